Source: an optimization exercise on an open RTL-to-GDS flow (aim: small area). Production flows keep margins and buffers that such runs may drop.
Only simulation tests tie the RTL to the original design; equivalence was not proved.
Order is by start time. A run may have started before the one above it ended, and the first run may already hold edits.
Not every run is shown, and edits may drop behaviour that the tests do not exercise.
Power figures rest on the tool's default switching activity, not on a simulated workload.

===== flow/config.mk =====
export PLATFORM = sky130hd
export DESIGN_NAME = angle_display
export DESIGN_NICKNAME = angle_display
export VERILOG_FILES = /design/flow/design.v
export SDC_FILE = /design/flow/constraint.sdc
export NUM_CORES = 4
export LEC_CHECK = 0
export CAP_MARGIN = 20
export CORE_MARGIN = 2
export CORE_UTILIZATION = 40
export SLEW_MARGIN = 20

===== flow/constraint.sdc =====
create_clock -name core_clock -period 40.0 [get_ports {clk}]
set_input_delay 8.0000 -clock core_clock [delete_from_list [all_inputs] [get_ports {clk}]]
set_output_delay 8.0000 -clock core_clock [all_outputs]
set_load 0.01 [all_outputs]

===== flow/design.v =====
module hex_to_angle (
	input [15:0] hex_value,      
	input wire is_negative,      
	output reg [11:0] angle_dec  
);
	wire [7:0] value_8bit = hex_value[7:0];
	always @(*) begin
		if (is_negative) begin
			angle_dec = 900-(value_8bit * 899) / 255;
		end else begin
			angle_dec = 900 + ((value_8bit * 900) / 255);
		end
	end
endmodule
module hvsync_generator(
	input clk, 
	input rst,
	output vga_h_sync,
	output frame_end,
	output vga_v_sync,
	output reg inDisplayArea,
	output reg [9:0] CounterX,
	output reg [9:0] CounterY
);
reg vga_HS, vga_VS;
wire CounterXmaxed = (CounterX == 800);  
wire CounterYmaxed = (CounterY == 525);  
assign frame_end = CounterXmaxed && CounterYmaxed;
always @(posedge clk)
begin
	if (rst || CounterXmaxed)
		CounterX <= 0;
	else
		CounterX <= CounterX + 1;
end
always @(posedge clk)
begin
	if (rst)
		CounterY <= 0;
	else if (CounterXmaxed)
	begin
		if(CounterYmaxed)
			CounterY <= 0;
		else
			CounterY <= CounterY + 1;
	end
end
always @(posedge clk)
begin
	if (rst)
	begin
		vga_HS <= 0;
		vga_VS <= 0;
	end
	else
	begin
	vga_HS <= (CounterX > (640 + 16) && (CounterX < (640 + 16 + 96)));
	vga_VS <= (CounterY > (480 + 10) && (CounterY < (480 + 10 + 2)));
	end
end
always @(posedge clk)
begin
	if (rst)
		inDisplayArea <= 0;
	else
	inDisplayArea <= (CounterX < 640) && (CounterY < 480);
end
assign vga_h_sync = ~vga_HS;
assign vga_v_sync = ~vga_VS;
endmodule	
module  VGADemo (
   input clk, 
	input rst,
	input [7:0] X_VALUE, Y_VALUE, Z_VALUE,
   output reg[2:0] pixel,
   output hsync_out,
   output vsync_out,
   output frame_end
);
	wire inDisplayArea;
	wire [9:0] CounterX, CounterY;
	wire clk_25 = clk;
	hvsync_generator HVSYNC(
		.clk(clk_25),
		.rst(rst),
		.frame_end(frame_end),
		.vga_h_sync(hsync_out),
		.vga_v_sync(vsync_out),
		.CounterX(CounterX),
		.CounterY(CounterY),
		.inDisplayArea(inDisplayArea)
	);
function [7:0] get_font_data;
	input [7:0] ascii;
	input [2:0] row;
	begin
		case (ascii)
			"X": 
				case (row)
					0: get_font_data = 8'b1000_0001;
					1: get_font_data = 8'b0100_0010;
					2: get_font_data = 8'b0010_0100;
					3: get_font_data = 8'b0001_1000;
					4: get_font_data = 8'b0010_0100;
					5: get_font_data = 8'b0100_0010;
					6: get_font_data = 8'b1000_0001;
					7: get_font_data = 8'b0000_0000;
				endcase
			"Y": 
				case (row)
					0: get_font_data = 8'b1000_0001;
					1: get_font_data = 8'b0100_0010;
					2: get_font_data = 8'b0010_0100;
					3: get_font_data = 8'b0001_1000;
					4: get_font_data = 8'b0001_1000;
					5: get_font_data = 8'b0001_1000;
					6: get_font_data = 8'b0001_1000;
					7: get_font_data = 8'b0000_0000;
				endcase
			"Z": 
				case (row)
					0: get_font_data = 8'b1111_1111;
					1: get_font_data = 8'b0000_0010;
					2: get_font_data = 8'b0000_0100;
					3: get_font_data = 8'b0000_1000;
					4: get_font_data = 8'b0001_0000;
					5: get_font_data = 8'b0010_0000;
					6: get_font_data = 8'b1111_1111;
					7: get_font_data = 8'b0000_0000;
				endcase
			":": 
				case (row)
					0: get_font_data = 8'b0000_0000;
					1: get_font_data = 8'b0001_1000;
					2: get_font_data = 8'b0001_1000;
					3: get_font_data = 8'b0000_0000;
					4: get_font_data = 8'b0001_1000;
					5: get_font_data = 8'b0001_1000;
					6: get_font_data = 8'b0000_0000;
					7: get_font_data = 8'b0000_0000;
				endcase
			"0": 
				case (row)
					0: get_font_data = 8'b0011_1100;
					1: get_font_data = 8'b0100_0110;
					2: get_font_data = 8'b0100_1010;
					3: get_font_data = 8'b0101_0010;
					4: get_font_data = 8'b0110_0010;
					5: get_font_data = 8'b0100_0010;
					6: get_font_data = 8'b0011_1100;
					7: get_font_data = 8'b0000_0000;
				endcase
			"1": 
				case (row)
					0: get_font_data = 8'b0001_1000;
					1: get_font_data = 8'b0010_1000;
					2: get_font_data = 8'b0100_1000;
					3: get_font_data = 8'b0000_1000;
					4: get_font_data = 8'b0000_1000;
					5: get_font_data = 8'b0000_1000;
					6: get_font_data = 8'b0111_1110;
					7: get_font_data = 8'b0000_0000;
				endcase
			"2": 
				case (row)
					0: get_font_data = 8'b0011_1100;
					1: get_font_data = 8'b0100_0010;
					2: get_font_data = 8'b0000_0010;
					3: get_font_data = 8'b0000_1100;
					4: get_font_data = 8'b0011_0000;
					5: get_font_data = 8'b0100_0000;
					6: get_font_data = 8'b0111_1110;
					7: get_font_data = 8'b0000_0000;
				endcase
			"3": 
				case (row)
					0: get_font_data = 8'b0011_1100;
					1: get_font_data = 8'b0100_0010;
					2: get_font_data = 8'b0000_0010;
					3: get_font_data = 8'b0001_1100;
					4: get_font_data = 8'b0000_0010;
					5: get_font_data = 8'b0100_0010;
					6: get_font_data = 8'b0011_1100;
					7: get_font_data = 8'b0000_0000;
				endcase
			"4": 
				case (row)
					0: get_font_data = 8'b0000_0100;
					1: get_font_data = 8'b0000_1100;
					2: get_font_data = 8'b0001_0100;
					3: get_font_data = 8'b0010_0100;
					4: get_font_data = 8'b0111_1110;
					5: get_font_data = 8'b0000_0100;
					6: get_font_data = 8'b0000_0100;
					7: get_font_data = 8'b0000_0000;
				endcase
			"5": 
				case (row)
					0: get_font_data = 8'b0111_1110;
					1: get_font_data = 8'b0100_0000;
					2: get_font_data = 8'b0111_1100;
					3: get_font_data = 8'b0000_0010;
					4: get_font_data = 8'b0000_0010;
					5: get_font_data = 8'b0100_0010;
					6: get_font_data = 8'b0011_1100;
					7: get_font_data = 8'b0000_0000;
				endcase
			"6": 
				case (row)
					0: get_font_data = 8'b0011_1100;
					1: get_font_data = 8'b0100_0000;
					2: get_font_data = 8'b0111_1100;
					3: get_font_data = 8'b0100_0010;
					4: get_font_data = 8'b0100_0010;
					5: get_font_data = 8'b0100_0010;
					6: get_font_data = 8'b0011_1100;
					7: get_font_data = 8'b0000_0000;
				endcase
			"7": 
				case (row)
					0: get_font_data = 8'b0111_1110;
					1: get_font_data = 8'b0000_0010;
					2: get_font_data = 8'b0000_0100;
					3: get_font_data = 8'b0000_1000;
					4: get_font_data = 8'b0001_0000;
					5: get_font_data = 8'b0010_0000;
					6: get_font_data = 8'b0010_0000;
					7: get_font_data = 8'b0000_0000;
				endcase
			"8": 
				case (row)
					0: get_font_data = 8'b0011_1100;
					1: get_font_data = 8'b0100_0010;
					2: get_font_data = 8'b0100_0010;
					3: get_font_data = 8'b0011_1100;
					4: get_font_data = 8'b0100_0010;
					5: get_font_data = 8'b0100_0010;
					6: get_font_data = 8'b0011_1100;
					7: get_font_data = 8'b0000_0000;
				endcase
			"9": 
				case (row)
					0: get_font_data = 8'b0011_1100;
					1: get_font_data = 8'b0100_0010;
					2: get_font_data = 8'b0100_0010;
					3: get_font_data = 8'b0011_1110;
					4: get_font_data = 8'b0000_0010;
					5: get_font_data = 8'b0000_0010;
					6: get_font_data = 8'b0011_1100;
					7: get_font_data = 8'b0000_0000;
				endcase
			default: 
				get_font_data = 8'b0000_0000;
		endcase
	end
endfunction
function is_in_character;
	input [9:0] chx, chy;        
	input [7:0] character;       
	input [9:0] cx, cy;          
	begin
		if (cx >= chx && cx < chx + 8 && cy >= chy && cy < chy + 8) 
			begin
				reg [2:0] row;
				reg [2:0] col;
				reg [7:0] font_row;
				row = cy - chy;   
				col = cx - chx;   
				font_row = get_font_data(character, row);
				is_in_character = font_row[7-col];
			end 
		else
			is_in_character = 0;
	end
endfunction
function [7:0] get_digit;
	input [7:0] value;
	input [1:0] position;  
	begin
		case(position)
         0: get_digit = 8'd48 + (value % 10);                   
         1: get_digit = 8'd48 + ((value / 10) % 10);            
			2: get_digit = 8'd48 + ((value / 100) % 10);           
			default: get_digit = 8'd32;  
		endcase
	end
endfunction
function show_digit;
	input [7:0] value;
	input [1:0] position;  
	begin
		if (position == 0) 
			show_digit = 1;  
		else if (position == 1 && value >= 10)
			show_digit = 1;  
		else if (position == 2 && value >= 100)
			show_digit = 1;  
		else
			show_digit = 0;  
	end
endfunction
reg [7:0] x_d2, x_d1, x_d0, y_d2, y_d1, y_d0, z_d2, z_d1, z_d0;
reg x_s2, x_s1, y_s2, y_s1, z_s2, z_s1;
always @(posedge clk_25)
begin
	x_d2 <= get_digit(X_VALUE, 2); x_d1 <= get_digit(X_VALUE, 1); x_d0 <= get_digit(X_VALUE, 0);
	y_d2 <= get_digit(Y_VALUE, 2); y_d1 <= get_digit(Y_VALUE, 1); y_d0 <= get_digit(Y_VALUE, 0);
	z_d2 <= get_digit(Z_VALUE, 2); z_d1 <= get_digit(Z_VALUE, 1); z_d0 <= get_digit(Z_VALUE, 0);
	x_s2 <= show_digit(X_VALUE, 2); x_s1 <= show_digit(X_VALUE, 1);
	y_s2 <= show_digit(Y_VALUE, 2); y_s1 <= show_digit(Y_VALUE, 1);
	z_s2 <= show_digit(Z_VALUE, 2); z_s1 <= show_digit(Z_VALUE, 1);
end
localparam X_POS_X = 100;
localparam X_POS_Y = 100;
localparam Y_POS_X = 100;
localparam Y_POS_Y = 120;
localparam Z_POS_X = 100;
localparam Z_POS_Y = 140;
localparam CHAR_SPACING = 8;
wire is_text_pixel = 
	is_in_character(X_POS_X, X_POS_Y, "X", CounterX, CounterY) || 
	is_in_character(X_POS_X + 10, X_POS_Y, ":", CounterX, CounterY) ||
	(x_s2 && is_in_character(X_POS_X + 20, X_POS_Y, x_d2, CounterX, CounterY)) ||
	(x_s1 && is_in_character(X_POS_X + 28, X_POS_Y, x_d1, CounterX, CounterY)) ||
	(is_in_character(X_POS_X + 36, X_POS_Y, x_d0, CounterX, CounterY)) ||
	is_in_character(Y_POS_X, Y_POS_Y, "Y", CounterX, CounterY) ||
	is_in_character(Y_POS_X + 10, Y_POS_Y, ":", CounterX, CounterY) ||
	(y_s2 && is_in_character(Y_POS_X + 20, Y_POS_Y, y_d2, CounterX, CounterY)) ||
	(y_s1 && is_in_character(Y_POS_X + 28, Y_POS_Y, y_d1, CounterX, CounterY)) ||
	(is_in_character(Y_POS_X + 36, Y_POS_Y, y_d0, CounterX, CounterY)) ||
	is_in_character(Z_POS_X, Z_POS_Y, "Z", CounterX, CounterY) ||
	is_in_character(Z_POS_X + 10, Z_POS_Y, ":", CounterX, CounterY) ||
	(z_s2 && is_in_character(Z_POS_X + 20, Z_POS_Y, z_d2, CounterX, CounterY)) ||
	(z_s1 && is_in_character(Z_POS_X + 28, Z_POS_Y, z_d1, CounterX, CounterY)) ||
	(is_in_character(Z_POS_X + 36, Z_POS_Y, z_d0, CounterX, CounterY));
always @(posedge clk_25)
begin
	if (rst)
		pixel <= 3'b000;
	else if (inDisplayArea) 
		begin
			if (is_text_pixel)
				pixel <= 3'b111;
			else
				pixel <= 3'b000;
		end
	else
		pixel <= 3'b000;
end
endmodule
module angle_display (
	input clk,
	input rst,
	input [7:0] x_hex,
	input x_neg,
	input [7:0] y_hex,
	input y_neg,
	input [7:0] z_hex,
	input z_neg,
	output [2:0] pixel,
	output hsync,
	output vsync
);
	wire frame_end;
	reg [7:0] abs_x, abs_y, abs_z;
	reg neg_x, neg_y, neg_z;
	always @(posedge clk)
	begin
		if (rst)
		begin
			abs_x <= 8'd0;
			abs_y <= 8'd0;
			abs_z <= 8'd0;
			neg_x <= 1'b0;
			neg_y <= 1'b0;
			neg_z <= 1'b0;
		end
		else if (frame_end)
		begin
			abs_x <= x_hex;
			abs_y <= y_hex;
			abs_z <= z_hex;
			neg_x <= x_neg;
			neg_y <= y_neg;
			neg_z <= z_neg;
		end
	end
	wire [11:0] miliangle_wireX, miliangle_wireY, miliangle_wireZ;
	hex_to_angle hex_to_angleX(
		.hex_value({8'b0, abs_x}),
		.is_negative(neg_x),
		.angle_dec(miliangle_wireX)
	);
	hex_to_angle hex_to_angleY(
		.hex_value({8'b0, abs_y}),
		.is_negative(neg_y),
		.angle_dec(miliangle_wireY)
	);
	hex_to_angle hex_to_angleZ(
		.hex_value({8'b0, abs_z}),
		.is_negative(neg_z),
		.angle_dec(miliangle_wireZ)
	);
	reg [11:0] ang_x_q, ang_y_q, ang_z_q;
	reg [7:0] deg_x_q, deg_y_q, deg_z_q;
	always @(posedge clk)
	begin
		ang_x_q <= miliangle_wireX;
		ang_y_q <= miliangle_wireY;
		ang_z_q <= miliangle_wireZ;
		deg_x_q <= ang_x_q / 10;
		deg_y_q <= ang_y_q / 10;
		deg_z_q <= ang_z_q / 10;
	end
	VGADemo vga_inst (
		.clk(clk),
		.rst(rst),
		.X_VALUE(deg_x_q),
		.Y_VALUE(deg_y_q),
		.Z_VALUE(deg_z_q),
		.pixel(pixel),
		.hsync_out(hsync),
		.vsync_out(vsync),
		.frame_end(frame_end)
	);
endmodule

===== flow/run.sh =====
#!/bin/bash
# synth_recipe.tcl (not shown) runs the flow's synth.tcl, then flattens the netlist and writes it again
# the make line also repeats each setting of config.mk as NAME=value (left out here)
make -C /OpenROAD-flow-scripts/flow DESIGN_CONFIG=/design/flow/config.mk WORK_HOME=/design/flow/orfs CLKGATE_MAP_FILE= SYNTH_SCRIPT=/design/flow/synth_recipe.tcl finish

==> results of run 1 <==
==> cell type report <==
type	instances	area, sq um	share of cell area [%]
inverter	251	942.2	2.063
clock buffer	37	794.5	1.740
tap	1403	1755	3.845
multi-input combinational	5439	37370	81.85
clock inverter	15	197.7	0.4330
timing repair buffer	66	570.5	1.250
sequential	201	4025	8.815
==> kinds of logic after synthesis <==
kind of cell,Yosys count,share of synthesized area [%]
compound gates,2063,33.45
xor+xnor,370,7.639
fa+ha+maj,403,12.21
buf+inv,535,4.840
flops,201,9.260
mux,164,4.310
simple gates,2439,28.29
==> worst paths after layout <==
| path | from | to | slack (ns) | cells after the start |
|---|---|---|---|---|
| min | deg_x_q[0] | vga_inst.x_d0[0] | 0.32 | 0 |
| max reg2reg | abs_x[1] | ang_x_q[10] | 26.22 | 39 |
| max | abs_x[1] | ang_x_q[10] | 26.22 | 39 |
| min reg2reg | deg_x_q[0] | vga_inst.x_d0[0] | 0.32 | 0 |
==> metal layers <==
metal  vias to the layer above  wire (um)
met5                         -          0
met4                         0       2737
met3                       197       7114
met2                      1594      60890
met1                     21840      63180
li1                      23070          -
==> layout by cell type (no fill, tap or decap), types with 98 or more instances in the layout <==
cell	count
a21oi_1	416
a31oi_1	123
dfxtp_1	200
ha_1	340
inv_1	244
mux2i_1	100
nand2_1	626
nand3_1	210
nor2_1	585
nor3_1	211
o211ai_1	98
o21ai_0	358
xnor2_1	252
xor2_1	109
==> through the flow <==
step                      utilization (%)  cell area [sq um]  hold WS (ns)  std cells  setup WS [ns]
after floorplan                         -              43460        0.3096       6175          28.50
after global placement              41.57              44630        0.3149       7359          26.43
after detailed placement            41.57              44630        0.3144       7359          26.33
after CTS                           42.50              45620        0.3225       7411          26.30
after global routing                42.53              45660        0.3231       7412          24.92
final                               42.53              45660        0.3220       7412          26.22
==> critical path, delay by kind of cell, from the launching register on <==
kind | cells | cell delay, ns
AOI/OAI and AO/OA | 17 | 6.01
xor gates and xnor gates | 1 | 0.79
adders and majority gates | 5 | 2.06
buffers and inverters | 4 | 0.63
DFF | 1 | 0.66
muxes | 2 | 0.82
and+or+nand+nor | 10 | 2.71
==> reports/metrics.sh, run 1 <==
FMAXACHIEVABLE_MHz=72.59
POST-ROUTE-DRC-COUNT=0
YS_SEQ_ELEMENTS=201
CORE-AREA_SQ_UM=107400
FINALSETUPVIOLATIONS=0
TRITONCTS_CLOCK_TREE='yes'
GLOBAL_ROUTE.PEAK_USAGE_LAYER='met2'
YS_TYPES=144
WORST-PATH-MAX-FANOUT=13
SYNTH_AREA_SQ_UM=43460
UNREPAIRED_SETUP_ENDPOINTS_AFTER_GLOBAL_ROUTING='no'
YOSYSSEQAREASHARE_PCT=9.260
CTS_SINKS=201
POSTROUTEANTENNANETS=0
POST_CTS_SETUP_BUFFERS=0
USE_MET2_PCT=38.01
FP.DIEAREA_SQ_UM=111300
GRT_MAX_DEGREE=60
CTS.REPORTEDPATHS.CLKPINSLEW_NS=0.06
WORST_CLOCK_SKEW_NS=0.02155
FILLERS=10990
WORST_SKEW_PAIR.LATE_LATENCY_NS=0.59
CTS_HOLD_REPAIR.BUFFERS=0
CTSRESIZECOUNT=0
BOUNDARYPINS=34
TIMING_HOLD_VIOLATIONS_FINAL=0
DELAY_OF_THE_SLOWEST_CELL_ON_THE_WORST_PATH_NS=0.80
AREA_DELTA_SYNTH_FINAL_PCT=5.073
GRT_OVERFLOW_TOTAL=0
GLOBAL_ROUTE_WIRE_LENGTH_BEFORE_REPAIR_UM=220200
SYNTH.NET_COUNT=6586
FIRST_GLOBAL_VIAS=42580
DR.FIRST_ITER.DRC_COUNT=4313
FINAL_NET_COUNT=6398
WORST_HOLD_PATH_TYPE='register to register'
PLACE_CONGESTION=0.9354
TIMING.MAX_CAP.VIOLATIONS=0
FINALSETUPTNS_NS=0
CTS_INSERTED_BUFFERS=28
TYPE_OF_THE_WORST_SETUP_PATH='register to register'
DIE_W_UM=333.6
DETAILEDROUTE.FIRSTPASSITERATIONCOUNT=9
NUMBER_OF_INSTANCES_IN_THE_SYNTHESIZED_NETLIST=6175
SYNTH_LARGEST_AREA_CELL='ha_1'
WORST-ENDPOINT-REQUIRED_NS=40.50
GLOBAL_ROUTE.USAGE.MET3_PCT=1.919
TIGHTEST_SLEW_NS=1.045
SYNTH_TOP_AREA_SHARE_PCT=9.790
ROUTED_VIA_COUNT_DIVIDED_BY_CELL_COUNT=6.300
RUN_STATUS='finished clean'
TOTALWIRELENGTH_UM=133900
PLACE.PORT_BUFFERS=33
WORST_EP_ARRIVAL_TIME_NS=14.28
GLOBALROUTEMET1UTIL_PCT=31.91
SYNTH-EDFF-COUNT=0
TIMING.FINAL.CRIT_SHARE_PCT=34.44
SETUP.WORST_PATH.START_CLASS='register'
N_ANTENNA_CELL=0
SETUP.WORST_PATH.END_CLASS='register'
HTREE_LEVELS=1
GLOBAL_ROUTE_USAGE_OVER_ALL_LAYERS_PCT=22.86
TOTAL_VIA_COUNT_IN_THE_ROUTED_DESIGN=46700
SYNTH_TOP_FLOP_CELL='dfxtp_1'
PLACEMENT_ROWS=120
CLOCK_TREE.ROOT_CELL='clkbuf_16'
CRITICAL_PATH.SLOWEST_CELL='o21bai_1'
SYNTH.MOST_COMMON_CELL='nand2_1'
SYN-MEAN-INSTANCE-AREA_SQ_UM=7.037
SYNTH_TOP_CELLS_BY_AREA='ha_1, dfxtp_1, nand2_1'
DPL.HPWL_UM=102800
CLK_PATH_BUF_DEPTH=3
INITIAL_ANTENNA_VIOLATION_COUNT=0
YS.WARNINGS.COUNT=4
WORST_SLEW_MARGIN_REL_PCT=30.32
START_UTIL_PCT=40.48
DRIVE_ABOVE_1_SHARE_PCT=6.124
SYNTH.CELLS.MOST_FREQUENT='nand2_1, nor2_1, a21oi_1, o21ai_0, ha_1'
PERIOD_NEEDED_NS=13.78
DIE_Y_UM=333.6
YS_ASYNC_SR_FRACTION_PCT=0
AVGROUTEDWIREPERCELL_UM=18.07
SLEW_VIOL_FINAL=0
Power of run 1 is not shown: the default activity estimate is doubtful for this run.
==> run 2, diff against run 1 <==
==> flow/design.v (replaced) <==
module hex_to_angle (
	input clk,
	input init,                  
	input sweep,                 
	input [7:0] i,
	input [7:0] m,               
	input s,                     
	input zero,                  
	output reg hun,              
	output reg [3:0] ten,
	output reg [3:0] uni
);
	function [255:0] step_table;
		input neg;
		integer k;
		begin
			for (k = 0; k < 256; k = k + 1)
				if (neg)
					step_table[k] = (k < 255) &&
						(((899*(k+1) + 2295) / 2550) != ((899*k + 2295) / 2550));
				else
					step_table[k] = ((6*(k+1)) / 17) != ((6*k) / 17);
		end
	endfunction
	localparam [255:0] STEP_POS = step_table(1'b0);
	localparam [255:0] STEP_NEG = step_table(1'b1);
	wire below = (i < m);
	wire inc = sweep && !zero && (s ? (!below && STEP_NEG[i]) : (below && STEP_POS[i]));
	always @(posedge clk)
	begin
		if (init)
		begin
			hun <= 1'b0;
			ten <= (s && !zero) ? 4'd0 : 4'd9;
			uni <= 4'd0;
		end
		else if (inc)
		begin
			if (uni == 4'd9)
			begin
				uni <= 4'd0;
				if (ten == 4'd9)
				begin
					ten <= 4'd0;
					hun <= 1'b1;
				end
				else
					ten <= ten + 4'd1;
			end
			else
				uni <= uni + 4'd1;
		end
	end
endmodule
module hvsync_generator(
	input clk,
	input rst,
	output reg [9:0] hd,
	output reg [9:0] vd,
	output frame_end,
	output hsync,
	output vsync
);
	wire hd_end = (hd == 10'd800);
	always @(posedge clk)
	begin
		if (rst)
		begin
			hd <= 10'd800;
			vd <= 10'd525;
		end
		else
		begin
			hd <= hd_end ? 10'd0 : hd + 10'd1;
			if (hd_end)
				vd <= (vd == 10'd525) ? 10'd0 : vd + 10'd1;
		end
	end
	assign frame_end = (hd == 10'd799) && (vd == 10'd525);
	assign hsync = ~((hd > 10'd656) && (hd < 10'd752));
	assign vsync = ~(vd == 10'd491);
endmodule
module VGADemo (
	input [9:0] cx,
	input [9:0] cy,
	input hun,
	input [3:0] ten,
	input [3:0] uni,
	output text
);
	function [7:0] font;
		input [3:0] code;    
		input [2:0] row;
		begin
			font = 8'h00;
			case (code)
				4'd0: case (row) 0: font = 8'b0011_1100; 1: font = 8'b0100_0110; 2: font = 8'b0100_1010; 3: font = 8'b0101_0010; 4: font = 8'b0110_0010; 5: font = 8'b0100_0010; 6: font = 8'b0011_1100; default: font = 8'h00; endcase
				4'd1: case (row) 0: font = 8'b0001_1000; 1: font = 8'b0010_1000; 2: font = 8'b0100_1000; 3: font = 8'b0000_1000; 4: font = 8'b0000_1000; 5: font = 8'b0000_1000; 6: font = 8'b0111_1110; default: font = 8'h00; endcase
				4'd2: case (row) 0: font = 8'b0011_1100; 1: font = 8'b0100_0010; 2: font = 8'b0000_0010; 3: font = 8'b0000_1100; 4: font = 8'b0011_0000; 5: font = 8'b0100_0000; 6: font = 8'b0111_1110; default: font = 8'h00; endcase
				4'd3: case (row) 0: font = 8'b0011_1100; 1: font = 8'b0100_0010; 2: font = 8'b0000_0010; 3: font = 8'b0001_1100; 4: font = 8'b0000_0010; 5: font = 8'b0100_0010; 6: font = 8'b0011_1100; default: font = 8'h00; endcase
				4'd4: case (row) 0: font = 8'b0000_0100; 1: font = 8'b0000_1100; 2: font = 8'b0001_0100; 3: font = 8'b0010_0100; 4: font = 8'b0111_1110; 5: font = 8'b0000_0100; 6: font = 8'b0000_0100; default: font = 8'h00; endcase
				4'd5: case (row) 0: font = 8'b0111_1110; 1: font = 8'b0100_0000; 2: font = 8'b0111_1100; 3: font = 8'b0000_0010; 4: font = 8'b0000_0010; 5: font = 8'b0100_0010; 6: font = 8'b0011_1100; default: font = 8'h00; endcase
				4'd6: case (row) 0: font = 8'b0011_1100; 1: font = 8'b0100_0000; 2: font = 8'b0111_1100; 3: font = 8'b0100_0010; 4: font = 8'b0100_0010; 5: font = 8'b0100_0010; 6: font = 8'b0011_1100; default: font = 8'h00; endcase
				4'd7: case (row) 0: font = 8'b0111_1110; 1: font = 8'b0000_0010; 2: font = 8'b0000_0100; 3: font = 8'b0000_1000; 4: font = 8'b0001_0000; 5: font = 8'b0010_0000; 6: font = 8'b0010_0000; default: font = 8'h00; endcase
				4'd8: case (row) 0: font = 8'b0011_1100; 1: font = 8'b0100_0010; 2: font = 8'b0100_0010; 3: font = 8'b0011_1100; 4: font = 8'b0100_0010; 5: font = 8'b0100_0010; 6: font = 8'b0011_1100; default: font = 8'h00; endcase
				4'd9: case (row) 0: font = 8'b0011_1100; 1: font = 8'b0100_0010; 2: font = 8'b0100_0010; 3: font = 8'b0011_1110; 4: font = 8'b0000_0010; 5: font = 8'b0000_0010; 6: font = 8'b0011_1100; default: font = 8'h00; endcase
				4'd10: case (row) 0: font = 8'b1000_0001; 1: font = 8'b0100_0010; 2: font = 8'b0010_0100; 3: font = 8'b0001_1000; 4: font = 8'b0010_0100; 5: font = 8'b0100_0010; 6: font = 8'b1000_0001; default: font = 8'h00; endcase
				4'd11: case (row) 0: font = 8'b1000_0001; 1: font = 8'b0100_0010; 2: font = 8'b0010_0100; 3: font = 8'b0001_1000; 4: font = 8'b0001_1000; 5: font = 8'b0001_1000; 6: font = 8'b0001_1000; default: font = 8'h00; endcase
				4'd12: case (row) 0: font = 8'b1111_1111; 1: font = 8'b0000_0010; 2: font = 8'b0000_0100; 3: font = 8'b0000_1000; 4: font = 8'b0001_0000; 5: font = 8'b0010_0000; 6: font = 8'b1111_1111; default: font = 8'h00; endcase
				4'd13: case (row) 1: font = 8'b0001_1000; 2: font = 8'b0001_1000; 4: font = 8'b0001_1000; 5: font = 8'b0001_1000; default: font = 8'h00; endcase
				default: font = 8'h00;
			endcase
		end
	endfunction
	wire line_x = (cy >= 10'd100) && (cy < 10'd108);
	wire line_y = (cy >= 10'd120) && (cy < 10'd128);
	wire line_z = (cy >= 10'd140) && (cy < 10'd148);
	wire [2:0] row = line_y ? cy[2:0] : (cy[2:0] ^ 3'd4);
	wire c_letter = (cx >= 10'd100) && (cx < 10'd108);
	wire c_colon  = (cx >= 10'd110) && (cx < 10'd118);
	wire c_hun    = (cx[9:3] == 7'd15);    
	wire c_ten    = (cx[9:3] == 7'd16);    
	wire c_uni    = (cx[9:3] == 7'd17);    
	reg [3:0] code;
	reg [2:0] col;
	reg show;
	always @(*)
	begin
		code = 4'd0;
		col = cx[2:0];
		show = 1'b0;
		if (c_letter)
		begin
			code = line_x ? 4'd10 : (line_y ? 4'd11 : 4'd12);
			col = cx[2:0] ^ 3'd4;
			show = 1'b1;
		end
		else if (c_colon)
		begin
			code = 4'd13;
			col = cx[2:0] - 3'd6;
			show = 1'b1;
		end
		else if (c_hun)
		begin
			code = 4'd1;
			show = hun;
		end
		else if (c_ten)
		begin
			code = ten;
			show = hun || (ten != 4'd0);
		end
		else if (c_uni)
		begin
			code = uni;
			show = 1'b1;
		end
	end
	wire [7:0] bits = font(code, row);
	assign text = (line_x || line_y || line_z) && show && bits[3'd7 - col];
endmodule
module angle_display (
	input clk,
	input rst,
	input [7:0] x_hex,
	input x_neg,
	input [7:0] y_hex,
	input y_neg,
	input [7:0] z_hex,
	input z_neg,
	output [2:0] pixel,
	output hsync,
	output vsync
);
	wire [9:0] hd, vd;
	wire frame_end;
	hvsync_generator HVSYNC (
		.clk(clk),
		.rst(rst),
		.hd(hd),
		.vd(vd),
		.frame_end(frame_end),
		.hsync(hsync),
		.vsync(vsync)
	);
	reg [7:0] abs_x, abs_y, abs_z;
	reg neg_x, neg_y, neg_z;
	reg zero;
	always @(posedge clk)
	begin
		if (rst)
			zero <= 1'b1;
		else if (frame_end)
			zero <= 1'b0;
		if (frame_end)
		begin
			abs_x <= x_hex;
			abs_y <= y_hex;
			abs_z <= z_hex;
			neg_x <= x_neg;
			neg_y <= y_neg;
			neg_z <= z_neg;
		end
	end
	wire [7:0] m = vd[5] ? (vd[4] ? abs_y : abs_x) : abs_z;
	wire s = vd[5] ? (vd[4] ? neg_y : neg_x) : neg_z;
	wire hun;
	wire [3:0] ten, uni;
	hex_to_angle CONV (
		.clk(clk),
		.init(hd[9:8] == 2'b01),
		.sweep(hd[9:8] == 2'b10),
		.i(hd[7:0]),
		.m(m),
		.s(s),
		.zero(zero),
		.hun(hun),
		.ten(ten),
		.uni(uni)
	);
	wire text;
	VGADemo TEXT (
		.cx(hd),
		.cy(vd),
		.hun(hun),
		.ten(ten),
		.uni(uni),
		.text(text)
	);
	assign pixel = {3{text}};
endmodule
==> reports/metrics.sh, run 2 <==
FINAL_COMMON_CELL='nor2_1'
DIE_Y_UM=113.1
SYNTH.MOST_COMMON_CELL='nor2_1'
PERIOD_NEEDED_NS=12.87
TRITONCTS_CLOCK_TREE='yes'
WORST_SLEW_MARGIN_REL_PCT=43.03
VDD.IR_DROP.WORST_uV=23.69
WORST_CLOCK_SKEW_NS=0.007773
YOSYSSEQAREASHARE_PCT=30.47
GRT_OVERFLOW_TOTAL=0
FIRST_GLOBAL_VIAS=4305
SYNTH-COMPOUND-AREA-SHARE_PCT=25.11
TIGHTEST_SLEW_NS=0.8495
TOTAL_VIA_COUNT_IN_THE_ROUTED_DESIGN=4631
NUMBER_OF_INSTANCES_IN_THE_SYNTHESIZED_NETLIST=588
TYPE_OF_THE_WORST_SETUP_PATH='register to output pin'
WORST_SLACK_NS=27.13
LARGEST_FAMILY_OF_LOGIC_CELLS_BY_SYNTHESIZED_AREA='simple AND/OR/NAND/NOR gates'
DR.FIRST_ITER.DRC_COUNT=314
CRIT-REG2REG-LAUNCH='HVSYNC.hd[0]'
YS.WARNINGS.COUNT=4
SYN-MEAN-INSTANCE-AREA_SQ_UM=8.101
LEAK_uW=0.001862
CRIT_START='HVSYNC.hd[0]'
START_UTIL_PCT=41.36
GLOBAL_ROUTE_WIRE_LENGTH_BEFORE_REPAIR_UM=21670
DIE_W_UM=113.1
PLACEMENT.SETUP.WORST_SLACK_NS=27.59
DPL.HPWL_UM=9912
FMAXACHIEVABLE_MHz=77.70
ROUTED_VIA_COUNT_DIVIDED_BY_CELL_COUNT=6.250
TIMING.MAX_CAP.VIOLATIONS=0
SYNTH_AREA_SQ_UM=4763
POST_SYNTH_FA_HA_MAJ_AREA_FRACTION_PCT=5.253
AVGROUTEDWIREPERCELL_UM=18.16
POWER.DENSITY_CELL_AREA_nW_PER_UM2=51.17
TOP_REGS='HVSYNC.hd: 10 flops, HVSYNC.vd: 10 flops'
WORST-ENDPOINT-REQUIRED_NS=32.00
POSTROUTEANTENNANETS=0
SYNTH_SIMPLE_GATE_AREA_SHARE_PCT=26.66
INITIAL_ANTENNA_VIOLATION_COUNT=0
CTS.REPORTEDPATHS.CLKPINSLEW_NS=0.06
WHS_NS=0.5347
CTS_HOLD_REPAIR.BUFFERS=0
TIMING_HOLD_VIOLATIONS_FINAL=0
CORE-AREA_SQ_UM=11520
SYNTH_LARGEST_AREA_CELL='edfxtp_1'
FILLERS=1123
SETUP.WORST_PATH.END_CLASS='output pin'
CLOCK_TREE.ROOT_CELL='clkbuf_16'
YS_SEQ_ELEMENTS=57
SYNTHXORXNORAREAFRAC_PCT=3.677
POST_CTS_SETUP_BUFFERS=0
AREA_DELTA_SYNTH_FINAL_PCT=14.03
CTS_SINKS=57
WORST_SKEW_PAIR.LATE_LATENCY_NS=0.33
CLK_PATH_BUF_DEPTH=2
FINISH.UTILIZATION_PCT=47.16
PLACE_CONGESTION=0.9270
PLACEMENT_ROWS=39
SYNTH.CELLS.MOST_FREQUENT='nor2_1, nand2_1, a21oi_1, o21ai_0, edfxtp_1'
SYNTH_TOP_AREA_SHARE_PCT=19.54
WORST_EP_ARRIVAL_TIME_NS=4.87
YS_TYPES=73
CTSRESIZECOUNT=0
N_ANTENNA_CELL=0
POST-ROUTE-DRC-COUNT=0
SYNTH_TOP_CELLS_BY_AREA='edfxtp_1, dfxtp_1, ha_1'
WORST_HOLD_PATH_TYPE='register to register'
GLOBAL_ROUTE_USAGE_OVER_ALL_LAYERS_PCT=21.16
HTREE_LEVELS=3
FP.DIEAREA_SQ_UM=12800
SLEW_VIOL_FINAL=0
SYNTH-EDFF-COUNT=31
FINALSETUPTNS_NS=0
DETAILEDROUTE.FIRSTPASSITERATIONCOUNT=18
FINAL_NET_COUNT=642
DRIVE_ABOVE_1_SHARE_PCT=7.191
SYNTH_MUX_AREA_SHARE_PCT=3.152
CTS_INSERTED_BUFFERS=9
YS_ASYNC_SR_FRACTION_PCT=0
SYNTH.NET_COUNT=637
GRT_MAX_DEGREE=49
FINALSETUPVIOLATIONS=0
TIMING.FINAL.CRIT_SHARE_PCT=32.18
BOUNDARYPINS=34
SETUP.WORST_PATH.START_CLASS='register'
LAYOUT_COMMON_CELLS='nor2_1, nand2_1, o21ai_0, a21oi_1, clkdlybuf4s50_1'
RUN_STATUS='finished clean'
TOTALWIRELENGTH_UM=13460
WORST-PATH-MAX-FANOUT=15
PLACE.PORT_BUFFERS=33
HOLD_PATH.STARTPOINT='CONV.hun'
UNREPAIRED_SETUP_ENDPOINTS_AFTER_GLOBAL_ROUTING='no'
SYNTH_TOP_FLOP_CELL='edfxtp_1'
-- run 2: cell count changes after synthesis, moves of 199 or more --
| cell | before | now |
|---|---|---|
| nor2_1 | 587 | 59 |
| xnor2_1 | 254 | 13 |
| a21oi_1 | 416 | 33 |
| clkbuf_1 | 219 | 20 |
| ha_1 | 340 | 20 |
| inv_1 | 244 | 16 |
| nand2_1 | 626 | 53 |
| o21ai_0 | 358 | 33 |
-- run 2: area by class of cell --
| type | instances | area (sq um) | share of cell area [%] |
|---|---|---|---|
| Clock buffer | 9 | 225.2 | 4.147 |
| Tap cell | 143 | 178.9 | 3.294 |
| Multi-Input combinational cell | 469 | 3048 | 56.12 |
| Inverter | 16 | 60.06 | 1.106 |
| Clock inverter | 7 | 85.08 | 1.566 |
| Timing Repair Buffer | 40 | 382.9 | 7.049 |
| Sequential cell | 57 | 1451 | 26.72 |
-- run 2: kinds of logic after synthesis --
| group | count (synthesis) |
|---|---|
| muxes | 15 |
| AOI/OAI and AO/OA | 171 |
| DFF | 57 |
| buffers and inverters | 62 |
| adders and majority gates | 20 |
| and+or+nand+nor | 243 |
| xor gates and xnor gates | 20 |
-- run 2: where the power goes --
| part | internal [uW] | switching [uW] |
|---|---|---|
| logic | 44.2 | 71.0 |
| registers | 68.8 | 14.6 |
| clock network | 49.4 | 29.9 |
-- run 2: path summary, 6_finish.rpt --
path | end | slack, ns | depth (start not counted)
worst max-delay path | pixel[1] | 27.13 | 10
worst min-delay path | CONV.hun | 0.53 | 1
worst max register to register | CONV.ten[3] | 35.72 | 10
worst min register to register | CONV.hun | 0.53 | 1
-- run 2: per-stage QoR --
stage          instance area [sq um]  power [uW]  std cells
2_1_floorplan                   4763       166.0        588
3_3_place_gp                    5121       197.3        725
3_5_place_dp                    5121       196.5        725
4_1_cts                         5431       276.1        741
5_1_grt                         5431       295.2        741
6_report                        5431       277.9        741
-- run 2: per-layer routing --
layer	vias up	part of all wire, %	global-route usage (%)
met2	206	48	35.61
met3	45	5.7	3.053
met5	-	0	0
met1	2145	42	26.32
met4	0	4.0	11.06
li1	2235	-	-
-- run 2: critical path, cell delays in order (launching register included) --
cell and delay (ns):
dfxtp_1 0.77, nor2b_1 0.20, o22ai_1 0.26, a21oi_1 0.20, nor2_1 0.64, nand2_1 0.20, o311ai_0 0.57, a211o_1 0.19
a32oi_1 0.09, a2111oi_0 0.74, clkdlybuf4s50_1 0.67
==> run 3, diff against run 2 <==
==> flow/design.v (replaced) <==
module hex_to_angle (
	input clk,
	input init,                  
	input sweep,                 
	input [7:0] i,
	input [7:0] m,               
	input s,                     
	input zero,                  
	output reg hun,              
	output reg [3:0] ten,
	output reg [3:0] uni
);
	function [255:0] step_table;
		input neg;
		integer k;
		begin
			for (k = 0; k < 256; k = k + 1)
				if (neg)
					step_table[k] = (k < 255) &&
						(((899*(k+1) + 2295) / 2550) != ((899*k + 2295) / 2550));
				else
					step_table[k] = ((6*(k+1)) / 17) != ((6*k) / 17);
		end
	endfunction
	localparam [255:0] STEP_POS = step_table(1'b0);
	localparam [255:0] STEP_NEG = step_table(1'b1);
	wire below = (i < m);
	wire inc = sweep && !zero && (s ? (!below && STEP_NEG[i]) : (below && STEP_POS[i]));
	always @(posedge clk)
	begin
		if (init)
		begin
			hun <= 1'b0;
			ten <= (s && !zero) ? 4'd0 : 4'd9;
			uni <= 4'd0;
		end
		else if (inc)
		begin
			if (uni == 4'd9)
			begin
				uni <= 4'd0;
				if (ten == 4'd9)
				begin
					ten <= 4'd0;
					hun <= 1'b1;
				end
				else
					ten <= ten + 4'd1;
			end
			else
				uni <= uni + 4'd1;
		end
	end
endmodule
module hvsync_generator(
	input clk,
	input rst,
	output reg [9:0] hd,
	output reg [9:0] vd,
	output frame_end,
	output hsync,
	output vsync
);
	wire hd_end = hd[9] & hd[8] & hd[5];                   
	wire vd_end = vd[9] & vd[3] & vd[2] & vd[0];           
	always @(posedge clk)
	begin
		if (rst)
		begin
			hd <= 10'd800;
			vd <= 10'd525;
		end
		else
		begin
			hd <= hd_end ? 10'd0 : hd + 10'd1;
			if (hd_end)
				vd <= vd_end ? 10'd0 : vd + 10'd1;
		end
	end
	assign frame_end = hd[9] & hd[8] & (&hd[4:0]) & vd_end;
	assign hsync = ~(hd[9] & ~hd[8] & hd[7] & (hd[6:0] >= 7'd17) & (hd[6:0] <= 7'd111));
	assign vsync = ~(vd[8:0] == 9'd491);
endmodule
module VGADemo (
	input [9:0] cx,
	input [9:0] cy,
	input hun,
	input [3:0] ten,
	input [3:0] uni,
	output text
);
	function [7:0] digit_font;
		input [3:0] code;
		input [2:0] row;
		begin
			digit_font = 8'h00;
			case (code)
				4'd0: case (row) 0: digit_font = 8'b0011_1100; 1: digit_font = 8'b0100_0110; 2: digit_font = 8'b0100_1010; 3: digit_font = 8'b0101_0010; 4: digit_font = 8'b0110_0010; 5: digit_font = 8'b0100_0010; 6: digit_font = 8'b0011_1100; default: digit_font = 8'h00; endcase
				4'd1: case (row) 0: digit_font = 8'b0001_1000; 1: digit_font = 8'b0010_1000; 2: digit_font = 8'b0100_1000; 3: digit_font = 8'b0000_1000; 4: digit_font = 8'b0000_1000; 5: digit_font = 8'b0000_1000; 6: digit_font = 8'b0111_1110; default: digit_font = 8'h00; endcase
				4'd2: case (row) 0: digit_font = 8'b0011_1100; 1: digit_font = 8'b0100_0010; 2: digit_font = 8'b0000_0010; 3: digit_font = 8'b0000_1100; 4: digit_font = 8'b0011_0000; 5: digit_font = 8'b0100_0000; 6: digit_font = 8'b0111_1110; default: digit_font = 8'h00; endcase
				4'd3: case (row) 0: digit_font = 8'b0011_1100; 1: digit_font = 8'b0100_0010; 2: digit_font = 8'b0000_0010; 3: digit_font = 8'b0001_1100; 4: digit_font = 8'b0000_0010; 5: digit_font = 8'b0100_0010; 6: digit_font = 8'b0011_1100; default: digit_font = 8'h00; endcase
				4'd4: case (row) 0: digit_font = 8'b0000_0100; 1: digit_font = 8'b0000_1100; 2: digit_font = 8'b0001_0100; 3: digit_font = 8'b0010_0100; 4: digit_font = 8'b0111_1110; 5: digit_font = 8'b0000_0100; 6: digit_font = 8'b0000_0100; default: digit_font = 8'h00; endcase
				4'd5: case (row) 0: digit_font = 8'b0111_1110; 1: digit_font = 8'b0100_0000; 2: digit_font = 8'b0111_1100; 3: digit_font = 8'b0000_0010; 4: digit_font = 8'b0000_0010; 5: digit_font = 8'b0100_0010; 6: digit_font = 8'b0011_1100; default: digit_font = 8'h00; endcase
				4'd6: case (row) 0: digit_font = 8'b0011_1100; 1: digit_font = 8'b0100_0000; 2: digit_font = 8'b0111_1100; 3: digit_font = 8'b0100_0010; 4: digit_font = 8'b0100_0010; 5: digit_font = 8'b0100_0010; 6: digit_font = 8'b0011_1100; default: digit_font = 8'h00; endcase
				4'd7: case (row) 0: digit_font = 8'b0111_1110; 1: digit_font = 8'b0000_0010; 2: digit_font = 8'b0000_0100; 3: digit_font = 8'b0000_1000; 4: digit_font = 8'b0001_0000; 5: digit_font = 8'b0010_0000; 6: digit_font = 8'b0010_0000; default: digit_font = 8'h00; endcase
				4'd8: case (row) 0: digit_font = 8'b0011_1100; 1: digit_font = 8'b0100_0010; 2: digit_font = 8'b0100_0010; 3: digit_font = 8'b0011_1100; 4: digit_font = 8'b0100_0010; 5: digit_font = 8'b0100_0010; 6: digit_font = 8'b0011_1100; default: digit_font = 8'h00; endcase
				4'd9: case (row) 0: digit_font = 8'b0011_1100; 1: digit_font = 8'b0100_0010; 2: digit_font = 8'b0100_0010; 3: digit_font = 8'b0011_1110; 4: digit_font = 8'b0000_0010; 5: digit_font = 8'b0000_0010; 6: digit_font = 8'b0011_1100; default: digit_font = 8'h00; endcase
				default: digit_font = 8'h00;
			endcase
		end
	endfunction
	function [7:0] letter_font;
		input [1:0] which;       
		input [2:0] row;
		begin
			letter_font = 8'h00;
			case (which)
				2'd0: case (row) 0: letter_font = 8'b1000_0001; 1: letter_font = 8'b0100_0010; 2: letter_font = 8'b0010_0100; 3: letter_font = 8'b0001_1000; 4: letter_font = 8'b0010_0100; 5: letter_font = 8'b0100_0010; 6: letter_font = 8'b1000_0001; default: letter_font = 8'h00; endcase
				2'd1: case (row) 0: letter_font = 8'b1000_0001; 1: letter_font = 8'b0100_0010; 2: letter_font = 8'b0010_0100; 3: letter_font = 8'b0001_1000; 4: letter_font = 8'b0001_1000; 5: letter_font = 8'b0001_1000; 6: letter_font = 8'b0001_1000; default: letter_font = 8'h00; endcase
				default: case (row) 0: letter_font = 8'b1111_1111; 1: letter_font = 8'b0000_0010; 2: letter_font = 8'b0000_0100; 3: letter_font = 8'b0000_1000; 4: letter_font = 8'b0001_0000; 5: letter_font = 8'b0010_0000; 6: letter_font = 8'b1111_1111; default: letter_font = 8'h00; endcase
			endcase
		end
	endfunction
	wire line_x = (cy[8:3] == 6'd12 & cy[2]) | (cy[8:3] == 6'd13 & ~cy[2]);
	wire line_y = (cy[8:3] == 6'd15);
	wire line_z = (cy[8:3] == 6'd17 & cy[2]) | (cy[8:3] == 6'd18 & ~cy[2]);
	wire [2:0] row = {cy[2] ^ ~line_y, cy[1:0]};
	wire c_letter = (cx[9:3] == 7'd12 & cx[2]) | (cx[9:3] == 7'd13 & ~cx[2]);
	wire c_colon  = (cx == 10'd113) | (cx == 10'd114);
	wire c_hun    = (cx[9:3] == 7'd15);
	wire c_ten    = (cx[9:3] == 7'd16);
	wire c_uni    = (cx[9:3] == 7'd17);
	wire [3:0] code = c_hun ? 4'd1 : (c_ten ? ten : uni);
	wire show = c_hun ? hun : (c_ten ? (hun | (ten != 4'd0)) : c_uni);
	wire [7:0] dbits = digit_font(code, row);
	wire [7:0] lbits = letter_font(line_x ? 2'd0 : (line_y ? 2'd1 : 2'd2), row);
	wire colon_row = (row == 3'd1) | (row == 3'd2) | (row == 3'd4) | (row == 3'd5);
	wire on_letter = c_letter & lbits[3'd7 - {~cx[2], cx[1:0]}];
	wire on_colon  = c_colon & colon_row;
	wire on_digit  = show & dbits[3'd7 - cx[2:0]];
	assign text = (line_x | line_y | line_z) & (on_letter | on_colon | on_digit);
endmodule
module angle_display (
	input clk,
	input rst,
	input [7:0] x_hex,
	input x_neg,
	input [7:0] y_hex,
	input y_neg,
	input [7:0] z_hex,
	input z_neg,
	output [2:0] pixel,
	output hsync,
	output vsync
);
	wire [9:0] hd, vd;
	wire frame_end;
	hvsync_generator HVSYNC (
		.clk(clk),
		.rst(rst),
		.hd(hd),
		.vd(vd),
		.frame_end(frame_end),
		.hsync(hsync),
		.vsync(vsync)
	);
	reg [7:0] abs_x, abs_y, abs_z;
	reg neg_x, neg_y, neg_z;
	reg zero;
	always @(posedge clk)
	begin
		if (rst)
			zero <= 1'b1;
		else if (frame_end)
			zero <= 1'b0;
		if (frame_end)
		begin
			abs_x <= x_hex;
			abs_y <= y_hex;
			abs_z <= z_hex;
			neg_x <= x_neg;
			neg_y <= y_neg;
			neg_z <= z_neg;
		end
	end
	wire [7:0] m = vd[5] ? (vd[4] ? abs_y : abs_x) : abs_z;
	wire s = vd[5] ? (vd[4] ? neg_y : neg_x) : neg_z;
	wire hun;
	wire [3:0] ten, uni;
	hex_to_angle CONV (
		.clk(clk),
		.init(~hd[9] & hd[8]),
		.sweep(hd[9] & ~hd[8]),
		.i(hd[7:0]),
		.m(m),
		.s(s),
		.zero(zero),
		.hun(hun),
		.ten(ten),
		.uni(uni)
	);
	wire text;
	VGADemo TEXT (
		.cx(hd),
		.cy(vd),
		.hun(hun),
		.ten(ten),
		.uni(uni),
		.text(text)
	);
	assign pixel = {3{text}};
endmodule
==> flow/flow/run.sh (new file) <==
#!/bin/bash
# Layout flow: the standard flow (standard.sh) unchanged, except that the
# synthesis maps the logic with a stronger ABC script (deep.abc: deepsyn, then
# area mapping) in place of ORFS's abc call. The synthesis script is otherwise
# synth_recipe.tcl and ORFS's synth.tcl as they are, so the registers, their
# names and their cells are the standard synthesis's.
set -euo pipefail
WORK=$(pwd)
F=$WORK/flow

# ORFS's synth.tcl with its abc call replaced
sed "s#log_cmd abc {\*}\$abc_args#log_cmd abc -script $F/deep.abc {*}\$lib_args {*}\$lib_dont_use_args#" \
	"$FLOW_HOME/scripts/synth.tcl" > "$WORK/synth_body.tcl"
grep -q "deep.abc" "$WORK/synth_body.tcl"
# synth_recipe.tcl sourcing it
sed "s#source \$::env(SCRIPTS_DIR)/synth.tcl#source $WORK/synth_body.tcl#" \
	"$WORK/synth_recipe.tcl" > "$WORK/own_synth.tcl"
grep -q "synth_body" "$WORK/own_synth.tcl"
# standard.sh with that synthesis script
sed "s#SYNTH_SCRIPT=[^ ]*#SYNTH_SCRIPT=$WORK/own_synth.tcl#" "$WORK/standard.sh" > "$WORK/own_standard.sh"
grep -q "own_synth" "$WORK/own_standard.sh"

bash "$WORK/own_standard.sh" synth > "$WORK/synth.log" 2>&1
bash "$WORK/standard.sh" > "$WORK/layout.log" 2>&1
==> flow/flow/deep.abc (new file) <==
strash
&get -n
&deepsyn -T 60
&put
dch -f
amap
==> flow/standard.sh (new file) <==
#!/bin/bash
# synth_recipe.tcl (not shown) runs the flow's synth.tcl, then flattens the netlist and writes it again
# the make line also repeats each setting of config.mk as NAME=value (left out here)
make -C /OpenROAD-flow-scripts/flow DESIGN_CONFIG=/design/flow/config.mk WORK_HOME=/design/flow/orfs CLKGATE_MAP_FILE= SYNTH_SCRIPT=/design/flow/synth_recipe.tcl "${@:-finish}"
removed: flow/run.sh
==> reports/metrics.sh, run 3 <==
HOLD_PATH.STARTPOINT='zero'
PLACE.PORT_BUFFERS=33
TIMING.MAX_CAP.VIOLATIONS=0
SYNTHXORXNORAREAFRAC_PCT=0
CRIT_START='HVSYNC.vd[2]'
SEQUENTIALPOWERSHARE_PCT=35.5
CLOCK_TREE.ROOT_CELL='clkbuf_8'
CELL_INT_POWER_uW=119.0
POST_CTS_SETUP_BUFFERS=0
CRITICAL_PATH.SLOWEST_CELL='o22ai_1'
PATH_CELLS='clkinv_1 > nor2_1 > clkinv_1 > o22ai_1 > clkinv_1 > nor2_1 > clkinv_1 > o21ai_0 > nand2_1 > o21ai_0 > o21a_1 > o32a_1 > o21ai_0 > o41ai_1 > nand3_1 > nand3_1 > nor3b_1 > clkdlybuf4s50_1'
VDD.IR_DROP.WORST_uV=20.56
YS_SEQ_ELEMENTS=57
SYNTH.NET_COUNT=535
CLOCKPOWERSHARE_PCT=26.8
PLACEMENT_ROWS=35
SYNTH_MUX_AREA_SHARE_PCT=0
CTSRESIZECOUNT=0
CTS.REPORTEDPATHS.CLKPINSLEW_NS=0.09
TOP_REGS='HVSYNC.hd: 10 flops, HVSYNC.vd: 10 flops'
YS_TYPES=44
TOTAL_VIA_COUNT_IN_THE_ROUTED_DESIGN=3761
FINALSETUPTNS_NS=0
GLOBAL_ROUTE_WIRE_LENGTH_BEFORE_REPAIR_UM=17550
FILLERS=945
YS_ASYNC_SR_FRACTION_PCT=0
DR.FIRST_ITER.DRC_COUNT=256
PWR-SHARE-COMB_PCT=37.6
SYNTH-EDFF-COUNT=31
FINAL_NET_COUNT=577
FIRST_GLOBAL_VIAS=3657
RUN_STATUS='finished clean'
ROUTED_VIA_COUNT_DIVIDED_BY_CELL_COUNT=5.849
POST-ROUTE-DRC-COUNT=0
LEAK_uW=0.001559
GRT_OVERFLOW_TOTAL=0
SYNTH_TOP_AREA_SHARE_PCT=24.64
SYNTH.MOST_COMMON_CELL='nor2_1'
FINAL_COMMON_CELL='nor2_1'
SYNTH_LARGEST_AREA_CELL='edfxtp_1'
TIGHTEST_SLEW_NS=0.7254
YS.WARNINGS.COUNT=4
TIMING_HOLD_VIOLATIONS_FINAL=0
DIE_W_UM=101.2
SYNTH_AREA_SQ_UM=3779
N_ANTENNA_CELL=0
PERIOD_NEEDED_NS=13.48
DETAILEDROUTE.FIRSTPASSITERATIONCOUNT=5
CLK_PATH_BUF_DEPTH=2
DPL.HPWL_UM=8207
FINALSETUPVIOLATIONS=0
TYPE_OF_THE_WORST_SETUP_PATH='register to output pin'
SYNTH_SIMPLE_GATE_AREA_SHARE_PCT=22.68
PLACEDINSTANCEAREA_SQ_UM=4238
TIMING.FINAL.CRIT_SHARE_PCT=33.71
RR_ENDPOINT='CONV.uni[3]'
CTS_HOLD_REPAIR.BUFFERS=0
WORST_HOLD_PATH_TYPE='register to register'
WHS_ENDPOINT='zero'
LAYOUT_COMMON_CELLS='nor2_1, clkinv_1, nand2_1'
LARGEST_FAMILY_OF_LOGIC_CELLS_BY_SYNTHESIZED_AREA='compound AO/OA/AOI/OAI gates'
FP.DIEAREA_SQ_UM=10240
POWER.DENSITY_CELL_AREA_nW_PER_UM2=44.96
SYNTH-COMPOUND-AREA-SHARE_PCT=25.00
TOTAL_NON_FILLER_CELL_AREA_IN_THE_FINISHED_LAYOUT_SQ_UM=4424
FMAXACHIEVABLE_MHz=74.17
WORST-PATH-MAX-FANOUT=7
CP.DEPTH=18
TRITONCTS_CLOCK_TREE='yes'
NUMBER_OF_INSTANCES_IN_THE_SYNTHESIZED_NETLIST=485
SYNTH_TOP_FLOP_CELL='edfxtp_1'
WORST_EP_ARRIVAL_TIME_NS=5.48
SYN-MEAN-INSTANCE-AREA_SQ_UM=7.791
POWER.SHARE.SWITCHING_PCT=40.19
CRIT-REG2REG-LAUNCH='HVSYNC.hd[0]'
MIN_PATH_CELLS=2
DRIVE_ABOVE_1_SHARE_PCT=3.008
DIE_Y_UM=101.2
GRT_MAX_DEGREE=29
CRITICAL_PATH.TOP_DELAY_FAMILY='buffers and inverters'
POSTROUTEANTENNANETS=0
INITIAL_ANTENNA_VIOLATION_COUNT=0
WORST_SLEW_MARGIN_REL_PCT=51.27
BOUNDARYPINS=34
SETUP.WORST_PATH.START_CLASS='register'
SEQCELLAREA_SQ_UM=1451
WORST-ENDPOINT-REQUIRED_NS=32.00
FF2FF_SETUP_SLACK_NS=35.57
CRITPATHBUFINV=5
START_UTIL_PCT=41.09
SYNTH.CELLS.MOST_FREQUENT='nor2_1, clkinv_1, nand2_1, edfxtp_1, o21ai_0'
DELAY_OF_THE_SLOWEST_CELL_ON_THE_WORST_PATH_NS=0.61
AVGROUTEDWIREPERCELL_UM=16.61
POWER.SWITCHING_uW=79.93
YOSYSSEQAREASHARE_PCT=38.41
WORST_CLOCK_SKEW_NS=0.01936
SETUP.WORST_PATH.END_CLASS='output pin'
SYNTH_TOP_CELLS_BY_AREA='edfxtp_1, dfxtp_1, nor2_1'
SLEW_VIOL_FINAL=0
CORE-AREA_SQ_UM=9196
PLACE_CONGESTION=0.9281
POST_SYNTH_FA_HA_MAJ_AREA_FRACTION_PCT=6.954
CRIT_TOP_CELL='clkinv_1'
GLOBAL_ROUTE_USAGE_OVER_ALL_LAYERS_PCT=21.60
TOTALWIRELENGTH_UM=10680
HTREE_LEVELS=3
FF2FF_PATH_DEPTH=20
WORST_SKEW_PAIR.LATE_LATENCY_NS=0.34
MULTI_INPUT_COMB_AREA_SQ_UM=2069
CTS_SINKS=57
UNREPAIRED_SETUP_ENDPOINTS_AFTER_GLOBAL_ROUTING='no'
CTS_INSERTED_BUFFERS=9
AREA_DELTA_SYNTH_FINAL_PCT=17.09
[run 3: cell count changes after synthesis, moves of 16 or more]
cell and delta:
a21oi_1 -18, inv_1 -16, nand2_1 -19, nor2_1 +50, clkinv_1 +64, clkbuf_1 -20
[run 3: cell families (layout without fill, tap and decap cells)]
family                     Yosys count  in the layout
DFF                                 57             57
AOI/OAI and AO/OA                  139            139
and+or+nand+nor                    201            201
buffers and inverters               67            114
adders and majority gates           21             21
[run 3: worst min-delay path, stage by stage, from the launching register on]
cell and delay, ns:
dfxtp_1 0.32, clkinv_1 0.04, o21ai_0 0.06
[run 3: stage by stage]
step / hold WS (ns) / utilization [%] / setup WS, ns / std cells / total power, uW
final: 0.4796 / 48.11 / 26.52 / 643 / 198.9
after global routing: 0.5078 / 48.11 / 26.26 / 643 / 210.4
after CTS: 0.4864 / 48.11 / 26.73 / 643 / 198.2
after detailed placement: 0.4735 / 46.08 / 27.15 / 627 / 144.0
after global placement: 0.4703 / 46.08 / 27.05 / 627 / 146.7
after floorplan: 0.4429 / - / 28.64 / 485 / 121.8
[run 3: area by class of cell]
type,instances,area share [%]
clock buffers,10,2.885
multi-input cells,361,46.78
repair buffers,34,7.636
flip-flops and latches,57,32.81
clock inverters,6,1.329
inverters,64,5.430
well taps,111,3.139
[run 3: power by group through the flow]
stage	registers [uW]	clock network [uW]	logic, uW
after floorplan	70.2	0	51.6
after global placement	71.7	0	74.9
after detailed placement	72.0	0	72.1
after CTS	70.6	55.0	72.6
after global routing	71.3	57.2	81.9
final	70.7	53.3	74.9
[run 3: how the worst max path moves through the flow]
stage	endpoint	slack, ns
after floorplan	pixel[0]	28.64
after global placement	pixel[2]	27.05
after detailed placement	pixel[2]	27.15
after CTS	pixel[2]	26.73
after global routing	pixel[1]	26.26
final	pixel[2]	26.52
[run 3: per-layer routing]
layer	wire [um]	track usage (%)	vias to the layer above
met2	4959	35.86	181
met5	0	0	-
met3	631	3.244	23
li1	-	-	1852
met1	4843	28.12	1705
met4	249	9.148	0
==> run 4, diff against run 3 <==
==> flow/flow/run.sh (replaced) <==
#!/bin/bash
# Layout flow: the standard flow (standard.sh), with three changes:
# - synthesis maps the logic with a stronger ABC script (deep.abc: deepsyn,
#   then area mapping) in place of ORFS's abc call, and lets ABC see the
#   adders and comparators as plain logic (no half/full-adder extraction, no
#   Kogge-Stone carry map). The synthesis script is otherwise synth_recipe.tcl
#   and ORFS's synth.tcl as they are, so the registers, their names and their
#   cells are the standard synthesis's.
# - the port buffers are buf_1 cells (the outputs drive 10 fF).
# Each tool's output goes to a log file in the work folder.
set -euo pipefail
WORK=$(pwd)
F=$WORK/flow

# ORFS's synth.tcl with its abc call replaced
sed "s#log_cmd abc {\*}\$abc_args#log_cmd abc -script $F/deep.abc {*}\$lib_args {*}\$lib_dont_use_args#" \
	"$FLOW_HOME/scripts/synth.tcl" > "$WORK/synth_body.tcl"
grep -q "deep.abc" "$WORK/synth_body.tcl"
# synth_recipe.tcl sourcing it
sed "s#source \$::env(SCRIPTS_DIR)/synth.tcl#source $WORK/synth_body.tcl#" \
	"$WORK/synth_recipe.tcl" > "$WORK/own_synth.tcl"
grep -q "synth_body" "$WORK/own_synth.tcl"
# standard.sh with that synthesis script and settings
sed "s#SYNTH_SCRIPT=[^ ]*#SYNTH_SCRIPT=$WORK/own_synth.tcl ADDER_MAP_FILE= SYNTH_OPERATIONS_ARGS=-flatten 'BUFFER_PORTS_ARGS=-buffer_cell sky130_fd_sc_hd__buf_1'#" \
	"$WORK/standard.sh" > "$WORK/own_standard.sh"
grep -q "own_synth" "$WORK/own_standard.sh"

bash "$WORK/own_standard.sh" synth > "$WORK/synth.log" 2>&1
bash "$WORK/own_standard.sh" > "$WORK/layout.log" 2>&1
--- a/flow/config.mk
+++ b/flow/config.mk
@@ -9,3 +9,4 @@
 export CORE_MARGIN = 2
 export CORE_UTILIZATION = 40
+export CTS_BUF_LIST = sky130_fd_sc_hd__clkbuf_4
 export SLEW_MARGIN = 20
==> reports/metrics.sh, run 4 <==
CELL_INT_POWER_uW=105.1
DIE_Y_UM=95.90
SYNTH-EDFF-COUNT=31
WORST_EP_ARRIVAL_TIME_NS=4.43
DETAILEDROUTE.FIRSTPASSITERATIONCOUNT=6
TIMING.FINAL.CRIT_SHARE_PCT=31.07
TIMING_HOLD_VIOLATIONS_FINAL=0
CP.DEPTH=14
SYN-MEAN-INSTANCE-AREA_SQ_UM=7.802
DR.FIRST_ITER.DRC_COUNT=294
SYNTH_AREA_SQ_UM=3378
FF2FF_PATH_DEPTH=23
LAYOUT_COMMON_CELLS='nor2_1, clkinv_1, nand2_1'
SYNTH_LARGEST_AREA_CELL='edfxtp_1'
SYNTH.CELLS.MOST_FREQUENT='nor2_1, clkinv_1, nand2_1, edfxtp_1, o21ai_0'
FINALSETUPVIOLATIONS=0
CLK_PATH_BUF_DEPTH=2
GLOBAL_ROUTE_WIRE_LENGTH_BEFORE_REPAIR_UM=15030
FMAXACHIEVABLE_MHz=80.47
FINAL_COMMON_CELL='nor2_1'
FINALPOWER_uW=159.8
CRIT-REG2REG-LAUNCH='HVSYNC.hd[0]'
RUN_STATUS='finished clean'
CRIT_TOP_CELL='o21a_1'
CRITICAL_PATH.SLOWEST_CELL='dfxtp_1'
YOSYSSEQAREASHARE_PCT=42.96
YS_ASYNC_SR_FRACTION_PCT=0
SYNTH.NET_COUNT=462
ROUTED_VIA_COUNT_DIVIDED_BY_CELL_COUNT=5.778
DRIVE_ABOVE_1_SHARE_PCT=3.542
PLACEMENT_ROWS=33
CTS_INSERTED_BUFFERS=9
PERIOD_NEEDED_NS=12.43
SYNTH.MOST_COMMON_CELL='nor2_1'
YS_SEQ_ELEMENTS=57
PWR-SHARE-COMB_PCT=26.7
FINALSETUPTNS_NS=0
TIGHTEST_SLEW_NS=0.9068
TIMING.MAX_CAP.VIOLATIONS=0
INITIAL_ANTENNA_VIOLATION_COUNT=0
CAPTURE_POINT_OF_THE_CRITICAL_PATH='pixel[2]'
UNREPAIRED_SETUP_ENDPOINTS_AFTER_GLOBAL_ROUTING='no'
CLOCK_TREE.ROOT_CELL='clkbuf_4'
YS_TYPES=37
POWER.DENSITY_CELL_AREA_nW_PER_UM2=42.26
CTS_HOLD_REPAIR.BUFFERS=0
SYNTH_TOP_CELLS_BY_AREA='edfxtp_1, dfxtp_1, nor2_1'
GRT_MAX_DEGREE=29
WORST_CLOCK_SKEW_NS=0.02137
PATH_CELLS='nand2_1 > o22ai_1 > clkinv_1 > or2_0 > nor2_1 > a211oi_1 > o21a_1 > o311a_1 > o21a_1 > or4_1 > a21oi_1 > a311oi_1 > nor4_1 > buf_1'
POSTROUTEANTENNANETS=0
HTREE_LEVELS=3
WHS_NS=0.4905
N_ANTENNA_CELL=0
CLOCKPOWERSHARE_PCT=30.1
RR_ENDPOINT='CONV.ten[0]'
GRT_OVERFLOW_TOTAL=0
SYNTH_TOP_FLOP_CELL='edfxtp_1'
SEQUENTIALPOWERSHARE_PCT=43.2
AVGROUTEDWIREPERCELL_UM=15.30
TYPE_OF_THE_WORST_SETUP_PATH='register to output pin'
POST_CTS_SETUP_BUFFERS=0
NUMBER_OF_INSTANCES_IN_THE_SYNTHESIZED_NETLIST=433
WORST_HOLD_PATH_TYPE='register to register'
AREA_DELTA_SYNTH_FINAL_PCT=11.96
CTS_SINKS=57
SETUP.WORST_PATH.END_CLASS='output pin'
DELAY_OF_THE_SLOWEST_CELL_ON_THE_WORST_PATH_NS=0.61
PLACE.PORT_BUFFERS=33
FIRST_GLOBAL_VIAS=3187
FILLERS=838
SEQCELLAREA_SQ_UM=1451
GLOBAL_ROUTE_USAGE_OVER_ALL_LAYERS_PCT=21.18
FP.DIEAREA_SQ_UM=9197
CRIT_START='HVSYNC.hd[3]'
CORE-AREA_SQ_UM=8217
WORST-PATH-MAX-FANOUT=13
WORST_SKEW_PAIR.LATE_LATENCY_NS=0.40
CRITPATHBUFINV=2
FF2FF_SETUP_SLACK_NS=35.19
WORST-ENDPOINT-REQUIRED_NS=32.00
CTS.REPORTEDPATHS.CLKPINSLEW_NS=0.09
LEAK_uW=0.001191
MULTI_INPUT_COMB_AREA_SQ_UM=1685
VDD.IR_DROP.WORST_uV=24.99
YS.WARNINGS.COUNT=4
PLACE_CONGESTION=0.9160
CTSRESIZECOUNT=0
WORST_SLEW_MARGIN_REL_PCT=38.90
TOTALWIRELENGTH_UM=8948
SETUP.WORST_PATH.START_CLASS='register'
POWER.SWITCHING_uW=54.76
DIE_W_UM=95.90
DPL.HPWL_UM=6967
POWER.SHARE.SWITCHING_PCT=34.26
SLEW_VIOL_FINAL=0
START_UTIL_PCT=41.11
POST-ROUTE-DRC-COUNT=0
BOUNDARYPINS=34
TOP_REGS='HVSYNC.hd: 10 flops, HVSYNC.vd: 10 flops'
SYNTH_TOP_AREA_SHARE_PCT=27.56
FINAL_NET_COUNT=504
TRITONCTS_CLOCK_TREE='yes'
TOTAL_VIA_COUNT_IN_THE_ROUTED_DESIGN=3380
CRITICAL_PATH.TOP_DELAY_FAMILY='compound AO/OA/AOI/OAI gates'
==> run 4: changes by cell type after synthesis, sizes merged, moves of 5 or more <==
cell,delta
ha,-21
o22ai,-13
nor2,-9
o21bai,-9
nand3,-6
and3,-5
or2,+5
or3,+5
==> run 4: layer usage <==
metal | vias up | track usage (%) | wire [um]
li1 | 1670 | - | -
met1 | 1557 | 27.17 | 3937
met2 | 130 | 35.55 | 4301
met3 | 23 | 4.150 | 493
met4 | 0 | 7.500 | 215
met5 | - | 0 | 0
==> run 4: worst register-to-register path, stage by stage (launching register included) <==
cell and delay [ns]:
dfxtp_1 0.51, clkinv_1 0.25, nor2_1 0.25, nor2_1 0.09, nand2_1 0.09, o21ai_0 0.23
nor2_1 0.28, nand2_1 0.10, o21ai_0 0.13, nor2_1 0.11, clkinv_1 0.09, nor3_1 0.06
or3_1 0.31, a31o_1 0.21, o21a_1 0.09, a311oi_1 0.30, a31oi_1 0.09, nor2_1 0.10
nand2_1 0.05, and2_0 0.17, nor3_1 0.19, nand2_1 0.15, or2_0 0.26, o21ai_0 0.35
==> run 4: cell families after synthesis <==
kind of cell    Yosys count  synth area share, %
compound gates          123                25.56
simple gates            190                24.15
buf+inv                  63                7.333
flops                    57                42.96
==> run 4: power groups by stage <==
| stage | combinational, uW | clock [uW] | sequential, uW |
|---|---|---|---|
| 3_3_place_gp | 41.9 | 0 | 70.3 |
| 4_1_cts | 41.7 | 49.7 | 69.0 |
| 6_report | 42.6 | 48.2 | 69.0 |
| 3_5_place_dp | 41.5 | 0 | 70.3 |
| 2_1_floorplan | 31.8 | 0 | 68.9 |
| 5_1_grt | 47.6 | 52.7 | 69.5 |
==> run 4: worst min path at each step <==
stage                     depth (start not counted)          from           end  slack (ns)
after detailed placement                          1  HVSYNC.vd[9]  HVSYNC.vd[9]        0.47
after global routing                              1  HVSYNC.vd[9]  HVSYNC.vd[9]        0.50
after global placement                            1  HVSYNC.vd[9]  HVSYNC.vd[9]        0.47
after CTS                                         1  HVSYNC.vd[9]  HVSYNC.vd[9]        0.49
after floorplan                                   2      CONV.hun      CONV.hun        0.45
final                                             1  HVSYNC.vd[9]  HVSYNC.vd[9]        0.49
==> run 4: layout make-up <==
| class | instances | share of cell area, % |
|---|---|---|
| Clock buffer | 10 | 1.985 |
| Clock inverter | 6 | 2.183 |
| Timing Repair Buffer | 34 | 3.473 |
| Inverter | 60 | 5.954 |
| Multi-Input combinational cell | 313 | 44.56 |
| Tap cell | 105 | 3.473 |
| Sequential cell | 57 | 38.37 |
==> run 4: per-stage QoR <==
| stage | worst slack (ns) | area (sq um) | instances | utilization [%] |
|---|---|---|---|---|
| 2_1_floorplan | 28.54 | 3378 | 433 | - |
| 3_3_place_gp | 28.13 | 3625 | 569 | 44.11 |
| 3_5_place_dp | 28.07 | 3625 | 569 | 44.11 |
| 4_1_cts | 27.61 | 3782 | 585 | 46.03 |
| 5_1_grt | 27.06 | 3782 | 585 | 46.03 |
| 6_report | 27.57 | 3782 | 585 | 46.03 |
==> run 5, diff against run 4 <==
--- a/flow/flow/run.sh
+++ b/flow/flow/run.sh
@@ -8,6 +8,8 @@
 #   cells are the standard synthesis's.
 # - the port buffers are buf_1 cells (the outputs drive 10 fF).
+# - clock tree synthesis adds no dummy loads and uses small clock buffers.
 # Each tool's output goes to a log file in the work folder.
 set -euo pipefail
+CTS="-sink_clustering_enable -repair_clock_nets -dont_use_dummy_load -sink_clustering_size 30 -buf_list sky130_fd_sc_hd__clkbuf_8"
 WORK=$(pwd)
 F=$WORK/flow
@@ -22,5 +24,5 @@
 grep -q "synth_body" "$WORK/own_synth.tcl"
 # standard.sh with that synthesis script and settings
-sed "s#SYNTH_SCRIPT=[^ ]*#SYNTH_SCRIPT=$WORK/own_synth.tcl ADDER_MAP_FILE= SYNTH_OPERATIONS_ARGS=-flatten 'BUFFER_PORTS_ARGS=-buffer_cell sky130_fd_sc_hd__buf_1'#" \
+sed "s#SYNTH_SCRIPT=[^ ]*#SYNTH_SCRIPT=$WORK/own_synth.tcl ADDER_MAP_FILE= SYNTH_OPERATIONS_ARGS=-flatten 'BUFFER_PORTS_ARGS=-buffer_cell sky130_fd_sc_hd__buf_1' 'CTS_ARGS=$CTS'#" \
 	"$WORK/standard.sh" > "$WORK/own_standard.sh"
 grep -q "own_synth" "$WORK/own_standard.sh"
--- a/flow/config.mk
+++ b/flow/config.mk
@@ -9,4 +9,3 @@
 export CORE_MARGIN = 2
 export CORE_UTILIZATION = 40
-export CTS_BUF_LIST = sky130_fd_sc_hd__clkbuf_4
 export SLEW_MARGIN = 20
==> reports/metrics.sh, run 5 <==
YS.WARNINGS.COUNT=4
CTS_INSERTED_BUFFERS=9
GLOBAL_ROUTE_USAGE_OVER_ALL_LAYERS_PCT=21.43
SETUP.WORST_PATH.START_CLASS='register'
TYPE_OF_THE_WORST_SETUP_PATH='register to output pin'
TIGHTEST_SLEW_NS=0.9074
TRITONCTS_CLOCK_TREE='yes'
N_ANTENNA_CELL=0
FINALSETUPVIOLATIONS=0
SETUP.WORST_PATH.END_CLASS='output pin'
RUN_STATUS='finished clean'
SYNTH.MOST_COMMON_CELL='nor2_1'
DPL.HPWL_UM=6967
CRIT_TOP_CELL='o21a_1'
CTS_HOLD_REPAIR.BUFFERS=0
WORST-PATH-MAX-FANOUT=13
NUMBER_OF_INSTANCES_IN_THE_SYNTHESIZED_NETLIST=433
WORST_SLACK_NS=27.62
FINAL_NET_COUNT=504
PLACEMENT_ROWS=33
LEAK_uW=0.001172
WORST_CLOCK_SKEW_NS=0.02108
DETAILEDROUTE.FIRSTPASSITERATIONCOUNT=5
GLOBAL_ROUTE_WIRE_LENGTH_BEFORE_REPAIR_UM=15060
VDD.IR_DROP.WORST_uV=23.06
PLACE_CONGESTION=0.9160
TOTAL_VIA_COUNT_IN_THE_ROUTED_DESIGN=3360
GRT_OVERFLOW_TOTAL=0
POSTROUTEANTENNANETS=0
BOUNDARYPINS=34
SLEW_VIOL_FINAL=0
POWER.SWITCHING_uW=52.41
FINALSETUPTNS_NS=0
ROUTED_VIA_COUNT_DIVIDED_BY_CELL_COUNT=5.813
UNREPAIRED_SETUP_ENDPOINTS_AFTER_GLOBAL_ROUTING='no'
AREA_DELTA_SYNTH_FINAL_PCT=10.96
FP.DIEAREA_SQ_UM=9197
INITIAL_ANTENNA_VIOLATION_COUNT=0
SYN-MEAN-INSTANCE-AREA_SQ_UM=7.802
YS_ASYNC_SR_FRACTION_PCT=0
YS_TYPES=37
SYNTH_TOP_CELLS_BY_AREA='edfxtp_1, dfxtp_1, nor2_1'
YS_SEQ_ELEMENTS=57
FMAXACHIEVABLE_MHz=80.78
CRITPATHBUFINV=2
FIRST_GLOBAL_VIAS=3192
TOTALWIRELENGTH_UM=9035
SYNTH-EDFF-COUNT=31
CELL_INT_POWER_uW=99.36
PERIOD_NEEDED_NS=12.38
WORST_SKEW_PAIR.LATE_LATENCY_NS=0.33
LAYOUT_COMMON_CELLS='nor2_1, clkinv_1, nand2_1'
POWER.SHARE.SWITCHING_PCT=34.53
DR.FIRST_ITER.DRC_COUNT=285
PATH_CELLS='nand2_1 > o22ai_1 > clkinv_1 > or2_0 > nor2_1 > a211oi_1 > o21a_1 > o311a_1 > o21a_1 > or4_1 > a21oi_1 > a311oi_1 > nor4_1 > buf_1'
START_UTIL_PCT=41.11
PLACEMENT.SETUP.WORST_SLACK_NS=28.07
FINAL_COMMON_CELL='nor2_1'
SYNTH_TOP_AREA_SHARE_PCT=27.56
GRT_MAX_DEGREE=29
TIMING_HOLD_VIOLATIONS_FINAL=0
AVGROUTEDWIREPERCELL_UM=15.63
SYNTH_LARGEST_AREA_CELL='edfxtp_1'
CRITICAL_PATH.TOP_DELAY_FAMILY='compound AO/OA/AOI/OAI gates'
PLACE.PORT_BUFFERS=33
FINISH.CELL_COUNT_WITHOUT_FILLERS=578
PWR-SHARE-COMB_PCT=28.2
YOSYSSEQAREASHARE_PCT=42.96
DRIVE_ABOVE_1_SHARE_PCT=2.326
TIMING.MAX_CAP.VIOLATIONS=0
TIMING.FINAL.CRIT_SHARE_PCT=30.95
POWER.DENSITY_CELL_AREA_nW_PER_UM2=40.49
CTSRESIZECOUNT=0
CORE-AREA_SQ_UM=8217
CRITICAL_PATH.SLOWEST_CELL='dfxtp_1'
DIE_Y_UM=95.90
WORST_SLEW_MARGIN_REL_PCT=38.87
CTS.REPORTEDPATHS.CLKPINSLEW_NS=0.06
SEQUENTIALPOWERSHARE_PCT=45.6
POST_CTS_SETUP_BUFFERS=0
HTREE_LEVELS=3
SYNTH.NET_COUNT=462
WORST_EP_ARRIVAL_TIME_NS=4.38
SYNTH_AREA_SQ_UM=3378
SYNTH.CELLS.MOST_FREQUENT='nor2_1, clkinv_1, nand2_1, edfxtp_1, o21ai_0'
FINALPOWER_uW=151.8
CLOCKPOWERSHARE_PCT=26.3
DIE_W_UM=95.90
DELAY_OF_THE_SLOWEST_CELL_ON_THE_WORST_PATH_NS=0.59
SYNTH_TOP_FLOP_CELL='edfxtp_1'
TOP_REGS='HVSYNC.hd: 10 flops, HVSYNC.vd: 10 flops'
CLOCK_TREE.ROOT_CELL='clkbuf_8'
POST-ROUTE-DRC-COUNT=0
CLK_PATH_BUF_DEPTH=2
WORST_HOLD_PATH_TYPE='register to register'
PLACE_INST=569
CTS_SINKS=57
WORST-ENDPOINT-REQUIRED_NS=32.00
[run 5: path summary, 6_finish.rpt]
kind                   to  cells past startpoint         start  slack [ns]
min          HVSYNC.vd[9]                      1  HVSYNC.vd[9]        0.48
max reg2reg   CONV.ten[0]                     23  HVSYNC.hd[0]       35.16
max              pixel[2]                     14  HVSYNC.hd[3]       27.62
min reg2reg  HVSYNC.vd[9]                      1  HVSYNC.vd[9]        0.48
[run 5: power groups by stage]
| stage | logic (uW) | registers (uW) | clock network, uW |
|---|---|---|---|
| after floorplan | 31.8 | 68.9 | 0 |
| after global placement | 41.9 | 70.3 | 0 |
| after detailed placement | 41.5 | 70.3 | 0 |
| after CTS | 41.7 | 69.1 | 41.5 |
| after global routing | 47.6 | 69.5 | 44.1 |
| final | 42.8 | 69.2 | 39.9 |
[run 5: per-layer routing]
metal  up-vias  track usage [%]  part of all wire (%)  wire (um)
li1       1662                -                     -          -
met1      1547            26.82                    44       3990
met2       132            35.61                    48       4308
met3        19            5.247                   5.5        500
met4         0            8.333                   2.6        236
met5         -                0                     0          0
[run 5: final cells by class]
type                    count  area [sq um]
clock buffers               9         123.9
fillers                   833          4468
inverters                  60         225.2
multi-input cells         313          1685
flip-flops and latches     57          1451
well taps                 105         131.4
repair buffers             34         131.4
[run 5: cell families (layout without fill, tap and decap cells)]
kind of cell | count (synthesis) | count (layout) | synth area share, %
flops | 57 | 57 | 42.96
compound gates | 123 | 123 | 25.56
buf+inv | 63 | 103 | 7.333
simple gates | 190 | 190 | 24.15
[run 5: per-stage QoR]
step	hold WS [ns]	cell area, sq um	utilization [%]
3_3_place_gp	0.4674	3625	44.11
3_5_place_dp	0.4716	3625	44.11
2_1_floorplan	0.4514	3378	-
4_1_cts	0.4845	3749	45.62
5_1_grt	0.4903	3749	45.62
6_report	0.4810	3749	45.62
==> run 6, diff against run 5 <==
--- a/flow/flow/run.sh
+++ b/flow/flow/run.sh
@@ -11,5 +11,5 @@
 # Each tool's output goes to a log file in the work folder.
 set -euo pipefail
-CTS="-sink_clustering_enable -repair_clock_nets -dont_use_dummy_load -sink_clustering_size 30 -buf_list sky130_fd_sc_hd__clkbuf_8"
+CTS="-sink_clustering_enable -repair_clock_nets -dont_use_dummy_load -buf_list sky130_fd_sc_hd__clkbuf_4"
 WORK=$(pwd)
 F=$WORK/flow
==> reports/metrics.sh, run 6 <==
TOP_REGS='HVSYNC.hd: 10 flops, HVSYNC.vd: 10 flops'
GRT_OVERFLOW_TOTAL=0
PLACEMENT_ROWS=33
GLOBAL_ROUTE_USAGE_OVER_ALL_LAYERS_PCT=21.16
FINALSETUPTNS_NS=0
WORST_HOLD_PATH_TYPE='register to register'
START_UTIL_PCT=41.11
CTSRESIZECOUNT=0
SYN-MEAN-INSTANCE-AREA_SQ_UM=7.802
NUMBER_OF_INSTANCES_IN_THE_SYNTHESIZED_NETLIST=433
CORE-AREA_SQ_UM=8217
INITIAL_ANTENNA_VIOLATION_COUNT=0
AREA_DELTA_SYNTH_FINAL_PCT=9.296
YS.WARNINGS.COUNT=4
SYNTH.MOST_COMMON_CELL='nor2_1'
TYPE_OF_THE_WORST_SETUP_PATH='register to output pin'
PLACE_CONGESTION=0.9160
SYNTH-EDFF-COUNT=31
FINALPOWER_uW=140.7
AVGROUTEDWIREPERCELL_UM=15.46
TRITONCTS_CLOCK_TREE='yes'
PLACE.PORT_BUFFERS=33
FP.DIEAREA_SQ_UM=9197
DIE_Y_UM=95.90
SETUP.WORST_PATH.END_CLASS='output pin'
DETAILEDROUTE.FIRSTPASSITERATIONCOUNT=5
CTS_HOLD_REPAIR.BUFFERS=0
LEAK_uW=0.001148
SYNTH.NET_COUNT=462
CTS_SINKS=57
POST_CTS_SETUP_BUFFERS=0
TIMING_HOLD_VIOLATIONS_FINAL=0
LAYOUT_COMMON_CELLS='nor2_1, clkinv_1, nand2_1'
WORST_SKEW_PAIR.LATE_LATENCY_NS=0.39
CLOCK_TREE.ROOT_CELL='clkbuf_4'
TIGHTEST_SLEW_NS=0.9035
ROUTED_VIA_COUNT_DIVIDED_BY_CELL_COUNT=5.811
YS_ASYNC_SR_FRACTION_PCT=0
SYNTH_LARGEST_AREA_CELL='edfxtp_1'
HTREE_LEVELS=3
DRIVE_ABOVE_1_SHARE_PCT=2.326
DPL.HPWL_UM=6967
SYNTH_TOP_FLOP_CELL='edfxtp_1'
VDD.IR_DROP.WORST_uV=20.59
WORST_CLOCK_SKEW_NS=0.03822
YOSYSSEQAREASHARE_PCT=42.96
BOUNDARYPINS=34
SYNTH.CELLS.MOST_FREQUENT='nor2_1, clkinv_1, nand2_1, edfxtp_1, o21ai_0'
WORST_SLEW_MARGIN_REL_PCT=39.13
PERIOD_NEEDED_NS=12.44
RUN_STATUS='finished clean'
TOTALWIRELENGTH_UM=8935
PLACE_INST=569
POSTROUTEANTENNANETS=0
SYNTH_AREA_SQ_UM=3378
WORST-PATH-MAX-FANOUT=13
YS_TYPES=37
WORST-ENDPOINT-REQUIRED_NS=32.00
YS_SEQ_ELEMENTS=57
SETUP.WORST_PATH.START_CLASS='register'
GLOBAL_ROUTE_WIRE_LENGTH_BEFORE_REPAIR_UM=14990
CTS_INSERTED_BUFFERS=9
FINAL_COMMON_CELL='nor2_1'
FINAL_NET_COUNT=504
POWER.DENSITY_CELL_AREA_nW_PER_UM2=38.10
POST-ROUTE-DRC-COUNT=0
TIMING.FINAL.CRIT_SHARE_PCT=31.10
FINALSETUPVIOLATIONS=0
SYNTH_TOP_CELLS_BY_AREA='edfxtp_1, dfxtp_1, nor2_1'
SYNTH_TOP_AREA_SHARE_PCT=27.56
CTS.REPORTEDPATHS.CLKPINSLEW_NS=0.08
UNREPAIRED_SETUP_ENDPOINTS_AFTER_GLOBAL_ROUTING='no'
N_ANTENNA_CELL=0
FINISH.CELL_COUNT_WITHOUT_FILLERS=578
CLK_PATH_BUF_DEPTH=2
FMAXACHIEVABLE_MHz=80.38
DR.FIRST_ITER.DRC_COUNT=242
TOTAL_VIA_COUNT_IN_THE_ROUTED_DESIGN=3359
DIE_W_UM=95.90
WORST_EP_ARRIVAL_TIME_NS=4.44
FIRST_GLOBAL_VIAS=3176
GRT_MAX_DEGREE=29
TIMING.MAX_CAP.VIOLATIONS=0
SLEW_VIOL_FINAL=0
## run 6: worst paths after layout
kind	startpoint	end	slack (ns)	cells after the start
worst min-delay path	HVSYNC.vd[9]	HVSYNC.vd[9]	0.49	1
worst min register to register	HVSYNC.vd[9]	HVSYNC.vd[9]	0.49	1
worst max register to register	HVSYNC.hd[0]	CONV.ten[0]	35.22	23
worst max-delay path	HVSYNC.hd[3]	pixel[2]	27.56	14
## run 6: per-stage QoR
step / utilization [%] / instance area [sq um] / hold WS, ns / worst slack (ns)
6_report: 44.94 / 3692 / 0.4864 / 27.56
3_5_place_dp: 44.11 / 3625 / 0.4716 / 28.07
5_1_grt: 44.94 / 3692 / 0.4978 / 27.08
2_1_floorplan: - / 3378 / 0.4514 / 28.54
3_3_place_gp: 44.11 / 3625 / 0.4674 / 28.13
4_1_cts: 44.94 / 3692 / 0.4901 / 27.62
## run 6: final cells by class
cell class | instances | area, sq um
fillers | 842 | 4524
inverters | 60 | 225.2
clock buffers | 9 | 67.56
repair buffers | 34 | 131.4
multi-input cells | 313 | 1685
flip-flops and latches | 57 | 1451
well taps | 105 | 131.4
## run 6: routing by layer
metal | wire length [um] | share of wire [%] | track usage [%] | vias to the layer above
met5 | 0 | 0 | 0 | -
met4 | 183 | 2.0 | 7.857 | 0
met3 | 522 | 5.8 | 3.915 | 20
met2 | 4281 | 48 | 35.55 | 129
met1 | 3948 | 44 | 27.12 | 1545
li1 | - | - | - | 1665
## run 6: cell families after synthesis
family / after synthesis / share of synthesized area (%)
AO/OA/AOI/OAI: 123 / 25.56
flip-flops: 57 / 42.96
buffers and inverters: 63 / 7.333
AND/OR/NAND/NOR: 190 / 24.15
## run 6: power by group
part	internal, uW	leakage (uW)	switching (uW)
sequential	64.7	0.000492	4.34
combinational	14.6	0.000615	28.1
clock	10.5	0.0000414	18.5
## run 6: worst max-delay path, stage by stage, from the launching register on
cell and delay, ns:
dfxtp_1 0.60, nand2_1 0.17, o22ai_1 0.59, clkinv_1 0.30, or2_0 0.35, nor2_1 0.17, a211oi_1 0.07, o21a_1 0.20
o311a_1 0.29, o21a_1 0.18, or4_1 0.40, a21oi_1 0.16, a311oi_1 0.07, nor4_1 0.33, buf_1 0.20
==> run 7, diff against run 6 <==
--- a/flow/flow/run.sh
+++ b/flow/flow/run.sh
@@ -11,5 +11,5 @@
 # Each tool's output goes to a log file in the work folder.
 set -euo pipefail
-CTS="-sink_clustering_enable -repair_clock_nets -dont_use_dummy_load -buf_list sky130_fd_sc_hd__clkbuf_4"
+CTS="-sink_clustering_enable -repair_clock_nets -dont_use_dummy_load -sink_clustering_size 30 -sink_clustering_max_diameter 300 -buf_list sky130_fd_sc_hd__clkbuf_8"
 WORK=$(pwd)
 F=$WORK/flow
==> reports/metrics.sh, run 7 <==
RUN_STATUS='finished clean'
GLOBALROUTEMET1UTIL_PCT=26.82
WORST-ENDPOINT-REQUIRED_NS=32.00
PLACE_CONGESTION=0.9160
HTREE_LEVELS=3
TIMING.FINAL.CRIT_SHARE_PCT=30.95
POST_CTS_SETUP_BUFFERS=0
DPL.HPWL_UM=6967
N_ANTENNA_CELL=0
CLOCK_TREE.ROOT_CELL='clkbuf_8'
YS.WARNINGS.COUNT=4
CRIT-REG2REG-LAUNCH='HVSYNC.hd[0]'
CRIT_TOP_CELL='o21a_1'
CTS_SINKS=57
WORST_HOLD_PATH_TYPE='register to register'
DRIVE_ABOVE_1_SHARE_PCT=2.326
UNREPAIRED_SETUP_ENDPOINTS_AFTER_GLOBAL_ROUTING='no'
GLOBAL_ROUTE.PEAK_USAGE_LAYER='met2'
FINAL_COMMON_CELL='nor2_1'
USE_MET2_PCT=35.61
WORST_SKEW_PAIR.LATE_LATENCY_NS=0.33
PLACE.PORT_BUFFERS=33
AREA_DELTA_SYNTH_FINAL_PCT=10.96
DIE_Y_UM=95.90
DETAILEDROUTE.FIRSTPASSITERATIONCOUNT=5
WORST_SLEW_MARGIN_REL_PCT=38.87
LAYOUT_COMMON_CELLS='nor2_1, clkinv_1, nand2_1'
SYN-MEAN-INSTANCE-AREA_SQ_UM=7.802
YS_SEQ_ELEMENTS=57
CORE-AREA_SQ_UM=8217
PLACEMENT.SETUP.WORST_SLACK_NS=28.07
TIMING_HOLD_VIOLATIONS_FINAL=0
POST-ROUTE-DRC-COUNT=0
SYNTH_AREA_SQ_UM=3378
VDD.IR_DROP.WORST_uV=23.06
CTS_HOLD_REPAIR.BUFFERS=0
LEAK_uW=0.001172
SETUP.WORST_PATH.START_CLASS='register'
YS_TYPES=37
DELAY_OF_THE_SLOWEST_CELL_ON_THE_WORST_PATH_NS=0.59
POWER.DENSITY_CELL_AREA_nW_PER_UM2=40.49
PLACEMENT_ROWS=33
FP.DIEAREA_SQ_UM=9197
YOSYSSEQAREASHARE_PCT=42.96
WORST_SLACK_NS=27.62
TOP_REGS='HVSYNC.hd: 10 flops, HVSYNC.vd: 10 flops'
BOUNDARYPINS=34
FIRST_GLOBAL_VIAS=3192
SYNTH.NET_COUNT=462
FINALSETUPVIOLATIONS=0
WORST-PATH-MAX-FANOUT=13
POSTROUTEANTENNANETS=0
CRITICAL_PATH.SLOWEST_CELL='dfxtp_1'
SYNTH_LARGEST_AREA_CELL='edfxtp_1'
NUMBER_OF_INSTANCES_IN_THE_SYNTHESIZED_NETLIST=433
SYNTH.CELLS.MOST_FREQUENT='nor2_1, clkinv_1, nand2_1, edfxtp_1, o21ai_0'
TRITONCTS_CLOCK_TREE='yes'
YS_ASYNC_SR_FRACTION_PCT=0
TOTAL_VIA_COUNT_IN_THE_ROUTED_DESIGN=3360
FILLERS=833
GRT_MAX_DEGREE=29
TOTALWIRELENGTH_UM=9035
FINALSETUPTNS_NS=0
SYNTH_TOP_CELLS_BY_AREA='edfxtp_1, dfxtp_1, nor2_1'
INITIAL_ANTENNA_VIOLATION_COUNT=0
SETUP.WORST_PATH.END_CLASS='output pin'
CTS_INSERTED_BUFFERS=9
SYNTH_TOP_AREA_SHARE_PCT=27.56
MULTI_INPUT_COMB_AREA_SQ_UM=1685
PATH_CELLS='nand2_1 > o22ai_1 > clkinv_1 > or2_0 > nor2_1 > a211oi_1 > o21a_1 > o311a_1 > o21a_1 > or4_1 > a21oi_1 > a311oi_1 > nor4_1 > buf_1'
CTS.REPORTEDPATHS.CLKPINSLEW_NS=0.06
PERIOD_NEEDED_NS=12.38
WORST_EP_ARRIVAL_TIME_NS=4.38
START_UTIL_PCT=41.11
SYNTH_TOP_FLOP_CELL='edfxtp_1'
TYPE_OF_THE_WORST_SETUP_PATH='register to output pin'
CLK_PATH_BUF_DEPTH=2
SYNTH.MOST_COMMON_CELL='nor2_1'
DIE_W_UM=95.90
TIGHTEST_SLEW_NS=0.9074
SYNTH-EDFF-COUNT=31
SLEW_VIOL_FINAL=0
SEQCELLAREA_SQ_UM=1451
CTSRESIZECOUNT=0
GRT_OVERFLOW_TOTAL=0
CRIT_START='HVSYNC.hd[3]'
GLOBAL_ROUTE_WIRE_LENGTH_BEFORE_REPAIR_UM=15060
FMAXACHIEVABLE_MHz=80.78
HOLD_PATH.STARTPOINT='HVSYNC.vd[9]'
TIMING.MAX_CAP.VIOLATIONS=0
AVGROUTEDWIREPERCELL_UM=15.63
DR.FIRST_ITER.DRC_COUNT=285
ROUTED_VIA_COUNT_DIVIDED_BY_CELL_COUNT=5.813
WORST_CLOCK_SKEW_NS=0.02108
FINAL_NET_COUNT=504
GLOBAL_ROUTE.USAGE.MET3_PCT=5.247
GLOBAL_ROUTE_USAGE_OVER_ALL_LAYERS_PCT=21.43
[run 7: cell counts after synthesis]
No cell type changed its count.
[run 7: final cells by class]
| class | instances | share of cell area (%) |
|---|---|---|
| clock buffer | 9 | 3.304 |
| inverter | 60 | 6.008 |
| multi-input combinational | 313 | 44.96 |
| sequential | 57 | 38.72 |
| tap | 105 | 3.505 |
| timing repair buffer | 34 | 3.505 |
[run 7: cell families after synthesis]
family / count (synthesis) / synth area share [%]
AND/OR/NAND/NOR: 190 / 24.15
flip-flops: 57 / 42.96
buffers and inverters: 63 / 7.333
AO/OA/AOI/OAI: 123 / 25.56
[run 7: metal layers]
| layer | wire [um] | up-vias |
|---|---|---|
| met3 | 500 | 19 |
| met4 | 236 | 0 |
| met1 | 3990 | 1547 |
| met5 | 0 | - |
| li1 | - | 1662 |
| met2 | 4308 | 132 |
[run 7: path summary, 6_finish.rpt]
path	to	slack, ns	cells after the start
worst max-delay path	pixel[2]	27.62	14
worst min-delay path	HVSYNC.vd[9]	0.48	1
worst max register to register	CONV.ten[0]	35.16	23
worst min register to register	HVSYNC.vd[9]	0.48	1
[run 7: power breakdown]
part	switching, uW	internal (uW)	leakage (uW)
sequential	4.37	64.8	0.000492
clock	19.9	19.9	0.0000647
combinational	28.1	14.6	0.000615
total	52.4	99.4	0.00117
[run 7: per-stage QoR]
step / utilization [%] / cell area (sq um) / hold slack [ns] / total power, uW / std cells
2_1_floorplan: - / 3378 / 0.4514 / 100.7 / 433
3_3_place_gp: 44.11 / 3625 / 0.4674 / 112.2 / 569
3_5_place_dp: 44.11 / 3625 / 0.4716 / 111.8 / 569
4_1_cts: 45.62 / 3749 / 0.4845 / 152.3 / 578
5_1_grt: 45.62 / 3749 / 0.4903 / 161.3 / 578
6_report: 45.62 / 3749 / 0.4810 / 151.8 / 578
[run 7: critical path, delay by kind of cell, from the launching register on]
kind,cells,cell delay (ns)
AO/OA/AOI/OAI,7,1.56
AND/OR/NAND/NOR,5,1.41
flip-flops,1,0.59
buffers and inverters,2,0.49
==> run 8, diff against run 7 <==
--- a/flow/flow/run.sh
+++ b/flow/flow/run.sh
@@ -11,5 +11,5 @@
 # Each tool's output goes to a log file in the work folder.
 set -euo pipefail
-CTS="-sink_clustering_enable -repair_clock_nets -dont_use_dummy_load -sink_clustering_size 30 -sink_clustering_max_diameter 300 -buf_list sky130_fd_sc_hd__clkbuf_8"
+CTS="-sink_clustering_enable -repair_clock_nets -dont_use_dummy_load -sink_clustering_size 60 -sink_clustering_max_diameter 300 -buf_list sky130_fd_sc_hd__clkbuf_16"
 WORK=$(pwd)
 F=$WORK/flow
==> reports/metrics.sh, run 8 <==
RUN_STATUS='finished clean'
FINALSETUPTNS_NS=0
CRIT_TOP_CELL='o21a_1'
FINALSETUPVIOLATIONS=0
CELL_INT_POWER_uW=118.7
AVGROUTEDWIREPERCELL_UM=15.61
FIRST_GLOBAL_VIAS=3198
GRT_MAX_DEGREE=29
GLOBAL_ROUTE_USAGE_OVER_ALL_LAYERS_PCT=21.35
CORE-AREA_SQ_UM=8217
SEQUENTIALPOWERSHARE_PCT=39.8
PLACEDINSTANCEAREA_SQ_UM=3625
DIE_Y_UM=95.90
SETUP.WORST_PATH.START_CLASS='register'
TIMING.FINAL.CRIT_SHARE_PCT=30.83
DRIVE_ABOVE_1_SHARE_PCT=2.326
POWER.SHARE.SWITCHING_PCT=31.75
NUMBER_OF_INSTANCES_IN_THE_SYNTHESIZED_NETLIST=433
BOUNDARYPINS=34
PLACE_CONGESTION=0.9160
DELAY_OF_THE_SLOWEST_CELL_ON_THE_WORST_PATH_NS=0.59
POWER.SWITCHING_uW=55.21
SYNTH_TOP_AREA_SHARE_PCT=27.56
LEAK_uW=0.001218
SYNTH_LARGEST_AREA_CELL='edfxtp_1'
FINAL_NET_COUNT=504
START_UTIL_PCT=41.11
CLK_PATH_BUF_DEPTH=2
VDD.IR_DROP.WORST_uV=29.24
CTSRESIZECOUNT=0
CRITICAL_PATH.SLOWEST_CELL='dfxtp_1'
TOP_REGS='HVSYNC.hd: 10 flops, HVSYNC.vd: 10 flops'
CLOCK_TREE.ROOT_CELL='clkbuf_16'
SYNTH.MOST_COMMON_CELL='nor2_1'
TYPE_OF_THE_WORST_SETUP_PATH='register to output pin'
TIMING.MAX_CAP.VIOLATIONS=0
TOTAL_VIA_COUNT_IN_THE_ROUTED_DESIGN=3370
POST-ROUTE-DRC-COUNT=0
FILLERS=821
SYNTH_TOP_FLOP_CELL='edfxtp_1'
YS.WARNINGS.COUNT=4
SYNTH_TOP_CELLS_BY_AREA='edfxtp_1, dfxtp_1, nor2_1'
WORST_EP_ARRIVAL_TIME_NS=4.33
FINISH.UTILIZATION_PCT=46.86
CLOCKPOWERSHARE_PCT=35.5
INITIAL_ANTENNA_VIOLATION_COUNT=0
SYN-MEAN-INSTANCE-AREA_SQ_UM=7.802
YS_SEQ_ELEMENTS=57
CTS_SINKS=57
WORST_SLACK_NS=27.67
ROUTED_VIA_COUNT_DIVIDED_BY_CELL_COUNT=5.830
PATH_CELLS='nand2_1 > o22ai_1 > clkinv_1 > or2_0 > nor2_1 > a211oi_1 > o21a_1 > o311a_1 > o21a_1 > or4_1 > a21oi_1 > a311oi_1 > nor4_1 > buf_1'
FMAXACHIEVABLE_MHz=81.09
GRT_OVERFLOW_TOTAL=0
SYNTH.NET_COUNT=462
LAYOUT_COMMON_CELLS='nor2_1, clkinv_1, nand2_1'
WORST_HOLD_PATH_TYPE='register to register'
FP.DIEAREA_SQ_UM=9197
AREA_DELTA_SYNTH_FINAL_PCT=13.96
USE_MET2_PCT=35.61
WORST_CLOCK_SKEW_NS=0.01663
DIE_W_UM=95.90
WORST-ENDPOINT-REQUIRED_NS=32.00
SYNTH-EDFF-COUNT=31
TOTAL_NON_FILLER_CELL_AREA_IN_THE_FINISHED_LAYOUT_SQ_UM=3850
DR.FIRST_ITER.DRC_COUNT=305
HTREE_LEVELS=3
GLOBAL_ROUTE_WIRE_LENGTH_BEFORE_REPAIR_UM=15070
FINAL_COMMON_CELL='nor2_1'
SYNTH_AREA_SQ_UM=3378
DPL.HPWL_UM=6967
SLEW_VIOL_FINAL=0
GLOBAL_ROUTE.PEAK_USAGE_LAYER='met2'
YS_ASYNC_SR_FRACTION_PCT=0
WORST_SKEW_PAIR.LATE_LATENCY_NS=0.32
CRITICAL_PATH.TOP_DELAY_FAMILY='compound AO/OA/AOI/OAI gates'
PLACE.PORT_BUFFERS=33
PLACEMENT.SETUP.WORST_SLACK_NS=28.07
CTS_HOLD_REPAIR.BUFFERS=0
GLOBALROUTEMET1UTIL_PCT=27.17
PLACEMENT_ROWS=33
POWER.DENSITY_CELL_AREA_nW_PER_UM2=45.17
CRITPATHBUFINV=2
TRITONCTS_CLOCK_TREE='yes'
UNREPAIRED_SETUP_ENDPOINTS_AFTER_GLOBAL_ROUTING='no'
GLOBAL_ROUTE.USAGE.MET3_PCT=4.385
PWR-SHARE-COMB_PCT=24.7
WORST_SLEW_MARGIN_REL_PCT=38.83
SETUP.WORST_PATH.END_CLASS='output pin'
PERIOD_NEEDED_NS=12.33
YOSYSSEQAREASHARE_PCT=42.96
CTS.REPORTEDPATHS.CLKPINSLEW_NS=0.05
TOTALWIRELENGTH_UM=9023
SYNTH.CELLS.MOST_FREQUENT='nor2_1, clkinv_1, nand2_1, edfxtp_1, o21ai_0'
POSTROUTEANTENNANETS=0
N_ANTENNA_CELL=0
DETAILEDROUTE.FIRSTPASSITERATIONCOUNT=5
YS_TYPES=37
POST_CTS_SETUP_BUFFERS=0
TIGHTEST_SLEW_NS=0.9080
WORST-PATH-MAX-FANOUT=13
TIMING_HOLD_VIOLATIONS_FINAL=0
CTS_INSERTED_BUFFERS=9
[run 8: final timing paths]
path                      from           end  slack [ns]  depth (start not counted)
setup reg to reg  HVSYNC.hd[0]   CONV.ten[2]       35.21                         23
hold / removal    HVSYNC.vd[9]  HVSYNC.vd[9]        0.48                          1
hold reg to reg   HVSYNC.vd[9]  HVSYNC.vd[9]        0.48                          1
setup / recovery  HVSYNC.hd[3]      pixel[2]       27.67                         14
[run 8: logic make-up after synthesis]
logic type      share of synthesized area [%]
simple gates                            24.15
compound gates                          25.56
flops                                   42.96
buf+inv                                 7.333
[run 8: per-stage QoR]
stage,total power (uW),std cells,hold slack [ns]
final,173.9,578,0.4787
after global routing,183.2,578,0.4872
after CTS,173.8,578,0.4819
after detailed placement,111.8,569,0.4716
after global placement,112.2,569,0.4674
after floorplan,100.7,433,0.4514
[run 8: layout make-up]
| class | instances | area, sq um | share of cell area, % |
|---|---|---|---|
| Multi-Input combinational cell | 313 | 1685 | 43.78 |
| Sequential cell | 57 | 1451 | 37.70 |
| Clock buffer | 9 | 225.2 | 5.850 |
| Inverter | 60 | 225.2 | 5.850 |
| Timing Repair Buffer | 34 | 131.4 | 3.412 |
| Tap cell | 105 | 131.4 | 3.412 |
[run 8: power groups by stage]
stage          Clock, uW  Combinational, uW  Sequential (uW)
2_1_floorplan          0               31.8             68.9
3_3_place_gp           0               41.9             70.3
3_5_place_dp           0               41.5             70.3
4_1_cts             62.9               41.7             69.2
5_1_grt             65.9               47.6             69.7
6_report            61.7               42.9             69.3
[run 8: routing by layer]
layer | part of all wire, % | up-vias
li1 | - | 1666
met1 | 44 | 1545
met2 | 48 | 139
met3 | 6.2 | 20
met4 | 2.3 | 0
met5 | 0 | -
[run 8: worst reg2reg max path, cell delays in order, from the launching register on]
cell      delay, ns
dfxtp_1        0.49
clkinv_1       0.24
nor2_1         0.24
nor2_1         0.09
nand2_1        0.09
o21ai_0        0.23
nor2_1         0.28
nand2_1        0.10
o21ai_0        0.13
nor2_1         0.11
clkinv_1       0.09
nor3_1         0.06
or3_1          0.31
a31o_1         0.21
o21a_1         0.09
a311oi_1       0.29
a31oi_1        0.09
nor2_1         0.10
nand2_1        0.05
and2_0         0.17
nor3_1         0.19
nand2_1        0.15
or2_0          0.26
o21ai_0        0.35
==> run 9, diff against run 8 <==
==> flow/flow/run.sh (replaced) <==
#!/bin/bash
# Layout flow: the standard flow (standard.sh), with these changes:
# - synthesis maps the logic with ABC's deepsyn and area mapping, under
#   several seeds, keeping the smallest (abc_best.tcl), in place of ORFS's
#   abc call, and lets ABC see adders and comparators as plain logic (no
#   half/full-adder extraction, no Kogge-Stone carry map). The synthesis
#   script is otherwise synth_recipe.tcl and ORFS's synth.tcl as they are, so
#   the registers, their names and their cells are the standard synthesis's.
# - the port buffers are buf_1 cells (the outputs drive 10 fF).
# - clock tree synthesis adds no dummy loads and uses clkbuf_4 buffers.
# Each tool's output goes to a log file in the work folder.
set -euo pipefail
CTS="-sink_clustering_enable -repair_clock_nets -dont_use_dummy_load -buf_list sky130_fd_sc_hd__clkbuf_4"
WORK=$(pwd)
F=$WORK/flow

# ORFS's synth.tcl with its abc call replaced
sed "s#log_cmd abc {\*}\$abc_args#source $F/abc_best.tcl#" \
	"$FLOW_HOME/scripts/synth.tcl" > "$WORK/synth_body.tcl"
grep -q "abc_best.tcl" "$WORK/synth_body.tcl"
# synth_recipe.tcl sourcing it
sed "s#source \$::env(SCRIPTS_DIR)/synth.tcl#source $WORK/synth_body.tcl#" \
	"$WORK/synth_recipe.tcl" > "$WORK/own_synth.tcl"
grep -q "synth_body" "$WORK/own_synth.tcl"
# standard.sh with that synthesis script and settings
sed "s#SYNTH_SCRIPT=[^ ]*#SYNTH_SCRIPT=$WORK/own_synth.tcl ADDER_MAP_FILE= SYNTH_OPERATIONS_ARGS=-flatten 'BUFFER_PORTS_ARGS=-buffer_cell sky130_fd_sc_hd__buf_1' 'CTS_ARGS=$CTS'#" \
	"$WORK/standard.sh" > "$WORK/own_standard.sh"
grep -q "own_synth" "$WORK/own_standard.sh"

bash "$WORK/own_standard.sh" synth > "$WORK/synth.log" 2>&1
bash "$WORK/own_standard.sh" > "$WORK/layout.log" 2>&1
==> flow/flow/abc_best.tcl (new file) <==
# Technology mapping for synth.tcl, in place of its single abc call: map the
# logic with deepsyn (under several random seeds) and area mapping, and keep
# the smallest result. Only the combinational logic changes; the flip-flops
# were mapped before this step.
set abc_dir [file dirname [info script]]
set abc_tmp $::env(RESULTS_DIR)
yosys design -save abc_pre
set abc_best_area -1
set abc_best_seed -1
foreach abc_seed {0 1 2 3 4 5 6 7} {
  yosys design -load abc_pre
  set fh [open $abc_tmp/deep_$abc_seed.abc w]
  puts $fh "strash\n&get -n\n&deepsyn -T 20 -S $abc_seed\n&put\ndch -f\namap"
  close $fh
  log_cmd abc -script $abc_tmp/deep_$abc_seed.abc {*}$lib_args {*}$lib_dont_use_args
  set abc_stat [tee -q -s result.string stat {*}$lib_args]
  if { ![regexp {Chip area for module [^:]*: ([0-9.]+)} $abc_stat -> abc_area] } {
    error "no area after abc"
  }
  puts "abc seed $abc_seed: area $abc_area"
  if { $abc_best_area < 0 || $abc_area < $abc_best_area } {
    set abc_best_area $abc_area
    set abc_best_seed $abc_seed
    yosys design -save abc_best
  }
}
puts "abc: kept seed $abc_best_seed, area $abc_best_area"
yosys design -load abc_best
removed: flow/flow/deep.abc
==> reports/metrics.sh, run 9 <==
RUN_STATUS='finished clean'
POWER.SHARE.SWITCHING_PCT=34.23
FINAL_NET_COUNT=484
UNREPAIRED_SETUP_ENDPOINTS_AFTER_GLOBAL_ROUTING='no'
CLOCKPOWERSHARE_PCT=24.0
FINAL_COMMON_CELL='nor2_1'
N_ANTENNA_CELL=0
FINISH.CELL_COUNT_WITHOUT_FILLERS=558
CRITICAL_PATH.TOP_DELAY_FAMILY='compound AO/OA/AOI/OAI gates'
SYN-MEAN-INSTANCE-AREA_SQ_UM=7.951
TOTAL_NON_FILLER_CELL_AREA_IN_THE_FINISHED_LAYOUT_SQ_UM=3593
DRIVE_ABOVE_1_SHARE_PCT=2.208
AREA_DELTA_SYNTH_FINAL_PCT=9.160
PLACEDINSTANCEAREA_SQ_UM=3526
CTSRESIZECOUNT=0
NUMBER_OF_INSTANCES_IN_THE_SYNTHESIZED_NETLIST=414
SYNTH-EDFF-COUNT=31
INITIAL_ANTENNA_VIOLATION_COUNT=0
POWER.DENSITY_CELL_AREA_nW_PER_UM2=35.21
SETUP.WORST_PATH.START_CLASS='register'
FMAXACHIEVABLE_MHz=78.62
TIGHTEST_SLEW_NS=0.7555
WORST_SKEW_PAIR.LATE_LATENCY_NS=0.40
FP.DIEAREA_SQ_UM=8972
CRITPATHBUFINV=2
FINALSETUPTNS_NS=0
WHS_NS=0.5081
WORST_EP_ARRIVAL_TIME_NS=4.72
POST_CTS_SETUP_BUFFERS=0
TRITONCTS_CLOCK_TREE='yes'
GLOBAL_ROUTE_USAGE_OVER_ALL_LAYERS_PCT=21.89
SYNTH_AREA_SQ_UM=3292
TIMING.MAX_CAP.VIOLATIONS=0
BOUNDARYPINS=34
SYNTH_TOP_FLOP_CELL='edfxtp_1'
POST-ROUTE-DRC-COUNT=0
WORST-ENDPOINT-REQUIRED_NS=32.00
WORST-PATH-MAX-FANOUT=11
LAYOUT_COMMON_CELLS='nor2_1, clkinv_1, buf_1'
LEAK_uW=0.001123
CRITICAL_PATH.SLOWEST_CELL='dfxtp_1'
FIRST_GLOBAL_VIAS=3223
PATH_CELLS='nand2_1 > nor2_1 > nand4_1 > nand2_1 > o22ai_1 > clkinv_1 > o21ai_0 > nand2_1 > a211oi_1 > and3_1 > a2111oi_0 > a31oi_1 > a311oi_1 > o21ai_0 > o21a_1 > nor2_1 > o41a_1 > nor4b_1 > buf_1'
TOTAL_VIA_COUNT_IN_THE_ROUTED_DESIGN=3352
SETUP.WORST_PATH.END_CLASS='output pin'
PERIOD_NEEDED_NS=12.72
GLOBAL_ROUTE_WIRE_LENGTH_BEFORE_REPAIR_UM=15330
DR.FIRST_ITER.DRC_COUNT=390
GRT_MAX_DEGREE=29
WORST_CLOCK_SKEW_NS=0.02874
FINISH.UTILIZATION_PCT=44.40
SLEW_VIOL_FINAL=0
CRIT_TOP_CELL='nand2_1'
TIMING_HOLD_VIOLATIONS_FINAL=0
PLACE_INST=549
TOP_REGS='HVSYNC.hd: 10 flops, HVSYNC.vd: 10 flops'
CTS_HOLD_REPAIR.BUFFERS=0
POSTROUTEANTENNANETS=0
CTS.REPORTEDPATHS.CLKPINSLEW_NS=0.09
YS_ASYNC_SR_FRACTION_PCT=0
HTREE_LEVELS=3
YS.WARNINGS.COUNT=4
PLACE_CONGESTION=0.9379
CORE-AREA_SQ_UM=8093
TOTALWIRELENGTH_UM=9118
DPL.HPWL_UM=6814
SYNTH.NET_COUNT=443
CLK_PATH_BUF_DEPTH=2
CTS_INSERTED_BUFFERS=9
TIMING.FINAL.CRIT_SHARE_PCT=31.80
AVGROUTEDWIREPERCELL_UM=16.34
YS_SEQ_ELEMENTS=57
VDD.IR_DROP.WORST_uV=19.86
SYNTH.CELLS.MOST_FREQUENT='nor2_1, clkinv_1, edfxtp_1, nand2_1, o21ai_0'
YS_TYPES=45
PLACE.PORT_BUFFERS=33
GRT_OVERFLOW_TOTAL=0
DIE_W_UM=94.72
FINALSETUPVIOLATIONS=0
CTS_SINKS=57
DETAILEDROUTE.FIRSTPASSITERATIONCOUNT=7
PWR-SHARE-COMB_PCT=23.5
SYNTH.MOST_COMMON_CELL='nor2_1'
DELAY_OF_THE_SLOWEST_CELL_ON_THE_WORST_PATH_NS=0.48
SEQUENTIALPOWERSHARE_PCT=52.5
ROUTED_VIA_COUNT_DIVIDED_BY_CELL_COUNT=6.007
YOSYSSEQAREASHARE_PCT=44.09
WORST_HOLD_PATH_TYPE='register to register'
PLACEMENT_ROWS=33
POWER.SWITCHING_uW=43.31
CELL_INT_POWER_uW=83.21
FILLERS=867
CLOCK_TREE.ROOT_CELL='clkbuf_4'
TYPE_OF_THE_WORST_SETUP_PATH='register to output pin'
WORST_SLEW_MARGIN_REL_PCT=49.10
DIE_Y_UM=94.72
SYNTH_TOP_CELLS_BY_AREA='edfxtp_1, dfxtp_1, nor2_1'
START_UTIL_PCT=40.68
SYNTH_LARGEST_AREA_CELL='edfxtp_1'
SYNTH_TOP_AREA_SHARE_PCT=28.28
[run 9: changes by cell type in the layout (fill, tap and decap cells not counted), sizes merged, moves of 5 or more]
| cell | previous run | this run |
|---|---|---|
| or3 | 7 | 1 |
| nand3 | 10 | 5 |
| clkinv | 60 | 52 |
| a222oi | 4 | 9 |
| a21oi | 17 | 23 |
| or2 | 8 | 2 |
[run 9: metal layers]
layer  share of wire (%)  global-route usage, %
met2                  47                  35.70
met4                 2.4                  7.971
met5                   0                      0
met3                 5.1                  4.389
met1                  46                  28.82
[run 9: logic make-up (layout without fill, tap and decap cells)]
kind of cell,count (synthesis),in the layout,synth area share [%]
AO/OA/AOI/OAI,124,124,26.30
AND/OR/NAND/NOR,178,178,22.99
flip-flops,57,57,44.09
buffers and inverters,55,94,6.613
[run 9: metrics by stage]
step | setup slack (ns) | power, uW
2_1_floorplan | 28.57 | 88.07
3_3_place_gp | 27.72 | 96.54
3_5_place_dp | 27.80 | 96.58
4_1_cts | 27.37 | 126.4
5_1_grt | 26.75 | 133.7
6_report | 27.28 | 126.5
[run 9: layout make-up]
type                       instances  area, sq um  area share [%]
inverter                          52        195.2           5.432
multi-input combinational        302         1624           45.20
clock buffer                       9        67.56           1.880
tap                              105        131.4           3.656
sequential                        57         1451           40.39
timing repair buffer              33        123.9           3.447
[run 9: power groups by stage]
stage	Combinational, uW	Clock (uW)	Sequential (uW)
after floorplan	21.3	0	66.7
after global placement	28.9	0	67.7
after detailed placement	28.8	0	67.8
after CTS	29.0	30.9	66.4
after global routing	33.4	33.5	66.8
final	29.8	30.3	66.4
[run 9: worst min-delay path: stages, from the launching register on]
cell and delay, ns:
dfxtp_1 0.34, clkinv_1 0.06, a211oi_1 0.06
[run 9: final timing paths]
check	from	end	slack [ns]	cells after the start
max reg2reg	HVSYNC.vd[5]	CONV.ten[0]	35.78	18
min reg2reg	HVSYNC.vd[8]	HVSYNC.vd[8]	0.51	2
min	HVSYNC.vd[8]	HVSYNC.vd[8]	0.51	2
max	HVSYNC.hd[5]	pixel[0]	27.28	19
==> run 10, diff against run 9 <==
==> flow/design.v (replaced) <==
module hex_to_angle (
	input clk,
	input init,                  
	input sweep,                 
	input [7:0] i,
	input [7:0] m,               
	input s,                     
	input zero,                  
	output reg hun,              
	output reg [3:0] ten,
	output reg [3:0] uni
);
	function [255:0] step_table;
		input neg;
		integer k;
		begin
			for (k = 0; k < 256; k = k + 1)
				if (neg)
					step_table[k] = (k < 255) &&
						(((899*(k+1) + 2295) / 2550) != ((899*k + 2295) / 2550));
				else
					step_table[k] = ((6*(k+1)) / 17) != ((6*k) / 17);
		end
	endfunction
	localparam [255:0] STEP_POS = step_table(1'b0);
	localparam [255:0] STEP_NEG = step_table(1'b1);
	wire below = (i < m);
	wire inc = sweep && !zero && (s ? (!below && STEP_NEG[i]) : (below && STEP_POS[i]));
	always @(posedge clk)
	begin
		if (init)
		begin
			hun <= 1'b0;
			ten <= (s && !zero) ? 4'd0 : 4'd9;
			uni <= 4'd0;
		end
		else if (inc)
		begin
			if (uni == 4'd9)
			begin
				uni <= 4'd0;
				if (ten == 4'd9)
				begin
					ten <= 4'd0;
					hun <= 1'b1;
				end
				else
					ten <= ten + 4'd1;
			end
			else
				uni <= uni + 4'd1;
		end
	end
endmodule
module hvsync_generator(
	input clk,
	input rst,
	output reg [9:0] hd,
	output reg [9:0] vd,
	output frame_end,
	output hsync,
	output vsync
);
	wire hd_end = hd[9] & hd[8] & hd[5];                   
	wire vd_end = vd[9] & vd[3] & vd[2] & vd[0];           
	always @(posedge clk)
	begin
		if (rst)
		begin
			hd <= 10'd800;
			vd <= 10'd525;
		end
		else
		begin
			hd <= hd_end ? 10'd0 : hd + 10'd1;
			if (hd_end)
				vd <= vd_end ? 10'd0 : vd + 10'd1;
		end
	end
	assign frame_end = hd[9] & hd[8] & (&hd[4:0]) & vd_end;
	assign hsync = ~(hd[9] & ~hd[8] & hd[7] & (hd[6:0] >= 7'd17) & (hd[6:0] <= 7'd111));
	assign vsync = ~(vd[8:0] == 9'd491);
endmodule
module VGADemo (
	input [9:0] cx,
	input [9:0] cy,
	input hun,
	input [3:0] ten,
	input [3:0] uni,
	output text
);
	function [7:0] font;
		input [3:0] code;       
		input [2:0] row;
		begin
			font = 8'h00;
			case (code)
				4'd0: case (row) 0: font = 8'b0011_1100; 1: font = 8'b0100_0110; 2: font = 8'b0100_1010; 3: font = 8'b0101_0010; 4: font = 8'b0110_0010; 5: font = 8'b0100_0010; 6: font = 8'b0011_1100; default: font = 8'h00; endcase
				4'd1: case (row) 0: font = 8'b0001_1000; 1: font = 8'b0010_1000; 2: font = 8'b0100_1000; 3: font = 8'b0000_1000; 4: font = 8'b0000_1000; 5: font = 8'b0000_1000; 6: font = 8'b0111_1110; default: font = 8'h00; endcase
				4'd2: case (row) 0: font = 8'b0011_1100; 1: font = 8'b0100_0010; 2: font = 8'b0000_0010; 3: font = 8'b0000_1100; 4: font = 8'b0011_0000; 5: font = 8'b0100_0000; 6: font = 8'b0111_1110; default: font = 8'h00; endcase
				4'd3: case (row) 0: font = 8'b0011_1100; 1: font = 8'b0100_0010; 2: font = 8'b0000_0010; 3: font = 8'b0001_1100; 4: font = 8'b0000_0010; 5: font = 8'b0100_0010; 6: font = 8'b0011_1100; default: font = 8'h00; endcase
				4'd4: case (row) 0: font = 8'b0000_0100; 1: font = 8'b0000_1100; 2: font = 8'b0001_0100; 3: font = 8'b0010_0100; 4: font = 8'b0111_1110; 5: font = 8'b0000_0100; 6: font = 8'b0000_0100; default: font = 8'h00; endcase
				4'd5: case (row) 0: font = 8'b0111_1110; 1: font = 8'b0100_0000; 2: font = 8'b0111_1100; 3: font = 8'b0000_0010; 4: font = 8'b0000_0010; 5: font = 8'b0100_0010; 6: font = 8'b0011_1100; default: font = 8'h00; endcase
				4'd6: case (row) 0: font = 8'b0011_1100; 1: font = 8'b0100_0000; 2: font = 8'b0111_1100; 3: font = 8'b0100_0010; 4: font = 8'b0100_0010; 5: font = 8'b0100_0010; 6: font = 8'b0011_1100; default: font = 8'h00; endcase
				4'd7: case (row) 0: font = 8'b0111_1110; 1: font = 8'b0000_0010; 2: font = 8'b0000_0100; 3: font = 8'b0000_1000; 4: font = 8'b0001_0000; 5: font = 8'b0010_0000; 6: font = 8'b0010_0000; default: font = 8'h00; endcase
				4'd8: case (row) 0: font = 8'b0011_1100; 1: font = 8'b0100_0010; 2: font = 8'b0100_0010; 3: font = 8'b0011_1100; 4: font = 8'b0100_0010; 5: font = 8'b0100_0010; 6: font = 8'b0011_1100; default: font = 8'h00; endcase
				4'd9: case (row) 0: font = 8'b0011_1100; 1: font = 8'b0100_0010; 2: font = 8'b0100_0010; 3: font = 8'b0011_1110; 4: font = 8'b0000_0010; 5: font = 8'b0000_0010; 6: font = 8'b0011_1100; default: font = 8'h00; endcase
				4'd10: case (row) 0: font = 8'b1000_0001; 1: font = 8'b0100_0010; 2: font = 8'b0010_0100; 3: font = 8'b0001_1000; 4: font = 8'b0010_0100; 5: font = 8'b0100_0010; 6: font = 8'b1000_0001; default: font = 8'h00; endcase
				4'd11: case (row) 0: font = 8'b1000_0001; 1: font = 8'b0100_0010; 2: font = 8'b0010_0100; 3: font = 8'b0001_1000; 4: font = 8'b0001_1000; 5: font = 8'b0001_1000; 6: font = 8'b0001_1000; default: font = 8'h00; endcase
				4'd12: case (row) 0: font = 8'b1111_1111; 1: font = 8'b0000_0010; 2: font = 8'b0000_0100; 3: font = 8'b0000_1000; 4: font = 8'b0001_0000; 5: font = 8'b0010_0000; 6: font = 8'b1111_1111; default: font = 8'h00; endcase
				4'd13: case (row) 1, 2, 4, 5: font = 8'b0110_0000; default: font = 8'h00; endcase
				default: font = 8'h00;
			endcase
		end
	endfunction
	wire line_x = (cy[8:3] == 6'd12 & cy[2]) | (cy[8:3] == 6'd13 & ~cy[2]);
	wire line_y = (cy[8:3] == 6'd15);
	wire line_z = (cy[8:3] == 6'd17 & cy[2]) | (cy[8:3] == 6'd18 & ~cy[2]);
	wire [2:0] row = {cy[2] ^ ~line_y, cy[1:0]};
	wire c_letter = (cx[9:3] == 7'd12 & cx[2]) | (cx[9:3] == 7'd13 & ~cx[2]);
	wire c_hun    = (cx[9:3] == 7'd15);
	wire c_ten    = (cx[9:3] == 7'd16);
	wire c_uni    = (cx[9:3] == 7'd17);
	wire c_char = c_letter | (cx[9:3] == 7'd14) | c_hun | c_ten | c_uni;
	wire [3:0] code = c_letter ? (line_x ? 4'd10 : (line_y ? 4'd11 : 4'd12)) :
	                  (cx[9:3] == 7'd14) ? 4'd13 :
	                  c_hun ? 4'd1 : (c_ten ? ten : uni);
	wire show = c_hun ? hun : (c_ten ? (hun | (ten != 4'd0)) : c_char);
	wire [2:0] col = c_letter ? {~cx[2], cx[1:0]} : cx[2:0];
	wire [7:0] bits = font(code, row);
	assign text = (line_x | line_y | line_z) & show & bits[3'd7 - col];
endmodule
module angle_display (
	input clk,
	input rst,
	input [7:0] x_hex,
	input x_neg,
	input [7:0] y_hex,
	input y_neg,
	input [7:0] z_hex,
	input z_neg,
	output [2:0] pixel,
	output hsync,
	output vsync
);
	wire [9:0] hd, vd;
	wire frame_end;
	hvsync_generator HVSYNC (
		.clk(clk),
		.rst(rst),
		.hd(hd),
		.vd(vd),
		.frame_end(frame_end),
		.hsync(hsync),
		.vsync(vsync)
	);
	reg [7:0] abs_x, abs_y, abs_z;
	reg neg_x, neg_y, neg_z;
	reg zero;
	always @(posedge clk)
	begin
		if (rst)
			zero <= 1'b1;
		else if (frame_end)
			zero <= 1'b0;
		if (frame_end)
		begin
			abs_x <= x_hex;
			abs_y <= y_hex;
			abs_z <= z_hex;
			neg_x <= x_neg;
			neg_y <= y_neg;
			neg_z <= z_neg;
		end
	end
	wire [7:0] m = vd[5] ? (vd[4] ? abs_y : abs_x) : abs_z;
	wire s = vd[5] ? (vd[4] ? neg_y : neg_x) : neg_z;
	wire hun;
	wire [3:0] ten, uni;
	hex_to_angle CONV (
		.clk(clk),
		.init(~hd[9] & hd[8]),
		.sweep(hd[9] & ~hd[8]),
		.i(hd[7:0]),
		.m(m),
		.s(s),
		.zero(zero),
		.hun(hun),
		.ten(ten),
		.uni(uni)
	);
	wire text;
	VGADemo TEXT (
		.cx(hd),
		.cy(vd),
		.hun(hun),
		.ten(ten),
		.uni(uni),
		.text(text)
	);
	assign pixel = {3{text}};
endmodule
--- a/flow/flow/run.sh
+++ b/flow/flow/run.sh
@@ -11,5 +11,5 @@
 # Each tool's output goes to a log file in the work folder.
 set -euo pipefail
-CTS="-sink_clustering_enable -repair_clock_nets -dont_use_dummy_load -buf_list sky130_fd_sc_hd__clkbuf_4"
+CTS="-repair_clock_nets -dont_use_dummy_load -buf_list sky130_fd_sc_hd__clkbuf_4"
 WORK=$(pwd)
 F=$WORK/flow
==> reports/metrics.sh, run 10 <==
RUN_STATUS='finished clean'
SYNTH_LARGEST_AREA_CELL='edfxtp_1'
SYNTH_TOP_AREA_SHARE_PCT=28.57
FINISH.CELL_COUNT_WITHOUT_FILLERS=562
TIMING_HOLD_VIOLATIONS_FINAL=0
FF2FF_PATH_DEPTH=21
CTS_HOLD_REPAIR.BUFFERS=0
INITIAL_ANTENNA_VIOLATION_COUNT=0
USE_MET2_PCT=31.43
CORE-AREA_SQ_UM=7807
RR_ENDPOINT='CONV.ten[1]'
TIGHTEST_SLEW_NS=0.7378
FINALSETUPTNS_NS=0
TOP_REGS='HVSYNC.hd: 10 flops, HVSYNC.vd: 10 flops'
CLK_PATH_BUF_DEPTH=2
FILLERS=813
SYN-MEAN-INSTANCE-AREA_SQ_UM=7.776
CRIT_START='HVSYNC.hd[6]'
YS_SEQ_ELEMENTS=57
FINAL_COMMON_CELL='nor2_1'
TRITONCTS_CLOCK_TREE='yes'
TYPE_OF_THE_WORST_SETUP_PATH='register to output pin'
FINALPOWER_uW=142.0
SETUP.WORST_PATH.START_CLASS='register'
FMAXACHIEVABLE_MHz=79.18
WORST-PATH-MAX-FANOUT=8
VDD.IR_DROP.WORST_uV=20.95
DELAY_OF_THE_SLOWEST_CELL_ON_THE_WORST_PATH_NS=0.48
SYNTH.MOST_COMMON_CELL='nor2_1'
CLOCK_TREE.ROOT_CELL='clkbuf_4'
DETAILEDROUTE.FIRSTPASSITERATIONCOUNT=5
FF2FF_SETUP_SLACK_NS=35.20
TOTALWIRELENGTH_UM=8915
CRITICAL_PATH.SLOWEST_CELL='dfxtp_1'
CTS_SINKS=57
START_UTIL_PCT=41.73
YS_ASYNC_SR_FRACTION_PCT=0
WORST_SKEW_PAIR.LATE_LATENCY_NS=0.41
SYNTH.NET_COUNT=448
CTS_INSERTED_BUFFERS=9
GLOBALROUTEMET1UTIL_PCT=29.08
YS.WARNINGS.COUNT=4
GRT_MAX_DEGREE=29
SYNTH_AREA_SQ_UM=3258
CRIT_TOP_CELL='nor2_1'
GLOBAL_ROUTE.USAGE.MET3_PCT=5.297
CAPTURE_POINT_OF_THE_CRITICAL_PATH='pixel[0]'
CTS.REPORTEDPATHS.CLKPINSLEW_NS=0.10
TIMING.FINAL.CRIT_SHARE_PCT=31.57
DIE_W_UM=94.25
GLOBAL_ROUTE.PEAK_USAGE_LAYER='met2'
FINALSETUPVIOLATIONS=0
SYNTH-EDFF-COUNT=31
GLOBAL_ROUTE_USAGE_OVER_ALL_LAYERS_PCT=20.61
TOTAL_VIA_COUNT_IN_THE_ROUTED_DESIGN=3274
PERIOD_NEEDED_NS=12.63
LEAK_uW=0.001135
AREA_DELTA_SYNTH_FINAL_PCT=9.716
POWER.DENSITY_CELL_AREA_nW_PER_UM2=39.72
BOUNDARYPINS=34
DRIVE_ABOVE_1_SHARE_PCT=2.609
WORST_HOLD_PATH_TYPE='register to register'
CRITICAL_PATH.TOP_DELAY_FAMILY='simple AND/OR/NAND/NOR gates'
GRT_OVERFLOW_TOTAL=0
YOSYSSEQAREASHARE_PCT=44.55
ROUTED_VIA_COUNT_DIVIDED_BY_CELL_COUNT=5.826
WORST_SLEW_MARGIN_REL_PCT=50.63
WORST_CLOCK_SKEW_NS=0.06215
PLACEMENT_ROWS=32
POST_CTS_SETUP_BUFFERS=0
GLOBAL_ROUTE_WIRE_LENGTH_BEFORE_REPAIR_UM=14200
DPL.HPWL_UM=6762
HTREE_LEVELS=3
CP.DEPTH=18
TIMING.MAX_CAP.VIOLATIONS=0
POST-ROUTE-DRC-COUNT=0
FP.DIEAREA_SQ_UM=8883
LAYOUT_COMMON_CELLS='nor2_1, clkinv_1, buf_1'
WORST-ENDPOINT-REQUIRED_NS=32.00
AVGROUTEDWIREPERCELL_UM=15.86
UNREPAIRED_SETUP_ENDPOINTS_AFTER_GLOBAL_ROUTING='no'
POSTROUTEANTENNANETS=0
SYNTH.CELLS.MOST_FREQUENT='nor2_1, clkinv_1, edfxtp_1, nand2_1, o21ai_0'
CRITPATHBUFINV=4
DIE_Y_UM=94.25
SLEW_VIOL_FINAL=0
DR.FIRST_ITER.DRC_COUNT=313
WORST_EP_ARRIVAL_TIME_NS=4.63
SYNTH_TOP_FLOP_CELL='edfxtp_1'
SETUP.WORST_PATH.END_CLASS='output pin'
PLACE.PORT_BUFFERS=33
CRIT-REG2REG-LAUNCH='HVSYNC.hd[4]'
SYNTH_TOP_CELLS_BY_AREA='edfxtp_1, dfxtp_1, nor2_1'
FINAL_NET_COUNT=491
N_ANTENNA_CELL=0
CTSRESIZECOUNT=0
PATH_CELLS='clkinv_1 > nor2_1 > clkinv_1 > o221ai_1 > clkinv_1 > or3_1 > nor2_1 > a21oi_1 > nor3_1 > nor2_1 > nor3_1 > a221oi_1 > a221oi_1 > nor2_1 > nor3_1 > o2111a_1 > o221a_1 > buf_1'
NUMBER_OF_INSTANCES_IN_THE_SYNTHESIZED_NETLIST=419
YS_TYPES=40
PLACE_INST=553
PLACE_CONGESTION=0.9504
FIRST_GLOBAL_VIAS=2928
==> run 10: stage by stage <==
step	hold WS (ns)	cell area, sq um	setup slack, ns	utilization [%]
global placement	0.4764	3507	27.85	44.92
finish	0.4973	3575	27.37	45.79
CTS	0.5014	3575	27.46	45.79
global route	0.5152	3575	26.96	45.79
floorplan	0.4378	3258	28.56	-
detailed placement	0.4806	3507	27.92	44.92
==> run 10: where the power goes <==
group	total [uW]	switching, uW	internal (uW)	leakage, uW
logic	43.3	29.6	13.8	0.000602
clock network	28.7	18.3	10.4	0.0000414
registers	69.9	4.85	65.1	0.000492
==> run 10: cell type report <==
class                   instances  area (sq um)  share of cell area, %
multi-input cells             305          1587                  44.38
flip-flops and latches         57          1451                  40.60
inverters                      54         202.7                  5.670
repair buffers                 35         138.9                  3.885
well taps                     102         127.6                  3.570
clock buffers                   9         67.56                  1.890
==> run 10: tightest hold or removal path: cells and delay by family, from the launching register on <==
family / cells / cell delay (ns)
compound gates: 1 / 0.07
buf+inv: 1 / 0.06
flops: 1 / 0.33
==> run 10: logic make-up (layout without fill, tap and decap cells) <==
family | count (synthesis) | after routing | synth area share [%]
compound gates | 110 | 110 | 22.97
buf+inv | 57 | 98 | 6.912
flops | 57 | 57 | 44.55
simple gates | 195 | 195 | 25.58
==> run 10: how the worst min path moves through the flow <==
stage                     startpoint        to  slack [ns]  cells after the start
after floorplan             CONV.hun  CONV.hun        0.44                      2
after global placement          zero      zero        0.48                      2
after detailed placement    CONV.hun  CONV.hun        0.48                      2
after CTS                       zero      zero        0.50                      2
after global routing            zero      zero        0.52                      2
final                           zero      zero        0.50                      2
==> run 10: routing by layer <==
layer  up-vias  part of all wire (%)  routed length (um)
li1       1590                     -                   -
met1      1505                    46                4133
met2       157                    44                3942
met3        22                   8.0                 711
met4         0                   1.4                 128
met5         -                     0                   0
==> run 11, diff against run 10 <==
--- a/flow/flow/run.sh
+++ b/flow/flow/run.sh
@@ -11,5 +11,5 @@
 # Each tool's output goes to a log file in the work folder.
 set -euo pipefail
-CTS="-repair_clock_nets -dont_use_dummy_load -buf_list sky130_fd_sc_hd__clkbuf_4"
+CTS="-sink_clustering_enable -repair_clock_nets -dont_use_dummy_load -buf_list sky130_fd_sc_hd__clkbuf_4"
 WORK=$(pwd)
 F=$WORK/flow
==> reports/metrics.sh, run 11 <==
RUN_STATUS='finished clean'
SYNTH_TOP_AREA_SHARE_PCT=28.57
SYNTH.NET_COUNT=448
WORST_SKEW_PAIR.LATE_LATENCY_NS=0.41
TRITONCTS_CLOCK_TREE='yes'
PLACEMENT_ROWS=32
CTS.REPORTEDPATHS.CLKPINSLEW_NS=0.10
FMAXACHIEVABLE_MHz=79.18
CRIT_START='HVSYNC.hd[6]'
GRT_MAX_DEGREE=29
TOP_REGS='HVSYNC.hd: 10 flops, HVSYNC.vd: 10 flops'
ROUTED_VIA_COUNT_DIVIDED_BY_CELL_COUNT=5.826
WL_MET3_UM=711
SYN-MEAN-INSTANCE-AREA_SQ_UM=7.776
WORST_CLOCK_SKEW_NS=0.06215
PLACEMENT.SETUP.WORST_SLACK_NS=27.92
TIGHTEST_SLEW_NS=0.7378
AVGROUTEDWIREPERCELL_UM=15.86
WORST_SLEW_MARGIN_REL_PCT=50.63
CAPTURE_POINT_OF_THE_CRITICAL_PATH='pixel[0]'
GRT_OVERFLOW_TOTAL=0
NUMBER_OF_INSTANCES_IN_THE_SYNTHESIZED_NETLIST=419
DRIVE_ABOVE_1_SHARE_PCT=2.609
BOUNDARYPINS=34
CLOCKPOWERSHARE_PCT=20.2
MULTI_INPUT_COMB_AREA_SQ_UM=1587
DIE_W_UM=94.25
TOTAL_VIA_COUNT_IN_THE_ROUTED_DESIGN=3274
HTREE_LEVELS=3
CLOCK_TREE.ROOT_CELL='clkbuf_4'
UPPERMOST_METAL_LAYER_OCCUPIED_BY_SIGNAL_NETS='met4'
AREA_DELTA_SYNTH_FINAL_PCT=9.716
WORST_SLACK_NS=27.37
MET1_LENGTH_UM=4133
DR.FIRST_ITER.DRC_COUNT=313
INITIAL_ANTENNA_VIOLATION_COUNT=0
PLACE_INST=553
YOSYSSEQAREASHARE_PCT=44.55
PLACEDINSTANCEAREA_SQ_UM=3507
WORST_HOLD_PATH_TYPE='register to register'
DETAILEDROUTE.FIRSTPASSITERATIONCOUNT=5
UNREPAIRED_SETUP_ENDPOINTS_AFTER_GLOBAL_ROUTING='no'
GLOBAL_ROUTE_WIRE_LENGTH_BEFORE_REPAIR_UM=14200
CTS_INSERTED_BUFFERS=9
SYNTH-EDFF-COUNT=31
SETUP.WORST_PATH.END_CLASS='output pin'
CORE-AREA_SQ_UM=7807
TIMING.FINAL.CRIT_SHARE_PCT=31.57
SLEW_VIOL_FINAL=0
TOTAL_NON_FILLER_CELL_AREA_IN_THE_FINISHED_LAYOUT_SQ_UM=3575
MET2ROUTEDLENGTH_UM=3942
START_UTIL_PCT=41.73
FF2FF_PATH_DEPTH=21
YS_ASYNC_SR_FRACTION_PCT=0
CTS_SINKS=57
PLACE_CONGESTION=0.9504
CRITICAL_PATH.SLOWEST_CELL='dfxtp_1'
CTS_HOLD_REPAIR.BUFFERS=0
TYPE_OF_THE_WORST_SETUP_PATH='register to output pin'
YS.WARNINGS.COUNT=4
SEQUENTIALPOWERSHARE_PCT=49.3
PERIOD_NEEDED_NS=12.63
SYNTH.MOST_COMMON_CELL='nor2_1'
FIRST_GLOBAL_VIAS=2928
POST_CTS_SETUP_BUFFERS=0
SYNTH_TOP_CELLS_BY_AREA='edfxtp_1, dfxtp_1, nor2_1'
FINALSETUPTNS_NS=0
WORST_EP_ARRIVAL_TIME_NS=4.63
CTSRESIZECOUNT=0
DIE_Y_UM=94.25
FINAL_COMMON_CELL='nor2_1'
FILLERS=813
SYNTH_TOP_FLOP_CELL='edfxtp_1'
POST-ROUTE-DRC-COUNT=0
VDD.IR_DROP.WORST_uV=20.95
SEQCELLAREA_SQ_UM=1451
SYNTH_AREA_SQ_UM=3258
POWER.SHARE.SWITCHING_PCT=37.13
FP.DIEAREA_SQ_UM=8883
TIMING_HOLD_VIOLATIONS_FINAL=0
PWR-SHARE-COMB_PCT=30.5
GLOBAL_ROUTE_USAGE_OVER_ALL_LAYERS_PCT=20.61
SETUP.WORST_PATH.START_CLASS='register'
CELL_INT_POWER_uW=89.25
POSTROUTEANTENNANETS=0
WHS_NS=0.4973
SYNTH_LARGEST_AREA_CELL='edfxtp_1'
POWER.SWITCHING_uW=52.72
PLACE.PORT_BUFFERS=33
LAYOUT_COMMON_CELLS='nor2_1, clkinv_1, buf_1'
WORST-ENDPOINT-REQUIRED_NS=32.00
FINISH.CELL_COUNT_WITHOUT_FILLERS=562
DPL.HPWL_UM=6762
RR_ENDPOINT='CONV.ten[1]'
YS_TYPES=40
PATH_CELLS='clkinv_1 > nor2_1 > clkinv_1 > o221ai_1 > clkinv_1 > or3_1 > nor2_1 > a21oi_1 > nor3_1 > nor2_1 > nor3_1 > a221oi_1 > a221oi_1 > nor2_1 > nor3_1 > o2111a_1 > o221a_1 > buf_1'
WORST-PATH-MAX-FANOUT=8
CRIT_TOP_CELL='nor2_1'
LEAK_uW=0.001135
CRIT-REG2REG-LAUNCH='HVSYNC.hd[4]'
FINALSETUPVIOLATIONS=0
FF2FF_SETUP_SLACK_NS=35.20
POWER.DENSITY_CELL_AREA_nW_PER_UM2=39.72
DELAY_OF_THE_SLOWEST_CELL_ON_THE_WORST_PATH_NS=0.48
SYNTH.CELLS.MOST_FREQUENT='nor2_1, clkinv_1, edfxtp_1, nand2_1, o21ai_0'
N_ANTENNA_CELL=0
FINAL_NET_COUNT=491
TOTALWIRELENGTH_UM=8915
CLK_PATH_BUF_DEPTH=2
YS_SEQ_ELEMENTS=57
TIMING.MAX_CAP.VIOLATIONS=0
-- run 11: cell counts after synthesis --
No cell type changed its count.
-- run 11: stage by stage --
step / utilization (%) / total power [uW]
floorplan: - / 100.9
global placement: 44.92 / 114.5
detailed placement: 44.92 / 112.9
CTS: 45.79 / 141.6
global route: 45.79 / 150.9
finish: 45.79 / 142.0
-- run 11: worst min-delay path by stage --
stage	slack, ns	endpoint	start	cells after the start
final	0.50	zero	zero	2
after global routing	0.52	zero	zero	2
after CTS	0.50	zero	zero	2
after detailed placement	0.48	CONV.hun	CONV.hun	2
after global placement	0.48	zero	zero	2
after floorplan	0.44	CONV.hun	CONV.hun	2
-- run 11: cell families (layout without fill, tap and decap cells) --
| logic type | after synthesis | count (layout) | share of synthesized area (%) |
|---|---|---|---|
| simple gates | 195 | 195 | 25.58 |
| compound gates | 110 | 110 | 22.97 |
| flops | 57 | 57 | 44.55 |
| buf+inv | 57 | 98 | 6.912 |
-- run 11: cell type report --
cell class | count | area share, %
Clock buffer | 9 | 1.890
Inverter | 54 | 5.670
Multi-Input combinational cell | 305 | 44.38
Sequential cell | 57 | 40.60
Tap cell | 102 | 3.570
Timing Repair Buffer | 35 | 3.885
-- run 11: worst max-delay path: cells and delay by family (launching register included) --
family                 cells  cell delay, ns
AOI/OAI and AO/OA          6            1.37
buffers and inverters      4            0.85
DFF                        1            0.48
and+or+nand+nor            8            1.51
-- run 11: power by group through the flow --
stage | registers [uW] | logic (uW) | clock network, uW
global route | 70.5 | 48.3 | 32.1
CTS | 69.8 | 42.0 | 29.8
detailed placement | 71.2 | 41.7 | 0
floorplan | 69.5 | 31.3 | 0
finish | 69.9 | 43.3 | 28.7
global placement | 71.2 | 43.3 | 0
-- run 11: per-layer routing --
metal,track usage [%],vias to the layer above
met1,29.08,1505
met3,5.297,22
met4,5.314,0
met2,31.43,157
met5,0,-
li1,-,1590
==> run 12, diff against run 11 <==
--- a/flow/flow/run.sh
+++ b/flow/flow/run.sh
@@ -11,5 +11,5 @@
 # Each tool's output goes to a log file in the work folder.
 set -euo pipefail
-CTS="-sink_clustering_enable -repair_clock_nets -dont_use_dummy_load -buf_list sky130_fd_sc_hd__clkbuf_4"
+CTS="-sink_clustering_enable -repair_clock_nets -dont_use_dummy_load -buf_list {sky130_fd_sc_hd__clkbuf_4 sky130_fd_sc_hd__clkbuf_8}"
 WORK=$(pwd)
 F=$WORK/flow
==> reports/metrics.sh, run 12 <==
ROUTED_VIA_COUNT_DIVIDED_BY_CELL_COUNT=5.826
YS_TYPES=40
YS_SEQ_ELEMENTS=57
DRIVE_ABOVE_1_SHARE_PCT=2.609
SYNTH.MOST_COMMON_CELL='nor2_1'
CRIT-REG2REG-LAUNCH='HVSYNC.hd[4]'
PATH_CELLS='clkinv_1 > nor2_1 > clkinv_1 > o221ai_1 > clkinv_1 > or3_1 > nor2_1 > a21oi_1 > nor3_1 > nor2_1 > nor3_1 > a221oi_1 > a221oi_1 > nor2_1 > nor3_1 > o2111a_1 > o221a_1 > buf_1'
WORST-ENDPOINT-REQUIRED_NS=32.00
SEQCELLAREA_SQ_UM=1451
SYNTH_LARGEST_AREA_CELL='edfxtp_1'
VDD.IR_DROP.WORST_uV=22.81
NUMBER_OF_INSTANCES_IN_THE_SYNTHESIZED_NETLIST=419
FINALSETUPVIOLATIONS=0
BOUNDARYPINS=34
CRITPATHBUFINV=4
TYPE_OF_THE_WORST_SETUP_PATH='register to output pin'
CTS.REPORTEDPATHS.CLKPINSLEW_NS=0.07
N_ANTENNA_CELL=0
AREA_DELTA_SYNTH_FINAL_PCT=11.44
TOTALWIRELENGTH_UM=8797
CTS_SINKS=57
RR_ENDPOINT='CONV.ten[1]'
HTREE_LEVELS=3
RUN_STATUS='finished clean'
POST_CTS_SETUP_BUFFERS=0
TOP_REGS='HVSYNC.hd: 10 flops, HVSYNC.vd: 10 flops'
WORST-PATH-MAX-FANOUT=8
SYNTH.NET_COUNT=448
YS.WARNINGS.COUNT=4
MULTI_INPUT_COMB_AREA_SQ_UM=1587
LAYOUT_COMMON_CELLS='nor2_1, clkinv_1, buf_1'
SETUP.WORST_PATH.END_CLASS='output pin'
WORST_SLEW_MARGIN_REL_PCT=50.50
CORE-AREA_SQ_UM=7807
FMAXACHIEVABLE_MHz=79.72
WORST_EP_ARRIVAL_TIME_NS=4.54
GRT_OVERFLOW_TOTAL=0
PLACE_CONGESTION=0.9504
SYNTH_TOP_FLOP_CELL='edfxtp_1'
CRITICAL_PATH.TOP_DELAY_FAMILY='simple AND/OR/NAND/NOR gates'
SYNTH-EDFF-COUNT=31
TIGHTEST_SLEW_NS=0.7397
CTS_HOLD_REPAIR.BUFFERS=0
POWER.DENSITY_CELL_AREA_nW_PER_UM2=42.05
DPL.HPWL_UM=6762
SLEW_VIOL_FINAL=0
UNREPAIRED_SETUP_ENDPOINTS_AFTER_GLOBAL_ROUTING='no'
FP.DIEAREA_SQ_UM=8883
TIMING.FINAL.CRIT_SHARE_PCT=31.36
DIE_W_UM=94.25
CLOCK_TREE.ROOT_CELL='clkbuf_8'
POST-ROUTE-DRC-COUNT=0
CTS_INSERTED_BUFFERS=9
WHS_ENDPOINT='zero'
SYN-MEAN-INSTANCE-AREA_SQ_UM=7.776
WORST_SKEW_PAIR.LATE_LATENCY_NS=0.34
FINALSETUPTNS_NS=0
CLK_PATH_BUF_DEPTH=2
PERIOD_NEEDED_NS=12.54
TRITONCTS_CLOCK_TREE='yes'
DIE_Y_UM=94.25
FF2FF_PATH_DEPTH=21
GLOBAL_ROUTE_USAGE_OVER_ALL_LAYERS_PCT=20.61
CRIT_TOP_CELL='nor2_1'
DELAY_OF_THE_SLOWEST_CELL_ON_THE_WORST_PATH_NS=0.47
GLOBAL_ROUTE_WIRE_LENGTH_BEFORE_REPAIR_UM=14200
GRT_MAX_DEGREE=29
FILLERS=806
YS_ASYNC_SR_FRACTION_PCT=0
CTSRESIZECOUNT=0
WORST_CLOCK_SKEW_NS=0.03897
FINAL_COMMON_CELL='nor2_1'
START_UTIL_PCT=41.73
POSTROUTEANTENNANETS=0
SYNTH_AREA_SQ_UM=3258
MIN_PATH_CELLS=2
SYNTH.CELLS.MOST_FREQUENT='nor2_1, clkinv_1, edfxtp_1, nand2_1, o21ai_0'
DR.FIRST_ITER.DRC_COUNT=309
TIMING_HOLD_VIOLATIONS_FINAL=0
FIRST_GLOBAL_VIAS=2926
TOTAL_VIA_COUNT_IN_THE_ROUTED_DESIGN=3274
PLACEMENT_ROWS=32
PLACE.PORT_BUFFERS=33
YOSYSSEQAREASHARE_PCT=44.55
SETUP.WORST_PATH.START_CLASS='register'
WORST_HOLD_PATH_TYPE='register to register'
SYNTH_TOP_CELLS_BY_AREA='edfxtp_1, dfxtp_1, nor2_1'
LEAK_uW=0.001158
HOLD_PATH.STARTPOINT='zero'
FINAL_NET_COUNT=491
WHS_NS=0.4942
TIMING.MAX_CAP.VIOLATIONS=0
DETAILEDROUTE.FIRSTPASSITERATIONCOUNT=5
CRITICAL_PATH.SLOWEST_CELL='dfxtp_1'
FF2FF_SETUP_SLACK_NS=35.24
SYNTH_TOP_AREA_SHARE_PCT=28.57
AVGROUTEDWIREPERCELL_UM=15.65
INITIAL_ANTENNA_VIOLATION_COUNT=0
run 12: changes by cell type in the layout (fill, tap and decap cells not counted):
cell / previous run / this run
clkbuf_4: 9 / 0
clkbuf_8: 0 / 9
run 12: cells by family after synthesis:
kind of cell | share of synthesized area [%]
AO/OA/AOI/OAI | 22.97
AND/OR/NAND/NOR | 25.58
flip-flops | 44.55
buffers and inverters | 6.912
run 12: stage by stage:
step / power (uW) / area [sq um] / instances / setup slack, ns / utilization, %
floorplan: 100.9 / 3258 / 419 / 28.56 / -
global placement: 114.5 / 3507 / 553 / 27.85 / 44.92
detailed placement: 112.9 / 3507 / 553 / 27.92 / 44.92
CTS: 152.4 / 3631 / 562 / 27.54 / 46.51
global route: 161.8 / 3631 / 562 / 27.06 / 46.51
finish: 152.7 / 3631 / 562 / 27.46 / 46.51
run 12: power by group:
| group | switching [uW] | total, uW | leakage, uW | internal [uW] |
|---|---|---|---|---|
| sequential | 4.79 | 70.0 | 0.000492 | 65.2 |
| combinational | 29.4 | 43.2 | 0.000602 | 13.8 |
| clock | 19.6 | 39.5 | 0.0000647 | 19.9 |
run 12: worst reg2reg max path, cell delays in order (launching register included):
cell,delay [ns]
dfxtp_1,0.49
clkinv_1,0.31
nor2_1,0.21
a21oi_1,0.07
nand2_1,0.11
clkinv_1,0.10
nor2_1,0.28
clkinv_1,0.16
a221oi_1,0.27
a221oi_1,0.12
o21ai_0,0.17
nor2_1,0.08
a211oi_1,0.34
nor3_1,0.08
a211oi_1,0.20
o311a_1,0.21
a31oi_1,0.04
nor2_1,0.13
nor2b_1,0.25
nand2_1,0.14
nor4_1,0.25
or2_0,0.40
run 12: worst max path at each step:
stage / start / endpoint / cells after the start
2_1_floorplan: HVSYNC.hd[6] / pixel[0] / 18
3_3_place_gp: HVSYNC.hd[6] / pixel[1] / 18
3_5_place_dp: HVSYNC.hd[6] / pixel[2] / 18
4_1_cts: HVSYNC.hd[6] / pixel[2] / 18
5_1_grt: HVSYNC.hd[6] / pixel[2] / 21
6_report: HVSYNC.hd[6] / pixel[0] / 18
run 12: per-layer routing:
| metal | routed length (um) | global-route usage, % | vias to the layer above |
|---|---|---|---|
| li1 | - | - | 1586 |
| met1 | 3965 | 29.23 | 1502 |
| met2 | 3992 | 31.25 | 171 |
| met3 | 706 | 4.334 | 15 |
| met4 | 133 | 6.763 | 0 |
| met5 | 0 | 0 | - |
run 12: area by class of cell:
| cell class | count | share of cell area (%) |
|---|---|---|
| repair buffers | 35 | 3.825 |
| well taps | 102 | 3.515 |
| flip-flops and latches | 57 | 39.97 |
| inverters | 54 | 5.582 |
| multi-input cells | 305 | 43.69 |
| clock buffers | 9 | 3.411 |
==> run 13, diff against run 12 <==
--- a/flow/flow/run.sh
+++ b/flow/flow/run.sh
@@ -11,5 +11,5 @@
 # Each tool's output goes to a log file in the work folder.
 set -euo pipefail
-CTS="-sink_clustering_enable -repair_clock_nets -dont_use_dummy_load -buf_list {sky130_fd_sc_hd__clkbuf_4 sky130_fd_sc_hd__clkbuf_8}"
+CTS="-sink_clustering_enable -repair_clock_nets -dont_use_dummy_load -sink_clustering_size 64 -sink_clustering_max_diameter 1000 -sink_clustering_levels 1 -buf_list sky130_fd_sc_hd__clkbuf_8"
 WORK=$(pwd)
 F=$WORK/flow
==> reports/metrics.sh, run 13 <==
DR.FIRST_ITER.DRC_COUNT=178
PATH_CELLS='clkinv_1 > o31ai_1 > clkinv_1 > nor2_1 > nand2_1 > o21a_1 > or4_1 > nand2_1 > o41a_1 > nor3_1 > a311oi_1 > a31oi_1 > nor4b_1 > buf_1'
PLACEMENT.SETUP.WORST_SLACK_NS=27.82
TIGHTEST_SLEW_NS=0.9623
POWER.SHARE.SWITCHING_PCT=38.57
BOUNDARYPINS=34
YS_TYPES=39
WORST-ENDPOINT-REQUIRED_NS=32.00
WORST_SLEW_MARGIN_REL_PCT=35.30
POWER.DENSITY_CELL_AREA_nW_PER_UM2=46.67
WORST_EP_ARRIVAL_TIME_NS=4.64
DELAY_OF_THE_SLOWEST_CELL_ON_THE_WORST_PATH_NS=0.88
INITIAL_ANTENNA_VIOLATION_COUNT=0
WORST_SLACK_NS=27.36
POST_CTS_SETUP_BUFFERS=0
PLACE_CONGESTION=0.9075
FINALSETUPTNS_NS=0
SYNTH.NET_COUNT=447
START_UTIL_PCT=41.62
POST-ROUTE-DRC-COUNT=0
FMAXACHIEVABLE_MHz=79.08
AVGROUTEDWIREPERCELL_UM=16.11
SYNTH_TOP_CELLS_BY_AREA='edfxtp_1, dfxtp_1, nor2_1'
PERIOD_NEEDED_NS=12.64
LEAK_uW=0.001199
TOTALWIRELENGTH_UM=9037
SYNTH.MOST_COMMON_CELL='nor2_1'
DRIVE_ABOVE_1_SHARE_PCT=2.614
SYNTH.CELLS.MOST_FREQUENT='nor2_1, clkinv_1, nand2_1, edfxtp_1, dfxtp_1'
N_ANTENNA_CELL=0
USE_MET2_PCT=34.82
FIRST_GLOBAL_VIAS=3169
GLOBAL_ROUTE.PEAK_USAGE_LAYER='met2'
PWR-SHARE-COMB_PCT=34.8
SEQUENTIALPOWERSHARE_PCT=41.5
CTS_INSERTED_BUFFERS=9
ROUTED_VIA_COUNT_DIVIDED_BY_CELL_COUNT=5.765
DIE_Y_UM=94.13
RUN_STATUS='finished clean'
SYNTH_LARGEST_AREA_CELL='edfxtp_1'
YS_ASYNC_SR_FRACTION_PCT=0
SYNTH_TOP_FLOP_CELL='edfxtp_1'
CLOCK_TREE.ROOT_CELL='clkbuf_8'
CTSRESIZECOUNT=0
CTS_HOLD_REPAIR.BUFFERS=0
TIMING.FINAL.CRIT_SHARE_PCT=31.61
SETUP.WORST_PATH.END_CLASS='output pin'
CORE-AREA_SQ_UM=7807
SYNTH_AREA_SQ_UM=3249
FP.DIEAREA_SQ_UM=8860
DPL.HPWL_UM=6924
CRITPATHBUFINV=3
WORST-PATH-MAX-FANOUT=8
CRITICAL_PATH.TOP_DELAY_FAMILY='simple AND/OR/NAND/NOR gates'
UNREPAIRED_SETUP_ENDPOINTS_AFTER_GLOBAL_ROUTING='no'
WORST_SKEW_PAIR.LATE_LATENCY_NS=0.34
YS_SEQ_ELEMENTS=57
DETAILEDROUTE.FIRSTPASSITERATIONCOUNT=5
FINISH.CELL_COUNT_WITHOUT_FILLERS=561
GRT_MAX_DEGREE=29
FILLERS=808
GLOBAL_ROUTE.USAGE.MET3_PCT=3.933
NUMBER_OF_INSTANCES_IN_THE_SYNTHESIZED_NETLIST=418
TIMING.MAX_CAP.VIOLATIONS=0
SETUP.WORST_PATH.START_CLASS='register'
TYPE_OF_THE_WORST_SETUP_PATH='register to output pin'
GLOBAL_ROUTE_WIRE_LENGTH_BEFORE_REPAIR_UM=14990
CTS_SINKS=57
TOTAL_VIA_COUNT_IN_THE_ROUTED_DESIGN=3234
SYNTH-EDFF-COUNT=31
CRITICAL_PATH.SLOWEST_CELL='o31ai_1'
LAYOUT_COMMON_CELLS='nor2_1, clkinv_1, nand2_1'
FINAL_NET_COUNT=490
WORST_CLOCK_SKEW_NS=0.02749
VDD.IR_DROP.WORST_uV=24.59
TIMING_HOLD_VIOLATIONS_FINAL=0
PLACE_INST=552
CLK_PATH_BUF_DEPTH=2
SYNTH_TOP_AREA_SHARE_PCT=28.65
HTREE_LEVELS=3
CLOCKPOWERSHARE_PCT=23.7
WHS_NS=0.4742
GLOBALROUTEMET1UTIL_PCT=28.35
POSTROUTEANTENNANETS=0
TRITONCTS_CLOCK_TREE='yes'
AREA_DELTA_SYNTH_FINAL_PCT=11.47
YOSYSSEQAREASHARE_PCT=44.67
FINALSETUPVIOLATIONS=0
GRT_OVERFLOW_TOTAL=0
WORST_HOLD_PATH_TYPE='register to register'
FINAL_COMMON_CELL='nor2_1'
CELL_INT_POWER_uW=103.9
PLACE.PORT_BUFFERS=33
GLOBAL_ROUTE_USAGE_OVER_ALL_LAYERS_PCT=21.87
SLEW_VIOL_FINAL=0
SYN-MEAN-INSTANCE-AREA_SQ_UM=7.774
POWER.SWITCHING_uW=65.20
FINALPOWER_uW=169.1
TOP_REGS='HVSYNC.hd: 10 flops, HVSYNC.vd: 10 flops'
DIE_W_UM=94.13
CTS.REPORTEDPATHS.CLKPINSLEW_NS=0.05
YS.WARNINGS.COUNT=4
PLACEMENT_ROWS=32
-- run 13: cell count changes in the layout (fill, tap and decap cells not counted), sizes merged, moves of 3 or more --
cell,before,now
nand2,29,41
a221oi,7,1
o21ai,29,23
o221ai,6,0
clkinv,54,49
a222oi,3,7
nor3,25,21
nor4,5,9
a21oi,14,17
and3,3,0
o211ai,2,5
o22ai,11,8
-- run 13: routing by layer --
layer | vias up | routed length [um]
met5 | - | 0
met4 | 0 | 262
met3 | 22 | 514
met2 | 123 | 4127
met1 | 1479 | 4133
li1 | 1610 | -
-- run 13: stage by stage --
stage / area [sq um] / utilization, %
after detailed placement: 3498 / 44.81
final: 3622 / 46.39
after global routing: 3622 / 46.39
after floorplan: 3249 / -
after global placement: 3498 / 44.81
after CTS: 3622 / 46.39
-- run 13: logic make-up (layout without fill, tap and decap cells) --
group	after synthesis	after routing	synth area share, %
AO/OA/AOI/OAI	108	108	22.87
buffers and inverters	52	93	6.354
flip-flops	57	57	44.67
AND/OR/NAND/NOR	201	201	26.11
-- run 13: power groups by stage --
stage | Sequential [uW] | Clock [uW] | Combinational [uW]
global route | 70.9 | 44.0 | 64.7
global placement | 71.4 | 0 | 58.7
detailed placement | 71.4 | 0 | 56.9
finish | 70.2 | 40.1 | 58.8
CTS | 70.1 | 40.7 | 57.4
floorplan | 69.8 | 0 | 41.6
-- run 13: final cells by class --
| cell class | count | area, sq um | share of cell area, % |
|---|---|---|---|
| Sequential cell | 57 | 1451 | 40.07 |
| Tap cell | 102 | 127.6 | 3.523 |
| Timing Repair Buffer | 35 | 138.9 | 3.834 |
| Multi-Input combinational cell | 309 | 1597 | 44.08 |
| Clock buffer | 9 | 123.9 | 3.420 |
| Inverter | 49 | 183.9 | 5.078 |
-- run 13: tightest hold or removal path, delay by kind of cell (launching register included) --
family	cells	cell delay [ns]
flops	1	0.33
simple gates	1	0.07
compound gates	1	0.04
-- run 13: worst paths after layout --
kind                startpoint          end  slack (ns)  depth (start not counted)
setup / recovery  HVSYNC.hd[7]     pixel[1]       27.36                         14
setup reg to reg  HVSYNC.vd[5]  CONV.ten[1]       35.09                         23
hold reg to reg       CONV.hun     CONV.hun        0.47                          2
hold / removal        CONV.hun     CONV.hun        0.47                          2
==> run 14, diff against run 13 <==
--- a/flow/design.v
+++ b/flow/design.v
@@ -7,5 +7,6 @@
 	input s,                     
 	input zero,                  
-	output reg hun,              
+	output hun,                  
+	output ten_on,               
 	output reg [3:0] ten,
 	output reg [3:0] uni
@@ -31,5 +32,4 @@
 		if (init)
 		begin
-			hun <= 1'b0;
 			ten <= (s && !zero) ? 4'd0 : 4'd9;
 			uni <= 4'd0;
@@ -37,12 +37,9 @@
 		else if (inc)
 		begin
-			if (uni == 4'd9)
+			if (uni[3] & uni[0])         
 			begin
 				uni <= 4'd0;
-				if (ten == 4'd9)
-				begin
+				if (ten[3] & ten[0])         
 					ten <= 4'd0;
-					hun <= 1'b1;
-				end
 				else
 					ten <= ten + 4'd1;
@@ -52,4 +49,6 @@
 		end
 	end
+	assign hun = ~s & ~(ten[3] & ten[0]);
+	assign ten_on = ~s | (ten != 4'd0);
 endmodule
 module hvsync_generator(
@@ -85,5 +84,6 @@
 	input [9:0] cx,
 	input [9:0] cy,
-	input hun,
+	input hun,           
+	input ten_on,        
 	input [3:0] ten,
 	input [3:0] uni,
@@ -126,5 +126,5 @@
 	                  (cx[9:3] == 7'd14) ? 4'd13 :
 	                  c_hun ? 4'd1 : (c_ten ? ten : uni);
-	wire show = c_hun ? hun : (c_ten ? (hun | (ten != 4'd0)) : c_char);
+	wire show = c_hun ? hun : (c_ten ? ten_on : c_char);
 	wire [2:0] col = c_letter ? {~cx[2], cx[1:0]} : cx[2:0];
 	wire [7:0] bits = font(code, row);
@@ -176,5 +176,5 @@
 	wire [7:0] m = vd[5] ? (vd[4] ? abs_y : abs_x) : abs_z;
 	wire s = vd[5] ? (vd[4] ? neg_y : neg_x) : neg_z;
-	wire hun;
+	wire hun, ten_on;
 	wire [3:0] ten, uni;
 	hex_to_angle CONV (
@@ -187,4 +187,5 @@
 		.zero(zero),
 		.hun(hun),
+		.ten_on(ten_on),
 		.ten(ten),
 		.uni(uni)
@@ -195,4 +196,5 @@
 		.cy(vd),
 		.hun(hun),
+		.ten_on(ten_on),
 		.ten(ten),
 		.uni(uni),
--- a/flow/flow/run.sh
+++ b/flow/flow/run.sh
@@ -8,8 +8,8 @@
 #   the registers, their names and their cells are the standard synthesis's.
 # - the port buffers are buf_1 cells (the outputs drive 10 fF).
-# - clock tree synthesis adds no dummy loads and uses clkbuf_4 buffers.
+# - clock tree synthesis adds no dummy loads and uses clkbuf_8 buffers.
 # Each tool's output goes to a log file in the work folder.
 set -euo pipefail
-CTS="-sink_clustering_enable -repair_clock_nets -dont_use_dummy_load -sink_clustering_size 64 -sink_clustering_max_diameter 1000 -sink_clustering_levels 1 -buf_list sky130_fd_sc_hd__clkbuf_8"
+CTS="-sink_clustering_enable -repair_clock_nets -dont_use_dummy_load -buf_list sky130_fd_sc_hd__clkbuf_8"
 WORK=$(pwd)
 F=$WORK/flow
==> reports/metrics.sh, run 14 <==
RUN_STATUS='finished clean'
INITIAL_ANTENNA_VIOLATION_COUNT=0
SETUP.WORST_PATH.START_CLASS='register'
SYNTH_SIMPLE_GATE_AREA_SHARE_PCT=22.82
FINALSETUPVIOLATIONS=0
SYNTH.MOST_COMMON_CELL='nor2_1'
PLACE_INST=546
YOSYSSEQAREASHARE_PCT=44.39
WHS_NS=0.4969
FF2FF_SETUP_SLACK_NS=35.39
AVGROUTEDWIREPERCELL_UM=16.14
POST_SYNTH_FA_HA_MAJ_AREA_FRACTION_PCT=0
LEAK_uW=0.001117
LARGEST_FAMILY_OF_LOGIC_CELLS_BY_SYNTHESIZED_AREA='compound AO/OA/AOI/OAI gates'
START_UTIL_PCT=41.51
SYNTH-COMPOUND-AREA-SHARE_PCT=25.92
SYNTHXORXNORAREAFRAC_PCT=0
DRIVE_ABOVE_1_SHARE_PCT=1.782
BOUNDARYPINS=34
CRIT_START='HVSYNC.hd[3]'
YS.WARNINGS.COUNT=4
TOP_REGS='HVSYNC.hd: 10 flops, HVSYNC.vd: 10 flops'
PLACE.PORT_BUFFERS=33
WORST_SLEW_MARGIN_REL_PCT=46.83
POSTROUTEANTENNANETS=0
TYPE_OF_THE_WORST_SETUP_PATH='register to output pin'
SYNTH_TOP_CELLS_BY_AREA='edfxtp_1, dfxtp_1, nor2_1'
TOTALWIRELENGTH_UM=8893
CORE-AREA_SQ_UM=7767
FINALSETUPTNS_NS=0
SETUP.WORST_PATH.END_CLASS='output pin'
WORST_HOLD_PATH_TYPE='register to register'
CTSRESIZECOUNT=0
YS_TYPES=41
SLEW_VIOL_FINAL=0
TOTAL_VIA_COUNT_IN_THE_ROUTED_DESIGN=3246
CTS_INSERTED_BUFFERS=5
SYNTH_AREA_SQ_UM=3224
NUMBER_OF_INSTANCES_IN_THE_SYNTHESIZED_NETLIST=412
FILLERS=807
POWER.DENSITY_CELL_AREA_nW_PER_UM2=41.60
YS_SEQ_ELEMENTS=56
SYNTH-EDFF-COUNT=31
FP.DIEAREA_SQ_UM=8795
PLACEMENT_ROWS=32
WORST_EP_ARRIVAL_TIME_NS=4.71
SYN-MEAN-INSTANCE-AREA_SQ_UM=7.826
SYNTH_LARGEST_AREA_CELL='edfxtp_1'
ROUTED_VIA_COUNT_DIVIDED_BY_CELL_COUNT=5.891
GRT_MAX_DEGREE=29
SYNTH_MUX_AREA_SHARE_PCT=0
AREA_DELTA_SYNTH_FINAL_PCT=9.895
VDD.IR_DROP.WORST_uV=16.24
DIE_W_UM=93.78
FINAL_COMMON_CELL='nor2_1'
SYNTH.CELLS.MOST_FREQUENT='nor2_1, clkinv_1, nand2_1, edfxtp_1, o21ai_0'
TIMING_HOLD_VIOLATIONS_FINAL=0
GLOBAL_ROUTE_USAGE_OVER_ALL_LAYERS_PCT=21.42
WORST_CLOCK_SKEW_NS=0.009548
SYNTH_TOP_AREA_SHARE_PCT=28.87
POST_CTS_SETUP_BUFFERS=0
DETAILEDROUTE.FIRSTPASSITERATIONCOUNT=5
DIE_Y_UM=93.78
DPL.HPWL_UM=6841
CTS_HOLD_REPAIR.BUFFERS=0
FMAXACHIEVABLE_MHz=78.66
SYNTH_TOP_FLOP_CELL='edfxtp_1'
HTREE_LEVELS=2
CLK_PATH_BUF_DEPTH=2
PLACE_CONGESTION=1.002
WORST-PATH-MAX-FANOUT=14
FINAL_NET_COUNT=480
CTS.REPORTEDPATHS.CLKPINSLEW_NS=0.09
N_ANTENNA_CELL=0
PERIOD_NEEDED_NS=12.71
FINISH.UTILIZATION_PCT=45.62
UNREPAIRED_SETUP_ENDPOINTS_AFTER_GLOBAL_ROUTING='no'
CRIT-REG2REG-LAUNCH='HVSYNC.vd[5]'
FIRST_GLOBAL_VIAS=3087
LAYOUT_COMMON_CELLS='nor2_1, clkinv_1, nand2_1'
GRT_OVERFLOW_TOTAL=0
POST-ROUTE-DRC-COUNT=0
WORST_SKEW_PAIR.LATE_LATENCY_NS=0.31
WORST-ENDPOINT-REQUIRED_NS=32.00
TRITONCTS_CLOCK_TREE='yes'
TIGHTEST_SLEW_NS=0.7893
TIMING.FINAL.CRIT_SHARE_PCT=31.78
YS_ASYNC_SR_FRACTION_PCT=0
SYNTH.NET_COUNT=441
DR.FIRST_ITER.DRC_COUNT=289
HOLD_PATH.STARTPOINT='zero'
TIMING.MAX_CAP.VIOLATIONS=0
CTS_SINKS=56
FINISH.CELL_COUNT_WITHOUT_FILLERS=551
CLOCK_TREE.ROOT_CELL='clkbuf_8'
GLOBAL_ROUTE_WIRE_LENGTH_BEFORE_REPAIR_UM=14840
run 14: cell types whose count changed after synthesis, moves of 4 or more:
cell	previous run	this run
nor2_1	112	108
o21ai_0	23	31
clkinv_1	49	53
o22ai_1	8	12
nand2_1	41	36
run 14: worst max-delay path, cell delays in order, from the launching register on:
cell and delay, ns:
dfxtp_1 0.62, clkinv_1 0.46, o22ai_1 0.62, nor2_1 0.16, o21ai_0 0.66, clkinv_1 0.32, a32oi_1 0.23, o22ai_1 0.14
o32a_1 0.35, a2111oi_0 0.34, o311ai_0 0.19, nor2b_1 0.18, buf_1 0.13
run 14: final timing paths:
check / cells after the start / endpoint
setup reg to reg: 19 / CONV.ten[1]
hold / removal: 2 / zero
hold reg to reg: 2 / zero
setup / recovery: 12 / pixel[1]
run 14: layout make-up:
class / instances / area, sq um / share of cell area [%]
clock buffers: 5 / 68.82 / 1.942
inverters: 53 / 198.9 / 5.614
multi-input cells: 300 / 1578 / 44.53
flip-flops and latches: 56 / 1431 / 40.40
well taps: 102 / 127.6 / 3.602
repair buffers: 35 / 138.9 / 3.919
run 14: cell families after synthesis:
kind of cell | count (synthesis)
buffers and inverters | 56
AO/OA/AOI/OAI | 120
flip-flops | 56
AND/OR/NAND/NOR | 180
run 14: metal layers:
metal	track usage (%)	vias to the layer above	wire, um
met5	0	-	0
li1	-	1598	-
met2	35.48	153	4093
met3	3.291	35	515
met4	10.63	0	351
met1	27.12	1460	3933
run 14: power breakdown:
group          total, uW  internal (uW)  switching [uW]
registers           68.6           64.1            4.56
clock network       27.9           11.3            16.5
logic               50.9           15.1            35.8
run 14: stage by stage:
| stage | worst slack, ns | power [uW] | instance area (sq um) |
|---|---|---|---|
| after global routing | 27.04 | 156.4 | 3543 |
| after global placement | 27.48 | 121.0 | 3475 |
| after CTS | 27.43 | 146.6 | 3543 |
| after floorplan | 28.78 | 104.6 | 3224 |
| after detailed placement | 27.80 | 118.5 | 3475 |
| final | 27.29 | 147.4 | 3543 |

what the ideal ports hide:
The flow's constraints put no driver on any port. The routed layouts listed below were extracted and timed again, unchanged, in two steps. Step 1 (the two cells are an assumption about what drives the block):
set clk [get_ports {clk}]
set_driving_cell -lib_cell sky130_fd_sc_hd__clkbuf_16 $clk
set_driving_cell -lib_cell sky130_fd_sc_hd__buf_2 [delete_from_list [all_inputs] $clk]
Step 2 times the ports against the registers' clock, not the clock port: input delays grow and output delays shrink by t, the midpoint of the rising clock arrivals with the driver on. a / b / c = ideal / step 1 / step 2; a / b = the first two.
run | shift t [ns] | slack for setup (ns) | worst hold slack (ns)
run 1 | 0.651 | 26.224 / 26.224 / 26.224 | 0.322 / 0.322 / 0.322
run 2 | 0.369 | 27.130 / 27.090 / 27.459 | 0.535 / 0.535 / 0.535
run 3 | 0.360 | 26.517 / 26.483 / 26.844 | 0.480 / 0.480 / 0.480
run 4 | 0.420 | 27.573 / 27.544 / 27.964 | 0.490 / 0.490 / 0.490
run 5 | 0.352 | 27.621 / 27.589 / 27.941 | 0.481 / 0.481 / 0.481
run 6 | 0.404 | 27.559 / 27.530 / 27.934 | 0.486 / 0.486 / 0.486
run 7 | 0.352 | 27.621 / 27.589 / 27.941 | 0.481 / 0.481 / 0.481
run 8 | 0.347 | 27.668 / 27.632 / 27.978 | 0.479 / 0.479 / 0.479
run 9 | 0.415 | 27.280 / 27.250 / 27.665 | 0.508 / 0.508 / 0.508
run 10 | 0.409 | 27.371 / 27.340 / 27.749 | 0.497 / 0.497 / 0.497
run 11 | 0.409 | 27.371 / 27.340 / 27.749 | 0.497 / 0.497 / 0.497
run 12 | 0.356 | 27.456 / 27.424 / 27.780 | 0.494 / 0.494 / 0.494
run 13 | 0.362 | 27.355 / 27.322 / 27.684 | 0.474 / 0.474 / 0.474
run 14 | 0.333 | 27.287 / 27.256 / 27.589 | 0.497 / 0.497 / 0.497
After both steps setup and hold are still met in every run listed.
